This is an optimization exercise on Yosys and OpenROAD, whose aim is small area, a short achievable clock period and few clock cycles, not a production implementation.
Where RTL was checked, it was by simulation tests only, not by an equivalence proof against the original.
Order is by start time. A run may have started before the one above it ended, and the first run may already hold edits.
Not every run is shown, and edits may drop behaviour that the tests do not exercise.
For runs 9, 10, 13 to 17, 21 and 26, only the layout was checked, not whether the RTL still works.
Power figures rest on the tool's default switching activity, not on a simulated workload.

===== flow/config.mk =====
export PLATFORM = sky130hd
export DESIGN_NAME = cordic_core
export DESIGN_NICKNAME = cordic_core
export VERILOG_FILES = /design/flow/design.v
export SDC_FILE = /design/flow/constraint.sdc
export NUM_CORES = 4
export LEC_CHECK = 0
export CAP_MARGIN = 20
export CORE_MARGIN = 2
export CORE_UTILIZATION = 40
export SLEW_MARGIN = 20

===== flow/constraint.sdc =====
create_clock -name core_clock -period 12.0 [get_ports {clk}]
set_input_delay 2.4000 -clock core_clock [delete_from_list [all_inputs] [get_ports {clk}]]
set_output_delay 2.4000 -clock core_clock [all_outputs]
set_load 0.01 [all_outputs]

===== flow/design.v =====
`timescale 1ns / 1ps
module booth#(parameter n = 32, START_STATE = 2'b00, SHIFT_AND_ADD_STATE = 2'b01, DONE_STATE = 2'b10)(input clk, input st, input [(n-1):0] A, input [(n-1):0] B, output[n*2-1:0] product, output Done, input rst
    );
    reg [(n):0] ACC;
    reg [(n):0] RegB;
    integer count;
    wire K;
    wire [n:0] A_in;
    wire [n:0] addout;
    reg load, sh, sh_addinvert, sh_add;
    reg [1:0] state, nextstate;
    assign Done = (state==DONE_STATE)? 1:0;
    assign A_in = (sh_add)? {A[n-1], A}:((sh_addinvert)? ~{A[n-1],A}+1:0);
    assign K = (count == n)? 1:0;
    assign addout = A_in + ACC;
    assign product = {ACC, RegB[n:1]};
    always@(*)
    begin
        nextstate<=0;
        load <=0;
        sh<=0;
        sh_addinvert <=0;
        sh_add <=0;
        case(state)
            START_STATE:
            begin
                if(st)
                begin
                    load <=1;
                    nextstate<=SHIFT_AND_ADD_STATE;
                end
                else
                    nextstate<=START_STATE;
            end
            SHIFT_AND_ADD_STATE:
            begin 
                if(K)
                    nextstate<=DONE_STATE;
                else
                begin
                    nextstate <= SHIFT_AND_ADD_STATE;
                if(RegB[1:0] == 2'b00 || RegB[1:0] == 2'b11)
                    sh<=1;
                else if(RegB[1:0] == 2'b01)
                    sh_add <=1;
                else if (RegB[1:0] == 2'b10)
                    sh_addinvert<=1;
                end
            end
            DONE_STATE:
            begin
                nextstate<=START_STATE;
            end
        endcase
    end
    always@(posedge clk)
    begin
        if(rst)
            state<=START_STATE;
        else
            state<=nextstate;
        if(load)
        begin
            ACC<=0;
            RegB[n:1] <= B;
            RegB[0] <= 0;
            count <=0;
        end
        if(sh_add || sh_addinvert)
        begin
            ACC <= {addout[n], addout[n:1]};
            RegB  <= {addout[0], RegB[n:1]};
            count <= count +1;
        end
        if(sh)
        begin
            ACC <= {ACC[n], ACC[n:1]};
            RegB <= {ACC[0], RegB[n:1]};
            count <= count + 1;
        end
    end
endmodule
`timescale 1ns / 1ps
module arctan_andmagnitude#(n = 16, START_STATE = 3'b000, ADD_STATE = 3'b001, MULT_STATE = 3'b010, DONE_STATE = 3'b011)(input clk, input st, input[15:0] x, input[15:0] y, input [3:0] func, output [31:0] result, input rst, output done_out
    );
    reg signed [15:0] x_reg[16:0];
    reg signed [15:0] y_reg [16:0];
    reg signed [15:0] z_reg[16:0];
    wire signed [15:0] d;
    integer i;
    wire k;
    wire Mdone;
    wire done;
    reg[2:0] state, nextstate;
    reg load, add, mult;
    wire [63:0] mult_temp;
    wire signed [15:0] arctan;
    wire signed [31:0] magnitude;
    wire [15:0] TANROM[15:0];
    assign TANROM[0] = 16'b0011001001000011;
    assign TANROM[1] = 16'b0001110110101100;
    assign TANROM[2] = 16'b0000111110101101;
    assign TANROM[3] = 16'b0000011111110101;
    assign TANROM[4] = 16'b0000001111111110;
    assign TANROM[5] = 16'b0000000111111111;
    assign TANROM[6] = 16'b0000000011111111;
    assign TANROM[7] = 16'b0000000001111111;
    assign TANROM[8] = 16'b0000000000111111;
    assign TANROM[9] = 16'b0000000000011111;
    assign TANROM[10] =16'b0000000000001111;
    assign TANROM[11] =16'b0000000000000111;
    assign TANROM[12] =16'b0000000000000011;
    assign TANROM[13] =16'b0000000000000001;
    assign TANROM[14] =16'b0000000000000000;
    assign TANROM[15] =16'b0000000000000000;
    always@(*)
    begin
        nextstate<=0;
        load<=0;
        add<=0;
        mult<=0;
        case(state)
            START_STATE:
            begin
                if(~st)
                    nextstate<=0;
                else if(st)
                begin
                    load<=1;
                    nextstate<=ADD_STATE;
                end
            end
            ADD_STATE:
            begin
                if(~k)
                begin
                    add<=1;
                    nextstate<=ADD_STATE;
                end
                else
                begin
                    mult<=1;
                    nextstate<= MULT_STATE;
                end
            end
            MULT_STATE:
            begin
                if(Mdone)
                    nextstate<=DONE_STATE;
                else
                    nextstate<=MULT_STATE;
            end
            DONE_STATE:
            begin
                if(~st)
                begin
                    nextstate<=DONE_STATE;
                end
                else
                begin
                    load<=1;
                    nextstate<=ADD_STATE;
                end
            end
        endcase
    end
    always@(posedge clk)
    begin
        if(rst)
            state<=START_STATE;
        else
            state<=nextstate;
        if(load)
        begin
            x_reg[0] <= x;
            y_reg[0] <= y;
            z_reg[0] <= 16'd0;
            i<=0;
        end
        if(add)
        begin
            x_reg[i+1] <= x_reg[i] - d*(y_reg[i] >>> i);
            y_reg[i+1] <= y_reg[i] + d*(x_reg[i] >>> i);
            z_reg[i+1] <= z_reg[i] - d*TANROM[i];
            i <= i+1;
        end
    end
    assign done = (state == DONE_STATE)? 1:0;
    assign k = (i == 16)? 1:0;
    assign d = (y_reg[i] < 0)? 1:-1;
    assign arctan = z_reg[16];
    assign magnitude = mult_temp[63:32];
    assign result = (func == 0)? {arctan}:((func == 1)? magnitude:32'd0);
    assign done_out = done;
    booth booth_alg (clk,mult,32'b00000000000000001001111000000000,{x_reg[16], 16'd0}, mult_temp, Mdone, rst); 
endmodule
`timescale 1ns / 1ps
module arcsin_andarccos#(parameter n = 16) (input clk, input st, input signed [15:0] arcsin_in, input [3:0] func, output signed [31:0] result, input rst, output done_out
    );
    wire k;
    integer i;
    reg signed [15:0] reg_x[n:0];
    reg signed [15:0] reg_y[n:0];
    reg signed [15:0] reg_z[n:0];
    reg[1:0] state, nextstate;
    reg load, add;
    wire signed [15:0] arcsin, arccos;
    wire done;
    wire [15:0] TANROM[15:0];
    assign TANROM[0] = 16'b0011001001000011;
    assign TANROM[1] = 16'b0001110110101100;
    assign TANROM[2] = 16'b0000111110101101;
    assign TANROM[3] = 16'b0000011111110101;
    assign TANROM[4] = 16'b0000001111111110;
    assign TANROM[5] = 16'b0000000111111111;
    assign TANROM[6] = 16'b0000000011111111;
    assign TANROM[7] = 16'b0000000001111111;
    assign TANROM[8] = 16'b0000000000111111;
    assign TANROM[9] = 16'b0000000000011111;
    assign TANROM[10] =16'b0000000000001111;
    assign TANROM[11] =16'b0000000000000111;
    assign TANROM[12] =16'b0000000000000011;
    assign TANROM[13] =16'b0000000000000001;
    assign TANROM[14] =16'b0000000000000000;
    assign TANROM[15] =16'b0000000000000000;
    always@(*)
    begin
        nextstate<=0;
        load<=0;
        add<=0;
        case(state)
        0:
        begin
            if(~st)
                nextstate<=0;
            else if(st == 1)
            begin
                load<=1;
                nextstate<=1;
            end
        end
        1:
        begin
            if(k)
            begin
                nextstate<=2;
            end
            else
            begin
                add<=1;
                nextstate<=1;
            end
        end
        2:
            begin
                if(~st)
                begin
                    nextstate<=2;
                end
                else
                begin
                    load<=1;
                    nextstate<=1;
                end
            end
        endcase
    end
    always@(posedge clk)
    begin
        if(rst)
            state<=0;
        else
            state<=nextstate;
        if(load)
        begin
            reg_x[0] <= 16'b0010011011011101;
            reg_y[0] <= 16'd0;
            reg_z[0] <= 16'd0;
            i<=0;
        end
        else if(add)
        begin
            i<= i+1;
            if(reg_y[i] < arcsin_in)
            begin
                reg_x[i+1] <= reg_x[i] -(reg_y[i] >>> i);
                reg_y[i+1] <= reg_y[i] + (reg_x[i]>>>i);
                reg_z[i+1] <= reg_z[i] + TANROM[i];
            end
            else
            begin
                reg_x[i+1] <= reg_x[i] +(reg_y[i] >>> i);
                reg_y[i+1] <= reg_y[i] - (reg_x[i]>>>i);
                reg_z[i+1] <= reg_z[i] - TANROM[i];
            end
        end
    end
    assign result = (func == 2)? arccos :((func == 3)?arcsin:32'd0);
    assign done_out = done;
    assign k = (i == n)? 1:0;
    assign done = (state == 2)? 1:0;
    assign arcsin = reg_z[n];
    assign arccos = ~{reg_z[n] - 16'b0110010010000111}+1;
endmodule
`timescale 1ns / 1ps
module sinh_andcosh #(parameter n = 16)(
    input clk, input st, input [15:0] z_0, input [3:0] func, output signed [15:0] sinh, output signed [15:0] cosh, output signed [31:0] result, input rst, output done_out);
    reg signed [15:0] reg_z [n:1];
    reg signed [15:0] reg_x[n:1];
    reg signed [15:0] reg_y [n:1];
    integer i;
    reg sign;
    reg [1:0] state, nextstate;
    reg load, add;
    wire LED_reset;
    wire k;
    wire [15:0] TANHROM [n-1:1];
    assign LED_reset = (state == 2'b00)? 1:0;
    assign TANHROM[1] = 16'b0010001100100111;
    assign TANHROM[2] = 16'b0001000001011000;
    assign TANHROM[3] = 16'b0000100000001010;
    assign TANHROM[4] = 16'b0000010000000001;
    assign TANHROM[5] = 16'b0000001000000000;
    assign TANHROM[6] = 16'b0000000100000000;
    assign TANHROM[7] = 16'b0000000010000000;
    assign TANHROM[8] = 16'b0000000001000000;
    assign TANHROM[9] = 16'b0000000000100000;
    assign TANHROM[10] =16'b0000000000010000;
    assign TANHROM[11] =16'b0000000000001000;
    assign TANHROM[12] =16'b0000000000000100;
    assign TANHROM[13] =16'b0000000000000010;
    assign TANHROM[14] =16'b0000000000000001;
    assign TANHROM[15] =16'b0000000000000000;
    always@(*)
    begin
        nextstate<=0;
        load<=0;
        add<=0;
        case(state)
            0:
            begin
                if(~st)
                    nextstate<=0;
                else if(st == 1)
                begin
                    load<=1;
                    nextstate<=1;
                end
            end
            1:
            begin
                if(k)
                    begin
                        nextstate<=2;
                    end
                else
                    begin
                        add<=1;
                        nextstate<=1;
                    end
            end
            2:
                begin
                if(~st)
                begin
                    nextstate<=2;
                end
                else
                begin
                    load<=1;
                    nextstate<=1;
                end
            end
        endcase
    end
    always@(posedge clk)
    begin
        if(rst)
            state<=0;
        else
            state<=nextstate;
        if(load)
        begin
            i<= 1;
            reg_x[1] <= 16'b0101000000000000;
            reg_y[1] <= 16'd0;
            reg_z[1] <= z_0;
        end
        if(add)
        begin
            i<= i+1;
            if(reg_z[i] < 0)
            begin
                reg_x[i+1] <= reg_x[i] -(reg_y[i] >>> i);
                reg_y[i+1] <= reg_y[i] - (reg_x[i]>>>i);
                reg_z[i+1] <= reg_z[i] + TANHROM[i];
            end
            else
            begin
                reg_x[i+1] <= reg_x[i] + (reg_y[i] >>> i);
                reg_y[i+1] <= reg_y[i] + (reg_x[i]>>>i);
                reg_z[i+1] <= reg_z[i] - TANHROM[i];
            end
        end
    end
    assign k = (i ==16)? 1:0;
    assign sinh = reg_y[n];
    assign cosh = reg_x[n];
    assign result = (func == 4)? cosh : ((func == 5)? sinh:32'd0);
    assign done_out = (state == 2'b10)? 1:0;
endmodule
`timescale 1ns / 1ps
module arctan_h #(parameter n = 16)(
    input clk, input st, input [15:0] x_1, input[15:0] y_1, input[3:0] func, output [15:0] arctanh,
 output [31:0] result, input rst, output done_out);
    wire k;
    reg signed [15:0] reg_z [n:1];
    reg signed [15:0] reg_x[n:1];
    reg signed [15:0] reg_y [n:1];
    integer i;
    reg sign;
    wire [15:0] TANHROM [n-1:1];
    wire LED_reset;
    reg [1:0] state, nextstate;
    reg load, add;
    assign k = (i ==16)? 1:0;
    assign arctanh = reg_z[16];
    assign result = (func == 7)? arctanh:32'd0;
    assign done_out = (state == 2'b10)? 1:0;
    assign LED_reset = (state == 2'b00)? 1:0;
    assign TANHROM[1] = 16'b0010001100100111;
    assign TANHROM[2] = 16'b0001000001011000;
    assign TANHROM[3] = 16'b0000100000001010;
    assign TANHROM[4] = 16'b0000010000000001;
    assign TANHROM[5] = 16'b0000001000000000;
    assign TANHROM[6] = 16'b0000000100000000;
    assign TANHROM[7] = 16'b0000000010000000;
    assign TANHROM[8] = 16'b0000000001000000;
    assign TANHROM[9] = 16'b0000000000100000;
    assign TANHROM[10] =16'b0000000000010000;
    assign TANHROM[11] =16'b0000000000001000;
    assign TANHROM[12] =16'b0000000000000100;
    assign TANHROM[13] =16'b0000000000000010;
    assign TANHROM[14] =16'b0000000000000001;
    assign TANHROM[15] =16'b0000000000000000;
    always@(*)
    begin
        nextstate<=0;
        load<=0;
        add<=0;
        case(state)
            0:
            begin
                if(~st)
                    nextstate<=0;
                else if(st == 1)
                begin
                    load<=1;
                    nextstate<=1;
                end
            end
            1:
            begin
                if(k)
                    begin
                        nextstate<=2;
                    end
                else
                    begin
                        add<=1;
                        nextstate<=1;
                    end
            end
            2:
                begin
                if(~st)
                begin
                    nextstate<=2;
                end
                else
                begin
                    load<=1;
                    nextstate<=1;
                end
            end
        endcase
    end
    always@(posedge clk)
    begin
        if(rst)
            state<=0;
        else
            state<=nextstate;
        if(load)
        begin
            i<= 1;
            reg_x[1] <= x_1;
            reg_y[1] <= y_1;
            reg_z[1] <= 0;
        end
        if(add)
        begin
            i<= i+1;
            if(reg_y[i] > 0)
            begin
                reg_x[i+1] <= reg_x[i] -(reg_y[i] >>> i);
                reg_y[i+1] <= reg_y[i] - (reg_x[i]>>>i);
                reg_z[i+1] <= reg_z[i] + TANHROM[i];
            end
            else
            begin
                reg_x[i+1] <= reg_x[i] + (reg_y[i] >>> i);
                reg_y[i+1] <= reg_y[i] + (reg_x[i]>>>i);
                reg_z[i+1] <= reg_z[i] - TANHROM[i];
            end
        end
    end
endmodule
`timescale 1ns / 1ps
module ex(input clk, input st, input signed [15:0] x, input[3:0] func, output [31:0] result, input rst, output done_out
    );
    wire signed [16:0] ex;
    wire signed [15:0] sinh;
    wire signed [15:0] cosh;
    wire signed [31:0] result_temp;
    sinh_andcosh s(clk, st, x, func,sinh, cosh, result_temp, rst, done_out);
    assign ex = sinh+cosh;
    assign result = (func == 6)? ex: 32'd0;
endmodule
`timescale 1ns / 1ps
module ln_x(
    input clk, input st, input [15:0] x,input[3:0] func, output signed [31:0] result, input rst, output done_out
    );
    wire [16:0] ln;
    wire [15:0] ln_temp;
    wire [31:0] result_temp;
    wire [15:0] x_1, y_1;
    assign x_1 = x+16'b0100000000000000;
    assign y_1 = x-16'b0100000000000000;
    arctan_h atanh (clk, st,x_1, y_1, func, ln_temp, result_temp, rst, done_out);
    assign ln = ln_temp <<< 1;
    assign result = (func == 8)? ln:32'd0;
endmodule
`timescale 1ns / 1ps
module cordic_core(input clk, input rst, input start, input [3:0] func, input [15:0] op1, input [15:0] op2,
    output busy, output done, output [31:0] result);
    reg [3:0] func_r;
    reg signed [15:0] op1_r, op2_r;
    reg clr, go, busy_r, done_r;
    wire [31:0] r_am, r_as, r_sc, r_ath, r_ex, r_ln;
    wire [15:0] sinh, cosh, atanh;
    wire d_am, d_as, d_sc, d_ath, d_ex, d_ln;
    wire unit_rst = rst | clr;
    reg sel_done;
    arctan_andmagnitude atan_mag(clk, go, op1_r, op2_r, func_r, r_am, unit_rst, d_am);
    arcsin_andarccos asin_andacos(clk, go, op1_r, func_r, r_as, unit_rst, d_as);
    sinh_andcosh sh_andch(clk, go, op1_r, func_r, sinh, cosh, r_sc, unit_rst, d_sc);
    arctan_h ath(clk, go, op1_r, op2_r, func_r, atanh, r_ath, unit_rst, d_ath);
    ex e_x(clk, go, op1_r, func_r, r_ex, unit_rst, d_ex);
    ln_x lnx(clk, go, op1_r, func_r, r_ln, unit_rst, d_ln);
    assign result = r_am | r_as | r_sc | r_ath | r_ex | r_ln;
    assign busy = busy_r;
    assign done = done_r;
    always @(*)
    begin
        case(func_r)
            4'd0, 4'd1: sel_done = d_am;
            4'd2, 4'd3: sel_done = d_as;
            4'd4, 4'd5: sel_done = d_sc;
            4'd6: sel_done = d_ex;
            4'd7: sel_done = d_ath;
            4'd8: sel_done = d_ln;
            default: sel_done = 1'b0;
        endcase
    end
    always @(posedge clk)
    begin
        if(rst)
        begin
            clr <= 0;
            go <= 0;
            busy_r <= 0;
            done_r <= 0;
        end
        else
        begin
            clr <= 0;
            go <= clr;
            if(start && !busy_r)
            begin
                func_r <= func;
                op1_r <= op1;
                op2_r <= op2;
                clr <= 1;
                busy_r <= 1;
                done_r <= 0;
            end
            else if(busy_r && !clr && !go && sel_done)
            begin
                busy_r <= 0;
                done_r <= 1;
            end
        end
    end
endmodule

===== flow/run.sh =====
#!/bin/bash
# synth_recipe.tcl (not shown) runs the flow's synth.tcl, then flattens the netlist and writes it again
# the make line also repeats each setting of config.mk as NAME=value (left out here)
make -C /OpenROAD-flow-scripts/flow DESIGN_CONFIG=/design/flow/config.mk WORK_HOME=/design/flow/orfs CLKGATE_MAP_FILE= SYNTH_SCRIPT=/design/flow/synth_recipe.tcl finish

==> results of run 1 <==
==> through the flow <==
step / cells / hold slack [ns] / utilization, % / setup WS [ns]
final: 22800 / 0.511 / 45.2 / 1.53
after global routing: 22800 / 0.524 / 45.2 / 0.890
after CTS: 22800 / 0.506 / 45.1 / 1.34
after detailed placement: 21800 / 0.499 / 42.2 / 1.38
after global placement: 21800 / 0.480 / 42.2 / 1.38
after floorplan: 14300 / 0.459 / - / 2.69
==> cell type report <==
class,count,area (sq um)
repair buffers,551,4610
clock inverters,272,2680
clock buffers,673,14200
multi-input cells,7826,77300
flip-flops and latches,5074,152000
fillers,50000,319000
inverters,650,2440
well taps,7755,9700
diodes,20,50.0
==> worst max-delay path by stage <==
stage / startpoint / end / slack, ns / depth (start not counted)
after floorplan: flip-flop / atan_mag.y_reg[0][14] / 2.69 / 36
after global placement: flip-flop / atan_mag.y_reg[13][15] / 1.38 / 33
after detailed placement: flip-flop / atan_mag.y_reg[13][15] / 1.38 / 33
after CTS: flip-flop / atan_mag.y_reg[0][15] / 1.34 / 33
after global routing: flip-flop / atan_mag.x_reg[1][14] / 0.89 / 32
final: flip-flop / atan_mag.x_reg[4][14] / 1.53 / 32
==> logic make-up after synthesis <==
| group | share of synthesized area [%] |
|---|---|
| AO/OA/AOI/OAI | 4.92 |
| XOR/XNOR | 2.55 |
| adder cells (fa/ha/maj) | 4.53 |
| buffers and inverters | 2.37 |
| flip-flops | 65.0 |
| multiplexers | 15.2 |
| AND/OR/NAND/NOR | 5.47 |
==> cell usage in the layout, fill, tap and decap left out, types with 54 or more instances in the layout <==
master,netlist,routed
a211oi_1,59,59
a21o_1,66,66
a21oi_1,507,502
a22oi_1,60,60
a31oi_1,75,75
and2_1,74,74
and3_1,61,60
buf_4,25,457
clkbuf_1,447,120
clkbuf_16,0,549
clkdlybuf4s50_1,0,72
clkinv_1,6,102
clkinv_2,0,65
edfxtp_1,4998,4998
fa_1,212,212
ha_1,503,503
inv_1,634,632
mux2_2,84,84
mux2i_1,248,248
mux4_2,1408,1408
nand2_1,989,988
nand2b_1,56,55
nand3_1,161,161
nand4_1,64,64
nor2_1,925,844
nor2_4,0,57
nor2b_1,86,84
nor3_1,193,142
nor3_2,3,54
nor4_1,57,55
o21ai_0,507,488
o21bai_1,77,77
or3_1,56,55
xnor2_1,398,398
xor2_1,280,279
==> report_power, final <==
group / internal, W / switching [W]
Sequential: 0.0201 / 0.000218
Combinational: 0.00666 / 0.00922
Clock: 0.00916 / 0.00702
==> critical path: cells and delay by family, from the launching register on <==
kind / cells / cell delay [ns]
adder cells (fa/ha/maj): 5 / 2.02
XOR/XNOR: 1 / 0.15
flip-flops: 1 / 0.81
AO/OA/AOI/OAI: 18 / 4.58
buffers and inverters: 4 / 1.41
AND/OR/NAND/NOR: 4 / 1.15
==> metal layers <==
metal | vias up | track usage, %
met3 | 891 | 2.85
met4 | 4 | 6.68
met5 | - | 0
met1 | 68900 | 30.0
met2 | 4732 | 33.0
li1 | 56600 | -
==> results.sh, run 1 <==
export IMPL_initial_utilization_pct=40.2
export IMPL_syn_area_sq_um=233000
export IMPL_power_density_nw_per_um2=199
export IMPL_grt_pass1_wl_um=913000
export IMPL_synth_cell_types=104
export IMPL_cts_setup_buffers=0
export IMPL_yosysTopAreaCell="edfxtp_1"
export IMPL_yosysMostFrequentCell="edfxtp_1"
export IMPL_cp_slowest_stage_delay_ns=0.86
export IMPL_wl_met2_um=293000
export IMPL_status="complete, no violations"
export IMPL_grt_total_usage_pct=20.9
export IMPL_wire_per_inst_um=27.5
export IMPL_num_vias=131000
export IMPL_placementRows=280
export IMPL_setup_tns_ns=0
export IMPL_grt_overflow=0
export IMPL_ff2ff_path_depth=32
export IMPL_area_growth_pct=12.5
export IMPL_leakage_nw=87.8
export IMPL_top_layer_used="met5"
export IMPL_yosysTopAreaCellShare_pct=64.3
export IMPL_fin_skew_ns=0.0504
export IMPL_ir_drop_v=0.000482
export IMPL_drtIter0Drc=14200
export IMPL_critPathLaunchType="flip-flop"
export IMPL_synth_seq_cells=5074
export IMPL_cp_common_cell="o21ai_0"
export IMPL_critPathKind="reg -> reg"
export IMPL_dp_hpwl_um=384000
export IMPL_ys_flop_type="edfxtp_1"
export IMPL_gp_congestion=0.934
export IMPL_clk_path_buf_depth=4
export IMPL_yosysSeqAreaShare_pct=65.0
export IMPL_path_clk_slew_ns=0.06
export IMPL_placement_io_buffers=72
export IMPL_met3WireLength_um=43100
export IMPL_report_final_slew_viol_count=0
export IMPL_period_share_pct=87.2
export IMPL_syn_avg_cell_area_sq_um=16.4
export IMPL_synth_nets=15000
export IMPL_rrSetupSlack_ns=1.53
export IMPL_fmax_mhz=95.5
export IMPL_antenna_left=0
export IMPL_final_area_sq_um=263000
export IMPL_ioPinCount=73
export IMPL_critical_path_max_fanout=49
export IMPL_cts_resized=0
export IMPL_core_area_sq_um=581000
export IMPL_dieArea_sq_um=590000
export IMPL_clock_root_buffer="clkbuf_16"
export IMPL_hold_viol=0
export IMPL_grt_pass1_vias=130000
export IMPL_worstPathArrival_ns=11.28
export IMPL_wl_um=628000
export IMPL_drive_gt1_share_pct=19.9
export IMPL_critPathCaptureType="flip-flop"
export IMPL_cpMaxStageDelayCell="a2111oi_0"
export IMPL_r2r_end="atan_mag.x_reg[4][14]"
export IMPL_yosys_warnings=70
export IMPL_insertion_delay_ns=1.10
export IMPL_power_w=0.0524
export IMPL_cts_htree_levels=6
export IMPL_hp_class="reg -> reg"
export IMPL_viasPerCell=5.75
export IMPL_antenna_found_initial=18
export IMPL_cts_tree="done"
export IMPL_wl_met1_um=270000
export IMPL_cap_violations=0
export IMPL_die_w_um=768
export IMPL_synthCells=14300
export IMPL_grt_max_degree=113
export IMPL_die_y_um=768
export IMPL_tightestPinTransition_ns=1.20
export IMPL_numCtsBuffers=537
export IMPL_min_delay_worst_endpoint="done_r"
export IMPL_dpl_instance_area_sq_um=245000
export IMPL_synth_area_top_cells="edfxtp_1 64%, mux4_2 14%, ha_1 2.7%"
export IMPL_final_nets=15400
export IMPL_async_flop_share_pct=0
export IMPL_hold_depth=2
export IMPL_dr_pass1_iters=6
export IMPL_period_needed_ns=10.47
export IMPL_numClockSinks=5074
export IMPL_worstHoldStart="done_r"
export IMPL_hold_buffers=0
export IMPL_drc_errors=0
export IMPL_crit_required_ns=12.82
export IMPL_synth_common_cells="4998 x edfxtp_1, 1408 x mux4_2, 989 x nand2_1"
export IMPL_setup_viol=0
export IMPL_rsz0062_at_grt="false"
export IMPL_synth_edff_count=4998
export IMPL_slew_headroom_pct=20.0
Testbench counts, summed over its fixed seeds: cycles 134,776.
==> run 2: changes to the inputs <==
==> flow/design.v (replaced) <==
`timescale 1ns / 1ps
module cordic_core(input clk, input rst, input start, input [3:0] func, input [15:0] op1, input [15:0] op2,
    output busy, output done, output [31:0] result);
    reg busy_r, done_r;
    reg prep, first, post;
    reg [3:0] f;
    reg [3:0] cnt;
    reg signed [15:0] x, y, t, z;
    reg r16, rhi;
    assign busy = busy_r;
    assign done = done_r;
    assign result = {{15{rhi}}, r16, z};
    wire m_circ = (f[3:1] == 3'd0);
    wire m_asin = (f[3:1] == 3'd1);
    wire m_hrot = (f == 4'd4) | (f == 4'd5) | (f == 4'd6);
    wire m_hvec = (f == 4'd7) | f[3];
    wire m_acos = (f == 4'd2);
    wire circular = m_circ | m_asin;
    reg [15:0] rom;
    always @(*)
    begin
        if(circular)
            case(cnt)
                4'd0: rom = 16'b0011001001000011;
                4'd1: rom = 16'b0001110110101100;
                4'd2: rom = 16'b0000111110101101;
                4'd3: rom = 16'b0000011111110101;
                4'd4: rom = 16'b0000001111111110;
                4'd5: rom = 16'b0000000111111111;
                4'd6: rom = 16'b0000000011111111;
                4'd7: rom = 16'b0000000001111111;
                4'd8: rom = 16'b0000000000111111;
                4'd9: rom = 16'b0000000000011111;
                4'd10: rom = 16'b0000000000001111;
                4'd11: rom = 16'b0000000000000111;
                4'd12: rom = 16'b0000000000000011;
                4'd13: rom = 16'b0000000000000001;
                default: rom = 16'd0;
            endcase
        else
            case(cnt)
                4'd1: rom = 16'b0010001100100111;
                4'd2: rom = 16'b0001000001011000;
                4'd3: rom = 16'b0000100000001010;
                4'd4: rom = 16'b0000010000000001;
                4'd5: rom = 16'b0000001000000000;
                4'd6: rom = 16'b0000000100000000;
                4'd7: rom = 16'b0000000010000000;
                4'd8: rom = 16'b0000000001000000;
                4'd9: rom = 16'b0000000000100000;
                4'd10: rom = 16'b0000000000010000;
                4'd11: rom = 16'b0000000000001000;
                4'd12: rom = 16'b0000000000000100;
                4'd13: rom = 16'b0000000000000010;
                4'd14: rom = 16'b0000000000000001;
                default: rom = 16'd0;
            endcase
    end
    wire d0 = ~t[15] & (t != 16'd0);
    reg d;
    always @(*)
    begin
        if(m_circ)
            d = y[15];
        else if(m_asin)
            d = first ? d0 : (y < t);
        else if(m_hrot)
            d = first ? t[15] : z[15];
        else
            d = ~y[15] & (y != 16'd0);
    end
    wire sub_x = d;
    wire sub_y = circular ? ~d : d;
    wire sub_z = (m_circ | m_acos) ? d : ~d;
    wire signed [15:0] xs = x >>> cnt;
    wire signed [15:0] ys = y >>> cnt;
    wire signed [15:0] zs = first ? (m_hrot ? t : (m_acos ? 16'h6487 : 16'h0000)) : z;
    wire [15:0] xn = sub_x ? x - ys : x + ys;
    wire [15:0] yn = sub_y ? y - xs : y + xs;
    wire [15:0] zn = sub_z ? zs - rom : zs + rom;
    wire last = (f == 4'd0 || m_asin) ? (cnt == 4'd13) :
                (m_hvec ? (cnt == 4'd14) : (cnt == 4'd15));
    wire need_post = (f == 4'd1) | (f == 4'd6);
    wire signed [22:0] mag_full = x * 23'sd79;
    wire [15:0] mag = mag_full[22:7];
    wire [16:0] esum = {x[15], x} + {y[15], y};
    always @(posedge clk)
    begin
        if(rst)
        begin
            busy_r <= 0;
            done_r <= 0;
            prep <= 0;
            first <= 0;
            post <= 0;
        end
        else if(!busy_r)
        begin
            x <= op1;
            y <= op2;
            t <= op1;
            f <= func;
            cnt <= {3'd0, func[3] | func[2]};
            if(start)
            begin
                busy_r <= 1;
                done_r <= 0;
                prep <= func[3];
                first <= 1;
                post <= 0;
            end
        end
        else if(prep)
        begin
            x <= {x[15:14] + 2'b01, x[13:0]};
            y <= {x[15:14] - 2'b01, x[13:0]};
            prep <= 0;
        end
        else if(post)
        begin
            post <= 0;
            busy_r <= 0;
            done_r <= 1;
            if(f == 4'd1)
            begin
                z <= mag;
                r16 <= x[15];
                rhi <= x[15];
            end
            else
            begin
                z <= esum[15:0];
                r16 <= esum[16];
                rhi <= 0;
            end
        end
        else
        begin
            first <= 0;
            cnt <= cnt + 4'd1;
            if(first && m_asin)
            begin
                x <= 16'h26DD;
                y <= d0 ? 16'h26DD : -16'sh26DD;
            end
            else if(first && m_hrot)
            begin
                x <= 16'h5000;
                y <= t[15] ? -16'sh2800 : 16'sh2800;
            end
            else
            begin
                x <= xn;
                y <= yn;
            end
            z <= zn;
            r16 <= 0;
            rhi <= 0;
            if(last)
            begin
                if(need_post)
                    post <= 1;
                else
                begin
                    busy_r <= 0;
                    done_r <= 1;
                end
                if(f == 4'd4)
                    z <= xn;
                else if(f == 4'd5)
                    z <= yn;
                else if(f == 4'd8)
                begin
                    z <= {zn[14:0], 1'b0};
                    r16 <= zn[15];
                end
            end
        end
    end
endmodule
==> run 2 against run 1 <==
Against the previous run: still clean on timing, DRC and antenna; clock skew is 0.033 ns lower; non-clock buffer count is 456 lower; via count decreased by 91%; sequential cell count down 4995; count of clock-buffer cells in the layout shrank 664; fmax is 64% higher; worst hold slack improved by 0.056 ns; setup slack better by 4.1 ns; routed wire length shrank 92%; combinational power shrank 82%; critical path depth fell by 11; power down 93%; critical path type unchanged; critical endpoint is now z[15].
==> results.sh, run 2 <==
export IMPL_clock_root_buffer="clkbuf_16"
export IMPL_tightestPinTransition_ns=0.946
export IMPL_period_share_pct=53.1
export IMPL_rsz0062_at_grt="false"
export IMPL_dr_pass1_iters=6
export IMPL_period_needed_ns=6.37
export IMPL_synth_common_cells="142 x ha_1, 125 x nand2_1, 120 x a21oi_1"
export IMPL_setup_tns_ns=0
export IMPL_worstPathArrival_ns=6.48
export IMPL_synth_nets=1720
export IMPL_r2r_start="f[2]"
export IMPL_diodes=0
export IMPL_numClockSinks=79
export IMPL_holdWs_ns=0.567
export IMPL_antenna_found_initial=0
export IMPL_async_flop_share_pct=0
export IMPL_syn_area_sq_um=12500
export IMPL_slew_headroom_pct=36.9
export IMPL_fin_skew_ns=0.0171
export IMPL_setup_viol=0
export IMPL_gp_congestion=1.01
export IMPL_grt_total_usage_pct=28.6
export IMPL_num_vias=11900
export IMPL_critical_path_max_fanout=16
export IMPL_power_density_nw_per_um2=262
export IMPL_drive_gt1_share_pct=6.51
export IMPL_final_area_sq_um=13800
export IMPL_ioPinCount=73
export IMPL_hold_viol=0
export IMPL_dieArea_sq_um=32600
export IMPL_dp_worst_setup_slack_ns=5.78
export IMPL_critPathKind="reg -> reg"
export IMPL_cts_setup_buffers=0
export IMPL_hp_class="reg -> reg"
export IMPL_power_w=0.00362
export IMPL_cap_violations=0
export IMPL_antenna_left=0
export IMPL_yosys_warnings=1
export IMPL_clk_path_buf_depth=2
export IMPL_layout_common_cells="142 x ha_1, 125 x nand2_1, 120 x a21oi_1, 116 x nor2_1, 112 x o21ai_0"
export IMPL_synth_seq_cells=79
export IMPL_ir_drop_v=0.000345
export IMPL_yosysSeqAreaShare_pct=18.6
export IMPL_numCtsBuffers=9
export IMPL_synth_area_top_cells="edfxtp_1 18%, ha_1 14%, fa_1 7.2%"
export IMPL_initial_utilization_pct=40.7
export IMPL_leakage_nw=5.63
export IMPL_grt_pass1_vias=11600
export IMPL_crit_start="f[2]"
export IMPL_syn_avg_cell_area_sq_um=8.36
export IMPL_die_y_um=181
export IMPL_synth_cell_types=83
export IMPL_crit_required_ns=12.11
export IMPL_drc_errors=0
export IMPL_grt_pass1_wl_um=70700
export IMPL_final_common_cell="ha_1"
export IMPL_grt_overflow=0
export IMPL_cts_htree_levels=3
export IMPL_ys_flop_type="edfxtp_1"
export IMPL_setup_ws_ns=5.63
export IMPL_cts_tree="done"
export IMPL_yosysTopAreaCellShare_pct=17.8
export IMPL_core_area_sq_um=30700
export IMPL_final_nets=1742
export IMPL_synthCells=1494
export IMPL_nFillCells=2984
export IMPL_dpl_instance_area_sq_um=13500
export IMPL_wl_um=47100
export IMPL_path_clk_slew_ns=0.08
export IMPL_yosysTopAreaCell="edfxtp_1"
export IMPL_dp_hpwl_um=37000
export IMPL_worstHoldStart="first"
export IMPL_cts_resized=0
export IMPL_area_growth_pct=10.6
export IMPL_drtIter0Drc=1264
export IMPL_fmax_mhz=157
export IMPL_yosysMostFrequentCell="ha_1"
export IMPL_critPathLaunchType="flip-flop"
export IMPL_placement_io_buffers=72
export IMPL_viasPerCell=6.21
export IMPL_critPathCaptureType="flip-flop"
export IMPL_die_w_um=181
export IMPL_placementRows=64
export IMPL_hold_buffers=0
export IMPL_report_final_slew_viol_count=0
export IMPL_status="complete, no violations"
export IMPL_synth_edff_count=74
export IMPL_insertion_delay_ns=0.37
export IMPL_grt_max_degree=65
export IMPL_wire_per_inst_um=24.6
[run 2: changes by cell type after synthesis, moves of 334 or more]
| cell | change |
|---|---|
| edfxtp_1 | -4924 |
| xnor2_1 | -334 |
| nand2_1 | -864 |
| clkbuf_1 | -401 |
| nor2_1 | -807 |
| ha_1 | -361 |
| o21ai_0 | -395 |
| mux4_2 | -1392 |
| inv_1 | -524 |
| a21oi_1 | -387 |
[run 2: critical path: stages (launching register included)]
cell,delay (ns)
edfxtp_1,0.59
nor2_1,0.16
buf_4,0.23
and3_1,0.58
nand2_1,0.37
inv_1,0.12
a211o_1,0.16
and2_1,0.44
nor2_1,0.10
xor2_1,0.16
ha_1,0.33
o21a_1,0.19
o31a_1,0.13
o41a_1,0.36
a2111oi_0,0.73
a21oi_1,0.23
a31oi_1,0.29
o21ai_0,0.16
xnor2_1,0.34
nor4_1,0.09
a221oi_1,0.25
nand3_1,0.11
[run 2: where the power goes]
part / total [W] / internal [W] / switching (W)
logic: 0.00282 / 0.00117 / 0.00165
registers: 0.000468 / 0.000367 / 0.000101
clock network: 0.000332 / 0.000188 / 0.000144
total: 0.00362 / 0.00173 / 0.00189
[run 2: cells by family (layout without fill, tap and decap cells)]
logic type / Yosys count / in the layout / synth area share, %
mux: 56 / 56 / 6.94
compound gates: 432 / 432 / 22.0
flops: 79 / 79 / 18.6
fa+ha+maj: 187 / 187 / 21.4
buf+inv: 194 / 221 / 6.69
xor+xnor: 106 / 106 / 7.44
simple gates: 440 / 440 / 16.9
[run 2: cell type report]
type / count / area (sq um) / area share, %
inverters: 110 / 413 / 2.99
multi-input cells: 1221 / 9350 / 67.7
well taps: 396 / 495 / 3.59
repair buffers: 95 / 893 / 6.47
clock buffers: 9 / 225 / 1.63
flip-flops and latches: 79 / 2320 / 16.8
clock inverters: 7 / 109 / 0.789
[run 2: routing by layer]
layer	share of wire [%]	track usage (%)	vias to the layer above
met5	0	0	-
met4	4.4	12.5	0
met3	9.2	5.03	102
met2	45	45.7	588
met1	41	37.8	5720
li1	-	-	5499
[run 2: final timing paths]
check,slack (ns),depth (start not counted),endpoint
worst max-delay path,5.63,21,z[15]
worst min-delay path,0.57,2,first
worst max register to register,5.63,21,z[15]
worst min register to register,0.57,2,first
[run 2: through the flow]
stage,utilization (%),std cells
2_1_floorplan,-,1494
3_3_place_gp,43.9,1901
3_5_place_dp,43.9,1901
4_1_cts,45.0,1917
5_1_grt,45.0,1917
6_report,45.0,1917
Testbench counts for the RTL of run 2, summed over its fixed seeds: cycles 76,328.
==> run 3: changes to the inputs <==
--- a/flow/design.v
+++ b/flow/design.v
@@ -3,9 +3,12 @@
     output busy, output done, output [31:0] result);
     reg busy_r, done_r;
-    reg prep, first, post;
+    reg prep, first;
+    reg [1:0] pst;
     reg [3:0] f;
     reg [3:0] cnt;
-    reg signed [15:0] x, y, t, z;
+    reg signed [15:0] x, y, t;
+    reg [15:0] z;
     reg r16, rhi;
+    reg lt;
     assign busy = busy_r;
     assign done = done_r;
@@ -14,6 +17,6 @@
     wire m_asin = (f[3:1] == 3'd1);
     wire m_hrot = (f == 4'd4) | (f == 4'd5) | (f == 4'd6);
-    wire m_hvec = (f == 4'd7) | f[3];
     wire m_acos = (f == 4'd2);
+    wire m_ln = f[3];
     wire circular = m_circ | m_asin;
     reg [15:0] rom;
@@ -36,4 +39,22 @@
                 4'd12: rom = 16'b0000000000000011;
                 4'd13: rom = 16'b0000000000000001;
+                default: rom = 16'd0;
+            endcase
+        else if(m_ln)
+            case(cnt)
+                4'd1: rom = 16'b0100011001001110;
+                4'd2: rom = 16'b0010000010110000;
+                4'd3: rom = 16'b0001000000010100;
+                4'd4: rom = 16'b0000100000000010;
+                4'd5: rom = 16'b0000010000000000;
+                4'd6: rom = 16'b0000001000000000;
+                4'd7: rom = 16'b0000000100000000;
+                4'd8: rom = 16'b0000000010000000;
+                4'd9: rom = 16'b0000000001000000;
+                4'd10: rom = 16'b0000000000100000;
+                4'd11: rom = 16'b0000000000010000;
+                4'd12: rom = 16'b0000000000001000;
+                4'd13: rom = 16'b0000000000000100;
+                4'd14: rom = 16'b0000000000000010;
                 default: rom = 16'd0;
             endcase
@@ -64,5 +85,5 @@
             d = y[15];
         else if(m_asin)
-            d = first ? d0 : (y < t);
+            d = first ? d0 : lt;
         else if(m_hrot)
             d = first ? t[15] : z[15];
@@ -70,19 +91,25 @@
             d = ~y[15] & (y != 16'd0);
     end
-    wire sub_x = d;
+    wire mc = ({x[1:0], 4'd0} < x[5:0]);
+    wire sub_x = pst[1] ? ~pst[0] : d;
+    wire cin_x = pst[1] ? (~pst[0] & ~mc) : d;
     wire sub_y = circular ? ~d : d;
     wire sub_z = (m_circ | m_acos) ? d : ~d;
     wire signed [15:0] xs = x >>> cnt;
     wire signed [15:0] ys = y >>> cnt;
-    wire signed [15:0] zs = first ? (m_hrot ? t : (m_acos ? 16'h6487 : 16'h0000)) : z;
-    wire [15:0] xn = sub_x ? x - ys : x + ys;
-    wire [15:0] yn = sub_y ? y - xs : y + xs;
-    wire [15:0] zn = sub_z ? zs - rom : zs + rom;
+    wire [16:0] zs = first ? {1'b0, (m_hrot ? t : (m_acos ? 16'h6487 : 16'h0000))} : {r16, z};
+    wire [16:0] xn = {x[15], x} + ({ys[15], ys} ^ {17{sub_x}}) + {16'd0, cin_x};
+    wire [15:0] yn = y + (xs ^ {16{sub_y}}) + {15'd0, sub_y};
+    wire [16:0] zn = zs + ({1'b0, rom} ^ {17{sub_z}}) + {16'd0, sub_z};
+    wire [16:0] ca = {y[15], y};
+    wire [16:0] cb = {xs[15], xs} ^ {17{sub_y}};
+    wire [16:0] cc = ~{t[15], t};
+    wire [16:0] cs_s = ca ^ cb ^ cc;
+    wire [16:0] cs_c = (ca & cb) | (ca & cc) | (cb & cc);
+    wire [17:0] cs_v = {cs_s, 1'b1} + {cs_c[15:0], 1'b1, sub_y};
+    wire lt_next = cs_v[17];
+    wire lt_first = d0 ? (t > 16'sh26DD) : (t > -16'sh26DD);
     wire last = (f == 4'd0 || m_asin) ? (cnt == 4'd13) :
-                (m_hvec ? (cnt == 4'd14) : (cnt == 4'd15));
-    wire need_post = (f == 4'd1) | (f == 4'd6);
-    wire signed [22:0] mag_full = x * 23'sd79;
-    wire [15:0] mag = mag_full[22:7];
-    wire [16:0] esum = {x[15], x} + {y[15], y};
+                ((f == 4'd7 || m_ln) ? (cnt == 4'd14) : (cnt == 4'd15));
     always @(posedge clk)
     begin
@@ -93,5 +120,5 @@
             prep <= 0;
             first <= 0;
-            post <= 0;
+            pst <= 0;
         end
         else if(!busy_r)
@@ -108,5 +135,5 @@
                 prep <= func[3];
                 first <= 1;
-                post <= 0;
+                pst <= 0;
             end
         end
@@ -117,19 +144,30 @@
             prep <= 0;
         end
-        else if(post)
-        begin
-            post <= 0;
+        else if(pst == 2'd1)
+        begin
+            y <= x;
+            cnt <= 4'd6;
+            pst <= 2'd2;
+        end
+        else if(pst == 2'd2)
+        begin
+            x <= xn[15:0];
+            cnt <= 4'd2;
+            pst <= 2'd3;
+        end
+        else if(pst == 2'd3)
+        begin
+            pst <= 0;
             busy_r <= 0;
             done_r <= 1;
+            r16 <= xn[16];
             if(f == 4'd1)
             begin
-                z <= mag;
-                r16 <= x[15];
-                rhi <= x[15];
+                z <= xn[16:1];
+                rhi <= xn[16];
             end
             else
             begin
-                z <= esum[15:0];
-                r16 <= esum[16];
+                z <= xn[15:0];
                 rhi <= 0;
             end
@@ -146,19 +184,30 @@
             else if(first && m_hrot)
             begin
-                x <= 16'h5000;
-                y <= t[15] ? -16'sh2800 : 16'sh2800;
+                if(f == 4'd5)
+                begin
+                    x <= t[15] ? -16'sh2800 : 16'sh2800;
+                    y <= 16'h5000;
+                end
+                else
+                begin
+                    x <= 16'h5000;
+                    y <= t[15] ? -16'sh2800 : 16'sh2800;
+                end
             end
             else
             begin
-                x <= xn;
+                x <= xn[15:0];
                 y <= yn;
             end
-            z <= zn;
-            r16 <= 0;
+            lt <= first ? lt_first : lt_next;
+            z <= zn[15:0];
+            r16 <= m_ln & zn[16];
             rhi <= 0;
             if(last)
             begin
-                if(need_post)
-                    post <= 1;
+                if(f == 4'd1)
+                    pst <= 2'd1;
+                else if(f == 4'd6)
+                    pst <= 2'd3;
                 else
                 begin
@@ -166,13 +215,6 @@
                     done_r <= 1;
                 end
-                if(f == 4'd4)
-                    z <= xn;
-                else if(f == 4'd5)
-                    z <= yn;
-                else if(f == 4'd8)
-                begin
-                    z <= {zn[14:0], 1'b0};
-                    r16 <= zn[15];
-                end
+                if(f == 4'd4 || f == 4'd5)
+                    z <= xn[15:0];
             end
         end
--- a/flow/config.mk
+++ b/flow/config.mk
@@ -6,4 +6,5 @@
 export NUM_CORES = 4
 export LEC_CHECK = 0
+export ABC_AREA = 1
 export CAP_MARGIN = 20
 export CORE_MARGIN = 2
==> run 3 against run 2 <==
Against the previous run: non-clock buffer count is 11 lower; critical path depth decreased by 1; core utilization up 0.69 points; clock power shrank 9.9%; synthesized cell count fell by 4.6%; sequential share of layout area is 4.4 points higher; sequential power fell by 4.5%; sequential cell count rose by 2; routed wire length shrank 16%; final cell count is 7.0% lower; critical endpoint is now z[10]; largest power group unchanged.
==> results.sh, run 3 <==
export IMPL_setup_viol=0
export IMPL_insertion_delay_ns=0.37
export IMPL_final_nets=1591
export IMPL_combPwrFrac_pct=66.7
export IMPL_dieArea_sq_um=26300
export IMPL_synth_seq_cells=81
export IMPL_yosys_warnings=1
export IMPL_ir_drop_v=0.0000930
export IMPL_worstHoldStart="done_r"
export IMPL_swShare_pct=53.7
export IMPL_cpMaxStageDelayCell="edfxtp_1"
export IMPL_placement_io_buffers=72
export IMPL_holdWs_ns=0.474
export IMPL_numClockSinks=81
export IMPL_gp_congestion=0.995
export IMPL_viasPerCell=5.76
export IMPL_dr_pass1_iters=7
export IMPL_cts_tree="done"
export IMPL_tightestPinTransition_ns=1.03
export IMPL_cpLargestDelayFamily="simple AND/OR/NAND/NOR gates"
export IMPL_r2r_start="f[3]"
export IMPL_grt_pass1_wl_um=59200
export IMPL_cts_resized=0
export IMPL_yosysTopAreaCell="edfxtp_1"
export IMPL_cp_common_cell="nand2_1"
export IMPL_yosysTopAreaCellShare_pct=22.5
export IMPL_core_area_sq_um=24500
export IMPL_ioPinCount=73
export IMPL_leakage_nw=4.98
export IMPL_setup_tns_ns=0
export IMPL_report_final_slew_viol_count=0
export IMPL_synthCells=1426
export IMPL_path_clk_slew_ns=0.08
export IMPL_power_frac_clock_pct=13.3
export IMPL_syn_avg_cell_area_sq_um=7.02
export IMPL_final_common_cell="nand2_1"
export IMPL_critPathCaptureType="flip-flop"
export IMPL_crit_start="f[3]"
export IMPL_worstPathArrival_ns=5.00
export IMPL_diodes=0
export IMPL_grt_overflow=0
export IMPL_antenna_left=0
export IMPL_area_growth_pct=11.7
export IMPL_syn_area_sq_um=10000
export IMPL_grt_total_usage_pct=30.4
export IMPL_yosysSeqAreaShare_pct=23.7
export IMPL_clk_path_buf_depth=2
export IMPL_dp_hpwl_um=31300
export IMPL_power_switching_w=0.00120
export IMPL_die_w_um=162
export IMPL_numCtsBuffers=9
export IMPL_critPathKind="reg -> reg"
export IMPL_synth_cell_types=62
export IMPL_yosysMostFrequentCell="nand2_1"
export IMPL_die_y_um=162
export IMPL_drc_errors=0
export IMPL_async_flop_share_pct=0
export IMPL_drtIter0Drc=1099
export IMPL_synth_common_cells="322 x nand2_1, 149 x inv_1, 143 x o21ai_0"
export IMPL_nFillCells=2610
export IMPL_drive_gt1_share_pct=6.24
export IMPL_synth_area_top_cells="edfxtp_1 23%, nand2_1 12%, ha_1 9.8%"
export IMPL_critical_path_max_fanout=17
export IMPL_grt_max_degree=53
export IMPL_cap_violations=0
export IMPL_power_density_nw_per_um2=200
export IMPL_wire_per_inst_um=22.3
export IMPL_placementRows=57
export IMPL_grt_pass1_vias=9763
export IMPL_slew_headroom_pct=31.0
export IMPL_num_vias=10300
export IMPL_cts_setup_buffers=0
export IMPL_sequentialPowerShare_pct=20.0
export IMPL_ys_flop_type="edfxtp_1"
export IMPL_cp_num_buf_inv=1
export IMPL_wl_um=39700
export IMPL_layout_common_cells="322 x nand2_1, 149 x inv_1, 143 x o21ai_0, 122 x a21oi_1, 96 x nor2_1"
export IMPL_cts_htree_levels=3
export IMPL_status="complete, no violations"
export IMPL_hold_viol=0
export IMPL_crit_required_ns=12.07
export IMPL_antenna_found_initial=0
export IMPL_fmax_mhz=203
export IMPL_cp_cell_sequence="nor2_2 -> nand2_1 -> nor2_4 -> nand3_1 -> nand2_1 -> inv_2 -> nand3_4 -> o21ai_4 -> xor2_1 -> fa_1 -> fa_1 -> nand3_1 -> nand2_1 -> a21o_1 -> a21o_1 -> a21oi_1 -> xor2_1 -> a21oi_1 -> o21ai_0 -> o21ai_0"
export IMPL_synth_edff_count=75
export IMPL_period_share_pct=41.0
export IMPL_rsz0062_at_grt="false"
export IMPL_initial_utilization_pct=40.9
export IMPL_hold_buffers=0
export IMPL_p_int_w=0.00104
export IMPL_power_w=0.00224
export IMPL_synth_nets=1563
export IMPL_clock_root_buffer="clkbuf_16"
export IMPL_hp_class="reg -> reg"
export IMPL_period_needed_ns=4.92
export IMPL_critPathLaunchType="flip-flop"
export IMPL_cp_slowest_stage_delay_ns=0.61
export IMPL_fin_skew_ns=0.0187
-- run 3: logic make-up (layout without fill, tap and decap cells) --
group	Yosys count	after routing	share of synthesized area (%)
fa+ha+maj	98	98	13.8
simple gates	557	557	23.9
compound gates	385	385	22.4
buf+inv	233	266	9.87
flops	81	81	23.7
mux	3	3	0.300
xor+xnor	69	69	6.04
-- run 3: worst register-to-register path: stages, from the launching register on --
cell	delay, ns
edfxtp_1	0.61
nor2_2	0.50
nand2_1	0.20
nor2_4	0.23
nand3_1	0.16
nand2_1	0.11
inv_2	0.06
nand3_4	0.09
o21ai_4	0.18
xor2_1	0.22
fa_1	0.46
fa_1	0.41
nand3_1	0.09
nand2_1	0.12
a21o_1	0.20
a21o_1	0.16
a21oi_1	0.15
xor2_1	0.39
a21oi_1	0.11
o21ai_0	0.09
o21ai_0	0.10
-- run 3: metal layers --
layer	part of all wire, %	wire length [um]	vias to the layer above	global-route usage, %
met5	0	0	-	0
met4	4.5	1800	0	13.1
met3	11	4220	87	6.31
met2	43	17100	516	46.0
met1	42	16600	4755	42.1
li1	-	-	4904	-
-- run 3: through the flow --
stage	cell area, sq um	util (%)	cells	setup WS [ns]
after floorplan	10000	-	1426	7.57
after global placement	10900	44.4	1767	7.27
after detailed placement	10900	44.4	1767	7.18
after CTS	11200	45.7	1783	7.17
after global routing	11200	45.7	1783	6.71
final	11200	45.7	1783	7.08
-- run 3: final timing paths --
kind / slack, ns / to / cells past startpoint
worst max-delay path: 7.08 / z[10] / 20
worst min-delay path: 0.47 / done_r / 1
worst max register to register: 7.08 / z[10] / 20
worst min register to register: 0.47 / done_r / 1
-- run 3: power by group through the flow --
| stage | registers [W] | clock network [W] | logic (W) |
|---|---|---|---|
| final | 0.000447 | 0.000299 | 0.00149 |
| after global routing | 0.000446 | 0.000312 | 0.00166 |
| after CTS | 0.000442 | 0.000299 | 0.00146 |
| after detailed placement | 0.000448 | 0 | 0.00145 |
| after global placement | 0.000448 | 0 | 0.00146 |
| after floorplan | 0.000411 | 0 | 0.00104 |
-- run 3: final cells by class --
class / instances / area [sq um] / area share [%]
multi-input cells: 1112 / 6660 / 59.6
flip-flops and latches: 81 / 2370 / 21.2
repair buffers: 84 / 811 / 7.25
inverters: 166 / 626 / 5.60
well taps: 324 / 405 / 3.63
clock buffers: 9 / 225 / 2.01
clock inverters: 7 / 81.3 / 0.728
Testbench counts for the RTL of run 3, summed over its fixed seeds: cycles 77,452.
==> run 4: changes to the inputs <==
==> flow/flow/run.sh (new file) <==
#!/bin/bash
# Standard synthesis, then the standard layout with repair_timing aiming for a larger setup margin.
set -euo pipefail
bash standard.sh synth > flow_synth.log 2>&1
bash standard.sh SETUP_SLACK_MARGIN=9 finish > flow_layout.log 2>&1
==> flow/standard.sh (new file) <==
#!/bin/bash
# synth_recipe.tcl (not shown) runs the flow's synth.tcl, then flattens the netlist and writes it again
# the make line also repeats each setting of config.mk as NAME=value (left out here)
make -C /OpenROAD-flow-scripts/flow DESIGN_CONFIG=/design/flow/config.mk WORK_HOME=/design/flow/orfs CLKGATE_MAP_FILE= SYNTH_SCRIPT=/design/flow/synth_recipe.tcl "${@:-finish}"
removed: flow/run.sh
==> run 4 against run 3 <==
Against the previous run: core utilization increased by 17 points; non-clock buffer count increased by 211; clock skew decreased by 0.0050 ns; register-to-register slack improved by 0.80 ns; routed wire length increased by 18%; fmax increased by 19%; sequential cell count unchanged; cell area increased by 37%; sequential share of layout area decreased by 5.7 points; critical path type unchanged; largest power group unchanged; highest routed layer unchanged.
==> results.sh, run 4 <==
export IMPL_critPathLaunchType="flip-flop"
export IMPL_critPathKind="reg -> reg"
export IMPL_setup_tns_ns=0
export IMPL_ioPinCount=73
export IMPL_yosysMostFrequentCell="nand2_1"
export IMPL_nFillCells=2032
export IMPL_yosysSeqAreaShare_pct=23.7
export IMPL_cts_htree_levels=3
export IMPL_async_flop_share_pct=0
export IMPL_period_share_pct=34.4
export IMPL_wl_um=46800
export IMPL_dr_pass1_iters=6
export IMPL_grt_util_met1_pct=44.5
export IMPL_place_inst=1763
export IMPL_grt_overflow=0
export IMPL_antenna_found_initial=0
export IMPL_cp_num_cells=21
export IMPL_fin_skew_ns=0.0137
export IMPL_instances_no_fill=1999
export IMPL_numClockSinks=81
export IMPL_report_final_slew_viol_count=0
export IMPL_dieArea_sq_um=26300
export IMPL_num_vias=11900
export IMPL_cp_slowest_stage_delay_ns=0.53
export IMPL_cap_violations=0
export IMPL_clock_root_buffer="clkbuf_16"
export IMPL_placementRows=57
export IMPL_power_density_nw_per_um2=218
export IMPL_die_w_um=162
export IMPL_cpLargestDelayFamily="compound AO/OA/AOI/OAI gates"
export IMPL_drive_gt1_share_pct=38.1
export IMPL_yosys_warnings=1
export IMPL_grt_max_degree=43
export IMPL_synthCells=1426
export IMPL_rrSetupSlack_ns=7.87
export IMPL_clk_path_buf_depth=2
export IMPL_yosysTopAreaCell="edfxtp_1"
export IMPL_grt_util_met3_pct=6.61
export IMPL_cts_tree="done"
export IMPL_top_usage_layer="met2"
export IMPL_insertion_delay_ns=0.37
export IMPL_hold_depth=1
export IMPL_setup_viol=0
export IMPL_period_needed_ns=4.13
export IMPL_final_common_cell="nand2_1"
export IMPL_cpMaxStageDelayCell="dfxtp_2"
export IMPL_swShare_pct=50.3
export IMPL_slew_headroom_pct=33.2
export IMPL_critPathCaptureType="flip-flop"
export IMPL_gp_congestion=1.04
export IMPL_sequentialPowerShare_pct=13.2
export IMPL_dp_hpwl_um=30600
export IMPL_power_frac_clock_pct=9.3
export IMPL_initial_utilization_pct=40.9
export IMPL_p_int_w=0.00166
export IMPL_synth_area_top_cells="edfxtp_1 23%, nand2_1 12%, ha_1 9.8%"
export IMPL_syn_avg_cell_area_sq_um=7.02
export IMPL_hold_viol=0
export IMPL_hp_class="reg -> reg"
export IMPL_ir_drop_v=0.000125
export IMPL_critical_path_max_fanout=18
export IMPL_synth_edff_count=75
export IMPL_status="complete, no violations"
export IMPL_drc_errors=0
export IMPL_viasPerCell=5.96
export IMPL_grt_pass1_wl_um=67300
export IMPL_core_area_sq_um=24500
export IMPL_tightestPinTransition_ns=1.00
export IMPL_grt_total_usage_pct=33.9
export IMPL_synth_nets=1563
export IMPL_fmax_mhz=242
export IMPL_ff2ff_path_depth=21
export IMPL_combPwrFrac_pct=77.5
export IMPL_cp_num_buf_inv=5
export IMPL_path_clk_slew_ns=0.09
export IMPL_wire_per_inst_um=23.4
export IMPL_crit_required_ns=12.09
export IMPL_synth_seq_cells=81
export IMPL_cp_cell_sequence="inv_2 -> nor2_4 -> nand3_4 -> nand2_2 -> inv_2 -> nand3_4 -> o21ai_4 -> buf_4 -> buf_6 -> buf_4 -> xnor2_2 -> ha_4 -> a21oi_1 -> o21ai_2 -> a21o_4 -> a21o_1 -> a21oi_2 -> xor2_2 -> a21oi_1 -> o21ai_1 -> o21ai_1"
export IMPL_worstPathArrival_ns=4.22
export IMPL_antenna_left=0
export IMPL_placement_io_buffers=72
export IMPL_leakage_nw=6.60
export IMPL_die_y_um=162
export IMPL_syn_area_sq_um=10000
export IMPL_final_nets=1807
export IMPL_synth_common_cells="322 x nand2_1, 149 x inv_1, 143 x o21ai_0"
export IMPL_grt_pass1_vias=11400
export IMPL_grtUsageMet2_pct=53.4
export IMPL_layout_common_cells="274 x nand2_1, 141 x buf_4, 129 x inv_1, 82 x a21oi_1, 77 x buf_6"
export IMPL_diodes=0
export IMPL_power_switching_w=0.00168
export IMPL_numCtsBuffers=9
export IMPL_rsz0062_at_grt="true"
export IMPL_drtIter0Drc=1432
export IMPL_yosysTopAreaCellShare_pct=22.5
export IMPL_area_growth_pct=53.1
export IMPL_synth_cell_types=62
export IMPL_ys_flop_type="edfxtp_1"
==> run 4: cell counts after synthesis <==
No cell type changed its count.
==> run 4: area by class of cell <==
type	count	area, sq um	share of cell area [%]
clock buffer	9	225	1.47
clock inverter	7	81.3	0.531
inverter	166	671	4.38
multi-input combinational	1115	8660	56.5
sequential	81	2380	15.5
tap	324	405	2.65
timing repair buffer	295	2890	18.8
timing repair inverter	2	16.3	0.106
==> run 4: power groups by stage <==
| stage | sequential, W | combinational, W | clock [W] |
|---|---|---|---|
| floorplan | 0.000412 | 0.00108 | 0 |
| global placement | 0.000447 | 0.00147 | 0 |
| detailed placement | 0.000446 | 0.00147 | 0 |
| CTS | 0.000434 | 0.00209 | 0.000308 |
| global route | 0.000441 | 0.00275 | 0.000316 |
| finish | 0.000442 | 0.00259 | 0.000310 |
==> run 4: worst register-to-register path: stages (launching register included) <==
cell and delay, ns:
dfxtp_2 0.53, inv_2 0.29, nor2_4 0.23, nand3_4 0.11, nand2_2 0.09, inv_2 0.07
nand3_4 0.08, o21ai_4 0.08, buf_4 0.16, buf_6 0.14, buf_4 0.16, xnor2_2 0.24
ha_4 0.27, a21oi_1 0.17, o21ai_2 0.11, a21o_4 0.22, a21o_1 0.17, a21oi_2 0.17
xor2_2 0.30, a21oi_1 0.12, o21ai_1 0.10, o21ai_1 0.07
==> run 4: timing repair <==
item                                    in CTS  in global routing
endpoints found under the hold margin        0                  0
hold buffers                                 0                  0
resized for setup                          498                177
buffers inserted                           149                 58
endpoints found under the setup margin     167                134
pin swaps                                   89                104
cloned                                      10                  3
==> run 4: kinds of logic after synthesis <==
logic type,after synthesis,synth area share [%]
xor+xnor,69,6.04
compound gates,385,22.4
fa+ha+maj,98,13.8
flops,81,23.7
mux,3,0.300
buf+inv,233,9.87
simple gates,557,23.9
==> run 4: worst paths after layout <==
path / startpoint / end
worst max-delay path: first / z[10]
worst min-delay path: done_r / done_r
worst max register to register: first / z[10]
worst min register to register: done_r / done_r
==> run 4: layer usage <==
metal,wire (um),vias to the layer above,part of all wire [%]
li1,-,5339,-
met4,3010,0,6.4
met3,4880,216,10
met2,20800,748,44
met1,18100,5613,39
met5,0,-,0
==> run 4: stage by stage <==
| step | area (sq um) | utilization (%) | hold WS (ns) | power [W] | setup WS (ns) |
|---|---|---|---|---|---|
| finish | 15300 | 62.6 | 0.512 | 0.00334 | 7.87 |
| global route | 15300 | 62.6 | 0.540 | 0.00351 | 7.71 |
| global placement | 11000 | 44.9 | 0.504 | 0.00192 | 7.28 |
| detailed placement | 11000 | 44.9 | 0.518 | 0.00192 | 7.33 |
| CTS | 14000 | 57.3 | 0.518 | 0.00283 | 8.08 |
| floorplan | 10300 | - | 0.509 | 0.00149 | 8.28 |
==> run 5: changes to the inputs <==
--- a/flow/design.v
+++ b/flow/design.v
@@ -6,18 +6,16 @@
     reg [1:0] pst;
     reg [3:0] f;
+    reg m_cir, m_asn, m_acs, m_hro, m_hve;
     reg [3:0] cnt;
     reg signed [15:0] x, y, t;
     reg [15:0] z;
     reg r16, rhi;
-    reg lt;
+    reg lt, zsg, ypos;
     assign busy = busy_r;
     assign done = done_r;
     assign result = {{15{rhi}}, r16, z};
-    wire m_circ = (f[3:1] == 3'd0);
-    wire m_asin = (f[3:1] == 3'd1);
+    wire circular = (f[3:1] == 3'd0) | (f[3:1] == 3'd1);
+    wire m_ln = f[3];
     wire m_hrot = (f == 4'd4) | (f == 4'd5) | (f == 4'd6);
-    wire m_acos = (f == 4'd2);
-    wire m_ln = f[3];
-    wire circular = m_circ | m_asin;
     reg [15:0] rom;
     always @(*)
@@ -79,36 +77,30 @@
     end
     wire d0 = ~t[15] & (t != 16'd0);
-    reg d;
-    always @(*)
-    begin
-        if(m_circ)
-            d = y[15];
-        else if(m_asin)
-            d = first ? d0 : lt;
-        else if(m_hrot)
-            d = first ? t[15] : z[15];
-        else
-            d = ~y[15] & (y != 16'd0);
-    end
     wire mc = ({x[1:0], 4'd0} < x[5:0]);
-    wire sub_x = pst[1] ? ~pst[0] : d;
-    wire cin_x = pst[1] ? (~pst[0] & ~mc) : d;
-    wire sub_y = circular ? ~d : d;
-    wire sub_z = (m_circ | m_acos) ? d : ~d;
+    wire pp1 = (pst == 2'd2);
+    wire sub_x = (m_cir & y[15]) | (m_asn & lt) | (m_acs & lt) | (m_hro & zsg) | (m_hve & ypos) | pp1;
+    wire sub_y = (m_cir & ~y[15]) | (m_asn & ~lt) | (m_acs & ~lt) | (m_hro & zsg) | (m_hve & ypos);
+    wire sub_z = (m_cir & y[15]) | (m_asn & ~lt) | (m_acs & lt) | (m_hro & ~zsg) | (m_hve & ~ypos);
+    wire cin_x = pp1 ? ~mc : sub_x;
     wire signed [15:0] xs = x >>> cnt;
     wire signed [15:0] ys = y >>> cnt;
-    wire [16:0] zs = first ? {1'b0, (m_hrot ? t : (m_acos ? 16'h6487 : 16'h0000))} : {r16, z};
+    wire [16:0] zs = first ? {1'b0, (m_hrot ? t : 16'h0000)} : {r16, z};
+    wire [15:0] yb = xs ^ {16{sub_y}};
     wire [16:0] xn = {x[15], x} + ({ys[15], ys} ^ {17{sub_x}}) + {16'd0, cin_x};
-    wire [15:0] yn = y + (xs ^ {16{sub_y}}) + {15'd0, sub_y};
+    wire [15:0] yn = y + yb + {15'd0, sub_y};
     wire [16:0] zn = zs + ({1'b0, rom} ^ {17{sub_z}}) + {16'd0, sub_z};
+    wire [15:0] zk = {y[14:0] | yb[14:0], sub_y};
+    wire yn_zero = &(~(y ^ yb ^ zk));
+    wire ypos_next = ~yn[15] & ~yn_zero;
     wire [16:0] ca = {y[15], y};
-    wire [16:0] cb = {xs[15], xs} ^ {17{sub_y}};
+    wire [16:0] cb = {xs[15], xs} ^ {17{~lt}};
     wire [16:0] cc = ~{t[15], t};
     wire [16:0] cs_s = ca ^ cb ^ cc;
     wire [16:0] cs_c = (ca & cb) | (ca & cc) | (cb & cc);
-    wire [17:0] cs_v = {cs_s, 1'b1} + {cs_c[15:0], 1'b1, sub_y};
+    wire [17:0] cs_v = {cs_s, 1'b1} + {cs_c[15:0], 1'b1, ~lt};
     wire lt_next = cs_v[17];
     wire lt_first = d0 ? (t > 16'sh26DD) : (t > -16'sh26DD);
-    wire last = (f == 4'd0 || m_asin) ? (cnt == 4'd13) :
+    wire [15:0] yprep = {x[15:14] - 2'b01, x[13:0]};
+    wire last = (f == 4'd0 || f[3:1] == 3'd1) ? (cnt == 4'd13) :
                 ((f == 4'd7 || m_ln) ? (cnt == 4'd14) : (cnt == 4'd15));
     always @(posedge clk)
@@ -128,4 +120,11 @@
             t <= op1;
             f <= func;
+            m_cir <= (func[3:1] == 3'd0);
+            m_acs <= (func[3:1] == 3'd1) & ~func[0];
+            m_asn <= (func[3:1] == 3'd1) & func[0];
+            m_hro <= (func[3:1] == 3'd2) | (func[3:0] == 4'd6);
+            m_hve <= (func[3:0] == 4'd7) | func[3];
+            zsg <= op1[15];
+            ypos <= ~op2[15] & (op2 != 16'd0);
             cnt <= {3'd0, func[3] | func[2]};
             if(start)
@@ -141,5 +140,6 @@
         begin
             x <= {x[15:14] + 2'b01, x[13:0]};
-            y <= {x[15:14] - 2'b01, x[13:0]};
+            y <= yprep;
+            ypos <= ~yprep[15] & (yprep != 16'd0);
             prep <= 0;
         end
@@ -177,37 +177,48 @@
             first <= 0;
             cnt <= cnt + 4'd1;
-            if(first && m_asin)
+            lt <= first ? lt_first : lt_next;
+            zsg <= zn[15];
+            ypos <= ypos_next;
+            r16 <= m_ln & zn[16];
+            rhi <= 0;
+            if(first && (m_asn || m_acs))
             begin
                 x <= 16'h26DD;
                 y <= d0 ? 16'h26DD : -16'sh26DD;
-            end
-            else if(first && m_hrot)
-            begin
-                if(f == 4'd5)
-                begin
-                    x <= t[15] ? -16'sh2800 : 16'sh2800;
-                    y <= 16'h5000;
-                end
+                if(m_acs)
+                    z <= d0 ? 16'h6487 - 16'h3243 : 16'h6487 + 16'h3243;
                 else
-                begin
-                    x <= 16'h5000;
-                    y <= t[15] ? -16'sh2800 : 16'sh2800;
-                end
+                    z <= d0 ? 16'h3243 : -16'sh3243;
             end
             else
             begin
-                x <= xn[15:0];
-                y <= yn;
-            end
-            lt <= first ? lt_first : lt_next;
-            z <= zn[15:0];
-            r16 <= m_ln & zn[16];
-            rhi <= 0;
+                if(first && m_hro)
+                begin
+                    if(f == 4'd5)
+                    begin
+                        x <= zsg ? -16'sh2800 : 16'sh2800;
+                        y <= 16'h5000;
+                    end
+                    else
+                    begin
+                        x <= 16'h5000;
+                        y <= zsg ? -16'sh2800 : 16'sh2800;
+                    end
+                end
+                else
+                begin
+                    x <= xn[15:0];
+                    y <= yn;
+                end
+                z <= zn[15:0];
+            end
             if(last)
             begin
-                if(f == 4'd1)
-                    pst <= 2'd1;
-                else if(f == 4'd6)
-                    pst <= 2'd3;
+                if(f == 4'd1 || f == 4'd6)
+                begin
+                    m_cir <= 0;
+                    m_hro <= 0;
+                    pst <= (f == 4'd1) ? 2'd1 : 2'd3;
+                end
                 else
                 begin
==> flow/run.sh (new file) <==
#!/bin/bash
# synth_recipe.tcl (not shown) runs the flow's synth.tcl, then flattens the netlist and writes it again
# the make line also repeats each setting of config.mk as NAME=value (left out here)
make -C /OpenROAD-flow-scripts/flow DESIGN_CONFIG=/design/flow/config.mk WORK_HOME=/design/flow/orfs CLKGATE_MAP_FILE= SYNTH_SCRIPT=/design/flow/synth_recipe.tcl finish
removed: flow/flow/run.sh
removed: flow/standard.sh
==> run 5 against run 4 <==
Against the previous run: highest routed layer unchanged; cell area fell by 21%; synthesized area rose by 9.9%; routed wire length fell by 7.8%; worst hold slack improved by 0.0092 ns; die area rose by 9.7%; sequential cell count rose by 7; power fell by 16%; via count fell by 6.4%; sequential power rose by 12%; clock power fell by 3%; setup slack got worse by 0.79 ns; register-to-register slack got worse by 0.79 ns; critical path type unchanged.
==> results.sh, run 5 <==
export IMPL_path_clk_slew_ns=0.07
export IMPL_diodes=0
export IMPL_synth_cell_types=59
export IMPL_wire_per_inst_um=22.5
export IMPL_fin_skew_ns=0.0119
export IMPL_clk_path_buf_depth=2
export IMPL_core_area_sq_um=27000
export IMPL_r2r_start="cnt[0]"
export IMPL_hold_buffers=0
export IMPL_placementRows=60
export IMPL_synthCells=1552
export IMPL_viasPerCell=5.81
export IMPL_min_delay_worst_endpoint="done_r"
export IMPL_cts_htree_levels=3
export IMPL_ff2ff_path_depth=24
export IMPL_fmax_mhz=204
export IMPL_period_share_pct=40.9
export IMPL_power_density_nw_per_um2=231
export IMPL_final_common_cell="nand2_1"
export IMPL_final_nets=1726
export IMPL_worstPathArrival_ns=5.04
export IMPL_final_area_sq_um=12200
export IMPL_drive_gt1_share_pct=5.64
export IMPL_status="complete, no violations"
export IMPL_synth_nets=1705
export IMPL_ioPinCount=73
export IMPL_report_final_slew_viol_count=0
export IMPL_r2r_end="y[15]"
export IMPL_hold_viol=0
export IMPL_wl_um=43100
export IMPL_cts_resized=0
export IMPL_synth_common_cells="362 x nand2_1, 178 x inv_1, 121 x o21ai_0"
export IMPL_die_w_um=170
export IMPL_ir_drop_v=0.000134
export IMPL_critPathLaunchType="flip-flop"
export IMPL_drc_errors=0
export IMPL_cap_violations=0
export IMPL_numClockSinks=88
export IMPL_grt_pass1_wl_um=64400
export IMPL_crit_required_ns=12.12
export IMPL_syn_area_sq_um=11000
export IMPL_cts_tree="done"
export IMPL_gp_congestion=0.944
export IMPL_slew_headroom_pct=20.7
export IMPL_hold_depth=2
export IMPL_yosysSeqAreaShare_pct=23.5
export IMPL_grt_pass1_vias=10500
export IMPL_numCtsBuffers=9
export IMPL_grt_max_degree=52
export IMPL_layout_common_cells="362 x nand2_1, 178 x inv_1, 121 x o21ai_0, 118 x a21oi_1, 95 x nor2_1"
export IMPL_placement_io_buffers=72
export IMPL_initial_utilization_pct=40.8
export IMPL_setup_viol=0
export IMPL_ys_flop_type="edfxtp_1"
export IMPL_leakage_nw=5.55
export IMPL_antenna_found_initial=0
export IMPL_antenna_left=0
export IMPL_synth_seq_cells=88
export IMPL_die_y_um=170
export IMPL_rsz0062_at_grt="false"
export IMPL_async_flop_share_pct=0
export IMPL_yosys_warnings=1
export IMPL_period_needed_ns=4.91
export IMPL_rrSetupSlack_ns=7.09
export IMPL_critPathKind="reg -> reg"
export IMPL_tightestPinTransition_ns=1.16
export IMPL_num_vias=11200
export IMPL_dp_hpwl_um=35400
export IMPL_grt_overflow=0
export IMPL_power_w=0.00281
export IMPL_yosysTopAreaCell="edfxtp_1"
export IMPL_worstHoldStart="done_r"
export IMPL_insertion_delay_ns=0.36
export IMPL_setup_tns_ns=0
export IMPL_yosysMostFrequentCell="nand2_1"
export IMPL_hp_class="reg -> reg"
export IMPL_syn_avg_cell_area_sq_um=7.09
export IMPL_critPathCaptureType="flip-flop"
export IMPL_critical_path_max_fanout=51
export IMPL_drtIter0Drc=1358
export IMPL_grt_total_usage_pct=29.9
export IMPL_synth_area_top_cells="edfxtp_1 22%, nand2_1 12%, ha_1 11%"
export IMPL_area_growth_pct=10.5
export IMPL_dieArea_sq_um=28800
export IMPL_cts_setup_buffers=0
export IMPL_dpl_instance_area_sq_um=11800
export IMPL_yosysTopAreaCellShare_pct=22.4
export IMPL_clock_root_buffer="clkbuf_16"
export IMPL_synth_edff_count=82
export IMPL_dr_pass1_iters=6
[run 5: worst max-delay path: stages (launching register included)]
cell       delay (ns)
edfxtp_1         0.50
buf_4            0.46
inv_4            0.19
nand2_1          0.12
nand3_1          0.06
o21ai_0          0.15
nand2_1          0.08
o21ai_0          0.15
nand2_1          0.09
nand2_1          0.14
xor2_1           0.26
inv_1            0.07
ha_1             0.39
nand2_1          0.19
nor2_1           0.07
nor2_1           0.17
nor2_1           0.07
a2111oi_0        0.91
nand3_1          0.20
nand3_1          0.14
nand2_1          0.06
nand2_1          0.05
nand2_1          0.04
nand2_1          0.06
nand2_1          0.05
[run 5: worst max-delay path by stage]
stage | startpoint | end | slack (ns) | cells after the start
final | cnt[0] | y[15] | 7.09 | 24
after global routing | cnt[0] | z[14] | 6.78 | 21
after CTS | lt | z[14] | 7.19 | 15
after detailed placement | lt | z[14] | 7.20 | 15
after global placement | cnt[0] | y[15] | 7.33 | 24
after floorplan | rst | prep | 7.98 | 4
[run 5: kinds of logic (layout without fill, tap and decap cells)]
group	after synthesis	count (layout)	synth area share, %
multiplexers	3	3	0.273
AND/OR/NAND/NOR	608	608	23.9
buffers and inverters	268	294	10.2
flip-flops	88	88	23.5
adder cells (fa/ha/maj)	114	114	14.3
AO/OA/AOI/OAI	379	379	20.5
XOR/XNOR	92	92	7.33
[run 5: stage by stage]
step	util [%]	instances	setup WS, ns	hold slack, ns
after detailed placement	43.9	1903	7.20	0.501
final	45.1	1919	7.09	0.522
after global routing	45.1	1919	6.78	0.561
after CTS	45.1	1919	7.19	0.519
after global placement	43.9	1903	7.33	0.505
after floorplan	-	1552	7.98	0.525
[run 5: cell type report]
| cell class | count | area [sq um] |
|---|---|---|
| clock inverter | 7 | 81.3 |
| multi-input combinational | 1196 | 7300 |
| timing repair buffer | 82 | 796 |
| clock buffer | 9 | 225 |
| fill | 2800 | 14800 |
| sequential | 88 | 2580 |
| inverter | 196 | 741 |
| tap | 341 | 427 |
[run 5: power by group]
group          total, W  internal (W)  switching [W]
logic           0.00201      0.000675        0.00133
registers      0.000495      0.000412      0.0000832
clock network  0.000302      0.000164       0.000138
[run 5: routing by layer]
metal	vias to the layer above	routed length, um	part of all wire (%)	track usage (%)
li1	5287	-	-	-
met1	5244	19200	44	42.6
met2	551	18800	44	46.5
met3	73	3760	8.7	4.98
met4	0	1400	3.3	9.25
met5	-	0	0	0
Testbench counts for the RTL of run 5, summed over its fixed seeds: cycles 77,452.
==> run 6: changes to the inputs <==
==> flow/flow/run.sh (new file) <==
#!/bin/bash
# Standard synthesis, then the standard layout with repair_timing aiming for a larger setup margin.
set -euo pipefail
bash standard.sh synth > flow_synth.log 2>&1
bash standard.sh SETUP_SLACK_MARGIN=8.5 TNS_END_PERCENT=0 finish > flow_layout.log 2>&1
==> flow/standard.sh (new file) <==
#!/bin/bash
# synth_recipe.tcl (not shown) runs the flow's synth.tcl, then flattens the netlist and writes it again
# the make line also repeats each setting of config.mk as NAME=value (left out here)
make -C /OpenROAD-flow-scripts/flow DESIGN_CONFIG=/design/flow/config.mk WORK_HOME=/design/flow/orfs CLKGATE_MAP_FILE= SYNTH_SCRIPT=/design/flow/synth_recipe.tcl "${@:-finish}"
removed: flow/run.sh
==> run 6 against run 5 <==
Against the previous run: non-clock buffer count increased by 33; power increased by 5.8%; clock skew decreased by 0.0034 ns; routed wire length increased by 4.7%; critical path depth decreased by 3; synthesized cell count unchanged; die area unchanged; final cell count increased by 1.7%; register-to-register slack improved by 0.91 ns; global-route usage increased by 1.3 points; via count increased by 2.2%.
==> results.sh, run 6 <==
export IMPL_cp_common_cell="nand2_1"
export IMPL_ys_flop_type="edfxtp_1"
export IMPL_dp_hpwl_um=36000
export IMPL_insertion_delay_ns=0.37
export IMPL_layout_common_cells="359 x nand2_1, 176 x inv_1, 112 x a21oi_1, 92 x nor2_1, 91 x o21ai_0"
export IMPL_final_area_sq_um=12900
export IMPL_hold_buffers=0
export IMPL_grt_total_usage_pct=31.3
export IMPL_final_nets=1759
export IMPL_hold_depth=2
export IMPL_synth_nets=1705
export IMPL_synthCells=1552
export IMPL_worstPathArrival_ns=4.25
export IMPL_min_delay_worst_endpoint="done_r"
export IMPL_wl_um=45200
export IMPL_cp_num_cells=21
export IMPL_numCtsBuffers=9
export IMPL_synth_edff_count=82
export IMPL_cp_num_buf_inv=4
export IMPL_placement_io_buffers=72
export IMPL_synth_cell_types=59
export IMPL_dieArea_sq_um=28800
export IMPL_numClockSinks=88
export IMPL_cpLargestDelayFamily="compound AO/OA/AOI/OAI gates"
export IMPL_fin_skew_ns=0.00851
export IMPL_syn_avg_cell_area_sq_um=7.09
export IMPL_fmax_mhz=250
export IMPL_dr_pass1_iters=6
export IMPL_period_share_pct=33.4
export IMPL_wire_per_inst_um=23.1
export IMPL_cts_htree_levels=3
export IMPL_drc_errors=0
export IMPL_critPathKind="reg -> reg"
export IMPL_period_needed_ns=4.01
export IMPL_hold_viol=0
export IMPL_initial_utilization_pct=40.8
export IMPL_num_vias=11400
export IMPL_r2r_end="z[12]"
export IMPL_rsz0062_at_grt="true"
export IMPL_synth_area_top_cells="edfxtp_1 22%, nand2_1 12%, ha_1 11%"
export IMPL_critPathCaptureType="flip-flop"
export IMPL_crit_required_ns=12.24
export IMPL_grt_pass1_wl_um=66200
export IMPL_leakage_nw=5.85
export IMPL_viasPerCell=5.84
export IMPL_cp_cell_sequence="buf_12 -> inv_6 -> nand2_4 -> inv_2 -> a22oi_1 -> inv_1 -> o221ai_1 -> xor2_1 -> fa_1 -> nand3b_1 -> a21oi_1 -> nor2_1 -> o21ai_1 -> nand2_1 -> nand2_1 -> a21oi_2 -> o21ai_0 -> o21ai_0 -> o21ai_0 -> nand2_1 -> nand2_1"
export IMPL_gp_congestion=0.946
export IMPL_diodes=0
export IMPL_critical_path_max_fanout=25
export IMPL_yosysTopAreaCellShare_pct=22.4
export IMPL_setup_tns_ns=0
export IMPL_power_density_nw_per_um2=230
export IMPL_antenna_found_initial=0
export IMPL_grt_pass1_vias=10600
export IMPL_critPathLaunchType="flip-flop"
export IMPL_cp_slowest_stage_delay_ns=0.43
export IMPL_r2r_start="cnt[2]"
export IMPL_nFillCells=2756
export IMPL_setup_viol=0
export IMPL_worstHoldStart="done_r"
export IMPL_yosys_warnings=1
export IMPL_final_common_cell="nand2_1"
export IMPL_area_growth_pct=17.3
export IMPL_clk_path_buf_depth=2
export IMPL_antenna_left=0
export IMPL_tightestPinTransition_ns=0.976
export IMPL_clock_root_buffer="clkbuf_16"
export IMPL_syn_area_sq_um=11000
export IMPL_ff2ff_path_depth=21
export IMPL_synth_seq_cells=88
export IMPL_drive_gt1_share_pct=10.9
export IMPL_path_clk_slew_ns=0.07
export IMPL_hp_class="reg -> reg"
export IMPL_yosysTopAreaCell="edfxtp_1"
export IMPL_die_y_um=170
export IMPL_synth_common_cells="362 x nand2_1, 178 x inv_1, 121 x o21ai_0"
export IMPL_report_final_slew_viol_count=0
export IMPL_status="complete, no violations"
export IMPL_async_flop_share_pct=0
export IMPL_drtIter0Drc=1344
export IMPL_dpl_instance_area_sq_um=11900
export IMPL_yosysMostFrequentCell="nand2_1"
export IMPL_ioPinCount=73
export IMPL_placementRows=60
export IMPL_grt_max_degree=46
export IMPL_yosysSeqAreaShare_pct=23.5
export IMPL_die_w_um=170
export IMPL_cts_tree="done"
export IMPL_ir_drop_v=0.000142
export IMPL_slew_headroom_pct=34.7
export IMPL_rrSetupSlack_ns=7.99
export IMPL_grt_overflow=0
export IMPL_cpMaxStageDelayCell="fa_1"
export IMPL_cap_violations=0
export IMPL_core_area_sq_um=27000
run 6: cell families after synthesis:
logic type	after synthesis	share of synthesized area (%)
and+or+nand+nor	608	23.9
AOI/OAI and AO/OA	379	20.5
buffers and inverters	268	10.2
adders and majority gates	114	14.3
xor gates and xnor gates	92	7.33
DFF	88	23.5
muxes	3	0.273
run 6: how the worst max path moves through the flow:
| stage | startpoint | endpoint |
|---|---|---|
| global placement | rst | z[11] |
| CTS | cnt[0] | z[14] |
| floorplan | cnt[0] | z[14] |
| finish | cnt[2] | z[12] |
| global route | cnt[0] | z[14] |
| detailed placement | lt | z[14] |
run 6: worst register-to-register path, stage by stage, from the launching register on:
cell and delay (ns):
edfxtp_1 0.42, buf_12 0.19, inv_6 0.20, nand2_4 0.16, inv_2 0.25, a22oi_1 0.13
inv_1 0.11, o221ai_1 0.15, xor2_1 0.21, fa_1 0.43, nand3b_1 0.20, a21oi_1 0.16
nor2_1 0.07, o21ai_1 0.16, nand2_1 0.11, nand2_1 0.09, a21oi_2 0.07, o21ai_0 0.24
o21ai_0 0.13, o21ai_0 0.27, nand2_1 0.08, nand2_1 0.06
run 6: through the flow:
stage                     worst slack [ns]  total power, W  util (%)  hold WS, ns  std cells
after floorplan                       8.31         0.00184         -        0.525       1552
after global placement                7.37         0.00246      44.2        0.527       1904
after detailed placement              7.30         0.00246      44.2        0.511       1904
after CTS                             8.08         0.00290      47.4        0.533       1944
after global routing                  7.79         0.00319      47.9        0.595       1952
final                                 7.99         0.00297      47.9        0.545       1952
run 6: final cells by class:
| type | count | area (sq um) | area share [%] |
|---|---|---|---|
| clock buffer | 10 | 229 | 1.77 |
| clock inverter | 6 | 97.6 | 0.756 |
| inverter | 196 | 753 | 5.84 |
| multi-input combinational | 1196 | 7590 | 58.9 |
| sequential | 88 | 2580 | 20.0 |
| tap | 341 | 427 | 3.31 |
| timing repair buffer | 115 | 1220 | 9.44 |
run 6: metal layers:
| layer | GRT usage, % | vias to the layer above | wire (um) |
|---|---|---|---|
| li1 | - | 5361 | - |
| met1 | 44.2 | 5360 | 19600 |
| met2 | 48.0 | 596 | 19800 |
| met3 | 4.42 | 86 | 3940 |
| met4 | 12.9 | 0 | 1790 |
| met5 | 0 | - | 0 |
run 6: timing repair:
action                                  CTS  global route
pin swaps                                15            10
gates resized for setup                  83            17
endpoints found under the setup margin  169           139
buffers inserted                         20             8
cloned                                    4             0
run 6: where the power goes:
part	total [W]	leakage [nW]	internal [W]	switching (W)
Clock	0.000328	0.160	0.000187	0.000141
Sequential	0.000501	0.840	0.000412	0.0000890
Combinational	0.00214	4.85	0.000767	0.00137
Total	0.00297	5.85	0.00137	0.00160
==> run 7: changes to the inputs <==
--- a/flow/design.v
+++ b/flow/design.v
@@ -11,5 +11,5 @@
     reg [15:0] z;
     reg r16, rhi;
-    reg lt, zsg, ypos;
+    reg zsg;
     assign busy = busy_r;
     assign done = done_r;
@@ -77,4 +77,6 @@
     end
     wire d0 = ~t[15] & (t != 16'd0);
+    wire lt = (y < t);
+    wire ypos = ~y[15] & (y != 16'd0);
     wire mc = ({x[1:0], 4'd0} < x[5:0]);
     wire pp1 = (pst == 2'd2);
@@ -90,15 +92,4 @@
     wire [15:0] yn = y + yb + {15'd0, sub_y};
     wire [16:0] zn = zs + ({1'b0, rom} ^ {17{sub_z}}) + {16'd0, sub_z};
-    wire [15:0] zk = {y[14:0] | yb[14:0], sub_y};
-    wire yn_zero = &(~(y ^ yb ^ zk));
-    wire ypos_next = ~yn[15] & ~yn_zero;
-    wire [16:0] ca = {y[15], y};
-    wire [16:0] cb = {xs[15], xs} ^ {17{~lt}};
-    wire [16:0] cc = ~{t[15], t};
-    wire [16:0] cs_s = ca ^ cb ^ cc;
-    wire [16:0] cs_c = (ca & cb) | (ca & cc) | (cb & cc);
-    wire [17:0] cs_v = {cs_s, 1'b1} + {cs_c[15:0], 1'b1, ~lt};
-    wire lt_next = cs_v[17];
-    wire lt_first = d0 ? (t > 16'sh26DD) : (t > -16'sh26DD);
     wire [15:0] yprep = {x[15:14] - 2'b01, x[13:0]};
     wire last = (f == 4'd0 || f[3:1] == 3'd1) ? (cnt == 4'd13) :
@@ -126,5 +117,4 @@
             m_hve <= (func[3:0] == 4'd7) | func[3];
             zsg <= op1[15];
-            ypos <= ~op2[15] & (op2 != 16'd0);
             cnt <= {3'd0, func[3] | func[2]};
             if(start)
@@ -141,5 +131,4 @@
             x <= {x[15:14] + 2'b01, x[13:0]};
             y <= yprep;
-            ypos <= ~yprep[15] & (yprep != 16'd0);
             prep <= 0;
         end
@@ -177,7 +166,5 @@
             first <= 0;
             cnt <= cnt + 4'd1;
-            lt <= first ? lt_first : lt_next;
             zsg <= zn[15];
-            ypos <= ypos_next;
             r16 <= m_ln & zn[16];
             rhi <= 0;
==> flow/run.sh (new file) <==
#!/bin/bash
# synth_recipe.tcl (not shown) runs the flow's synth.tcl, then flattens the netlist and writes it again
# the make line also repeats each setting of config.mk as NAME=value (left out here)
make -C /OpenROAD-flow-scripts/flow DESIGN_CONFIG=/design/flow/config.mk WORK_HOME=/design/flow/orfs CLKGATE_MAP_FILE= SYNTH_SCRIPT=/design/flow/synth_recipe.tcl finish
removed: flow/flow/run.sh
removed: flow/standard.sh
==> run 7 against run 6 <==
Against the previous run: register-to-register slack worse by 1.3 ns; highest routed layer unchanged; critical path depth is 5 higher; clock skew grew 0.0020 ns; critical path type unchanged; combinational power decreased by 35%; largest cell class unchanged; non-clock buffer count decreased by 30; largest power group unchanged.
==> results.sh, run 7 <==
export IMPL_hold_depth=2
export IMPL_ioPinCount=73
export IMPL_tightestPinTransition_ns=1.03
export IMPL_period_needed_ns=5.35
export IMPL_insertion_delay_ns=0.36
export IMPL_cts_resized=0
export IMPL_drive_gt1_share_pct=4.93
export IMPL_final_area_sq_um=10900
export IMPL_initial_utilization_pct=41.1
export IMPL_r2r_start="y[15]"
export IMPL_num_vias=10200
export IMPL_synth_common_cells="354 x nand2_1, 154 x o21ai_0, 145 x inv_1"
export IMPL_cp_common_cell="nand2_1"
export IMPL_setup_viol=0
export IMPL_grt_pass1_vias=9464
export IMPL_rsz0062_at_grt="false"
export IMPL_hp_class="reg -> reg"
export IMPL_placementRows=56
export IMPL_rrSetupSlack_ns=6.65
export IMPL_critical_path_max_fanout=16
export IMPL_antenna_left=0
export IMPL_cts_tree="done"
export IMPL_synth_edff_count=80
export IMPL_fin_skew_ns=0.0105
export IMPL_slew_headroom_pct=31.3
export IMPL_period_share_pct=44.6
export IMPL_nFillCells=2496
export IMPL_wl_met1_um=17200
export IMPL_die_y_um=160
export IMPL_critPathKind="reg -> reg"
export IMPL_numCtsBuffers=9
export IMPL_dp_hpwl_um=30400
export IMPL_grt_total_usage_pct=29.5
export IMPL_drc_errors=0
export IMPL_report_final_slew_viol_count=0
export IMPL_numClockSinks=86
export IMPL_wl_met2_um=17100
export IMPL_dieArea_sq_um=25500
export IMPL_gp_congestion=0.982
export IMPL_ff2ff_path_depth=26
export IMPL_hold_buffers=0
export IMPL_placement_io_buffers=72
export IMPL_layout_common_cells="354 x nand2_1, 154 x o21ai_0, 145 x inv_1, 115 x a21oi_1, 93 x nor2_1"
export IMPL_cts_setup_buffers=0
export IMPL_dpl_instance_area_sq_um=10600
export IMPL_min_delay_worst_endpoint="done_r"
export IMPL_crit_required_ns=12.12
export IMPL_cpMaxStageDelayCell="edfxtp_1"
export IMPL_power_density_nw_per_um2=197
export IMPL_wl_um=38300
export IMPL_status="complete, no violations"
export IMPL_final_nets=1556
export IMPL_synth_seq_cells=86
export IMPL_dr_pass1_iters=8
export IMPL_yosysTopAreaCellShare_pct=24.8
export IMPL_clk_path_buf_depth=2
export IMPL_synth_nets=1523
export IMPL_yosysMostFrequentCell="nand2_1"
export IMPL_ys_flop_type="edfxtp_1"
export IMPL_leakage_nw=4.83
export IMPL_final_common_cell="nand2_1"
export IMPL_setup_tns_ns=0
export IMPL_grt_max_degree=50
export IMPL_r2r_end="z[15]"
export IMPL_critPathLaunchType="flip-flop"
export IMPL_async_flop_share_pct=0
export IMPL_grt_pass1_wl_um=57500
export IMPL_fmax_mhz=187
export IMPL_core_area_sq_um=23600
export IMPL_synth_area_top_cells="edfxtp_1 25%, nand2_1 14%, ha_1 10%"
export IMPL_critPathCaptureType="flip-flop"
export IMPL_yosysSeqAreaShare_pct=26.0
export IMPL_die_w_um=160
export IMPL_ir_drop_v=0.0000832
export IMPL_top_layer_used="met4"
export IMPL_clock_root_buffer="clkbuf_16"
export IMPL_yosysTopAreaCell="edfxtp_1"
export IMPL_cts_htree_levels=3
export IMPL_path_clk_slew_ns=0.08
export IMPL_syn_avg_cell_area_sq_um=6.92
export IMPL_cap_violations=0
export IMPL_viasPerCell=5.79
export IMPL_diodes=0
export IMPL_worstPathArrival_ns=5.47
export IMPL_synth_cell_types=60
export IMPL_worstHoldStart="done_r"
export IMPL_grt_overflow=0
export IMPL_wire_per_inst_um=21.8
export IMPL_area_growth_pct=12.0
export IMPL_cp_slowest_stage_delay_ns=0.57
export IMPL_drtIter0Drc=1087
export IMPL_met3WireLength_um=3020
export IMPL_synthCells=1402
export IMPL_syn_area_sq_um=9700
export IMPL_hold_viol=0
export IMPL_antenna_found_initial=0
export IMPL_yosys_warnings=1
[run 7: changes by cell type in the layout (fill, tap and decap cells not counted), sizes merged, moves of 8 or more]
cell / before / now
o211ai: 24 / 14
o21ai: 137 / 163
fa: 20 / 4
o31ai: 17 / 1
o22ai: 14 / 6
xor2: 62 / 36
buf: 41 / 13
inv: 197 / 155
ha: 94 / 78
nand2: 384 / 364
[run 7: kinds of logic (layout without fill, tap and decap cells)]
family	count (synthesis)	count (layout)	share of synthesized area, %
AO/OA/AOI/OAI	361	361	21.4
adder cells (fa/ha/maj)	82	82	10.9
AND/OR/NAND/NOR	581	581	25.5
flip-flops	86	86	26.0
buffers and inverters	221	259	9.72
XOR/XNOR	67	67	6.05
multiplexers	4	4	0.413
[run 7: power breakdown]
part           total (W)  switching, W  internal (W)
Clock           0.000295      0.000140      0.000155
Combinational    0.00139      0.000913      0.000478
Sequential      0.000453     0.0000611      0.000391
Total            0.00214       0.00111       0.00102
[run 7: critical path, delay by kind of cell (launching register included)]
| kind | cells | cell delay [ns] |
|---|---|---|
| AND/OR/NAND/NOR | 14 | 1.94 |
| flip-flops | 1 | 0.57 |
| XOR/XNOR | 1 | 0.37 |
| AO/OA/AOI/OAI | 6 | 1.19 |
| buffers and inverters | 2 | 0.14 |
| adder cells (fa/ha/maj) | 3 | 0.93 |
[run 7: metrics by stage]
| step | total power [W] | instances | util [%] | setup WS (ns) | hold slack [ns] |
|---|---|---|---|---|---|
| after CTS | 0.00212 | 1759 | 46.0 | 6.76 | 0.482 |
| after global routing | 0.00230 | 1759 | 46.0 | 6.18 | 0.499 |
| after global placement | 0.00183 | 1743 | 44.8 | 6.77 | 0.472 |
| after floorplan | 0.00141 | 1402 | - | 7.76 | 0.476 |
| final | 0.00214 | 1759 | 46.0 | 6.65 | 0.480 |
| after detailed placement | 0.00181 | 1743 | 44.8 | 6.77 | 0.468 |
[run 7: worst max-delay path by stage]
stage,depth (start not counted),slack (ns),endpoint,from
2_1_floorplan,23,7.76,z[14],y[9]
3_3_place_gp,26,6.77,z[15],y[15]
3_5_place_dp,27,6.77,z[15],y[15]
4_1_cts,27,6.76,z[15],y[15]
5_1_grt,27,6.18,z[15],y[15]
6_report,26,6.65,z[15],y[15]
[run 7: routing by layer]
layer	GRT usage, %	vias up
li1	-	4850
met1	42.8	4776
met2	46.4	489
met3	2.70	66
met4	9.09	0
met5	0	-
[run 7: cell type report]
cell class	instances	area [sq um]	area share, %
inverters	158	598	5.50
multi-input cells	1095	6240	57.4
clock buffers	11	254	2.34
clock inverters	5	40.0	0.368
flip-flops and latches	86	2520	23.2
repair buffers	85	818	7.53
well taps	319	399	3.67
Testbench counts for the RTL of run 7, summed over its fixed seeds: cycles 77,452.
==> run 8: changes to the inputs <==
==> flow/flow/run.sh (new file) <==
#!/bin/bash
# Standard synthesis, then the standard layout with repair_timing aiming for a larger setup margin.
set -euo pipefail
bash standard.sh synth > flow_synth.log 2>&1
bash standard.sh SETUP_SLACK_MARGIN=8.5 TNS_END_PERCENT=0 finish > flow_layout.log 2>&1
==> flow/standard.sh (new file) <==
#!/bin/bash
# synth_recipe.tcl (not shown) runs the flow's synth.tcl, then flattens the netlist and writes it again
# the make line also repeats each setting of config.mk as NAME=value (left out here)
make -C /OpenROAD-flow-scripts/flow DESIGN_CONFIG=/design/flow/config.mk WORK_HOME=/design/flow/orfs CLKGATE_MAP_FILE= SYNTH_SCRIPT=/design/flow/synth_recipe.tcl "${@:-finish}"
removed: flow/run.sh
==> run 8 against run 7 <==
Against the previous run: fmax rose by 24%; still clean on timing, DRC and antenna; global-route usage rose by 0.36 points; core utilization rose by 4.8 points.
==> results.sh, run 8 <==
export IMPL_status="complete, no violations"
export IMPL_area_growth_pct=23.6
export IMPL_yosysTopAreaCellShare_pct=24.8
export IMPL_placementRows=56
export IMPL_combPwrFrac_pct=70.1
export IMPL_instances_no_fill=1818
export IMPL_syn_avg_cell_area_sq_um=6.92
export IMPL_antenna_found_initial=0
export IMPL_critPathCaptureType="flip-flop"
export IMPL_fin_skew_ns=0.00882
export IMPL_period_share_pct=36.0
export IMPL_final_area_sq_um=12000
export IMPL_yosysSeqAreaShare_pct=26.0
export IMPL_slew_headroom_pct=48.6
export IMPL_grt_pass1_wl_um=59100
export IMPL_layout_common_cells="342 x nand2_1, 141 x o21ai_0, 140 x inv_1, 104 x a21oi_1, 89 x nor2_1"
export IMPL_power_density_nw_per_um2=207
export IMPL_yosysMostFrequentCell="nand2_1"
export IMPL_sequentialPowerShare_pct=18.0
export IMPL_drc_errors=0
export IMPL_die_w_um=160
export IMPL_dr_pass1_iters=6
export IMPL_core_area_sq_um=23600
export IMPL_p_int_w=0.00122
export IMPL_final_common_cell="nand2_1"
export IMPL_hp_class="reg -> reg"
export IMPL_ioPinCount=73
export IMPL_viasPerCell=5.83
export IMPL_place_inst=1744
export IMPL_placement_io_buffers=72
export IMPL_diodes=0
export IMPL_num_vias=10600
export IMPL_hold_viol=0
export IMPL_grt_max_degree=50
export IMPL_tightestPinTransition_ns=0.770
export IMPL_ys_flop_type="edfxtp_1"
export IMPL_grt_total_usage_pct=29.9
export IMPL_async_flop_share_pct=0
export IMPL_swShare_pct=50.9
export IMPL_wl_um=39100
export IMPL_synthCells=1402
export IMPL_cts_htree_levels=3
export IMPL_dp_hpwl_um=29400
export IMPL_drive_gt1_share_pct=14.5
export IMPL_wire_per_inst_um=21.5
export IMPL_synth_cell_types=60
export IMPL_path_clk_slew_ns=0.07
export IMPL_yosys_warnings=1
export IMPL_synth_simple_area_share_pct=25.5
export IMPL_antenna_left=0
export IMPL_leakage_nw=5.29
export IMPL_ir_drop_v=0.000130
export IMPL_synth_seq_cells=86
export IMPL_synth_compound_area_share_pct=21.4
export IMPL_critPathLaunchType="flip-flop"
export IMPL_crit_required_ns=12.10
export IMPL_die_y_um=160
export IMPL_rsz0062_at_grt="true"
export IMPL_synth_common_cells="354 x nand2_1, 154 x o21ai_0, 145 x inv_1"
export IMPL_grt_pass1_vias=10000
export IMPL_final_nets=1615
export IMPL_drtIter0Drc=1115
export IMPL_power_switching_w=0.00126
export IMPL_critPathKind="reg -> reg"
export IMPL_critical_path_max_fanout=5
export IMPL_setup_tns_ns=0
export IMPL_synth_area_top_cells="edfxtp_1 25%, nand2_1 14%, ha_1 10%"
export IMPL_worstPathArrival_ns=4.42
export IMPL_grt_overflow=0
export IMPL_initial_utilization_pct=41.1
export IMPL_synth_edff_count=80
export IMPL_power_frac_clock_pct=11.9
export IMPL_rrSetupSlack_ns=7.68
export IMPL_dieArea_sq_um=25500
export IMPL_numClockSinks=86
export IMPL_fin_util_pct=50.8
export IMPL_synth_nets=1523
export IMPL_yosys_area_share_adder_pct=10.9
export IMPL_cap_violations=0
export IMPL_synth_xor_area_share_pct=6.05
export IMPL_numCtsBuffers=9
export IMPL_report_final_slew_viol_count=0
export IMPL_insertion_delay_ns=0.36
export IMPL_fmax_mhz=231
export IMPL_period_needed_ns=4.32
export IMPL_clock_root_buffer="clkbuf_16"
export IMPL_yosysTopAreaCell="edfxtp_1"
export IMPL_clk_path_buf_depth=2
export IMPL_setup_viol=0
export IMPL_syn_area_sq_um=9700
export IMPL_synth_top_family_by_area="simple AND/OR/NAND/NOR gates"
export IMPL_cts_tree="done"
export IMPL_gp_congestion=0.975
export IMPL_muxShareOfSynthArea_pct=0.413
export IMPL_dpl_instance_area_sq_um=10600
[run 8: cell counts after synthesis]
Identical to the previous run, type by type.
[run 8: per-layer routing]
| layer | GRT usage, % | vias up | part of all wire [%] |
|---|---|---|---|
| met5 | 0 | - | 0 |
| li1 | - | 4946 | - |
| met2 | 48.3 | 547 | 46 |
| met4 | 9.01 | 0 | 2.9 |
| met1 | 42.3 | 5040 | 43 |
| met3 | 2.65 | 65 | 8.4 |
[run 8: repair_timing]
item / 4_1_cts / 5_1_grt
buffers inserted: 39 / 18
hold buffers: 0 / 0
pin swaps: 22 / 35
resized for setup: 50 / 73
gates cloned: 1 / 0
setup endpoints to repair: 154 / 155
[run 8: path summary, 6_finish.rpt]
check                             from      to  depth (start not counted)
worst max-delay path              y[9]    z[8]                         20
worst min-delay path            done_r  done_r                          2
worst max register to register    y[9]    z[8]                         20
worst min register to register  done_r  done_r                          2
[run 8: cell families (layout without fill, tap and decap cells)]
family          Yosys count  after routing
simple gates            581            582
compound gates          361            361
buf+inv                 221            317
flops                    86             86
fa+ha+maj                82             82
xor+xnor                 67             67
mux                       4              4
[run 8: through the flow]
step	setup WS (ns)	power, W	hold WS (ns)
2_1_floorplan	8.11	0.00142	0.476
3_3_place_gp	7.19	0.00183	0.455
3_5_place_dp	7.20	0.00183	0.466
4_1_cts	7.78	0.00227	0.477
5_1_grt	7.50	0.00264	0.486
6_report	7.68	0.00248	0.469
[run 8: final cells by class]
type                    instances  area [sq um]
multi-input cells            1096          6890
flip-flops and latches         86          2520
well taps                     319           399
inverters                     158           606
clock inverters                 5          41.3
clock buffers                  11           253
fillers                      2340         11600
repair buffers                143          1280
[run 8: power groups by stage]
stage	Combinational (W)	Clock, W	Sequential (W)
floorplan	0.000989	0	0.000429
global placement	0.00138	0	0.000455
detailed placement	0.00137	0	0.000454
CTS	0.00153	0.000297	0.000441
global route	0.00189	0.000305	0.000447
finish	0.00174	0.000295	0.000445
[run 8: critical path, stage by stage, from the launching register on]
cell and delay, ns:
edfxtp_1 0.39, buf_4 0.15, buf_4 0.15, nor4_2 0.31, nand3_1 0.19, nand3_1 0.11
nand2_1 0.12, nor2_4 0.28, nand2_8 0.11, xnor2_4 0.16, fa_2 0.37, fa_2 0.38
a21oi_2 0.15, o21bai_2 0.12, a21o_1 0.19, buf_4 0.13, buf_4 0.13, xor2_2 0.33
o21ai_0 0.14, nand2_1 0.07, o21ai_0 0.08
==> run 9: changes to the inputs <==
--- a/flow/design.v
+++ b/flow/design.v
@@ -11,5 +11,5 @@
     reg [15:0] z;
     reg r16, rhi;
-    reg zsg;
+    reg lt, zsg, ypos;
     assign busy = busy_r;
     assign done = done_r;
@@ -77,6 +77,4 @@
     end
     wire d0 = ~t[15] & (t != 16'd0);
-    wire lt = (y < t);
-    wire ypos = ~y[15] & (y != 16'd0);
     wire mc = ({x[1:0], 4'd0} < x[5:0]);
     wire pp1 = (pst == 2'd2);
@@ -89,7 +87,21 @@
     wire [16:0] zs = first ? {1'b0, (m_hrot ? t : 16'h0000)} : {r16, z};
     wire [15:0] yb = xs ^ {16{sub_y}};
-    wire [16:0] xn = {x[15], x} + ({ys[15], ys} ^ {17{sub_x}}) + {16'd0, cin_x};
-    wire [15:0] yn = y + yb + {15'd0, sub_y};
-    wire [16:0] zn = zs + ({1'b0, rom} ^ {17{sub_z}}) + {16'd0, sub_z};
+    wire [17:0] xn2 = {x[15], x, 1'b1} + {({ys[15], ys} ^ {17{sub_x}}), cin_x};
+    wire [16:0] yn2 = {y, 1'b1} + {yb, sub_y};
+    wire [17:0] zn2 = {zs, 1'b1} + {({1'b0, rom} ^ {17{sub_z}}), sub_z};
+    wire [16:0] xn = xn2[17:1];
+    wire [15:0] yn = yn2[16:1];
+    wire [16:0] zn = zn2[17:1];
+    wire [15:0] zk = {y[14:0] | yb[14:0], sub_y};
+    wire yn_zero = &(~(y ^ yb ^ zk));
+    wire ypos_next = ~yn[15] & ~yn_zero;
+    wire [16:0] ca = {y[15], y};
+    wire [16:0] cb = {xs[15], xs} ^ {17{~lt}};
+    wire [16:0] cc = ~{t[15], t};
+    wire [16:0] cs_s = ca ^ cb ^ cc;
+    wire [16:0] cs_c = (ca & cb) | (ca & cc) | (cb & cc);
+    wire [17:0] cs_v = {cs_s, 1'b1} + {cs_c[15:0], 1'b1, ~lt};
+    wire lt_next = cs_v[17];
+    wire lt_first = d0 ? (t > 16'sh26DD) : (t > -16'sh26DD);
     wire [15:0] yprep = {x[15:14] - 2'b01, x[13:0]};
     wire last = (f == 4'd0 || f[3:1] == 3'd1) ? (cnt == 4'd13) :
@@ -106,4 +118,45 @@
         end
         else if(!busy_r)
+        begin
+            if(start)
+            begin
+                busy_r <= 1;
+                done_r <= 0;
+                prep <= func[3];
+                first <= 1;
+                pst <= 0;
+            end
+        end
+        else if(prep)
+            prep <= 0;
+        else if(pst != 2'd0)
+        begin
+            pst <= pst + 2'd1;
+            if(pst == 2'd3)
+            begin
+                busy_r <= 0;
+                done_r <= 1;
+            end
+        end
+        else
+        begin
+            first <= 0;
+            if(last)
+            begin
+                if(f == 4'd1)
+                    pst <= 2'd1;
+                else if(f == 4'd6)
+                    pst <= 2'd3;
+                else
+                begin
+                    busy_r <= 0;
+                    done_r <= 1;
+                end
+            end
+        end
+    end
+    always @(posedge clk)
+    begin
+        if(!busy_r)
         begin
             x <= op1;
@@ -117,13 +170,6 @@
             m_hve <= (func[3:0] == 4'd7) | func[3];
             zsg <= op1[15];
+            ypos <= ~op2[15] & (op2 != 16'd0);
             cnt <= {3'd0, func[3] | func[2]};
-            if(start)
-            begin
-                busy_r <= 1;
-                done_r <= 0;
-                prep <= func[3];
-                first <= 1;
-                pst <= 0;
-            end
         end
         else if(prep)
@@ -131,5 +177,5 @@
             x <= {x[15:14] + 2'b01, x[13:0]};
             y <= yprep;
-            prep <= 0;
+            ypos <= ~yprep[15] & (yprep != 16'd0);
         end
         else if(pst == 2'd1)
@@ -137,5 +183,4 @@
             y <= x;
             cnt <= 4'd6;
-            pst <= 2'd2;
         end
         else if(pst == 2'd2)
@@ -143,11 +188,7 @@
             x <= xn[15:0];
             cnt <= 4'd2;
-            pst <= 2'd3;
         end
         else if(pst == 2'd3)
         begin
-            pst <= 0;
-            busy_r <= 0;
-            done_r <= 1;
             r16 <= xn[16];
             if(f == 4'd1)
@@ -164,7 +205,8 @@
         else
         begin
-            first <= 0;
             cnt <= cnt + 4'd1;
+            lt <= first ? lt_first : lt_next;
             zsg <= zn[15];
+            ypos <= ypos_next;
             r16 <= m_ln & zn[16];
             rhi <= 0;
@@ -206,10 +248,4 @@
                     m_cir <= 0;
                     m_hro <= 0;
-                    pst <= (f == 4'd1) ? 2'd1 : 2'd3;
-                end
-                else
-                begin
-                    busy_r <= 0;
-                    done_r <= 1;
                 end
                 if(f == 4'd4 || f == 4'd5)
==> run 9 against run 8 <==
Against the previous run: still clean; non-clock buffer count rose by 1; core utilization fell by 1.1 points; global-route usage rose by 1.1 points; die area rose by 14%.
==> results.sh, run 9 <==
export IMPL_status="complete, no violations"
export IMPL_ioPinCount=73
export IMPL_antenna_left=0
export IMPL_insertion_delay_ns=0.37
export IMPL_clock_root_buffer="clkbuf_16"
export IMPL_cpMaxStageDelayCell="edfxtp_1"
export IMPL_yosysSeqAreaShare_pct=23.0
export IMPL_yosysTopAreaCellShare_pct=21.3
export IMPL_report_final_slew_viol_count=0
export IMPL_numClockSinks=88
export IMPL_multi_input_area_sq_um=8220
export IMPL_dp_hpwl_um=34900
export IMPL_grt_pass1_wl_um=67500
export IMPL_syn_avg_cell_area_sq_um=6.94
export IMPL_initial_utilization_pct=40.3
export IMPL_synth_nets=1757
export IMPL_critical_path_max_fanout=6
export IMPL_grt_pass1_vias=11200
export IMPL_syn_area_sq_um=11100
export IMPL_synthCells=1602
export IMPL_period_needed_ns=3.89
export IMPL_rsz0062_at_grt="true"
export IMPL_num_vias=11900
export IMPL_crit_required_ns=12.07
export IMPL_antenna_found_initial=1
export IMPL_yosysMostFrequentCell="nand2_1"
export IMPL_fin_skew_ns=0.0143
export IMPL_synth_cell_types=60
export IMPL_hold_buffers=0
export IMPL_cp_common_cell="o21ai_2"
export IMPL_wl_um=45500
export IMPL_cap_violations=0
export IMPL_critPathLaunchType="flip-flop"
export IMPL_setup_tns_ns=0
export IMPL_path_clk_slew_ns=0.08
export IMPL_cp_cell_sequence="buf_6 -> bufbuf_16 -> nand2_1 -> o21ai_1 -> o21ai_2 -> o21ai_2 -> a32oi_2 -> xor2_2 -> inv_1 -> ha_1 -> inv_1 -> nor3_2 -> nand2_1 -> o21ai_2 -> inv_1 -> o21ai_2 -> xnor2_2 -> buf_4 -> nand2_1 -> o211ai_1 -> o21ai_0"
export IMPL_holdWs_ns=0.510
export IMPL_dieArea_sq_um=29100
export IMPL_fmax_mhz=257
export IMPL_critPathCaptureType="flip-flop"
export IMPL_synth_edff_count=79
export IMPL_core_area_sq_um=27600
export IMPL_placementRows=61
export IMPL_cts_htree_levels=3
export IMPL_yosysTopAreaCell="edfxtp_1"
export IMPL_period_share_pct=32.4
export IMPL_layout_common_cells="362 x nand2_1, 167 x inv_1, 107 x nor2_1, 103 x a21oi_1, 95 x o21ai_0"
export IMPL_die_y_um=171
export IMPL_die_w_um=171
export IMPL_cpLargestDelayFamily="compound AO/OA/AOI/OAI gates"
export IMPL_cts_tree="done"
export IMPL_hold_viol=0
export IMPL_dr_pass1_iters=6
export IMPL_placement_io_buffers=72
export IMPL_async_flop_share_pct=0
export IMPL_synth_seq_cells=88
export IMPL_final_nets=1834
export IMPL_wire_per_inst_um=22.0
export IMPL_grt_max_degree=39
export IMPL_synth_area_top_cells="edfxtp_1 21%, nand2_1 13%, ha_1 11%"
export IMPL_dp_worst_setup_slack_ns=7.11
export IMPL_grt_overflow=0
export IMPL_cp_num_buf_inv=6
export IMPL_nFillCells=2795
export IMPL_setup_viol=0
export IMPL_gp_congestion=0.978
export IMPL_synth_common_cells="385 x nand2_1, 174 x inv_1, 155 x o21ai_0"
export IMPL_hp_class="reg -> reg"
export IMPL_yosys_warnings=1
export IMPL_area_growth_pct=23.3
export IMPL_worstPathArrival_ns=3.97
export IMPL_tightestPinTransition_ns=1.12
export IMPL_ys_flop_type="edfxtp_1"
export IMPL_final_common_cell="nand2_1"
export IMPL_numCtsBuffers=9
export IMPL_seq_area_sq_um=2560
export IMPL_drtIter0Drc=1405
export IMPL_drc_errors=0
export IMPL_drive_gt1_share_pct=16.6
export IMPL_critPathKind="reg -> reg"
export IMPL_viasPerCell=5.78
export IMPL_cp_slowest_stage_delay_ns=0.45
export IMPL_setup_ws_ns=8.11
export IMPL_slew_headroom_pct=24.9
export IMPL_clk_path_buf_depth=2
export IMPL_grt_total_usage_pct=30.9
[run 9: worst reg2reg max path, cell delays in order (launching register included)]
cell       delay [ns]
edfxtp_1         0.45
buf_6            0.17
bufbuf_16        0.27
nand2_1          0.06
o21ai_1          0.11
o21ai_2          0.26
o21ai_2          0.11
a32oi_2          0.21
xor2_2           0.22
inv_1            0.07
ha_1             0.27
inv_1            0.06
nor3_2           0.19
nand2_1          0.10
o21ai_2          0.25
inv_1            0.08
o21ai_2          0.17
xnor2_2          0.15
buf_4            0.16
nand2_1          0.05
o211ai_1         0.08
o21ai_0          0.10
[run 9: cell families after synthesis]
group,after synthesis,synth area share [%]
AND/OR/NAND/NOR,656,25.2
AO/OA/AOI/OAI,383,19.9
buffers and inverters,262,9.98
adder cells (fa/ha/maj),116,14.3
XOR/XNOR,94,7.41
flip-flops,88,23.0
multiplexers,3,0.270
[run 9: final cells by class]
cell class              count  share of cell area [%]
well taps                 378                    3.45
repair buffers            144                    10.3
diodes                      1                  0.0183
flip-flops and latches     88                    18.7
clock buffers               9                    1.64
multi-input cells        1252                    60.0
inverters                 184                    5.35
clock inverters             7                   0.584
[run 9: layer usage]
metal | share of wire [%] | global-route usage (%) | vias to the layer above
li1 | - | - | 5537
met1 | 42 | 42.0 | 5588
met2 | 45 | 49.0 | 655
met3 | 8.0 | 3.65 | 137
met4 | 5.4 | 14.8 | 0
met5 | 0 | 0 | -
[run 9: final timing paths]
check	startpoint	to	slack, ns	cells after the start
min	done_r	done_r	0.51	1
max	cnt[0]	z[9]	8.11	21
max reg2reg	cnt[0]	z[9]	8.11	21
min reg2reg	done_r	done_r	0.51	1
[run 9: metrics by stage]
| stage | std cells | utilization [%] | cell area (sq um) |
|---|---|---|---|
| after floorplan | 1602 | - | 11200 |
| after global placement | 1985 | 43.7 | 12000 |
| after detailed placement | 1985 | 43.7 | 12000 |
| after CTS | 2044 | 48.0 | 13200 |
| after global routing | 2062 | 49.7 | 13700 |
| final | 2063 | 49.7 | 13700 |
[run 9: what timing repair did]
action / in CTS / in global routing
endpoints found under the setup margin: 84 / 103
cloned: 4 / 1
setup buffers: 39 / 17
gates resized for setup: 154 / 83
pin swaps: 52 / 51
Power of run 9 is left out: the tool's default activity adds up to more than one toggle a clock period on the data nets, which glitch-free logic cannot reach.
==> run 10: changes to the inputs <==
==> flow/flow/run.sh (replaced) <==
#!/bin/bash
# Standard synthesis, then the standard layout with repair_timing aiming for a larger setup margin.
set -euo pipefail
bash standard.sh synth > flow_synth.log 2>&1
bash standard.sh SETUP_SLACK_MARGIN=8.5 TNS_END_PERCENT=0 SETUP_MOVE_SEQUENCE=unbuffer,sizeup,swap SKIP_GATE_CLONING=1 finish > flow_layout.log 2>&1
==> run 10 against run 9 <==
Against the previous run: die area is the same; non-clock buffer count shrank 61; via count shrank 3.8%; register-to-register slack lost 0.26 ns; count of clock-buffer cells in the layout is the same; critical path type unchanged.
==> results.sh, run 10 <==
export IMPL_critPathKind="reg -> reg"
export IMPL_seq_area_sq_um=2560
export IMPL_rsz0062_at_grt="true"
export IMPL_path_clk_slew_ns=0.07
export IMPL_grt_util_met1_pct=41.0
export IMPL_placementRows=61
export IMPL_numClockSinks=88
export IMPL_cts_tree="done"
export IMPL_period_needed_ns=4.15
export IMPL_nFillCells=2866
export IMPL_cts_setup_buffers=0
export IMPL_layout_common_cells="377 x nand2_1, 170 x inv_1, 113 x o21ai_0, 111 x nor2_1, 104 x a21oi_1"
export IMPL_wl_um=43300
export IMPL_r2r_end="z[9]"
export IMPL_grt_total_usage_pct=29.9
export IMPL_ff2ff_path_depth=18
export IMPL_synth_seq_cells=88
export IMPL_synthCells=1602
export IMPL_dr_pass1_iters=5
export IMPL_period_share_pct=34.6
export IMPL_slew_headroom_pct=25.9
export IMPL_final_nets=1773
export IMPL_core_area_sq_um=27600
export IMPL_fin_skew_ns=0.0125
export IMPL_report_final_slew_viol_count=0
export IMPL_top_usage_layer="met2"
export IMPL_drive_gt1_share_pct=9.67
export IMPL_dieArea_sq_um=29100
export IMPL_cap_violations=0
export IMPL_ys_flop_type="edfxtp_1"
export IMPL_final_common_cell="nand2_1"
export IMPL_grt_util_met3_pct=3.72
export IMPL_die_w_um=171
export IMPL_antenna_found_initial=1
export IMPL_placement_io_buffers=72
export IMPL_async_flop_share_pct=0
export IMPL_wire_per_inst_um=21.6
export IMPL_hold_viol=0
export IMPL_crit_required_ns=12.07
export IMPL_setup_viol=0
export IMPL_yosysTopAreaCell="edfxtp_1"
export IMPL_syn_area_sq_um=11100
export IMPL_critPathCaptureType="flip-flop"
export IMPL_tightestPinTransition_ns=1.11
export IMPL_r2r_start="cnt[0]"
export IMPL_crit_end="z[9]"
export IMPL_grt_pass1_wl_um=65300
export IMPL_syn_avg_cell_area_sq_um=6.94
export IMPL_area_growth_pct=15.1
export IMPL_synth_edff_count=79
export IMPL_setup_tns_ns=0
export IMPL_yosys_warnings=1
export IMPL_ioPinCount=73
export IMPL_drc_errors=0
export IMPL_fmax_mhz=241
export IMPL_dp_hpwl_um=34900
export IMPL_hp_class="reg -> reg"
export IMPL_synth_area_top_cells="edfxtp_1 21%, nand2_1 13%, ha_1 11%"
export IMPL_num_vias=11500
export IMPL_grt_max_degree=51
export IMPL_multi_input_area_sq_um=7910
export IMPL_yosysSeqAreaShare_pct=23.0
export IMPL_crit_start="cnt[0]"
export IMPL_critPathLaunchType="flip-flop"
export IMPL_numCtsBuffers=9
export IMPL_status="complete, no violations"
export IMPL_yosysMostFrequentCell="nand2_1"
export IMPL_synth_cell_types=60
export IMPL_antenna_left=0
export IMPL_critical_path_max_fanout=50
export IMPL_initial_utilization_pct=40.3
export IMPL_gp_congestion=0.978
export IMPL_synth_nets=1757
export IMPL_yosysTopAreaCellShare_pct=21.3
export IMPL_cts_htree_levels=3
export IMPL_synth_common_cells="385 x nand2_1, 174 x inv_1, 155 x o21ai_0"
export IMPL_clock_root_buffer="clkbuf_16"
export IMPL_rrSetupSlack_ns=7.85
export IMPL_worstPathArrival_ns=4.22
export IMPL_viasPerCell=5.72
export IMPL_grt_overflow=0
export IMPL_die_y_um=171
export IMPL_insertion_delay_ns=0.36
export IMPL_grt_pass1_vias=10900
export IMPL_drtIter0Drc=1331
export IMPL_grtUsageMet2_pct=47.4
export IMPL_clk_path_buf_depth=2
run 10: cell counts after synthesis:
No cell type changed its count.
run 10: repair_timing:
action	in CTS	in global routing
hold buffers	0	0
pin swaps	25	29
gates resized for setup	86	28
setup endpoints to repair	84	105
run 10: worst min path at each step:
stage | start | endpoint | slack, ns | cells past startpoint
global route | done_r | done_r | 0.55 | 1
CTS | done_r | done_r | 0.51 | 1
global placement | done_r | done_r | 0.49 | 1
finish | done_r | done_r | 0.51 | 1
detailed placement | done_r | done_r | 0.49 | 1
floorplan | done_r | done_r | 0.54 | 1
run 10: cells by family (layout without fill, tap and decap cells):
kind of cell	count (synthesis)	after routing	share of synthesized area, %
other cells	0	1	0
compound gates	383	383	19.9
simple gates	656	656	25.2
xor+xnor	94	94	7.41
fa+ha+maj	116	116	14.3
mux	3	3	0.270
flops	88	88	23.0
buf+inv	262	283	9.98
run 10: final cells by class:
type	count	area share (%)
Multi-Input combinational cell	1252	61.9
Sequential cell	88	20.0
Timing Repair Buffer	83	6.41
Inverter	184	5.63
Tap cell	378	3.70
Clock buffer	9	1.76
Clock inverter	7	0.626
Antenna cell	1	0.0196
run 10: worst max-delay path: stages, from the launching register on:
cell and delay [ns]:
edfxtp_1 0.65, buf_12 0.30, nand2_1 0.07, o21ai_1 0.14
mux2i_1 0.17, a221oi_1 0.38, nand2_1 0.14, xnor2_1 0.19
ha_1 0.37, nand2_1 0.09, nor3_1 0.21, nand2_1 0.10
o21ai_2 0.22, inv_1 0.05, o21ai_0 0.20, xnor2_1 0.27
nand2_1 0.10, o211ai_1 0.10, o21ai_0 0.10
run 10: layer usage:
metal  part of all wire (%)  vias up
met4                    4.5        0
met2                     45      597
met5                      0        -
li1                       -     5418
met1                     43     5328
met3                    7.8      117
run 10: stage by stage:
step	setup WS (ns)	cell area, sq um	hold slack [ns]	utilization (%)	cells
floorplan	8.49	11200	0.539	-	1602
global placement	7.03	12000	0.493	43.7	1985
detailed placement	7.11	12000	0.493	43.7	1985
CTS	7.97	12700	0.515	46.1	2001
global route	7.63	12800	0.552	46.4	2001
finish	7.85	12800	0.510	46.4	2002
Power of run 10 is left out for the same reason.
==> run 11: changes to the inputs <==
--- a/flow/design.v
+++ b/flow/design.v
@@ -3,5 +3,5 @@
     output busy, output done, output [31:0] result);
     reg busy_r, done_r;
-    reg prep, first;
+    reg first;
     reg [1:0] pst;
     reg [3:0] f;
@@ -104,5 +104,6 @@
     wire lt_next = cs_v[17];
     wire lt_first = d0 ? (t > 16'sh26DD) : (t > -16'sh26DD);
-    wire [15:0] yprep = {x[15:14] - 2'b01, x[13:0]};
+    wire [15:0] xln = {op1[15:14] + 2'b01, op1[13:0]};
+    wire [15:0] yln = {op1[15:14] - 2'b01, op1[13:0]};
     wire last = (f == 4'd0 || f[3:1] == 3'd1) ? (cnt == 4'd13) :
                 ((f == 4'd7 || m_ln) ? (cnt == 4'd14) : (cnt == 4'd15));
@@ -113,5 +114,4 @@
             busy_r <= 0;
             done_r <= 0;
-            prep <= 0;
             first <= 0;
             pst <= 0;
@@ -123,11 +123,8 @@
                 busy_r <= 1;
                 done_r <= 0;
-                prep <= func[3];
                 first <= 1;
                 pst <= 0;
             end
         end
-        else if(prep)
-            prep <= 0;
         else if(pst != 2'd0)
         begin
@@ -160,6 +157,6 @@
         if(!busy_r)
         begin
-            x <= op1;
-            y <= op2;
+            x <= func[3] ? xln : op1;
+            y <= func[3] ? yln : op2;
             t <= op1;
             f <= func;
@@ -170,12 +167,6 @@
             m_hve <= (func[3:0] == 4'd7) | func[3];
             zsg <= op1[15];
-            ypos <= ~op2[15] & (op2 != 16'd0);
+            ypos <= func[3] ? (~yln[15] & (yln != 16'd0)) : (~op2[15] & (op2 != 16'd0));
             cnt <= {3'd0, func[3] | func[2]};
-        end
-        else if(prep)
-        begin
-            x <= {x[15:14] + 2'b01, x[13:0]};
-            y <= yprep;
-            ypos <= ~yprep[15] & (yprep != 16'd0);
         end
         else if(pst == 2'd1)
==> flow/flow/run.sh (replaced) <==
#!/bin/bash
# Standard synthesis, then the standard layout with repair_timing aiming for a larger setup margin.
set -euo pipefail
bash standard.sh synth > flow_synth.log 2>&1
bash standard.sh SETUP_SLACK_MARGIN=8.5 TNS_END_PERCENT=0 finish > flow_layout.log 2>&1
==> run 11 against run 10 <==
Against the previous run: still clean on timing, DRC and antenna; via count increased by 9.1%; die area increased by 1.2%; final cell count increased by 4.4%; sequential cell count decreased by 1; count of clock-buffer cells in the layout unchanged; cell area increased by 9.8%; worst hold slack got worse by 0.043 ns; non-clock buffer count increased by 57; critical path depth decreased by 11; synthesized area increased by 1.2%; synthesized cell count increased by 1.6%; highest routed layer unchanged.
==> results.sh, run 11 <==
export IMPL_rsz0062_at_grt="true"
export IMPL_die_w_um=172
export IMPL_wl_um=48800
export IMPL_area_growth_pct=24.9
export IMPL_synth_area_top_cells="edfxtp_1 21%, nand2_1 12%, ha_1 11%"
export IMPL_synth_top_family_by_area="simple AND/OR/NAND/NOR gates"
export IMPL_seq_area_sq_um=2540
export IMPL_muxShareOfSynthArea_pct=0.178
export IMPL_grt_pass1_wl_um=69900
export IMPL_synth_seq_cells=87
export IMPL_fmax_mhz=265
export IMPL_hold_viol=0
export IMPL_syn_avg_cell_area_sq_um=6.91
export IMPL_numCtsBuffers=9
export IMPL_setup_viol=0
export IMPL_layout_common_cells="333 x nand2_1, 173 x inv_1, 105 x o21ai_0, 101 x a21oi_1, 89 x nand3_1"
export IMPL_critical_path_max_fanout=30
export IMPL_synth_common_cells="361 x nand2_1, 190 x inv_1, 161 x o21ai_0"
export IMPL_worstPathArrival_ns=4.00
export IMPL_syn_area_sq_um=11200
export IMPL_hp_class="reg -> reg"
export IMPL_numClockSinks=87
export IMPL_antenna_left=0
export IMPL_fin_skew_ns=0.0165
export IMPL_hold_depth=2
export IMPL_path_clk_slew_ns=0.09
export IMPL_period_share_pct=31.4
export IMPL_insertion_delay_ns=0.36
export IMPL_initial_utilization_pct=40.6
export IMPL_dp_hpwl_um=37000
export IMPL_yosysMostFrequentCell="nand2_1"
export IMPL_synth_xor_area_share_pct=7.09
export IMPL_multi_input_area_sq_um=8520
export IMPL_ys_flop_type="edfxtp_1"
export IMPL_grt_overflow=0
export IMPL_critPathKind="in -> reg"
export IMPL_gp_congestion=0.976
export IMPL_hold_buffers=0
export IMPL_final_nets=1861
export IMPL_yosys_area_share_adder_pct=14.1
export IMPL_grt_pass1_vias=11100
export IMPL_synth_cell_types=58
export IMPL_report_final_slew_viol_count=0
export IMPL_critPathCaptureType="flip-flop"
export IMPL_async_flop_share_pct=0
export IMPL_synth_compound_area_share_pct=21.3
export IMPL_yosys_warnings=1
export IMPL_cap_violations=0
export IMPL_tightestPinTransition_ns=1.02
export IMPL_yosysTopAreaCell="edfxtp_1"
export IMPL_synthCells=1628
export IMPL_status="complete, no violations"
export IMPL_clk_path_buf_depth=2
export IMPL_crit_required_ns=12.23
export IMPL_dr_pass1_iters=6
export IMPL_drc_errors=0
export IMPL_final_common_cell="nand2_1"
export IMPL_antenna_found_initial=0
export IMPL_synth_nets=1783
export IMPL_num_vias=12500
export IMPL_yosysSeqAreaShare_pct=22.5
export IMPL_grt_total_usage_pct=32.1
export IMPL_placementRows=61
export IMPL_synth_simple_area_share_pct=24.5
export IMPL_slew_headroom_pct=32.2
export IMPL_critPathLaunchType="primary input"
export IMPL_setup_tns_ns=0
export IMPL_grt_max_degree=54
export IMPL_placement_io_buffers=72
export IMPL_drive_gt1_share_pct=19.3
export IMPL_synth_edff_count=79
export IMPL_yosysTopAreaCellShare_pct=21.1
export IMPL_ff2ff_path_depth=19
export IMPL_cts_htree_levels=3
export IMPL_drtIter0Drc=1650
export IMPL_core_area_sq_um=27700
export IMPL_viasPerCell=5.98
export IMPL_wire_per_inst_um=23.3
export IMPL_cts_tree="done"
export IMPL_nFillCells=2741
export IMPL_clock_root_buffer="clkbuf_16"
export IMPL_ioPinCount=73
export IMPL_die_y_um=172
export IMPL_dieArea_sq_um=29500
export IMPL_period_needed_ns=3.77
[run 11: routing by layer]
layer / GRT usage (%) / vias up / part of all wire [%]
met3: 6.97 / 130 / 12
met4: 11.2 / 0 / 4.2
met5: 0 / - / 0
met2: 47.8 / 797 / 43
li1: - / 5667 / -
met1: 45.7 / 5911 / 41
[run 11: layout make-up]
type | instances | share of cell area, %
timing repair buffer | 140 | 9.63
clock inverter | 7 | 0.597
multi-input combinational | 1261 | 60.7
timing repair inverter | 2 | 0.134
inverter | 205 | 5.86
sequential | 87 | 18.1
antenna | 1 | 0.0178
tap | 378 | 3.37
clock buffer | 9 | 1.60
[run 11: what timing repair did]
action / CTS / global route
hold endpoints to repair: 0 / 0
setup buffers: 19 / 34
pin swaps: 11 / 67
setup endpoints to repair: 88 / 86
cloned: 2 / 4
gates resized for setup: 114 / 227
[run 11: per-stage QoR]
step | utilization, % | worst slack, ns | area, sq um | instances | hold slack, ns
3_3_place_gp | 43.8 | 7.12 | 12100 | 2014 | 0.458
6_report | 50.7 | 8.23 | 14000 | 2090 | 0.467
4_1_cts | 46.3 | 8.26 | 12800 | 2051 | 0.475
5_1_grt | 50.7 | 8.10 | 14000 | 2089 | 0.525
3_5_place_dp | 43.8 | 7.10 | 12100 | 2014 | 0.457
2_1_floorplan | - | 8.45 | 11200 | 1628 | 0.476
[run 11: path summary, 6_finish.rpt]
kind | from | end | slack (ns)
worst max-delay path | func[3] | y[12] | 8.23
worst min-delay path | done_r | done_r | 0.47
worst max register to register | cnt[0] | lt | 8.28
worst min register to register | done_r | done_r | 0.47
[run 11: worst max-delay path: stages]
cell and delay, ns:
clkdlybuf4s50_1 0.43, buf_8 0.18, nor2_1 0.35, inv_1 0.22
a21oi_1 0.24, a21oi_2 0.08, nand2_1 0.09
[run 11: cell families (layout without fill, tap and decap cells)]
| family | Yosys count | in the layout |
|---|---|---|
| and+or+nand+nor | 632 | 632 |
| AOI/OAI and AO/OA | 420 | 420 |
| buffers and inverters | 280 | 363 |
| adders and majority gates | 116 | 116 |
| xor gates and xnor gates | 91 | 91 |
| DFF | 87 | 87 |
| muxes | 2 | 2 |
| other | 0 | 1 |
Testbench counts for the RTL of run 11, summed over its fixed seeds: cycles 76,922.
Power of run 11 is left out for the same reason.
==> run 12: changes to the inputs <==
==> flow/flow/run.sh (replaced) <==
#!/bin/bash
# Standard synthesis, then the standard layout with repair_timing aiming for a larger setup margin.
set -euo pipefail
bash standard.sh synth > flow_synth.log 2>&1
bash standard.sh SETUP_SLACK_MARGIN=8.5 TNS_END_PERCENT=0 RECOVER_POWER=100 finish > flow_layout.log 2>&1
==> run 12 against run 11 <==
Against the previous run: the layout now fails its checks (capacitance limit, slew limit); synthesized area is the same; setup slack lost 1.7 ns; routed wire length shrank 0.21%; cell area shrank 1.5%; synthesized cell count is the same; first-iteration DRC count grew 0.91%; die area is the same; largest cell class unchanged.
==> results.sh, run 12 <==
export IMPL_synth_common_cells="361 x nand2_1, 190 x inv_1, 161 x o21ai_0"
export IMPL_rsz0062_at_grt="true"
export IMPL_report_final_slew_viol_count=54
export IMPL_nFillCells=2770
export IMPL_synth_seq_cells=87
export IMPL_grt_max_degree=54
export IMPL_rrSetupSlack_ns=6.56
export IMPL_crit_required_ns=12.11
export IMPL_initial_utilization_pct=40.6
export IMPL_die_w_um=172
export IMPL_setup_viol=0
export IMPL_fin_skew_ns=0.0182
export IMPL_fmax_mhz=184
export IMPL_grt_total_usage_pct=32.1
export IMPL_async_flop_share_pct=0
export IMPL_drc_errors=0
export IMPL_period_share_pct=45.3
export IMPL_dpl_instance_area_sq_um=12100
export IMPL_numClockSinks=87
export IMPL_core_area_sq_um=27700
export IMPL_ys_flop_type="edfxtp_1"
export IMPL_violations="capacitance limit, slew limit"
export IMPL_final_common_cell="nand2_1"
export IMPL_num_vias=12400
export IMPL_final_nets=1861
export IMPL_diodes=0
export IMPL_yosysMostFrequentCell="nand2_1"
export IMPL_dr_pass1_iters=6
export IMPL_setup_tns_ns=0
export IMPL_clock_root_buffer="clkbuf_16"
export IMPL_grt_pass1_vias=11100
export IMPL_hold_buffers=0
export IMPL_path_clk_slew_ns=0.09
export IMPL_crit_start="cnt[0]"
export IMPL_clk_path_buf_depth=2
export IMPL_synth_cell_types=58
export IMPL_status="finished with violations"
export IMPL_antenna_found_initial=0
export IMPL_hp_class="reg -> reg"
export IMPL_place_inst=2014
export IMPL_cts_tree="done"
export IMPL_gp_congestion=0.976
export IMPL_insertion_delay_ns=0.37
export IMPL_yosysSeqAreaShare_pct=22.5
export IMPL_yosysTopAreaCellShare_pct=21.1
export IMPL_r2r_start="cnt[0]"
export IMPL_area_growth_pct=23.0
export IMPL_placement_io_buffers=72
export IMPL_cts_htree_levels=3
export IMPL_worstPathArrival_ns=5.55
export IMPL_grt_overflow=0
export IMPL_synth_area_top_cells="edfxtp_1 21%, nand2_1 12%, ha_1 11%"
export IMPL_ioPinCount=73
export IMPL_numCtsBuffers=9
export IMPL_period_needed_ns=5.44
export IMPL_grt_pass1_wl_um=69900
export IMPL_multi_input_area_sq_um=8440
export IMPL_seq_area_sq_um=2540
export IMPL_critPathLaunchType="flip-flop"
export IMPL_synth_nets=1783
export IMPL_instances_no_fill=2089
export IMPL_viasPerCell=5.96
export IMPL_drive_gt1_share_pct=17.5
export IMPL_hold_viol=0
export IMPL_wire_per_inst_um=23.3
export IMPL_critPathCaptureType="flip-flop"
export IMPL_yosysTopAreaCell="edfxtp_1"
export IMPL_layout_common_cells="337 x nand2_1, 175 x inv_1, 116 x o21ai_0, 103 x a21oi_1, 89 x nand3_1"
export IMPL_drtIter0Drc=1665
export IMPL_slew_headroom_pct=-115
export IMPL_tightestPinTransition_ns=3.23
export IMPL_dieArea_sq_um=29500
export IMPL_syn_area_sq_um=11200
export IMPL_syn_avg_cell_area_sq_um=6.91
export IMPL_synthCells=1628
export IMPL_wl_um=48600
export IMPL_final_area_sq_um=13800
export IMPL_yosys_warnings=1
export IMPL_die_y_um=172
export IMPL_cap_violations=2
export IMPL_holdWs_ns=0.464
export IMPL_critical_path_max_fanout=8
export IMPL_worstHoldStart="done_r"
export IMPL_synth_edff_count=79
export IMPL_placementRows=61
export IMPL_antenna_left=0
export IMPL_critPathKind="reg -> reg"
export IMPL_dp_hpwl_um=37000
==> run 12: final cells by class <==
| type | instances | area share, % |
|---|---|---|
| clock buffers | 9 | 1.63 |
| clock inverters | 7 | 0.606 |
| inverters | 205 | 5.77 |
| multi-input cells | 1261 | 61.0 |
| flip-flops and latches | 87 | 18.3 |
| well taps | 378 | 3.42 |
| repair buffers | 140 | 9.10 |
| repair inverters | 2 | 0.136 |
==> run 12: routing by layer <==
metal,vias up,GRT usage [%],wire length (um)
met5,-,0,0
met4,0,11.2,2150
met3,136,6.97,5370
met2,793,47.8,20700
met1,5848,45.7,20400
li1,5666,-,-
==> run 12: cells by family after synthesis <==
| family | share of synthesized area [%] |
|---|---|
| flip-flops | 22.5 |
| AND/OR/NAND/NOR | 24.5 |
| adder cells (fa/ha/maj) | 14.1 |
| buffers and inverters | 10.3 |
| AO/OA/AOI/OAI | 21.3 |
| multiplexers | 0.178 |
| XOR/XNOR | 7.09 |
==> run 12: path summary, 6_finish.rpt <==
path / to / cells after the start
hold / removal: done_r / 2
setup reg to reg: y[8] / 22
hold reg to reg: done_r / 2
setup / recovery: y[8] / 22
==> run 12: worst max-delay path: stages, from the launching register on <==
cell	delay [ns]
edfxtp_1	0.39
clkbuf_1	0.37
clkbuf_1	0.64
clkinvlp_2	0.71
nand2_1	0.17
o21ai_0	0.22
a21oi_1	0.23
a32oi_1	0.21
clkbuf_4	0.20
xor2_1	0.17
inv_1	0.07
ha_1	0.35
a21oi_1	0.17
nand2_1	0.13
a21boi_0	0.31
o21ai_0	0.23
nand2_1	0.11
nand2_1	0.09
nor2_1	0.09
nand3b_1	0.12
nand2_1	0.06
nand2_1	0.07
nand2_1	0.06
==> run 12: metrics by stage <==
step / setup slack (ns) / utilization, %
global placement: 7.12 / 43.8
finish: 6.56 / 49.9
floorplan: 8.45 / -
CTS: 8.26 / 46.3
detailed placement: 7.10 / 43.8
global route: 6.20 / 49.9
==> run 12: repair_timing <==
| action | in CTS | in global routing |
|---|---|---|
| endpoints found under the setup margin | 88 | 86 |
| gates resized for setup | 114 | 227 |
| buffers inserted | 19 | 34 |
| pin swaps | 11 | 67 |
| gates cloned | 2 | 4 |
Power of run 12 is left out for the same reason.
==> run 13: changes to the inputs <==
--- a/flow/design.v
+++ b/flow/design.v
@@ -59,5 +59,5 @@
         else
             case(cnt)
-                4'd1: rom = 16'b0010001100100111;
+                4'd1: rom = m_hro ? ((zsg == s2) ? 16'h337F : 16'h12CF) : 16'b0010001100100111;
                 4'd2: rom = 16'b0001000001011000;
                 4'd3: rom = 16'b0000100000001010;
@@ -76,4 +76,8 @@
             endcase
     end
+    wire s2 = zsg ? (t < -16'sh2327) : (t < 16'sh2327);
+    wire [15:0] hx = (zsg ^ s2) ? 16'h4600 : 16'h5A00;
+    wire [15:0] hy0 = (zsg ^ s2) ? 16'h1400 : 16'h3C00;
+    wire [15:0] hy = zsg ? -hy0 : hy0;
     wire d0 = ~t[15] & (t != 16'd0);
     wire mc = ({x[1:0], 4'd0} < x[5:0]);
@@ -215,13 +219,14 @@
                 if(first && m_hro)
                 begin
+                    cnt <= 4'd3;
                     if(f == 4'd5)
                     begin
-                        x <= zsg ? -16'sh2800 : 16'sh2800;
-                        y <= 16'h5000;
+                        x <= hy;
+                        y <= hx;
                     end
                     else
                     begin
-                        x <= 16'h5000;
-                        y <= zsg ? -16'sh2800 : 16'sh2800;
+                        x <= hx;
+                        y <= hy;
                     end
                 end
==> flow/flow/run.sh (replaced) <==
#!/bin/bash
# Standard synthesis, then the standard layout with repair_timing aiming for a larger setup margin.
set -euo pipefail
bash standard.sh synth > flow_synth.log 2>&1
bash standard.sh SETUP_SLACK_MARGIN=8.5 TNS_END_PERCENT=0 finish > flow_layout.log 2>&1
==> run 13 against run 12 <==
Against the previous run: now clean on timing, DRC and antenna; synthesized area rose by 4.5%; final cell count is 9.0% higher; critical endpoint is now y[10]; sequential share of layout area down 1.6 points; non-clock buffer count up 31; largest cell class unchanged; synthesized cell count up 9.0%; critical path type is now in -> reg; highest routed layer unchanged; core utilization up 2.7 points.
==> results.sh, run 13 <==
export IMPL_fmax_mhz=261
export IMPL_synth_area_top_cells="edfxtp_1 20%, nand2_1 15%, ha_1 10%"
export IMPL_synthCells=1774
export IMPL_placement_io_buffers=72
export IMPL_insertion_delay_ns=0.37
export IMPL_placementRows=62
export IMPL_rrSetupSlack_ns=8.20
export IMPL_area_growth_pct=28.8
export IMPL_die_y_um=175
export IMPL_synth_seq_cells=87
export IMPL_grt_pass1_vias=12500
export IMPL_ys_flop_type="edfxtp_1"
export IMPL_yosysTopAreaCellShare_pct=20.2
export IMPL_hp_class="reg -> reg"
export IMPL_cts_tree="done"
export IMPL_cts_htree_levels=3
export IMPL_wl_um=52500
export IMPL_yosys_warnings=1
export IMPL_die_w_um=175
export IMPL_syn_avg_cell_area_sq_um=6.62
export IMPL_diodes=0
export IMPL_worstPathArrival_ns=4.04
export IMPL_critPathCaptureType="flip-flop"
export IMPL_yosysMostFrequentCell="nand2_1"
export IMPL_path_clk_slew_ns=0.08
export IMPL_dieArea_sq_um=30800
export IMPL_slew_headroom_pct=45.1
export IMPL_num_vias=13500
export IMPL_clk_path_buf_depth=2
export IMPL_critPathLaunchType="primary input"
export IMPL_drc_errors=0
export IMPL_report_final_slew_viol_count=0
export IMPL_layout_common_cells="435 x nand2_1, 203 x inv_1, 111 x nor2_1, 100 x nand3_1, 86 x o21ai_0"
export IMPL_status="complete, no violations"
export IMPL_period_needed_ns=3.83
export IMPL_crit_required_ns=12.22
export IMPL_synth_nets=1927
export IMPL_core_area_sq_um=28800
export IMPL_wire_per_inst_um=23.1
export IMPL_clock_root_buffer="clkbuf_16"
export IMPL_dr_pass1_iters=5
export IMPL_antenna_found_initial=0
export IMPL_numClockSinks=87
export IMPL_cap_violations=0
export IMPL_grt_total_usage_pct=33.3
export IMPL_grt_overflow=0
export IMPL_dp_hpwl_um=40300
export IMPL_grt_pass1_wl_um=76900
export IMPL_viasPerCell=5.95
export IMPL_fin_skew_ns=0.00946
export IMPL_critPathKind="in -> reg"
export IMPL_nFillCells=2806
export IMPL_critical_path_max_fanout=30
export IMPL_ioPinCount=73
export IMPL_drive_gt1_share_pct=20.7
export IMPL_setup_viol=0
export IMPL_syn_area_sq_um=11800
export IMPL_yosysTopAreaCell="edfxtp_1"
export IMPL_grt_max_degree=48
export IMPL_drtIter0Drc=1684
export IMPL_yosysSeqAreaShare_pct=21.5
export IMPL_rsz0062_at_grt="true"
export IMPL_async_flop_share_pct=0
export IMPL_tightestPinTransition_ns=0.821
export IMPL_final_nets=2040
export IMPL_numCtsBuffers=9
export IMPL_final_common_cell="nand2_1"
export IMPL_synth_cell_types=65
export IMPL_period_share_pct=31.9
export IMPL_antenna_left=0
export IMPL_synth_edff_count=79
export IMPL_initial_utilization_pct=40.8
export IMPL_hold_viol=0
export IMPL_gp_congestion=1.08
export IMPL_setup_tns_ns=0
export IMPL_synth_common_cells="473 x nand2_1, 214 x inv_1, 153 x o21ai_0"
==> run 13: logic make-up after synthesis <==
group | after synthesis | synth area share, %
compound gates | 379 | 18.8
flops | 87 | 21.5
simple gates | 811 | 29.5
buf+inv | 298 | 10.5
mux | 3 | 0.256
fa+ha+maj | 114 | 13.2
xor+xnor | 82 | 6.11
==> run 13: worst paths after layout <==
check | to | start | depth (start not counted)
worst max-delay path | y[10] | func[3] | 7
worst max register to register | lt | cnt[0] | 21
worst min register to register | done_r | done_r | 2
worst min-delay path | done_r | done_r | 2
==> run 13: per-layer routing <==
| layer | track usage [%] | vias up | routed length, um |
|---|---|---|---|
| met1 | 46.2 | 6389 | 21400 |
| met3 | 10.3 | 141 | 7060 |
| met5 | 0 | - | 0 |
| met4 | 11.3 | 0 | 2120 |
| met2 | 49.1 | 855 | 22000 |
| li1 | - | 6159 | - |
==> run 13: cell type report <==
cell class                 instances  area (sq um)  area share, %
timing repair buffer             171          1680           11.1
multi-input combinational       1389          9230           61.0
tap                              384           480           3.17
inverter                         228           885           5.85
clock buffer                       9           225           1.49
clock inverter                     7          81.3          0.537
sequential                        87          2540           16.8
timing repair inverter             1          7.51         0.0496
==> run 13: repair_timing <==
action / 4_1_cts / 5_1_grt
hold buffers: 0 / 0
hold endpoints to repair: 0 / 0
cloned: 6 / 0
buffers inserted: 53 / 27
endpoints found under the setup margin: 86 / 83
gates resized for setup: 168 / 207
pin swaps: 44 / 84
==> run 13: worst max-delay path, cell delays in order <==
cell and delay [ns]:
clkdlybuf4s50_1 0.41, buf_6 0.18, nor2_1 0.45, inv_1 0.20
a21oi_1 0.17, a21oi_1 0.08, o21ai_0 0.11
==> run 13: through the flow <==
step	setup slack, ns	hold slack (ns)	cell area [sq um]	utilization, %	cells
final	8.17	0.466	15100	52.6	2276
after global routing	8.01	0.508	15100	52.6	2276
after CTS	8.23	0.471	14100	49.0	2249
after detailed placement	7.18	0.457	12700	44.2	2174
after global placement	7.13	0.461	12700	44.2	2174
after floorplan	8.48	0.476	11800	-	1774
Power of run 13 is left out for the same reason.
==> run 14: changes to the inputs <==
--- a/flow/design.v
+++ b/flow/design.v
@@ -8,4 +8,5 @@
     reg m_cir, m_asn, m_acs, m_hro, m_hve;
     reg [3:0] cnt;
+    reg [3:0] sh_lo, sh_hi;
     reg signed [15:0] x, y, t;
     reg [15:0] z;
@@ -59,5 +60,5 @@
         else
             case(cnt)
-                4'd1: rom = m_hro ? ((zsg == s2) ? 16'h337F : 16'h12CF) : 16'b0010001100100111;
+                4'd1: rom = 16'b0010001100100111;
                 4'd2: rom = 16'b0001000001011000;
                 4'd3: rom = 16'b0000100000001010;
@@ -76,8 +77,4 @@
             endcase
     end
-    wire s2 = zsg ? (t < -16'sh2327) : (t < 16'sh2327);
-    wire [15:0] hx = (zsg ^ s2) ? 16'h4600 : 16'h5A00;
-    wire [15:0] hy0 = (zsg ^ s2) ? 16'h1400 : 16'h3C00;
-    wire [15:0] hy = zsg ? -hy0 : hy0;
     wire d0 = ~t[15] & (t != 16'd0);
     wire mc = ({x[1:0], 4'd0} < x[5:0]);
@@ -87,6 +84,7 @@
     wire sub_z = (m_cir & y[15]) | (m_asn & ~lt) | (m_acs & lt) | (m_hro & ~zsg) | (m_hve & ~ypos);
     wire cin_x = pp1 ? ~mc : sub_x;
-    wire signed [15:0] xs = x >>> cnt;
-    wire signed [15:0] ys = y >>> cnt;
+    wire [15:0] xs, ys;
+    shift_r4 shx(x, sh_lo, sh_hi, xs);
+    shift_r4 shy(y, sh_lo, sh_hi, ys);
     wire [16:0] zs = first ? {1'b0, (m_hrot ? t : 16'h0000)} : {r16, z};
     wire [15:0] yb = xs ^ {16{sub_y}};
@@ -110,4 +108,7 @@
     wire [15:0] xln = {op1[15:14] + 2'b01, op1[13:0]};
     wire [15:0] yln = {op1[15:14] - 2'b01, op1[13:0]};
+    wire [3:0] cnt_nx = (pst == 2'd1) ? 4'd6 : (pst == 2'd2) ? 4'd2 : cnt + 4'd1;
+    wire [3:0] sh_lo_nx = 4'd1 << cnt_nx[1:0];
+    wire [3:0] sh_hi_nx = 4'd1 << cnt_nx[3:2];
     wire last = (f == 4'd0 || f[3:1] == 3'd1) ? (cnt == 4'd13) :
                 ((f == 4'd7 || m_ln) ? (cnt == 4'd14) : (cnt == 4'd15));
@@ -173,14 +174,20 @@
             ypos <= func[3] ? (~yln[15] & (yln != 16'd0)) : (~op2[15] & (op2 != 16'd0));
             cnt <= {3'd0, func[3] | func[2]};
+            sh_lo <= (func[3] | func[2]) ? 4'b0010 : 4'b0001;
+            sh_hi <= 4'b0001;
         end
         else if(pst == 2'd1)
         begin
             y <= x;
-            cnt <= 4'd6;
+            cnt <= cnt_nx;
+            sh_lo <= sh_lo_nx;
+            sh_hi <= sh_hi_nx;
         end
         else if(pst == 2'd2)
         begin
             x <= xn[15:0];
-            cnt <= 4'd2;
+            cnt <= cnt_nx;
+            sh_lo <= sh_lo_nx;
+            sh_hi <= sh_hi_nx;
         end
         else if(pst == 2'd3)
@@ -200,5 +207,7 @@
         else
         begin
-            cnt <= cnt + 4'd1;
+            cnt <= cnt_nx;
+            sh_lo <= sh_lo_nx;
+            sh_hi <= sh_hi_nx;
             lt <= first ? lt_first : lt_next;
             zsg <= zn[15];
@@ -219,14 +228,13 @@
                 if(first && m_hro)
                 begin
-                    cnt <= 4'd3;
                     if(f == 4'd5)
                     begin
-                        x <= hy;
-                        y <= hx;
+                        x <= zsg ? -16'sh2800 : 16'sh2800;
+                        y <= 16'h5000;
                     end
                     else
                     begin
-                        x <= hx;
-                        y <= hy;
+                        x <= 16'h5000;
+                        y <= zsg ? -16'sh2800 : 16'sh2800;
                     end
                 end
@@ -251,2 +259,21 @@
     end
 endmodule
+module shift_r4(input [15:0] v, input [3:0] lo, input [3:0] hi, output [15:0] o);
+    wire [18:0] ve = {{3{v[15]}}, v};
+    wire [27:0] s1e;
+    wire [15:0] s1;
+    genvar b;
+    generate
+        for(b = 0; b < 16; b = b + 1)
+        begin : g
+            assign s1[b] = (lo[0] & ve[b]) | (lo[1] & ve[b + 1]) | (lo[2] & ve[b + 2]) | (lo[3] & ve[b + 3]);
+        end
+    endgenerate
+    assign s1e = {{12{s1[15]}}, s1};
+    generate
+        for(b = 0; b < 16; b = b + 1)
+        begin : h
+            assign o[b] = (hi[0] & s1e[b]) | (hi[1] & s1e[b + 4]) | (hi[2] & s1e[b + 8]) | (hi[3] & s1e[b + 12]);
+        end
+    endgenerate
+endmodule
==> flow/flow/run.sh (replaced) <==
#!/bin/bash
# Standard synthesis, then the standard layout with buf_4 port buffers and repair_timing
# aiming for a larger setup margin.
set -euo pipefail
bash standard.sh synth > flow_synth.log 2>&1
bash standard.sh SETUP_SLACK_MARGIN=8.5 TNS_END_PERCENT=0 "BUFFER_PORTS_ARGS=-buffer_cell sky130_fd_sc_hd__buf_4" finish > flow_layout.log 2>&1
==> run 14 against run 13 <==
Against the previous run: still clean; synthesized cell count shrank 6.0%; count of clock-buffer cells in the layout is the same; worst hold slack gained 0.091 ns; via count shrank 5.7%; final cell count shrank 6.1%; sequential cell count grew 8; synthesized area grew 0.38%; setup slack gained 0.081 ns; die area grew 0.37%; clock skew grew 0.0094 ns; sequential share of layout area grew 2.8 points; fmax grew 2.2%; highest routed layer unchanged.
==> results.sh, run 14 <==
export IMPL_num_vias=12800
export IMPL_synth_edff_count=83
export IMPL_final_common_cell="nand2_1"
export IMPL_yosysTopAreaCell="edfxtp_1"
export IMPL_yosysTopAreaCellShare_pct=21.1
export IMPL_clk_path_buf_depth=2
export IMPL_numCtsBuffers=9
export IMPL_cp_slowest_stage_delay_ns=0.55
export IMPL_worstHoldStart="done_r"
export IMPL_dp_worst_setup_slack_ns=7.51
export IMPL_cp_cell_sequence="inv_1 -> o22ai_1 -> a221oi_2 -> buf_4 -> o221ai_4 -> xor2_1 -> fa_1 -> ha_1 -> inv_1 -> nor3_1 -> o31ai_1 -> o311ai_1 -> nand2_1 -> nand3_2 -> xor2_1 -> nand2_1 -> nand2_1"
export IMPL_critPathCaptureType="flip-flop"
export IMPL_area_growth_pct=18.5
export IMPL_antenna_left=0
export IMPL_synth_nets=1820
export IMPL_status="complete, no violations"
export IMPL_r2r_start="x[12]"
export IMPL_ioPinCount=73
export IMPL_fmax_mhz=267
export IMPL_report_final_slew_viol_count=0
export IMPL_cap_violations=0
export IMPL_yosysSeqAreaShare_pct=23.2
export IMPL_setup_ws_ns=8.26
export IMPL_cp_num_buf_inv=3
export IMPL_synth_common_cells="359 x nand2_1, 202 x inv_1, 127 x a21oi_1"
export IMPL_critical_path_max_fanout=4
export IMPL_grt_total_usage_pct=31.0
export IMPL_cts_tree="done"
export IMPL_holdWs_ns=0.557
export IMPL_r2r_end="lt"
export IMPL_grt_max_degree=57
export IMPL_crit_required_ns=12.15
export IMPL_grt_overflow=0
export IMPL_instances_no_fill=2138
export IMPL_worstPathArrival_ns=3.89
export IMPL_path_clk_slew_ns=0.09
export IMPL_initial_utilization_pct=40.9
export IMPL_insertion_delay_ns=0.38
export IMPL_critPathLaunchType="flip-flop"
export IMPL_dr_pass1_iters=7
export IMPL_dieArea_sq_um=30900
export IMPL_layout_common_cells="357 x nand2_1, 186 x inv_1, 134 x buf_4, 103 x a21oi_1, 101 x nor2_1"
export IMPL_core_area_sq_um=28900
export IMPL_wl_um=49400
export IMPL_synthCells=1667
export IMPL_synth_cell_types=64
export IMPL_grt_pass1_vias=11500
export IMPL_viasPerCell=5.98
export IMPL_tightestPinTransition_ns=1.00
export IMPL_synth_area_top_cells="edfxtp_1 21%, nand2_1 11%, ha_1 10%"
export IMPL_ff2ff_path_depth=17
export IMPL_period_share_pct=31.2
export IMPL_async_flop_share_pct=0
export IMPL_numClockSinks=95
export IMPL_yosysMostFrequentCell="nand2_1"
export IMPL_wire_per_inst_um=23.1
export IMPL_setup_viol=0
export IMPL_syn_area_sq_um=11800
export IMPL_cpMaxStageDelayCell="edfxtp_1"
export IMPL_die_y_um=176
export IMPL_hold_buffers=0
export IMPL_hold_viol=0
export IMPL_fin_skew_ns=0.0189
export IMPL_critPathKind="reg -> reg"
export IMPL_crit_start="x[12]"
export IMPL_setup_tns_ns=0
export IMPL_drtIter0Drc=1785
export IMPL_place_inst=2058
export IMPL_placement_io_buffers=72
export IMPL_dp_hpwl_um=38600
export IMPL_diodes=0
export IMPL_die_w_um=176
export IMPL_clock_root_buffer="clkbuf_16"
export IMPL_period_needed_ns=3.74
export IMPL_rsz0062_at_grt="true"
export IMPL_drc_errors=0
export IMPL_slew_headroom_pct=33.2
export IMPL_drive_gt1_share_pct=21.1
export IMPL_yosys_warnings=1
export IMPL_final_nets=1902
export IMPL_ys_flop_type="edfxtp_1"
export IMPL_placementRows=62
export IMPL_hold_depth=2
export IMPL_syn_avg_cell_area_sq_um=7.08
export IMPL_cts_htree_levels=3
export IMPL_grt_pass1_wl_um=71900
export IMPL_gp_congestion=1.00
export IMPL_rrSetupSlack_ns=8.26
export IMPL_cpLargestDelayFamily="compound AO/OA/AOI/OAI gates"
export IMPL_min_delay_worst_endpoint="done_r"
export IMPL_hp_class="reg -> reg"
export IMPL_cp_common_cell="nand2_1"
export IMPL_antenna_found_initial=0
export IMPL_synth_seq_cells=95
==> run 14: cell types whose count changed after synthesis, moves of 12 or more <==
cell | previous run | this run
a221oi_1 | 7 | 20
nand3_1 | 116 | 94
nand2_1 | 473 | 359
inv_1 | 214 | 202
a21oi_1 | 106 | 127
nor2_1 | 127 | 109
o22ai_1 | 12 | 36
o21ai_0 | 153 | 119
o211ai_1 | 31 | 19
==> run 14: worst reg2reg max path, stage by stage (launching register included) <==
cell and delay, ns:
edfxtp_1 0.55, inv_1 0.23, o22ai_1 0.12, a221oi_2 0.35, buf_4 0.21, o221ai_4 0.16
xor2_1 0.21, fa_1 0.44, ha_1 0.32, inv_1 0.07, nor3_1 0.05, o31ai_1 0.22
o311ai_1 0.14, nand2_1 0.10, nand3_2 0.08, xor2_1 0.16, nand2_1 0.06, nand2_1 0.06
==> run 14: how the worst max path moves through the flow <==
stage                     endpoint  slack [ns]  depth (start not counted)
after floorplan                 lt        8.54                         19
after global routing         z[12]        8.10                         21
final                           lt        8.26                         17
after detailed placement      ypos        7.51                         16
after global placement        y[6]        7.50                         18
after CTS                       lt        8.32                         18
==> run 14: logic make-up (layout without fill, tap and decap cells) <==
group | Yosys count | count (layout) | share of synthesized area, %
and+or+nand+nor | 660 | 660 | 25.0
AOI/OAI and AO/OA | 421 | 421 | 21.7
buffers and inverters | 294 | 381 | 10.7
adders and majority gates | 114 | 114 | 13.2
DFF | 95 | 95 | 23.2
xor gates and xnor gates | 83 | 83 | 6.29
==> run 14: final cells by class <==
class,instances,area [sq um]
Fill cell,2989,14900
Multi-Input combinational cell,1278,8450
Sequential cell,95,2740
Timing Repair Buffer,141,1100
Inverter,221,865
Tap cell,384,480
Clock buffer,9,225
Clock inverter,7,86.3
Timing Repair inverter,3,23.8
==> run 14: repair_timing <==
action / 4_1_cts / 5_1_grt
resized for setup: 70 / 111
pin swaps: 15 / 39
gates cloned: 3 / 0
setup endpoints to repair: 65 / 62
buffers inserted: 31 / 30
==> run 14: per-layer routing <==
metal	vias to the layer above	GRT usage (%)	share of wire (%)
met5	-	0	0
met4	0	11.5	4.5
met3	128	3.94	9.0
met2	741	49.0	45
met1	6047	43.2	42
li1	5859	-	-
==> run 14: through the flow <==
stage | instance area [sq um] | util, %
2_1_floorplan | 11800 | -
3_3_place_gp | 12500 | 43.1
3_5_place_dp | 12500 | 43.1
4_1_cts | 13300 | 45.9
5_1_grt | 14000 | 48.4
6_report | 14000 | 48.4
Power of run 14 is left out for the same reason.
==> run 15: changes to the inputs <==
==> flow/flow/run.sh (replaced) <==
#!/bin/bash
# Standard synthesis, then the standard layout with buf_4 port buffers and repair_timing
# aiming for a larger setup margin.
set -euo pipefail
bash standard.sh synth > flow_synth.log 2>&1
bash standard.sh SETUP_SLACK_MARGIN=8.8 TNS_END_PERCENT=0 "BUFFER_PORTS_ARGS=-buffer_cell sky130_fd_sc_hd__buf_4" finish > flow_layout.log 2>&1
==> run 15 against run 14 <==
Against the previous run: non-clock buffer count fell by 1; routed wire length fell by 0.77%; first-iteration DRC count fell by 3.8%; critical path type unchanged; critical endpoint is now z[10].
==> results.sh, run 15 <==
export IMPL_yosysMostFrequentCell="nand2_1"
export IMPL_r2r_start="y[11]"
export IMPL_multi_input_area_sq_um=8280
export IMPL_cts_htree_levels=3
export IMPL_cpMaxStageDelayCell="edfxtp_1"
export IMPL_synth_common_cells="359 x nand2_1, 202 x inv_1, 127 x a21oi_1"
export IMPL_synth_top_family_by_area="simple AND/OR/NAND/NOR gates"
export IMPL_grt_pass1_wl_um=71900
export IMPL_placementRows=62
export IMPL_cpLargestDelayFamily="compound AO/OA/AOI/OAI gates"
export IMPL_num_vias=12800
export IMPL_grt_max_degree=57
export IMPL_synth_area_top_cells="edfxtp_1 21%, nand2_1 11%, ha_1 10%"
export IMPL_yosysSeqAreaShare_pct=23.2
export IMPL_drc_errors=0
export IMPL_setup_tns_ns=0
export IMPL_cp_num_cells=22
export IMPL_final_area_sq_um=13800
export IMPL_drive_gt1_share_pct=19.5
export IMPL_synth_edff_count=83
export IMPL_rrSetupSlack_ns=8.20
export IMPL_place_inst=2058
export IMPL_layout_common_cells="358 x nand2_1, 186 x inv_1, 135 x buf_4, 110 x a21oi_1, 105 x o21ai_0"
export IMPL_numCtsBuffers=9
export IMPL_cp_slowest_stage_delay_ns=0.56
export IMPL_seq_area_sq_um=2740
export IMPL_slew_headroom_pct=32.9
export IMPL_critPathCaptureType="flip-flop"
export IMPL_hp_class="reg -> reg"
export IMPL_ys_flop_type="edfxtp_1"
export IMPL_clk_path_buf_depth=2
export IMPL_area_growth_pct=17.0
export IMPL_nFillCells=2966
export IMPL_cp_common_cell="nand2_1"
export IMPL_numClockSinks=95
export IMPL_path_clk_slew_ns=0.09
export IMPL_fmax_mhz=263
export IMPL_crit_required_ns=12.13
export IMPL_synth_xor_area_share_pct=6.29
export IMPL_fin_skew_ns=0.0169
export IMPL_syn_area_sq_um=11800
export IMPL_status="complete, no violations"
export IMPL_tightestPinTransition_ns=1.01
export IMPL_yosysTopAreaCell="edfxtp_1"
export IMPL_report_final_slew_viol_count=0
export IMPL_grt_total_usage_pct=31.0
export IMPL_synth_simple_area_share_pct=25.0
export IMPL_rsz0062_at_grt="true"
export IMPL_placement_io_buffers=72
export IMPL_dpl_instance_area_sq_um=12500
export IMPL_cp_num_buf_inv=1
export IMPL_wl_um=49000
export IMPL_yosysTopAreaCellShare_pct=21.1
export IMPL_synth_nets=1820
export IMPL_period_share_pct=31.7
export IMPL_dieArea_sq_um=30900
export IMPL_cap_violations=0
export IMPL_wire_per_inst_um=22.9
export IMPL_final_nets=1902
export IMPL_async_flop_share_pct=0
export IMPL_grt_pass1_vias=11700
export IMPL_die_y_um=176
export IMPL_setup_viol=0
export IMPL_synth_seq_cells=95
export IMPL_cts_tree="done"
export IMPL_instances_no_fill=2138
export IMPL_crit_start="y[11]"
export IMPL_grt_overflow=0
export IMPL_fin_util_pct=47.8
export IMPL_critPathLaunchType="flip-flop"
export IMPL_viasPerCell=5.98
export IMPL_yosys_warnings=1
export IMPL_synthCells=1667
export IMPL_worstPathArrival_ns=3.93
export IMPL_dp_hpwl_um=38300
export IMPL_gp_congestion=1.01
export IMPL_critPathKind="reg -> reg"
export IMPL_ff2ff_path_depth=22
export IMPL_final_common_cell="nand2_1"
export IMPL_initial_utilization_pct=40.9
export IMPL_synth_cell_types=64
export IMPL_period_needed_ns=3.80
export IMPL_syn_avg_cell_area_sq_um=7.08
export IMPL_r2r_end="z[10]"
export IMPL_clock_root_buffer="clkbuf_16"
export IMPL_insertion_delay_ns=0.38
export IMPL_dr_pass1_iters=8
export IMPL_hold_viol=0
export IMPL_diodes=0
export IMPL_cp_cell_sequence="inv_1 -> o22ai_1 -> a21oi_1 -> o21ai_1 -> nand2_1 -> o2111ai_1 -> xor2_1 -> ha_1 -> a21oi_1 -> o21ai_2 -> nand2_1 -> nand3_1 -> nand3_1 -> nand2_1 -> nand2_1 -> nand2_1 -> nand2_1 -> nand2_1 -> nand2_1 -> nand2_1 -> o211ai_1 -> nand2_1"
export IMPL_drtIter0Drc=1718
export IMPL_critical_path_max_fanout=4
export IMPL_core_area_sq_um=28900
export IMPL_synth_compound_area_share_pct=21.7
export IMPL_ioPinCount=73
export IMPL_die_w_um=176
export IMPL_muxShareOfSynthArea_pct=0
export IMPL_yosys_area_share_adder_pct=13.2
export IMPL_antenna_left=0
export IMPL_antenna_found_initial=0
export IMPL_crit_end="z[10]"
-- run 15: cell counts after synthesis --
No cell type changed its count.
-- run 15: area by class of cell --
class                      instances  area share, %
multi-input combinational       1278           60.0
sequential                        95           19.8
timing repair buffer             140           7.82
inverter                         221           6.41
tap                              384           3.48
clock buffer                       9           1.63
clock inverter                     7          0.626
timing repair inverter             4          0.199
-- run 15: metal layers --
layer | GRT usage [%] | up-vias | part of all wire (%)
met5 | 0 | - | 0
met4 | 16.4 | 0 | 5.9
met3 | 4.55 | 174 | 9.2
met2 | 47.8 | 739 | 44
met1 | 41.9 | 6009 | 41
li1 | - | 5862 | -
-- run 15: worst min path at each step --
stage	startpoint	cells after the start	slack (ns)	endpoint
2_1_floorplan	sh_hi[3]	2	0.48	sh_hi[3]
3_3_place_gp	done_r	2	0.54	done_r
3_5_place_dp	pst[1]	2	0.55	pst[1]
4_1_cts	pst[1]	2	0.56	pst[1]
5_1_grt	sh_hi[3]	2	0.60	sh_hi[3]
6_report	pst[1]	2	0.56	pst[1]
-- run 15: cell families (layout without fill, tap and decap cells) --
group	count (synthesis)	in the layout
and+or+nand+nor	660	660
xor gates and xnor gates	83	83
adders and majority gates	114	114
AOI/OAI and AO/OA	421	421
buffers and inverters	294	381
DFF	95	95
-- run 15: worst min-delay path: stages, from the launching register on --
cell      delay [ns]
dfxtp_1         0.34
inv_1           0.10
a211oi_1        0.07
-- run 15: metrics by stage --
step           hold slack (ns)  setup slack, ns
6_report                 0.559             8.20
5_1_grt                  0.599             8.01
4_1_cts                  0.564             8.36
3_5_place_dp             0.553             7.43
3_3_place_gp             0.535             7.43
2_1_floorplan            0.484             8.68
-- run 15: what timing repair did --
item                                    CTS  global route
gates resized for setup                  67            60
cloned                                    3             1
hold buffers                              0             0
endpoints found under the setup margin   87           102
setup buffers                            29            31
pin swaps                                10            26
endpoints found under the hold margin     0             0
Power of run 15 is left out for the same reason.
==> run 16: changes to the inputs <==
==> flow/flow/run.sh (replaced) <==
#!/bin/bash
# Standard synthesis, then the standard layout with buf_4 port buffers and repair_timing
# aiming for a larger setup margin.
set -euo pipefail
bash standard.sh synth > flow_synth.log 2>&1
bash standard.sh SETUP_SLACK_MARGIN=8.5 TNS_END_PERCENT=0 "BUFFER_PORTS_ARGS=-buffer_cell sky130_fd_sc_hd__buf_4" finish > flow_layout.log 2>&1
--- a/flow/config.mk
+++ b/flow/config.mk
@@ -9,4 +9,4 @@
 export CAP_MARGIN = 20
 export CORE_MARGIN = 2
-export CORE_UTILIZATION = 40
+export CORE_UTILIZATION = 55
 export SLEW_MARGIN = 20
==> run 16 against run 15 <==
Against the previous run: worst hold slack got worse by 0.027 ns; setup slack got worse by 0.074 ns; critical path depth unchanged; sequential cell count unchanged; count of clock-buffer cells in the layout unchanged; via count is 1.9% higher; cell area is 0.58% higher; final cell count down 4.9%; core utilization up 18 points; clock skew decreased by 0.0025 ns.
==> results.sh, run 16 <==
export IMPL_status="complete, no violations"
export IMPL_critPathLaunchType="flip-flop"
export IMPL_setup_tns_ns=0
export IMPL_numClockSinks=95
export IMPL_grt_overflow=0
export IMPL_setup_ws_ns=8.13
export IMPL_hp_class="reg -> reg"
export IMPL_ff2ff_path_depth=22
export IMPL_multi_input_area_sq_um=8430
export IMPL_hold_buffers=0
export IMPL_cts_tree="done"
export IMPL_viasPerCell=6.41
export IMPL_num_vias=13000
export IMPL_layout_common_cells="355 x nand2_1, 189 x inv_1, 136 x buf_4, 109 x a21oi_1"
export IMPL_synth_cell_types=64
export IMPL_ioPinCount=73
export IMPL_tightestPinTransition_ns=0.961
export IMPL_crit_end="z[10]"
export IMPL_area_growth_pct=17.6
export IMPL_cp_common_cell="nand2_1"
export IMPL_dr_pass1_iters=6
export IMPL_final_common_cell="nand2_1"
export IMPL_synth_area_top_cells="edfxtp_1 21%, nand2_1 11%, ha_1 10%"
export IMPL_report_final_slew_viol_count=0
export IMPL_rsz0062_at_grt="true"
export IMPL_clock_root_buffer="clkbuf_16"
export IMPL_syn_avg_cell_area_sq_um=7.08
export IMPL_final_area_sq_um=13900
export IMPL_path_clk_slew_ns=0.08
export IMPL_wire_per_inst_um=23.7
export IMPL_rrSetupSlack_ns=8.13
export IMPL_cts_htree_levels=3
export IMPL_antenna_left=0
export IMPL_synth_common_cells="359 x nand2_1, 202 x inv_1, 127 x a21oi_1"
export IMPL_r2r_start="sh_lo[0]"
export IMPL_yosysTopAreaCellShare_pct=21.1
export IMPL_worstPathArrival_ns=3.98
export IMPL_drtIter0Drc=1798
export IMPL_fmax_mhz=258
export IMPL_async_flop_share_pct=0
export IMPL_grt_total_usage_pct=41.6
export IMPL_grt_pass1_vias=11700
export IMPL_cp_slowest_stage_delay_ns=0.49
export IMPL_wl_um=48200
export IMPL_initial_utilization_pct=56.1
export IMPL_yosysMostFrequentCell="nand2_1"
export IMPL_yosys_warnings=1
export IMPL_synth_edff_count=83
export IMPL_insertion_delay_ns=0.37
export IMPL_syn_area_sq_um=11800
export IMPL_grt_pass1_wl_um=69700
export IMPL_diodes=0
export IMPL_synth_nets=1820
export IMPL_dp_hpwl_um=37000
export IMPL_gp_congestion=1.07
export IMPL_crit_required_ns=12.11
export IMPL_cpMaxStageDelayCell="edfxtp_1"
export IMPL_cp_cell_sequence="buf_6 -> clkinv_4 -> buf_12 -> o22ai_1 -> a21oi_1 -> o21ai_0 -> a21oi_1 -> o221ai_2 -> xnor2_2 -> fa_2 -> o21ai_2 -> nand2_1 -> nand3_2 -> nand3_1 -> nand2_2 -> nand2_1 -> nand2_1 -> nand2_1 -> nand3_1 -> nand2_1 -> o211ai_1 -> nand2_1"
export IMPL_placement_io_buffers=72
export IMPL_final_nets=1906
export IMPL_nFillCells=1868
export IMPL_yosysTopAreaCell="edfxtp_1"
export IMPL_grt_max_degree=36
export IMPL_core_area_sq_um=21000
export IMPL_fin_skew_ns=0.0144
export IMPL_period_share_pct=32.3
export IMPL_clk_path_buf_depth=2
export IMPL_yosysSeqAreaShare_pct=23.2
export IMPL_cap_violations=0
export IMPL_dp_worst_setup_slack_ns=7.48
export IMPL_r2r_end="z[10]"
export IMPL_hold_viol=0
export IMPL_period_needed_ns=3.87
export IMPL_ys_flop_type="edfxtp_1"
export IMPL_seq_area_sq_um=2740
export IMPL_synthCells=1667
export IMPL_dpl_instance_area_sq_um=12300
export IMPL_placementRows=53
export IMPL_die_w_um=150
export IMPL_critPathCaptureType="flip-flop"
export IMPL_setup_viol=0
export IMPL_critical_path_max_fanout=6
export IMPL_drc_errors=0
export IMPL_numCtsBuffers=9
export IMPL_crit_start="sh_lo[0]"
export IMPL_dieArea_sq_um=22600
export IMPL_drive_gt1_share_pct=20.0
export IMPL_die_y_um=150
export IMPL_critPathKind="reg -> reg"
export IMPL_antenna_found_initial=0
export IMPL_slew_headroom_pct=36.0
export IMPL_synth_seq_cells=95
==> run 16: cell counts after synthesis <==
No cell type changed its count.
==> run 16: worst max-delay path: cells and delay by family (launching register included) <==
family,cells,cell delay [ns]
buf+inv,3,0.35
xor+xnor,1,0.19
fa+ha+maj,1,0.42
flops,1,0.49
compound gates,7,1.20
simple gates,10,0.94
==> run 16: how the worst min path moves through the flow <==
| stage | startpoint | end | slack (ns) | cells past startpoint |
|---|---|---|---|---|
| 2_1_floorplan | sh_hi[3] | sh_hi[3] | 0.48 | 2 |
| 3_3_place_gp | first | first | 0.51 | 2 |
| 3_5_place_dp | first | first | 0.51 | 2 |
| 4_1_cts | first | first | 0.53 | 2 |
| 5_1_grt | first | first | 0.55 | 2 |
| 6_report | first | first | 0.53 | 2 |
==> run 16: logic make-up after synthesis <==
logic type | after synthesis | synth area share, %
and+or+nand+nor | 660 | 25.0
adders and majority gates | 114 | 13.2
buffers and inverters | 294 | 10.7
AOI/OAI and AO/OA | 421 | 21.7
xor gates and xnor gates | 83 | 6.29
DFF | 95 | 23.2
==> run 16: per-layer routing <==
layer	up-vias	global-route usage, %	wire length (um)
li1	5862	-	-
met1	5979	53.9	18100
met2	956	64.3	21200
met3	230	9.55	5700
met4	0	22.3	3240
met5	-	0	0
==> run 16: per-stage QoR <==
stage / hold slack [ns] / std cells / utilization [%]
6_report: 0.533 / 2033 / 66.0
5_1_grt: 0.551 / 2033 / 66.0
4_1_cts: 0.529 / 2006 / 63.4
3_5_place_dp: 0.511 / 1948 / 58.6
3_3_place_gp: 0.511 / 1948 / 58.6
2_1_floorplan: 0.484 / 1667 / -
==> run 16: cell type report <==
class / instances / share of cell area [%]
multi-input combinational: 1278 / 60.7
sequential: 95 / 19.7
timing repair buffer: 145 / 8.62
inverter: 221 / 6.25
tap: 275 / 2.48
clock buffer: 9 / 1.62
clock inverter: 7 / 0.460
timing repair inverter: 3 / 0.135
==> run 16: timing repair <==
action                                  in CTS  in global routing
endpoints found under the setup margin      64                 62
setup buffers                               38                 27
resized for setup                           90                 75
cloned                                       4                  0
pin swaps                                   13                 34
Power of run 16 is left out for the same reason.
==> run 17: changes to the inputs <==
--- a/flow/config.mk
+++ b/flow/config.mk
@@ -9,4 +9,5 @@
 export CAP_MARGIN = 20
 export CORE_MARGIN = 2
-export CORE_UTILIZATION = 55
+export CORE_UTILIZATION = 50
+export PLACE_DENSITY = 0.7
 export SLEW_MARGIN = 20
==> run 17 against run 16 <==
Against the previous run: global-route usage fell by 1.8 points; setup slack improved by 0.091 ns; die area rose by 9.7%; final cell count rose by 2.1%; highest routed layer unchanged.
==> results.sh, run 17 <==
export IMPL_status="complete, no violations"
export IMPL_critPathCaptureType="flip-flop"
export IMPL_hp_class="reg -> reg"
export IMPL_drtIter0Drc=1441
export IMPL_grt_pass1_vias=11900
export IMPL_gp_congestion=1.01
export IMPL_crit_required_ns=12.12
export IMPL_synth_simple_area_share_pct=25.0
export IMPL_dr_pass1_iters=6
export IMPL_yosysTopAreaCellShare_pct=21.1
export IMPL_fin_util_pct=58.8
export IMPL_critical_path_max_fanout=8
export IMPL_period_share_pct=31.5
export IMPL_insertion_delay_ns=0.36
export IMPL_numClockSinks=95
export IMPL_drc_errors=0
export IMPL_dieArea_sq_um=24800
export IMPL_dp_hpwl_um=38900
export IMPL_period_needed_ns=3.78
export IMPL_final_nets=1904
export IMPL_grt_pass1_wl_um=72800
export IMPL_cts_tree="done"
export IMPL_report_final_slew_viol_count=0
export IMPL_clk_path_buf_depth=2
export IMPL_yosysTopAreaCell="edfxtp_1"
export IMPL_grt_max_degree=35
export IMPL_area_growth_pct=16.4
export IMPL_tightestPinTransition_ns=1.11
export IMPL_rsz0062_at_grt="true"
export IMPL_yosys_warnings=1
export IMPL_ioPinCount=73
export IMPL_critPathKind="reg -> reg"
export IMPL_wire_per_inst_um=23.9
export IMPL_antenna_found_initial=1
export IMPL_muxShareOfSynthArea_pct=0
export IMPL_synthCells=1667
export IMPL_viasPerCell=6.15
export IMPL_grt_overflow=0
export IMPL_wl_um=49600
export IMPL_fin_skew_ns=0.00962
export IMPL_fmax_mhz=264
export IMPL_synth_nets=1820
export IMPL_worstPathArrival_ns=3.90
export IMPL_cts_htree_levels=3
export IMPL_setup_tns_ns=0
export IMPL_placement_io_buffers=72
export IMPL_final_common_cell="nand2_1"
export IMPL_synth_top_family_by_area="simple AND/OR/NAND/NOR gates"
export IMPL_num_vias=12800
export IMPL_synth_seq_cells=95
export IMPL_initial_utilization_pct=50.6
export IMPL_yosys_area_share_adder_pct=13.2
export IMPL_path_clk_slew_ns=0.08
export IMPL_setup_viol=0
export IMPL_clock_root_buffer="clkbuf_16"
export IMPL_yosysMostFrequentCell="nand2_1"
export IMPL_synth_xor_area_share_pct=6.29
export IMPL_grt_total_usage_pct=39.7
export IMPL_ys_flop_type="edfxtp_1"
export IMPL_yosysSeqAreaShare_pct=23.2
export IMPL_dp_worst_setup_slack_ns=7.49
export IMPL_setup_ws_ns=8.22
export IMPL_hold_viol=0
export IMPL_nFillCells=2229
export IMPL_syn_area_sq_um=11800
export IMPL_layout_common_cells="356 x nand2_1, 188 x inv_1, 138 x buf_4, 115 x a21oi_1, 106 x o21ai_0"
export IMPL_rrSetupSlack_ns=8.22
export IMPL_die_w_um=158
export IMPL_antenna_left=0
export IMPL_drive_gt1_share_pct=19.0
export IMPL_core_area_sq_um=23300
export IMPL_placementRows=56
export IMPL_numCtsBuffers=9
export IMPL_synth_compound_area_share_pct=21.7
export IMPL_cap_violations=0
export IMPL_critPathLaunchType="flip-flop"
export IMPL_syn_avg_cell_area_sq_um=7.08
export IMPL_synth_edff_count=83
export IMPL_synth_cell_types=64
export IMPL_slew_headroom_pct=25.1
export IMPL_die_y_um=158
export IMPL_async_flop_share_pct=0
export IMPL_synth_common_cells="359 x nand2_1, 202 x inv_1, 127 x a21oi_1"
export IMPL_diodes=0
export IMPL_synth_area_top_cells="edfxtp_1 21%, nand2_1 11%, ha_1 10%"
run 17: cell counts after synthesis:
Identical to the previous run, type by type.
run 17: per-stage QoR:
step                hold slack, ns  cell area, sq um  std cells
CTS                          0.561             13300       2050
detailed placement           0.545             12400       1993
finish                       0.568             13700       2075
global route                 0.608             13700       2075
global placement             0.543             12400       1993
floorplan                    0.484             11800       1667
run 17: repair_timing:
item / 4_1_cts / 5_1_grt
gates resized for setup: 88 / 48
pin swaps: 7 / 17
buffers inserted: 39 / 25
setup endpoints to repair: 65 / 63
cloned: 2 / 0
hold buffers: 0 / 0
run 17: area by class of cell:
type / instances / area, sq um / area share, %
multi-input cells: 1278 / 8300 / 60.4
flip-flops and latches: 95 / 2740 / 19.9
repair buffers: 144 / 1110 / 8.10
inverters: 221 / 888 / 6.47
well taps: 319 / 399 / 2.91
clock buffers: 9 / 225 / 1.64
clock inverters: 7 / 56.3 / 0.410
repair inverters: 2 / 13.8 / 0.100
run 17: metal layers:
metal | up-vias | wire (um) | GRT usage [%]
met4 | 0 | 3010 | 20.7
met3 | 179 | 5090 | 7.91
met1 | 5941 | 19300 | 51.1
met5 | - | 0 | 0
li1 | 5861 | - | -
met2 | 786 | 22200 | 63.4
run 17: cells by family (layout without fill, tap and decap cells):
logic type	Yosys count	count (layout)
flip-flops	95	95
AND/OR/NAND/NOR	660	660
XOR/XNOR	83	83
adder cells (fa/ha/maj)	114	114
AO/OA/AOI/OAI	421	421
buffers and inverters	294	383
run 17: worst max-delay path, stage by stage (launching register included):
cell and delay [ns]:
edfxtp_1 0.44, buf_6 0.17, clkinv_8 0.07, nand2_8 0.06, nor2_4 0.17, a21oi_4 0.09, inv_2 0.07, nor2_2 0.06
a21oi_1 0.24, o211ai_2 0.28, xor2_2 0.25, inv_1 0.07, ha_2 0.42, nand2_1 0.13, nor2_1 0.14, nand4_1 0.11
o21ai_2 0.24, nand2_1 0.10, nand2_1 0.09, a21oi_1 0.07, o21ai_0 0.09, nand2_1 0.07, nand2_1 0.07, nand2_1 0.05
run 17: final timing paths:
kind                               start      to  depth (start not counted)
worst max register to register  sh_lo[2]   y[14]                         23
worst max-delay path            sh_lo[2]   y[14]                         23
worst min-delay path              done_r  done_r                          2
worst min register to register    done_r  done_r                          2
Power of run 17 is left out for the same reason.
==> run 18: changes to the inputs <==
==> flow/design.v: back to that of run 11 <==
--- a/flow/config.mk
+++ b/flow/config.mk
@@ -9,5 +9,4 @@
 export CAP_MARGIN = 20
 export CORE_MARGIN = 2
-export CORE_UTILIZATION = 50
-export PLACE_DENSITY = 0.7
+export CORE_UTILIZATION = 40
 export SLEW_MARGIN = 20
==> run 18 against run 17 <==
Against the previous run: highest routed layer is now met5; critical path depth down 1; critical endpoint is now z[12]; via count down 4.3%; clock skew up 0.0054 ns; count of clock-buffer cells in the layout unchanged; still clean; synthesized cell count down 2.3%; sequential share of layout area down 0.19 points; non-clock buffer count down 31; first-iteration DRC count up 18%; core utilization down 12 points.
==> results.sh, run 18 <==
export IMPL_cpLargestDelayFamily="simple AND/OR/NAND/NOR gates"
export IMPL_initial_utilization_pct=40.6
export IMPL_drc_errors=0
export IMPL_hold_viol=0
export IMPL_drtIter0Drc=1699
export IMPL_report_final_slew_viol_count=0
export IMPL_ioPinCount=73
export IMPL_synth_seq_cells=87
export IMPL_final_common_cell="nand2_1"
export IMPL_dieArea_sq_um=29500
export IMPL_synth_area_top_cells="edfxtp_1 21%, nand2_1 12%, ha_1 11%"
export IMPL_grt_pass1_wl_um=67000
export IMPL_synth_compound_area_share_pct=21.3
export IMPL_syn_avg_cell_area_sq_um=6.91
export IMPL_cts_tree="done"
export IMPL_worstPathArrival_ns=4.16
export IMPL_synth_nets=1783
export IMPL_yosysTopAreaCellShare_pct=21.1
export IMPL_yosysSeqAreaShare_pct=22.5
export IMPL_syn_area_sq_um=11200
export IMPL_numCtsBuffers=9
export IMPL_num_vias=12200
export IMPL_setup_ws_ns=7.97
export IMPL_seq_area_sq_um=2540
export IMPL_setup_viol=0
export IMPL_drive_gt1_share_pct=14.1
export IMPL_synthCells=1628
export IMPL_synth_edff_count=79
export IMPL_cp_common_cell="nand2_1"
export IMPL_grt_overflow=0
export IMPL_grt_total_usage_pct=30.7
export IMPL_dp_worst_setup_slack_ns=7.12
export IMPL_fmax_mhz=248
export IMPL_diodes=0
export IMPL_core_area_sq_um=27700
export IMPL_instances_no_fill=2061
export IMPL_cap_violations=0
export IMPL_yosys_area_share_adder_pct=14.1
export IMPL_synth_xor_area_share_pct=7.09
export IMPL_placementRows=61
export IMPL_status="complete, no violations"
export IMPL_synth_simple_area_share_pct=24.5
export IMPL_area_growth_pct=14.2
export IMPL_synth_top_family_by_area="simple AND/OR/NAND/NOR gates"
export IMPL_crit_required_ns=12.13
export IMPL_clock_root_buffer="clkbuf_16"
export IMPL_dpl_instance_area_sq_um=12000
export IMPL_antenna_left=0
export IMPL_yosys_warnings=1
export IMPL_placement_io_buffers=72
export IMPL_final_area_sq_um=12800
export IMPL_dr_pass1_iters=6
export IMPL_tightestPinTransition_ns=1.03
export IMPL_layout_common_cells="358 x nand2_1, 188 x inv_1, 129 x o21ai_0, 115 x a21oi_1, 106 x buf_4"
export IMPL_period_needed_ns=4.03
export IMPL_muxShareOfSynthArea_pct=0.178
export IMPL_grt_max_degree=55
export IMPL_yosysTopAreaCell="edfxtp_1"
export IMPL_gp_congestion=0.997
export IMPL_cp_num_buf_inv=3
export IMPL_period_share_pct=33.6
export IMPL_dp_hpwl_um=35700
export IMPL_cts_htree_levels=3
export IMPL_cpMaxStageDelayCell="edfxtp_1"
export IMPL_final_nets=1833
export IMPL_wl_um=46500
export IMPL_hp_class="reg -> reg"
export IMPL_synth_cell_types=58
export IMPL_insertion_delay_ns=0.37
export IMPL_critPathLaunchType="flip-flop"
export IMPL_critPathCaptureType="flip-flop"
export IMPL_path_clk_slew_ns=0.08
export IMPL_nFillCells=2844
export IMPL_critPathKind="reg -> reg"
export IMPL_async_flop_share_pct=0
export IMPL_numClockSinks=87
export IMPL_die_y_um=172
export IMPL_cp_cell_sequence="buf_4 -> clkbuf_16 -> o21ai_0 -> inv_1 -> nand2_1 -> o21ai_0 -> a21oi_1 -> nand2_1 -> nand2_1 -> xor2_1 -> ha_1 -> a21oi_2 -> o21ai_0 -> a21oi_2 -> nand2_2 -> nand2_1 -> nand2_1 -> or2_1 -> nand2_2 -> nand2_1 -> nand3_1 -> nand2_1"
export IMPL_fin_skew_ns=0.0151
export IMPL_rsz0062_at_grt="true"
export IMPL_ys_flop_type="edfxtp_1"
export IMPL_slew_headroom_pct=31.2
export IMPL_critical_path_max_fanout=7
export IMPL_clk_path_buf_depth=2
export IMPL_viasPerCell=5.93
export IMPL_yosysMostFrequentCell="nand2_1"
export IMPL_synth_common_cells="361 x nand2_1, 190 x inv_1, 161 x o21ai_0"
export IMPL_cp_slowest_stage_delay_ns=0.57
export IMPL_place_inst=2013
export IMPL_die_w_um=172
export IMPL_grt_pass1_vias=10900
export IMPL_antenna_found_initial=2
export IMPL_wire_per_inst_um=22.5
export IMPL_setup_tns_ns=0
export IMPL_multi_input_area_sq_um=7810
[run 18: cell types whose count changed after synthesis, sizes merged, moves of 8 or more]
| cell | previous run | this run |
|---|---|---|
| nor2 | 121 | 90 |
| xnor2 | 15 | 27 |
| inv | 213 | 201 |
| o221ai | 20 | 9 |
| o31ai | 4 | 17 |
| o22ai | 36 | 14 |
| clkbuf | 29 | 39 |
| or2 | 5 | 15 |
| nand2 | 385 | 377 |
| buf | 44 | 36 |
| o21ai | 139 | 179 |
| a221oi | 20 | 3 |
[run 18: area by class of cell]
type	count	area share, %
Clock buffer	9	1.75
Clock inverter	7	0.672
Inverter	205	6.10
Multi-Input combinational cell	1261	60.8
Sequential cell	87	19.8
Tap cell	378	3.68
Timing Repair Buffer	113	7.17
Timing Repair inverter	1	0.0585
[run 18: routing by layer]
metal / up-vias / part of all wire [%] / wire length (um) / track usage, %
met5: - / 0.028 / 13 / 0
met4: 2 / 5.0 / 2320 / 13.0
met3: 141 / 11 / 5180 / 5.80
met2: 805 / 42 / 19700 / 45.5
met1: 5640 / 41 / 19200 / 43.5
li1: 5630 / - / - / -
[run 18: path summary, 6_finish.rpt]
check	slack (ns)	start	cells after the start	endpoint
max	7.97	cnt[0]	22	z[12]
min	0.47	done_r	2	done_r
max reg2reg	7.97	cnt[0]	22	z[12]
min reg2reg	0.47	done_r	2	done_r
[run 18: stage by stage]
| stage | hold WS [ns] | utilization, % |
|---|---|---|
| final | 0.469 | 46.3 |
| after global routing | 0.492 | 46.3 |
| after CTS | 0.471 | 44.8 |
| after detailed placement | 0.457 | 43.1 |
| after global placement | 0.456 | 43.1 |
| after floorplan | 0.476 | - |
[run 18: cells by family after synthesis]
group | after synthesis
multiplexers | 2
AND/OR/NAND/NOR | 632
AO/OA/AOI/OAI | 420
flip-flops | 87
buffers and inverters | 280
adder cells (fa/ha/maj) | 116
XOR/XNOR | 91
[run 18: worst reg2reg max path: stages (launching register included)]
cell	delay [ns]
edfxtp_1	0.57
buf_4	0.23
clkbuf_16	0.16
o21ai_0	0.21
inv_1	0.10
nand2_1	0.06
o21ai_0	0.13
a21oi_1	0.23
nand2_1	0.10
nand2_1	0.10
xor2_1	0.22
ha_1	0.31
a21oi_2	0.19
o21ai_0	0.15
a21oi_2	0.19
nand2_2	0.09
nand2_1	0.07
nand2_1	0.08
or2_1	0.26
nand2_2	0.12
nand2_1	0.07
nand3_1	0.10
nand2_1	0.07
[run 18: repair_timing]
action	4_1_cts	5_1_grt
resized for setup	35	62
pin swaps	2	17
setup endpoints to repair	69	65
hold buffers	0	0
buffers inserted	8	18
gates cloned	1	5
Testbench counts for the RTL of run 18, summed over its fixed seeds: cycles 76,922.
Power of run 18 is left out for the same reason.
==> run 19: changes to the inputs <==
==> flow/design.v: back to that of run 7 <==
==> run 19 against run 18 <==
Against the previous run: worst hold slack improved by 0.013 ns; non-clock buffer count rose by 44; fmax fell by 6.9%; cell area fell by 6.0%; first-iteration DRC count fell by 31%; clock skew fell by 0.0047 ns; routed wire length fell by 14%; critical endpoint is now z[10]; still clean; count of clock-buffer cells in the layout rose by 1; register-to-register slack got worse by 0.30 ns; largest cell class unchanged; sequential share of layout area rose by 1.1 points; final cell count fell by 11%; synthesized cell count fell by 14%.
==> results.sh, run 19 <==
export IMPL_cts_tree="done"
export IMPL_yosysTopAreaCell="edfxtp_1"
export IMPL_yosysTopAreaCellShare_pct=24.8
export IMPL_numClockSinks=86
export IMPL_grt_total_usage_pct=29.4
export IMPL_clk_path_buf_depth=2
export IMPL_synth_common_cells="354 x nand2_1, 154 x o21ai_0, 145 x inv_1"
export IMPL_fin_skew_ns=0.0103
export IMPL_critPathCaptureType="flip-flop"
export IMPL_yosys_warnings=1
export IMPL_clock_root_buffer="clkbuf_16"
export IMPL_rrSetupSlack_ns=7.67
export IMPL_critPathLaunchType="flip-flop"
export IMPL_synth_edff_count=80
export IMPL_final_nets=1630
export IMPL_placement_io_buffers=72
export IMPL_critical_path_max_fanout=7
export IMPL_power_density_nw_per_um2=202
export IMPL_wl_um=39800
export IMPL_slew_headroom_pct=42.4
export IMPL_grt_pass1_vias=9803
export IMPL_report_final_slew_viol_count=0
export IMPL_grt_overflow=0
export IMPL_setup_tns_ns=0
export IMPL_fmax_mhz=231
export IMPL_dieArea_sq_um=25500
export IMPL_p_int_w=0.00118
export IMPL_path_clk_slew_ns=0.07
export IMPL_async_flop_share_pct=0
export IMPL_power_switching_w=0.00125
export IMPL_power_w=0.00244
export IMPL_combPwrFrac_pct=70.1
export IMPL_diodes=0
export IMPL_die_y_um=160
export IMPL_grt_max_degree=50
export IMPL_insertion_delay_ns=0.36
export IMPL_critPathKind="reg -> reg"
export IMPL_place_inst=1742
export IMPL_synthCells=1402
export IMPL_tightestPinTransition_ns=0.863
export IMPL_dr_pass1_iters=8
export IMPL_nFillCells=2346
export IMPL_antenna_left=0
export IMPL_wire_per_inst_um=21.7
export IMPL_hp_class="reg -> reg"
export IMPL_cpMaxStageDelayCell="edfxtp_1"
export IMPL_instances_no_fill=1833
export IMPL_cts_htree_levels=3
export IMPL_drtIter0Drc=1173
export IMPL_power_frac_clock_pct=11.5
export IMPL_yosysSeqAreaShare_pct=26.0
export IMPL_synth_seq_cells=86
export IMPL_numCtsBuffers=9
export IMPL_viasPerCell=5.77
export IMPL_sequentialPowerShare_pct=18.3
export IMPL_layout_common_cells="337 x nand2_1, 148 x buf_4, 138 x inv_1, 129 x o21ai_0, 99 x a21oi_1"
export IMPL_ys_flop_type="edfxtp_1"
export IMPL_worstPathArrival_ns=4.43
export IMPL_ir_drop_v=0.000128
export IMPL_cp_common_cell="nand2_1"
export IMPL_rsz0062_at_grt="true"
export IMPL_crit_required_ns=12.10
export IMPL_drive_gt1_share_pct=21.9
export IMPL_placementRows=56
export IMPL_cp_slowest_stage_delay_ns=0.53
export IMPL_leakage_nw=5.46
export IMPL_swShare_pct=51.4
export IMPL_holdWs_ns=0.482
export IMPL_multi_input_area_sq_um=6990
export IMPL_initial_utilization_pct=41.1
export IMPL_cp_cell_sequence="ha_4 -> nand2_1 -> inv_1 -> o21ai_0 -> nand2_1 -> nor2_4 -> nand2_4 -> nand2_4 -> nand2_4 -> nand2_8 -> nand2_8 -> xnor2_2 -> fa_2 -> fa_2 -> a21oi_4 -> o21bai_4 -> a21o_1 -> nand2_1 -> nand2_1 -> a21oi_2 -> xor2_2 -> inv_2 -> a21oi_2 -> o22ai_1"
export IMPL_yosysMostFrequentCell="nand2_1"
export IMPL_seq_area_sq_um=2520
export IMPL_period_share_pct=36.1
export IMPL_die_w_um=160
export IMPL_cap_violations=0
export IMPL_synth_nets=1523
export IMPL_final_common_cell="nand2_1"
export IMPL_syn_avg_cell_area_sq_um=6.92
export IMPL_grt_pass1_wl_um=57500
export IMPL_area_growth_pct=24.4
export IMPL_drc_errors=0
export IMPL_status="complete, no violations"
export IMPL_antenna_found_initial=0
export IMPL_period_needed_ns=4.33
export IMPL_gp_congestion=0.980
export IMPL_setup_viol=0
export IMPL_synth_area_top_cells="edfxtp_1 25%, nand2_1 14%, ha_1 10%"
export IMPL_num_vias=10600
export IMPL_syn_area_sq_um=9700
export IMPL_dp_hpwl_um=29600
export IMPL_synth_cell_types=60
export IMPL_core_area_sq_um=23600
export IMPL_hold_viol=0
export IMPL_ioPinCount=73
run 19: cell types whose count changed after synthesis, moves of 14 or more:
cell and change:
ha_1 -20, nand3_1 -14, xor2_1 -28, fa_1 -14, inv_1 -45, o31ai_1 -16
run 19: layout make-up:
cell class              instances  area share [%]
flip-flops and latches         86            20.9
clock buffers                  10            1.90
clock inverters                 6           0.384
well taps                     319            3.31
inverters                     158            5.11
repair buffers                157            10.5
multi-input cells            1097            57.9
run 19: through the flow:
stage	setup slack (ns)	util [%]	instance area [sq um]
global placement	7.24	44.1	10400
CTS	7.70	47.0	11100
floorplan	8.11	-	9730
global route	7.59	51.1	12100
detailed placement	7.22	44.1	10400
finish	7.67	51.1	12100
run 19: worst paths after layout:
| check | to | cells past startpoint | startpoint |
|---|---|---|---|
| hold / removal | done_r | 2 | done_r |
| setup reg to reg | z[10] | 24 | y[13] |
| setup / recovery | z[10] | 24 | y[13] |
| hold reg to reg | done_r | 2 | done_r |
run 19: worst max-delay path: cells and delay by family (launching register included):
kind / cells / cell delay [ns]
adders and majority gates: 3 / 1.02
AOI/OAI and AO/OA: 7 / 1.00
and+or+nand+nor: 10 / 0.96
DFF: 1 / 0.53
xor gates and xnor gates: 2 / 0.43
buffers and inverters: 2 / 0.11
run 19: kinds of logic (layout without fill, tap and decap cells):
family | after synthesis | after routing | share of synthesized area (%)
DFF | 86 | 86 | 26.0
buffers and inverters | 221 | 331 | 9.72
and+or+nand+nor | 581 | 583 | 25.5
adders and majority gates | 82 | 82 | 10.9
muxes | 4 | 4 | 0.413
xor gates and xnor gates | 67 | 67 | 6.05
AOI/OAI and AO/OA | 361 | 361 | 21.4
run 19: repair_timing:
action,CTS,global route
resized for setup,44,131
buffers inserted,25,46
endpoints found under the setup margin,64,65
hold buffers,0,0
cloned,2,2
pin swaps,17,57
run 19: routing by layer:
metal,wire (um),up-vias,track usage [%]
met1,16800,4955,40.4
met4,1270,0,9.21
li1,-,4983,-
met3,3490,79,4.10
met5,0,-,0
met2,18200,566,47.8
run 19: power groups by stage:
stage	clock (W)	sequential [W]	combinational, W
after floorplan	0	0.000429	0.000989
after global placement	0	0.000459	0.00136
after detailed placement	0	0.000459	0.00135
after CTS	0.000282	0.000447	0.00146
after global routing	0.000291	0.000449	0.00186
final	0.000281	0.000447	0.00171
Testbench counts for the RTL of run 19, summed over its fixed seeds: cycles 77,452.
==> run 20: changes to the inputs <==
==> flow/design.v: back to that of run 11 <==
==> flow/flow/run.sh (replaced) <==
#!/bin/bash
# Standard synthesis and floorplan, then the standard layout with buf_4 port buffers and
# repair_timing (after CTS and global routing) aiming for a larger setup margin.
set -euo pipefail
bash standard.sh synth > flow_synth.log 2>&1
bash standard.sh floorplan > flow_floorplan.log 2>&1
bash standard.sh SETUP_SLACK_MARGIN=8.5 TNS_END_PERCENT=0 "BUFFER_PORTS_ARGS=-buffer_cell sky130_fd_sc_hd__buf_4" finish > flow_layout.log 2>&1
==> run 20 against run 19 <==
Against the previous run: count of clock-buffer cells in the layout decreased by 1; core utilization down 2.6 points; highest routed layer is now met5; sequential cell count up 1; routed wire length grew 23%; largest cell class unchanged; still clean on timing, DRC and antenna; critical path type unchanged; fmax is 14% higher; synthesized cell count increased by 16%; critical path depth shrank 5; synthesized area increased by 16%; cell area grew 11%; clock skew rose by 0.0089 ns; final cell count is 14% higher.
==> results.sh, run 20 <==
export IMPL_status="complete, no violations"
export IMPL_placement_io_buffers=72
export IMPL_layout_common_cells="341 x nand2_1, 183 x inv_1, 122 x buf_4, 115 x o21ai_0, 109 x a21oi_1"
export IMPL_worstPathArrival_ns=3.89
export IMPL_rsz0062_at_grt="true"
export IMPL_ys_flop_type="edfxtp_1"
export IMPL_synth_seq_cells=87
export IMPL_path_clk_slew_ns=0.09
export IMPL_wire_per_inst_um=23.4
export IMPL_period_share_pct=31.7
export IMPL_synth_top_family_by_area="simple AND/OR/NAND/NOR gates"
export IMPL_yosysTopAreaCell="edfxtp_1"
export IMPL_rrSetupSlack_ns=8.19
export IMPL_syn_area_sq_um=11200
export IMPL_viasPerCell=5.86
export IMPL_synth_area_top_cells="edfxtp_1 21%, nand2_1 12%, ha_1 11%"
export IMPL_critPathKind="reg -> reg"
export IMPL_cts_tree="done"
export IMPL_grt_overflow=0
export IMPL_crit_end="z[11]"
export IMPL_clk_path_buf_depth=2
export IMPL_crit_required_ns=12.09
export IMPL_async_flop_share_pct=0
export IMPL_setup_ws_ns=8.19
export IMPL_fin_util_pct=48.5
export IMPL_numCtsBuffers=9
export IMPL_hp_class="reg -> reg"
export IMPL_critPathLaunchType="flip-flop"
export IMPL_drive_gt1_share_pct=19.2
export IMPL_yosys_warnings=1
export IMPL_synth_simple_area_share_pct=24.5
export IMPL_synth_edff_count=79
export IMPL_die_w_um=172
export IMPL_yosys_area_share_adder_pct=14.1
export IMPL_grt_max_degree=54
export IMPL_crit_start="cnt[0]"
export IMPL_dp_hpwl_um=37700
export IMPL_synth_nets=1783
export IMPL_drtIter0Drc=1595
export IMPL_cp_slowest_stage_delay_ns=0.38
export IMPL_yosysMostFrequentCell="nand2_1"
export IMPL_critPathCaptureType="flip-flop"
export IMPL_muxShareOfSynthArea_pct=0.178
export IMPL_die_y_um=172
export IMPL_dieArea_sq_um=29500
export IMPL_final_nets=1856
export IMPL_insertion_delay_ns=0.37
export IMPL_synth_common_cells="361 x nand2_1, 190 x inv_1, 161 x o21ai_0"
export IMPL_critical_path_max_fanout=7
export IMPL_initial_utilization_pct=40.6
export IMPL_gp_congestion=0.995
export IMPL_synth_compound_area_share_pct=21.3
export IMPL_numClockSinks=87
export IMPL_cp_common_cell="o21ai_0"
export IMPL_cts_htree_levels=3
export IMPL_grt_pass1_vias=11200
export IMPL_dp_worst_setup_slack_ns=7.51
export IMPL_core_area_sq_um=27700
export IMPL_cap_violations=0
export IMPL_antenna_found_initial=1
export IMPL_report_final_slew_viol_count=0
export IMPL_yosysSeqAreaShare_pct=22.5
export IMPL_placementRows=61
export IMPL_ff2ff_path_depth=19
export IMPL_r2r_end="z[11]"
export IMPL_tightestPinTransition_ns=1.08
export IMPL_slew_headroom_pct=28.1
export IMPL_clock_root_buffer="clkbuf_16"
export IMPL_cp_cell_sequence="buf_6 -> buf_12 -> o21ai_0 -> inv_1 -> nand2_1 -> o21ai_0 -> o21ai_1 -> o21ai_1 -> xnor2_1 -> ha_1 -> a21oi_1 -> o21ai_0 -> a21oi_1 -> nand2_1 -> or2_2 -> nand2_1 -> inv_1 -> o21ai_0 -> o22ai_1"
export IMPL_r2r_start="cnt[0]"
export IMPL_diodes=0
export IMPL_area_growth_pct=19.6
export IMPL_yosysTopAreaCellShare_pct=21.1
export IMPL_wl_um=48800
export IMPL_grt_total_usage_pct=32.4
export IMPL_num_vias=12200
export IMPL_grt_pass1_wl_um=70200
export IMPL_synth_xor_area_share_pct=7.09
export IMPL_synthCells=1628
export IMPL_syn_avg_cell_area_sq_um=6.91
export IMPL_fin_skew_ns=0.0193
export IMPL_final_common_cell="nand2_1"
export IMPL_dr_pass1_iters=6
export IMPL_antenna_left=0
export IMPL_period_needed_ns=3.81
export IMPL_hold_viol=0
export IMPL_synth_cell_types=58
export IMPL_setup_tns_ns=0
export IMPL_ioPinCount=73
export IMPL_worstHoldStart="done_r"
export IMPL_setup_viol=0
export IMPL_cpMaxStageDelayCell="edfxtp_1"
export IMPL_drc_errors=0
export IMPL_fmax_mhz=263
run 20: metal layers:
layer / up-vias / part of all wire, % / global-route usage, %
met5: - / 0.027 / 0
met4: 2 / 4.1 / 11.7
met3: 104 / 11 / 6.97
met2: 704 / 43 / 48.1
met1: 5740 / 42 / 46.1
li1: 5652 / - / -
run 20: how the worst min path moves through the flow:
| stage | cells past startpoint | endpoint |
|---|---|---|
| after detailed placement | 2 | done_r |
| after global routing | 2 | done_r |
| after global placement | 2 | done_r |
| after floorplan | 2 | done_r |
| final | 2 | done_r |
| after CTS | 2 | done_r |
run 20: layout make-up:
type / count / area [sq um]
Clock buffer: 9 / 225
Timing Repair inverter: 3 / 23.8
Timing Repair Buffer: 134 / 1160
Tap cell: 378 / 473
Inverter: 205 / 813
Clock inverter: 7 / 86.3
Sequential cell: 87 / 2530
Fill cell: 2887 / 14300
Multi-Input combinational cell: 1261 / 8130
run 20: logic make-up after synthesis:
logic type,Yosys count
adders and majority gates,116
muxes,2
DFF,87
AOI/OAI and AO/OA,420
xor gates and xnor gates,91
and+or+nand+nor,632
buffers and inverters,280
run 20: repair_timing:
action,in CTS,in global routing
setup buffers,24,21
pin swaps,16,41
cloned,3,5
gates resized for setup,94,109
hold buffers,0,0
endpoints found under the setup margin,66,65
run 20: metrics by stage:
stage,area [sq um],instances,hold WS (ns)
2_1_floorplan,11200,1628,0.476
3_3_place_gp,12000,2015,0.450
3_5_place_dp,12000,2015,0.457
4_1_cts,12800,2058,0.476
5_1_grt,13400,2084,0.519
6_report,13400,2084,0.472
run 20: worst max-delay path: cells and delay by family, from the launching register on:
family / cells / cell delay [ns]
AO/OA/AOI/OAI: 9 / 1.52
buffers and inverters: 4 / 0.53
flip-flops: 1 / 0.38
adder cells (fa/ha/maj): 1 / 0.35
AND/OR/NAND/NOR: 4 / 0.61
XOR/XNOR: 1 / 0.15
Testbench counts for the RTL of run 20, summed over its fixed seeds: cycles 76,922.
Power of run 20 is left out: the tool's default activity adds up to more than one toggle a clock period on the data nets, which glitch-free logic cannot reach.
==> run 21: changes to the inputs <==
==> flow/design.v: back to that of run 14 <==
==> run 21 against run 20 <==
Against the previous run: largest cell class unchanged; clock skew is essentially flat; sequential share of layout area up 0.76 points; fmax is 1.6% higher; via count increased by 4.7%.
==> results.sh, run 21 <==
export IMPL_gp_congestion=1.00
export IMPL_critPathCaptureType="flip-flop"
export IMPL_grt_pass1_vias=11500
export IMPL_antenna_left=0
export IMPL_syn_area_sq_um=11800
export IMPL_dpl_instance_area_sq_um=12500
export IMPL_r2r_start="x[12]"
export IMPL_slew_headroom_pct=33.2
export IMPL_synth_nets=1820
export IMPL_wire_per_inst_um=23.1
export IMPL_critPathKind="reg -> reg"
export IMPL_final_common_cell="nand2_1"
export IMPL_holdWs_ns=0.557
export IMPL_ys_flop_type="edfxtp_1"
export IMPL_drive_gt1_share_pct=21.1
export IMPL_async_flop_share_pct=0
export IMPL_dieArea_sq_um=30900
export IMPL_yosysTopAreaCell="edfxtp_1"
export IMPL_hold_depth=2
export IMPL_worstHoldStart="done_r"
export IMPL_ioPinCount=73
export IMPL_die_y_um=176
export IMPL_numCtsBuffers=9
export IMPL_yosysMostFrequentCell="nand2_1"
export IMPL_r2r_end="lt"
export IMPL_status="complete, no violations"
export IMPL_rrSetupSlack_ns=8.26
export IMPL_synth_edff_count=83
export IMPL_layout_common_cells="357 x nand2_1, 186 x inv_1, 134 x buf_4, 103 x a21oi_1, 101 x nor2_1"
export IMPL_cts_htree_levels=3
export IMPL_cpMaxStageDelayCell="edfxtp_1"
export IMPL_hold_viol=0
export IMPL_cp_num_buf_inv=3
export IMPL_tightestPinTransition_ns=1.00
export IMPL_dr_pass1_iters=7
export IMPL_min_delay_worst_endpoint="done_r"
export IMPL_report_final_slew_viol_count=0
export IMPL_cap_violations=0
export IMPL_path_clk_slew_ns=0.09
export IMPL_final_nets=1902
export IMPL_yosys_warnings=1
export IMPL_insertion_delay_ns=0.38
export IMPL_clk_path_buf_depth=2
export IMPL_cp_slowest_stage_delay_ns=0.55
export IMPL_synthCells=1667
export IMPL_syn_avg_cell_area_sq_um=7.08
export IMPL_fmax_mhz=267
export IMPL_critical_path_max_fanout=4
export IMPL_hp_class="reg -> reg"
export IMPL_period_needed_ns=3.74
export IMPL_antenna_found_initial=0
export IMPL_cp_common_cell="nand2_1"
export IMPL_placementRows=62
export IMPL_worstPathArrival_ns=3.89
export IMPL_synth_cell_types=64
export IMPL_wl_um=49400
export IMPL_drtIter0Drc=1785
export IMPL_grt_pass1_wl_um=71900
export IMPL_yosysSeqAreaShare_pct=23.2
export IMPL_clock_root_buffer="clkbuf_16"
export IMPL_ff2ff_path_depth=17
export IMPL_cts_tree="done"
export IMPL_critPathLaunchType="flip-flop"
export IMPL_yosysTopAreaCellShare_pct=21.1
export IMPL_core_area_sq_um=28900
export IMPL_num_vias=12800
export IMPL_dp_hpwl_um=38600
export IMPL_crit_required_ns=12.15
export IMPL_grt_total_usage_pct=31.0
export IMPL_synth_seq_cells=95
export IMPL_setup_tns_ns=0
export IMPL_diodes=0
export IMPL_grt_max_degree=57
export IMPL_viasPerCell=5.98
export IMPL_synth_area_top_cells="edfxtp_1 21%, nand2_1 11%, ha_1 10%"
export IMPL_area_growth_pct=18.5
export IMPL_grt_overflow=0
export IMPL_synth_common_cells="359 x nand2_1, 202 x inv_1, 127 x a21oi_1"
export IMPL_die_w_um=176
export IMPL_rsz0062_at_grt="true"
export IMPL_fin_skew_ns=0.0189
export IMPL_final_area_sq_um=14000
export IMPL_setup_viol=0
export IMPL_placement_io_buffers=72
export IMPL_drc_errors=0
export IMPL_cpLargestDelayFamily="compound AO/OA/AOI/OAI gates"
export IMPL_cp_cell_sequence="inv_1 -> o22ai_1 -> a221oi_2 -> buf_4 -> o221ai_4 -> xor2_1 -> fa_1 -> ha_1 -> inv_1 -> nor3_1 -> o31ai_1 -> o311ai_1 -> nand2_1 -> nand3_2 -> xor2_1 -> nand2_1 -> nand2_1"
export IMPL_initial_utilization_pct=40.9
export IMPL_numClockSinks=95
export IMPL_period_share_pct=31.2
[run 21: cell types whose count changed after synthesis, moves of 8 or more]
cell	change
nor2_1	+20
a221oi_1	+17
inv_1	+12
o221ai_1	+11
o22ai_1	+22
xnor2_1	-13
o31ai_1	-13
o21ai_0	-42
nand2_2	+8
clkbuf_1	-11
or2_2	-8
[run 21: cells by family (layout without fill, tap and decap cells)]
group	after synthesis	in the layout	share of synthesized area [%]
adder cells (fa/ha/maj)	114	114	13.2
buffers and inverters	294	381	10.7
XOR/XNOR	83	83	6.29
AND/OR/NAND/NOR	660	660	25.0
flip-flops	95	95	23.2
AO/OA/AOI/OAI	421	421	21.7
[run 21: repair_timing]
action                                  4_1_cts  5_1_grt
pin swaps                                    15       39
buffers inserted                             31       30
gates cloned                                  3        0
gates resized for setup                      70      111
hold buffers                                  0        0
endpoints found under the setup margin       65       62
[run 21: cell type report]
class | count | area [sq um]
sequential | 95 | 2740
timing repair inverter | 3 | 23.8
tap | 384 | 480
inverter | 221 | 865
fill | 2989 | 14900
multi-input combinational | 1278 | 8450
clock inverter | 7 | 86.3
clock buffer | 9 | 225
timing repair buffer | 141 | 1100
[run 21: worst max-delay path by stage]
stage / from / to / slack (ns) / cells past startpoint
floorplan: sh_lo[1] / lt / 8.54 / 19
global placement: sh_lo[2] / y[6] / 7.50 / 18
detailed placement: sh_lo[3] / ypos / 7.51 / 16
CTS: sh_lo[1] / lt / 8.32 / 18
global route: sh_lo[3] / z[12] / 8.10 / 21
finish: x[12] / lt / 8.26 / 17
[run 21: worst reg2reg max path, stage by stage, from the launching register on]
cell and delay [ns]:
edfxtp_1 0.55, inv_1 0.23, o22ai_1 0.12, a221oi_2 0.35, buf_4 0.21, o221ai_4 0.16
xor2_1 0.21, fa_1 0.44, ha_1 0.32, inv_1 0.07, nor3_1 0.05, o31ai_1 0.22
o311ai_1 0.14, nand2_1 0.10, nand3_2 0.08, xor2_1 0.16, nand2_1 0.06, nand2_1 0.06
[run 21: layer usage]
metal,GRT usage (%),share of wire [%]
met5,0,0
met4,11.5,4.5
met3,3.94,9.0
met2,49.0,45
met1,43.2,42
[run 21: stage by stage]
step | utilization, % | instances | setup WS [ns]
6_report | 48.4 | 2138 | 8.26
3_3_place_gp | 43.1 | 2058 | 7.50
4_1_cts | 45.9 | 2108 | 8.32
3_5_place_dp | 43.1 | 2058 | 7.51
2_1_floorplan | - | 1667 | 8.54
5_1_grt | 48.4 | 2138 | 8.10
Power of run 21 is left out for the same reason.
==> run 22: changes to the inputs <==
==> flow/design.v: back to that of run 11 <==
==> flow/flow/run.sh (replaced) <==
#!/bin/bash
# Standard synthesis and floorplan, then the standard layout with buf_4 port buffers and
# repair_timing (after CTS and global routing) aiming for a larger setup margin.
set -euo pipefail
bash standard.sh synth > flow_synth.log 2>&1
bash standard.sh floorplan > flow_floorplan.log 2>&1
bash standard.sh SETUP_SLACK_MARGIN=7.6 TNS_END_PERCENT=0 "BUFFER_PORTS_ARGS=-buffer_cell sky130_fd_sc_hd__buf_4" finish > flow_layout.log 2>&1
==> run 22 against run 21 <==
Against the previous run: still clean; cell area is 11% lower; non-clock buffer count decreased by 46; count of clock-buffer cells in the layout did not move; fmax down 12%; worst hold slack worse by 0.085 ns; setup slack got worse by 0.53 ns; core utilization decreased by 3.6 points; via count is 7.0% lower; synthesized cell count fell by 2.3%; largest cell class unchanged.
==> results.sh, run 22 <==
export IMPL_status="complete, no violations"
export IMPL_critPathKind="reg -> reg"
export IMPL_cts_htree_levels=3
export IMPL_r2r_end="y[10]"
export IMPL_rrSetupSlack_ns=7.72
export IMPL_cap_violations=0
export IMPL_final_nets=1815
export IMPL_initial_utilization_pct=40.6
export IMPL_synth_edff_count=79
export IMPL_final_common_cell="nand2_1"
export IMPL_syn_avg_cell_area_sq_um=6.91
export IMPL_worstPathArrival_ns=4.33
export IMPL_wl_um=47100
export IMPL_hp_class="reg -> reg"
export IMPL_grt_max_degree=54
export IMPL_grt_pass1_wl_um=68300
export IMPL_nFillCells=2989
export IMPL_critPathCaptureType="flip-flop"
export IMPL_path_clk_slew_ns=0.09
export IMPL_drive_gt1_share_pct=10.3
export IMPL_area_growth_pct=10.4
export IMPL_critPathLaunchType="flip-flop"
export IMPL_wire_per_inst_um=23.0
export IMPL_yosysSeqAreaShare_pct=22.5
export IMPL_hold_depth=2
export IMPL_viasPerCell=5.82
export IMPL_fmax_mhz=234
export IMPL_core_area_sq_um=27700
export IMPL_min_delay_worst_endpoint="done_r"
export IMPL_instances_no_fill=2043
export IMPL_diodes=0
export IMPL_ys_flop_type="edfxtp_1"
export IMPL_gp_congestion=0.995
export IMPL_dp_hpwl_um=37700
export IMPL_hold_viol=0
export IMPL_seq_area_sq_um=2530
export IMPL_yosys_warnings=1
export IMPL_clock_root_buffer="clkbuf_16"
export IMPL_syn_area_sq_um=11200
export IMPL_yosysTopAreaCell="edfxtp_1"
export IMPL_yosysTopAreaCellShare_pct=21.1
export IMPL_async_flop_share_pct=0
export IMPL_numCtsBuffers=9
export IMPL_drc_errors=0
export IMPL_report_final_slew_viol_count=0
export IMPL_setup_viol=0
export IMPL_synth_nets=1783
export IMPL_numClockSinks=87
export IMPL_synth_area_top_cells="edfxtp_1 21%, nand2_1 12%, ha_1 11%"
export IMPL_ioPinCount=73
export IMPL_setup_tns_ns=0
export IMPL_cp_common_cell="a21oi_1"
export IMPL_placement_io_buffers=72
export IMPL_die_y_um=172
export IMPL_num_vias=11900
export IMPL_cts_tree="done"
export IMPL_cp_slowest_stage_delay_ns=0.46
export IMPL_yosysMostFrequentCell="nand2_1"
export IMPL_dr_pass1_iters=9
export IMPL_place_inst=2015
export IMPL_cpMaxStageDelayCell="edfxtp_1"
export IMPL_synthCells=1628
export IMPL_slew_headroom_pct=30.6
export IMPL_placementRows=61
export IMPL_period_share_pct=35.6
export IMPL_drtIter0Drc=1564
export IMPL_clk_path_buf_depth=2
export IMPL_multi_input_area_sq_um=7590
export IMPL_grt_total_usage_pct=31.8
export IMPL_crit_required_ns=12.05
export IMPL_antenna_found_initial=2
export IMPL_r2r_start="cnt[0]"
export IMPL_ff2ff_path_depth=17
export IMPL_layout_common_cells="361 x nand2_1, 188 x inv_1, 158 x o21ai_0, 124 x a21oi_1, 98 x ha_1"
export IMPL_cp_cell_sequence="clkbuf_8 -> nand2_1 -> o21ai_0 -> o21ai_0 -> a21oi_1 -> o221ai_1 -> xor2_1 -> inv_1 -> ha_1 -> a21oi_1 -> o21ai_0 -> a21oi_1 -> nand2_1 -> o21ai_0 -> a21oi_1 -> a21oi_1 -> o22ai_1"
export IMPL_grt_pass1_vias=10900
export IMPL_synth_common_cells="361 x nand2_1, 190 x inv_1, 161 x o21ai_0"
export IMPL_grt_overflow=0
export IMPL_period_needed_ns=4.28
export IMPL_synth_seq_cells=87
export IMPL_synth_cell_types=58
export IMPL_dieArea_sq_um=29500
export IMPL_rsz0062_at_grt="true"
export IMPL_fin_skew_ns=0.0197
export IMPL_tightestPinTransition_ns=1.04
export IMPL_worstHoldStart="done_r"
export IMPL_die_w_um=172
export IMPL_antenna_left=0
export IMPL_insertion_delay_ns=0.37
export IMPL_critical_path_max_fanout=48
[run 22: cells by family (layout without fill, tap and decap cells)]
logic type               after synthesis  in the layout  synth area share [%]
AND/OR/NAND/NOR                      632            632                  24.5
flip-flops                            87             87                  22.5
AO/OA/AOI/OAI                        420            420                  21.3
buffers and inverters                280            317                  10.3
multiplexers                           2              2                 0.178
adder cells (fa/ha/maj)              116            116                  14.1
XOR/XNOR                              91             91                  7.09
[run 22: through the flow]
| step | hold slack (ns) | util [%] | setup WS, ns | instance area (sq um) |
|---|---|---|---|---|
| 2_1_floorplan | 0.476 | - | 8.44 | 11200 |
| 4_1_cts | 0.476 | 44.3 | 7.56 | 12300 |
| 6_report | 0.472 | 44.8 | 7.72 | 12400 |
| 3_3_place_gp | 0.450 | 43.2 | 7.57 | 12000 |
| 5_1_grt | 0.519 | 44.8 | 7.59 | 12400 |
| 3_5_place_dp | 0.457 | 43.2 | 7.51 | 12000 |
[run 22: how the worst max path moves through the flow]
stage                      start    end  slack (ns)  depth (start not counted)
final                     cnt[0]  y[10]        7.72                         17
after global placement    cnt[0]     lt        7.57                         17
after detailed placement    f[3]  z[10]        7.51                         18
after floorplan           cnt[0]     lt        8.44                         20
after CTS                 cnt[0]     lt        7.56                         17
after global routing      cnt[0]  z[14]        7.59                         22
[run 22: cell type report]
cell class / instances / share of cell area, %
multi-input cells: 1261 / 61.1
flip-flops and latches: 87 / 20.4
inverters: 205 / 6.32
repair buffers: 95 / 5.82
well taps: 378 / 3.81
clock buffers: 9 / 1.81
clock inverters: 7 / 0.695
repair inverters: 1 / 0.0403
[run 22: per-layer routing]
metal	vias to the layer above	part of all wire, %	track usage (%)
li1	5565	-	-
met1	5568	42	44.3
met2	651	42	46.5
met3	96	12	8.21
met4	4	4.4	12.7
met5	-	0.057	0
[run 22: critical path, delay by kind of cell (launching register included)]
family / cells / cell delay, ns
flops: 1 / 0.46
xor+xnor: 1 / 0.30
compound gates: 11 / 2.22
fa+ha+maj: 1 / 0.37
buf+inv: 2 / 0.37
simple gates: 2 / 0.26
[run 22: repair_timing]
item                                    4_1_cts  5_1_grt
endpoints found under the hold margin         0        0
endpoints found under the setup margin        4       33
gates resized for setup                       1       14
buffers inserted                              0       11
hold buffers                                  0        0
gates cloned                                  0        1
Testbench counts for the RTL of run 22, summed over its fixed seeds: cycles 76,922.
Power of run 22 is left out for the same reason.
==> run 23: changes to the inputs <==
==> flow/flow/run.sh (replaced) <==
#!/bin/bash
# Standard synthesis and floorplan, then the standard layout with buf_4 port buffers and
# repair_timing (after CTS and global routing) aiming for a larger setup margin.
set -euo pipefail
bash standard.sh synth > flow_synth.log 2>&1
bash standard.sh floorplan > flow_floorplan.log 2>&1
bash standard.sh SETUP_SLACK_MARGIN=7.8 TNS_END_PERCENT=0 "BUFFER_PORTS_ARGS=-buffer_cell sky130_fd_sc_hd__buf_4" finish > flow_layout.log 2>&1
==> run 23 against run 22 <==
Against the previous run: register-to-register slack improved by 0.20 ns; fmax increased by 4.9%; core utilization increased by 0.18 points; non-clock buffer count decreased by 2; global-route usage about the same; routed wire length increased by 0.45%; synthesized area unchanged; cell area increased by 0.39%; final cell count about the same; clock skew about the same; worst hold slack about the same; largest cell class unchanged.
==> results.sh, run 23 <==
export IMPL_area_growth_pct=10.9
export IMPL_final_nets=1813
export IMPL_period_needed_ns=4.08
export IMPL_grt_total_usage_pct=31.8
export IMPL_yosysSeqAreaShare_pct=22.5
export IMPL_gp_congestion=0.995
export IMPL_clock_root_buffer="clkbuf_16"
export IMPL_insertion_delay_ns=0.37
export IMPL_period_share_pct=34.0
export IMPL_slew_headroom_pct=29.4
export IMPL_setup_ws_ns=7.92
export IMPL_synth_area_top_cells="edfxtp_1 21%, nand2_1 12%, ha_1 11%"
export IMPL_grt_overflow=0
export IMPL_syn_area_sq_um=11200
export IMPL_setup_viol=0
export IMPL_synth_common_cells="361 x nand2_1, 190 x inv_1, 161 x o21ai_0"
export IMPL_path_clk_slew_ns=0.09
export IMPL_critPathCaptureType="flip-flop"
export IMPL_diodes=0
export IMPL_yosysTopAreaCell="edfxtp_1"
export IMPL_status="complete, no violations"
export IMPL_num_vias=11900
export IMPL_ys_flop_type="edfxtp_1"
export IMPL_crit_required_ns=12.06
export IMPL_hp_class="reg -> reg"
export IMPL_drtIter0Drc=1516
export IMPL_dpl_instance_area_sq_um=12000
export IMPL_synthCells=1628
export IMPL_grt_max_degree=54
export IMPL_syn_avg_cell_area_sq_um=6.91
export IMPL_grt_pass1_vias=10900
export IMPL_drc_errors=0
export IMPL_setup_tns_ns=0
export IMPL_hold_buffers=0
export IMPL_fmax_mhz=245
export IMPL_die_y_um=172
export IMPL_numClockSinks=87
export IMPL_initial_utilization_pct=40.6
export IMPL_grt_pass1_wl_um=68500
export IMPL_dp_hpwl_um=37700
export IMPL_antenna_left=0
export IMPL_core_area_sq_um=27700
export IMPL_wl_um=47300
export IMPL_yosysMostFrequentCell="nand2_1"
export IMPL_ioPinCount=73
export IMPL_wire_per_inst_um=23.2
export IMPL_cts_tree="done"
export IMPL_critPathLaunchType="flip-flop"
export IMPL_fin_util_pct=45.0
export IMPL_nFillCells=2979
export IMPL_yosys_warnings=1
export IMPL_placement_io_buffers=72
export IMPL_die_w_um=172
export IMPL_seq_area_sq_um=2530
export IMPL_numCtsBuffers=9
export IMPL_final_common_cell="nand2_1"
export IMPL_dp_worst_setup_slack_ns=7.51
export IMPL_dieArea_sq_um=29500
export IMPL_antenna_found_initial=2
export IMPL_synth_edff_count=79
export IMPL_async_flop_share_pct=0
export IMPL_final_area_sq_um=12500
export IMPL_report_final_slew_viol_count=0
export IMPL_multi_input_area_sq_um=7640
export IMPL_rsz0062_at_grt="true"
export IMPL_dr_pass1_iters=6
export IMPL_critPathKind="reg -> reg"
export IMPL_synth_nets=1783
export IMPL_synth_cell_types=58
export IMPL_yosysTopAreaCellShare_pct=21.1
export IMPL_clk_path_buf_depth=2
export IMPL_drive_gt1_share_pct=10.8
export IMPL_layout_common_cells="360 x nand2_1, 188 x inv_1, 154 x o21ai_0, 124 x a21oi_1, 98 x ha_1"
export IMPL_cts_htree_levels=3
export IMPL_fin_skew_ns=0.0194
export IMPL_hold_viol=0
export IMPL_viasPerCell=5.83
export IMPL_synth_seq_cells=87
export IMPL_worstPathArrival_ns=4.13
export IMPL_tightestPinTransition_ns=1.06
export IMPL_cap_violations=0
export IMPL_critical_path_max_fanout=48
export IMPL_placementRows=61
## run 23: cell counts after synthesis
Identical to the previous run, type by type.
## run 23: per-stage QoR
stage | cells | hold WS [ns]
finish | 2041 | 0.472
global route | 2041 | 0.519
CTS | 2033 | 0.476
detailed placement | 2015 | 0.457
global placement | 2015 | 0.450
floorplan | 1628 | 0.476
## run 23: layer usage
layer	routed length, um	share of wire [%]	vias up	track usage (%)
li1	-	-	5568	-
met1	20100	42	5574	44.7
met2	19900	42	656	46.4
met3	5260	11	96	7.94
met4	1970	4.2	4	12.6
met5	27	0.057	-	0
## run 23: layout make-up
type / instances / area share, %
inverters: 205 / 6.29
repair buffers: 93 / 5.75
clock inverters: 7 / 0.692
well taps: 378 / 3.79
flip-flops and latches: 87 / 20.3
clock buffers: 9 / 1.81
repair inverters: 1 / 0.0602
multi-input cells: 1261 / 61.3
## run 23: cell families (layout without fill, tap and decap cells)
| kind of cell | Yosys count | in the layout | share of synthesized area (%) |
|---|---|---|---|
| compound gates | 420 | 420 | 21.3 |
| xor+xnor | 91 | 91 | 7.09 |
| fa+ha+maj | 116 | 116 | 14.1 |
| buf+inv | 280 | 315 | 10.3 |
| flops | 87 | 87 | 22.5 |
| mux | 2 | 2 | 0.178 |
| simple gates | 632 | 632 | 24.5 |
## run 23: worst paths after layout
| path | startpoint | endpoint | slack [ns] | cells after the start |
|---|---|---|---|---|
| worst min register to register | done_r | done_r | 0.47 | 2 |
| worst max-delay path | cnt[0] | y[10] | 7.92 | 17 |
| worst min-delay path | done_r | done_r | 0.47 | 2 |
| worst max register to register | cnt[0] | y[10] | 7.92 | 17 |
## run 23: critical path: stages (launching register included)
cell	delay (ns)
edfxtp_1	0.48
buf_8	0.24
nand2_1	0.09
o21ai_1	0.09
o21ai_0	0.31
a21oi_1	0.16
o221ai_2	0.25
xor2_1	0.29
inv_1	0.08
ha_1	0.37
a21oi_1	0.22
o21ai_0	0.12
a21oi_1	0.13
nand2_1	0.14
o21ai_0	0.33
a21oi_1	0.19
a21oi_1	0.17
o22ai_1	0.12
## run 23: timing repair
item / 4_1_cts / 5_1_grt
setup endpoints to repair: 20 / 40
pin swaps: 0 / 0
setup buffers: 2 / 7
gates resized for setup: 5 / 29
gates cloned: 0 / 1
Power of run 23 is left out for the same reason.
==> run 24: changes to the inputs <==
==> flow/flow/run.sh (replaced) <==
#!/bin/bash
# Standard synthesis and floorplan, then the standard layout with buf_4 port buffers and
# repair_timing (after CTS and global routing) aiming for a larger setup margin.
set -euo pipefail
bash standard.sh synth > flow_synth.log 2>&1
bash standard.sh floorplan > flow_floorplan.log 2>&1
bash standard.sh SETUP_SLACK_MARGIN=8.0 TNS_END_PERCENT=0 "BUFFER_PORTS_ARGS=-buffer_cell sky130_fd_sc_hd__buf_4" finish > flow_layout.log 2>&1
==> run 24 against run 23 <==
Against the previous run: still clean; via count increased by 0.82%; final cell count is 0.78% higher; die area stayed put; register-to-register slack better by 0.15 ns; global-route usage up 0.22 points; critical path depth is 4 higher; sequential cell count did not move; cell area rose by 3.0%; highest routed layer unchanged.
==> results.sh, run 24 <==
export IMPL_worstHoldStart="done_r"
export IMPL_layout_common_cells="358 x nand2_1, 186 x inv_1, 131 x o21ai_0, 118 x a21oi_1, 102 x buf_4"
export IMPL_clock_root_buffer="clkbuf_16"
export IMPL_synth_edff_count=79
export IMPL_cts_tree="done"
export IMPL_tightestPinTransition_ns=1.08
export IMPL_min_delay_worst_endpoint="done_r"
export IMPL_final_nets=1829
export IMPL_numClockSinks=87
export IMPL_setup_tns_ns=0
export IMPL_antenna_left=0
export IMPL_synth_common_cells="361 x nand2_1, 190 x inv_1, 161 x o21ai_0"
export IMPL_grt_max_degree=54
export IMPL_critical_path_max_fanout=24
export IMPL_r2r_start="cnt[0]"
export IMPL_grt_pass1_wl_um=68900
export IMPL_synth_area_top_cells="edfxtp_1 21%, nand2_1 12%, ha_1 11%"
export IMPL_synthCells=1628
export IMPL_dp_hpwl_um=37700
export IMPL_period_share_pct=32.8
export IMPL_seq_area_sq_um=2530
export IMPL_initial_utilization_pct=40.6
export IMPL_ff2ff_path_depth=21
export IMPL_rrSetupSlack_ns=8.07
export IMPL_drive_gt1_share_pct=13.8
export IMPL_num_vias=12000
export IMPL_synth_cell_types=58
export IMPL_area_growth_pct=14.2
export IMPL_period_needed_ns=3.93
export IMPL_yosys_warnings=1
export IMPL_cap_violations=0
export IMPL_critPathCaptureType="flip-flop"
export IMPL_multi_input_area_sq_um=7830
export IMPL_hold_viol=0
export IMPL_antenna_found_initial=2
export IMPL_r2r_end="rhi"
export IMPL_slew_headroom_pct=27.7
export IMPL_viasPerCell=5.83
export IMPL_critPathKind="reg -> reg"
export IMPL_ioPinCount=73
export IMPL_status="complete, no violations"
export IMPL_core_area_sq_um=27700
export IMPL_fin_util_pct=46.4
export IMPL_placement_io_buffers=72
export IMPL_grt_pass1_vias=11000
export IMPL_clk_path_buf_depth=2
export IMPL_synth_nets=1783
export IMPL_report_final_slew_viol_count=0
export IMPL_yosysSeqAreaShare_pct=22.5
export IMPL_drc_errors=0
export IMPL_final_common_cell="nand2_1"
export IMPL_dr_pass1_iters=6
export IMPL_critPathLaunchType="flip-flop"
export IMPL_die_w_um=172
export IMPL_grt_total_usage_pct=32.0
export IMPL_yosysTopAreaCellShare_pct=21.1
export IMPL_drtIter0Drc=1576
export IMPL_fmax_mhz=254
export IMPL_fin_skew_ns=0.0205
export IMPL_placementRows=61
export IMPL_worstPathArrival_ns=4.04
export IMPL_insertion_delay_ns=0.37
export IMPL_hold_depth=2
export IMPL_synth_seq_cells=87
export IMPL_yosysMostFrequentCell="nand2_1"
export IMPL_die_y_um=172
export IMPL_crit_required_ns=12.11
export IMPL_numCtsBuffers=9
export IMPL_async_flop_share_pct=0
export IMPL_syn_avg_cell_area_sq_um=6.91
export IMPL_gp_congestion=0.995
export IMPL_syn_area_sq_um=11200
export IMPL_ys_flop_type="edfxtp_1"
export IMPL_yosysTopAreaCell="edfxtp_1"
export IMPL_setup_viol=0
export IMPL_hold_buffers=0
export IMPL_nFillCells=2945
export IMPL_wire_per_inst_um=23.3
export IMPL_grt_overflow=0
export IMPL_hp_class="reg -> reg"
export IMPL_cts_htree_levels=3
export IMPL_crit_start="cnt[0]"
export IMPL_path_clk_slew_ns=0.09
export IMPL_dieArea_sq_um=29500
export IMPL_diodes=0
export IMPL_rsz0062_at_grt="true"
export IMPL_wl_um=47900
## run 24: cell types whose count changed in the layout (fill, tap and decap cells not counted), moves of 6 or more
cell,previous run,this run
o21ai_0,154,131
o21ai_1,23,39
buf_4,90,102
xor2_1,63,56
xor2_2,1,8
a21oi_1,124,118
a21oi_2,2,8
o21ai_2,2,8
## run 24: through the flow
step	instances	area [sq um]	setup slack, ns	hold slack (ns)
6_report	2057	12800	8.07	0.472
5_1_grt	2057	12800	7.87	0.519
4_1_cts	2038	12400	7.98	0.476
3_5_place_dp	2015	12000	7.51	0.457
3_3_place_gp	2015	12000	7.57	0.450
2_1_floorplan	1628	11200	8.44	0.476
## run 24: area by class of cell
cell class,count,share of cell area (%)
Timing Repair Buffer,109,6.93
Multi-Input combinational cell,1261,61.0
Clock buffer,9,1.75
Sequential cell,87,19.7
Clock inverter,7,0.672
Inverter,205,6.22
Timing Repair inverter,1,0.0584
Tap cell,378,3.68
## run 24: worst max-delay path: stages, from the launching register on
cell	delay, ns
edfxtp_1	0.39
buf_4	0.19
clkbuf_16	0.20
o21ai_0	0.27
inv_1	0.13
o21ai_1	0.18
nor2_1	0.08
a221oi_1	0.26
xnor2_1	0.16
inv_1	0.06
ha_1	0.35
a21oi_1	0.22
o21ai_0	0.12
a21oi_2	0.17
nand2_2	0.08
nand2_1	0.06
nand2_1	0.11
nand2_1	0.09
nand3_1	0.12
xor2_2	0.20
or2_1	0.18
nor2_1	0.05
## run 24: cells by family (layout without fill, tap and decap cells)
kind of cell | count (synthesis) | in the layout | share of synthesized area [%]
AOI/OAI and AO/OA | 420 | 420 | 21.3
adders and majority gates | 116 | 116 | 14.1
xor gates and xnor gates | 91 | 91 | 7.09
DFF | 87 | 87 | 22.5
buffers and inverters | 280 | 331 | 10.3
muxes | 2 | 2 | 0.178
and+or+nand+nor | 632 | 632 | 24.5
## run 24: what timing repair did
action / CTS / global route
pin swaps: 0 / 14
cloned: 1 / 2
gates resized for setup: 12 / 92
buffers inserted: 6 / 17
setup endpoints to repair: 37 / 40
## run 24: worst max path at each step
stage / to / slack (ns) / depth (start not counted)
final: rhi / 8.07 / 21
after global routing: z[14] / 7.87 / 21
after CTS: ypos / 7.98 / 17
after detailed placement: z[10] / 7.51 / 18
after global placement: lt / 7.57 / 17
after floorplan: lt / 8.44 / 20
## run 24: metal layers
layer	wire length (um)	GRT usage [%]	up-vias	share of wire, %
li1	-	-	5600	-
met1	20500	44.9	5634	43
met2	19900	46.2	653	42
met3	5180	8.28	105	11
met4	2240	13.7	4	4.7
met5	27	0	-	0.056
Power of run 24 is left out for the same reason.
==> run 25: changes to the inputs <==
==> flow/flow/run.sh (replaced) <==
#!/bin/bash
# Standard synthesis and floorplan, then the standard layout with buf_4 port buffers and
# repair_timing (after CTS and global routing) aiming for a larger setup margin.
set -euo pipefail
bash standard.sh synth > flow_synth.log 2>&1
bash standard.sh floorplan > flow_floorplan.log 2>&1
bash standard.sh SETUP_SLACK_MARGIN=8.2 TNS_END_PERCENT=0 "BUFFER_PORTS_ARGS=-buffer_cell sky130_fd_sc_hd__buf_4" finish > flow_layout.log 2>&1
==> run 25 against run 24 <==
Against the previous run: still clean on timing, DRC and antenna; register-to-register slack better by 0.12 ns; via count is 1.9% higher; clock skew is 0.0016 ns lower; non-clock buffer count is 21 higher; final cell count is 1.1% higher; critical path depth is 15 lower; global-route usage hardly changed; sequential share of layout area is 0.84 points lower; worst hold slack hardly changed; routed wire length is 1.6% higher; synthesized area stayed put; first-iteration DRC count is 5.5% higher; critical path type is now in -> reg; critical endpoint is now ypos.
==> results.sh, run 25 <==
export IMPL_cts_htree_levels=3
export IMPL_muxShareOfSynthArea_pct=0.178
export IMPL_hp_class="reg -> reg"
export IMPL_die_y_um=172
export IMPL_grt_overflow=0
export IMPL_grt_max_degree=54
export IMPL_yosysTopAreaCellShare_pct=21.1
export IMPL_numClockSinks=87
export IMPL_rsz0062_at_grt="true"
export IMPL_syn_avg_cell_area_sq_um=6.91
export IMPL_gp_congestion=0.995
export IMPL_core_area_sq_um=27700
export IMPL_synth_edff_count=79
export IMPL_async_flop_share_pct=0
export IMPL_final_nets=1851
export IMPL_cts_tree="done"
export IMPL_wl_um=48700
export IMPL_insertion_delay_ns=0.37
export IMPL_area_growth_pct=19.4
export IMPL_drc_errors=0
export IMPL_synth_common_cells="361 x nand2_1, 190 x inv_1, 161 x o21ai_0"
export IMPL_numCtsBuffers=9
export IMPL_fmax_mhz=260
export IMPL_layout_common_cells="344 x nand2_1, 180 x inv_1, 115 x o21ai_0, 114 x buf_4, 112 x a21oi_1"
export IMPL_cap_violations=0
export IMPL_grt_pass1_vias=11100
export IMPL_grt_total_usage_pct=32.0
export IMPL_synth_area_top_cells="edfxtp_1 21%, nand2_1 12%, ha_1 11%"
export IMPL_placement_io_buffers=72
export IMPL_report_final_slew_viol_count=0
export IMPL_synth_compound_area_share_pct=21.3
export IMPL_cpLargestDelayFamily="simple AND/OR/NAND/NOR gates"
export IMPL_yosys_warnings=1
export IMPL_path_clk_slew_ns=0.09
export IMPL_hold_viol=0
export IMPL_clk_path_buf_depth=2
export IMPL_yosysMostFrequentCell="nand2_1"
export IMPL_critPathCaptureType="flip-flop"
export IMPL_drive_gt1_share_pct=18.7
export IMPL_synth_cell_types=58
export IMPL_slew_headroom_pct=29.1
export IMPL_yosysSeqAreaShare_pct=22.5
export IMPL_fin_skew_ns=0.0190
export IMPL_diodes=0
export IMPL_synth_simple_area_share_pct=24.5
export IMPL_cp_slowest_stage_delay_ns=0.61
export IMPL_die_w_um=172
export IMPL_placementRows=61
export IMPL_synth_top_family_by_area="simple AND/OR/NAND/NOR gates"
export IMPL_initial_utilization_pct=40.6
export IMPL_period_needed_ns=3.85
export IMPL_synth_seq_cells=87
export IMPL_synthCells=1628
export IMPL_antenna_found_initial=2
export IMPL_crit_required_ns=12.09
export IMPL_synth_xor_area_share_pct=7.09
export IMPL_cp_num_buf_inv=1
export IMPL_setup_tns_ns=0
export IMPL_period_share_pct=32.1
export IMPL_grt_pass1_wl_um=69000
export IMPL_yosysTopAreaCell="edfxtp_1"
export IMPL_dr_pass1_iters=6
export IMPL_synth_nets=1783
export IMPL_tightestPinTransition_ns=1.06
export IMPL_num_vias=12200
export IMPL_syn_area_sq_um=11200
export IMPL_wire_per_inst_um=23.4
export IMPL_cp_cell_sequence="buf_4 -> nor4_1 -> nand4_1 -> a22o_1 -> nand2_1 -> o21ai_2"
export IMPL_viasPerCell=5.88
export IMPL_critical_path_max_fanout=2
export IMPL_dp_hpwl_um=37700
export IMPL_critPathKind="in -> reg"
export IMPL_ioPinCount=73
export IMPL_clock_root_buffer="clkbuf_16"
export IMPL_drtIter0Drc=1662
export IMPL_status="complete, no violations"
export IMPL_cpMaxStageDelayCell="nor4_1"
export IMPL_final_common_cell="nand2_1"
export IMPL_yosys_area_share_adder_pct=14.1
export IMPL_antenna_left=0
export IMPL_worstPathArrival_ns=3.95
export IMPL_ys_flop_type="edfxtp_1"
export IMPL_critPathLaunchType="primary input"
export IMPL_setup_viol=0
export IMPL_dieArea_sq_um=29500
[run 25: logic make-up after synthesis]
family                     after synthesis
muxes                                    2
adders and majority gates              116
xor gates and xnor gates                91
and+or+nand+nor                        632
AOI/OAI and AO/OA                      420
DFF                                     87
buffers and inverters                  280
[run 25: tightest hold or removal path, cell delays in order, from the launching register on]
cell,delay (ns)
dfxtp_1,0.33
inv_1,0.05
a211oi_1,0.06
[run 25: worst paths after layout]
path / start / endpoint / slack [ns] / cells after the start
worst min-delay path: done_r / done_r / 0.47 / 2
worst max register to register: cnt[0] / r16 / 8.19 / 17
worst max-delay path: op2[13] / ypos / 8.15 / 6
worst min register to register: done_r / done_r / 0.47 / 2
[run 25: through the flow]
step,hold WS [ns],util (%),worst slack [ns],instances,area (sq um)
after floorplan,0.476,-,8.44,1628,11200
after global placement,0.450,43.2,7.57,2015,12000
after detailed placement,0.457,43.2,7.51,2015,12000
after CTS,0.476,44.9,8.06,2041,12400
after global routing,0.519,48.5,8.01,2079,13400
final,0.472,48.5,8.15,2079,13400
[run 25: final cells by class]
class | instances | area [sq um]
Fill cell | 2877 | 14300
Multi-Input combinational cell | 1261 | 8120
Sequential cell | 87 | 2540
Timing Repair Buffer | 130 | 1150
Inverter | 205 | 822
Tap cell | 378 | 473
Clock buffer | 9 | 225
Clock inverter | 7 | 86.3
Timing Repair inverter | 2 | 18.8
[run 25: repair_timing]
action / 4_1_cts / 5_1_grt
endpoints found under the setup margin: 47 / 44
cloned: 1 / 8
gates resized for setup: 24 / 179
hold buffers: 0 / 0
pin swaps: 0 / 47
setup buffers: 9 / 30
[run 25: routing by layer]
metal / GRT usage (%) / share of wire (%) / vias to the layer above
li1: - / - / 5644
met1: 45.0 / 42 / 5745
met2: 46.8 / 42 / 702
met3: 8.01 / 12 / 130
met4: 12.7 / 4.7 / 4
met5: 0 / 0.055 / -
Power of run 25 is left out for the same reason.
==> run 26: changes to the inputs <==
==> flow/design.v: back to that of run 14 <==
==> flow/flow/run.sh (replaced) <==
#!/bin/bash
# Standard synthesis and floorplan, then the standard layout with buf_4 port buffers and
# repair_timing (after CTS and global routing) aiming for a larger setup margin.
set -euo pipefail
bash standard.sh synth > flow_synth.log 2>&1
bash standard.sh floorplan > flow_floorplan.log 2>&1
bash standard.sh SETUP_SLACK_MARGIN=8.0 TNS_END_PERCENT=0 "BUFFER_PORTS_ARGS=-buffer_cell sky130_fd_sc_hd__buf_4" finish > flow_layout.log 2>&1
==> run 26 against run 25 <==
Against the previous run: sequential share of layout area increased by 2.1 points; sequential cell count increased by 8; critical path type is now reg -> reg; cell area decreased by 2.8%; highest routed layer is now met4; die area increased by 4.8%; first-iteration DRC count increased by 17%; non-clock buffer count decreased by 35; critical path depth increased by 11.
==> results.sh, run 26 <==
export IMPL_dieArea_sq_um=30900
export IMPL_setup_tns_ns=0
export IMPL_numCtsBuffers=9
export IMPL_ioPinCount=73
export IMPL_yosysTopAreaCell="edfxtp_1"
export IMPL_grt_pass1_wl_um=70800
export IMPL_dr_pass1_iters=5
export IMPL_synthCells=1667
export IMPL_num_vias=12500
export IMPL_syn_area_sq_um=11800
export IMPL_tightestPinTransition_ns=1.00
export IMPL_final_common_cell="nand2_1"
export IMPL_cp_cell_sequence="inv_1 -> o22ai_1 -> a221oi_2 -> o221ai_1 -> xnor2_1 -> inv_1 -> ha_1 -> a21oi_1 -> o21ai_0 -> a21oi_1 -> o21ai_2 -> nand2_1 -> nand2_1 -> xnor2_2 -> inv_1 -> o21ai_0 -> o21ai_1"
export IMPL_antenna_found_initial=0
export IMPL_drc_errors=0
export IMPL_synth_seq_cells=95
export IMPL_wl_um=47800
export IMPL_ff2ff_path_depth=17
export IMPL_yosysSeqAreaShare_pct=23.2
export IMPL_crit_start="y[13]"
export IMPL_synth_area_top_cells="edfxtp_1 21%, nand2_1 11%, ha_1 10%"
export IMPL_grt_util_met3_pct=3.53
export IMPL_critical_path_max_fanout=5
export IMPL_placement_io_buffers=72
export IMPL_worstPathArrival_ns=3.96
export IMPL_cpMaxStageDelayCell="edfxtp_1"
export IMPL_initial_utilization_pct=40.9
export IMPL_worstHoldStart="done_r"
export IMPL_drive_gt1_share_pct=13.7
export IMPL_status="complete, no violations"
export IMPL_grt_util_met1_pct=43.3
export IMPL_hold_viol=0
export IMPL_grt_overflow=0
export IMPL_clock_root_buffer="clkbuf_16"
export IMPL_critPathLaunchType="flip-flop"
export IMPL_syn_avg_cell_area_sq_um=7.08
export IMPL_wire_per_inst_um=22.9
export IMPL_synth_edff_count=83
export IMPL_yosysTopAreaCellShare_pct=21.1
export IMPL_path_clk_slew_ns=0.09
export IMPL_hp_class="reg -> reg"
export IMPL_diodes=0
export IMPL_drtIter0Drc=1946
export IMPL_cap_violations=0
export IMPL_placementRows=62
export IMPL_async_flop_share_pct=0
export IMPL_clk_path_buf_depth=2
export IMPL_fin_skew_ns=0.0204
export IMPL_top_usage_layer="met2"
export IMPL_slew_headroom_pct=33.2
export IMPL_viasPerCell=5.96
export IMPL_final_nets=1855
export IMPL_cp_slowest_stage_delay_ns=0.59
export IMPL_ys_flop_type="edfxtp_1"
export IMPL_report_final_slew_viol_count=0
export IMPL_cp_common_cell="inv_1"
export IMPL_synth_cell_types=64
export IMPL_fmax_mhz=258
export IMPL_antenna_left=0
export IMPL_numClockSinks=95
export IMPL_die_w_um=176
export IMPL_core_area_sq_um=28900
export IMPL_period_needed_ns=3.88
export IMPL_critPathKind="reg -> reg"
export IMPL_crit_required_ns=12.08
export IMPL_gp_congestion=1.00
export IMPL_cts_htree_levels=3
export IMPL_r2r_end="z[12]"
export IMPL_layout_common_cells="359 x nand2_1, 194 x inv_1, 122 x a21oi_1, 113 x o21ai_0, 108 x nor2_1"
export IMPL_area_growth_pct=10.7
export IMPL_grt_pass1_vias=11300
export IMPL_setup_viol=0
export IMPL_yosys_warnings=1
export IMPL_grt_total_usage_pct=30.6
export IMPL_grtUsageMet2_pct=48.3
export IMPL_crit_end="z[12]"
export IMPL_cts_tree="done"
export IMPL_rrSetupSlack_ns=8.12
export IMPL_die_y_um=176
export IMPL_synth_nets=1820
export IMPL_synth_common_cells="359 x nand2_1, 202 x inv_1, 127 x a21oi_1"
export IMPL_r2r_start="y[13]"
export IMPL_dp_hpwl_um=38600
export IMPL_hold_buffers=0
export IMPL_critPathCaptureType="flip-flop"
export IMPL_grt_max_degree=57
export IMPL_insertion_delay_ns=0.38
export IMPL_period_share_pct=32.3
export IMPL_rsz0062_at_grt="true"
export IMPL_yosysMostFrequentCell="nand2_1"
[run 26: cell count changes after synthesis, sizes merged, moves of 8 or more]
cell    change
o221ai     +11
nand2       +8
a221oi     +17
buf         +8
o22ai      +22
o21ai      -40
clkbuf     -10
xnor2      -12
or2        -10
o31ai      -13
inv        +12
nor2       +31
[run 26: layout make-up]
type                            count  area, sq um
Timing Repair Buffer               95          713
Sequential cell                    95         2740
Clock buffer                        9          225
Clock inverter                      7         86.3
Multi-Input combinational cell   1278         7940
Inverter                          221          863
Tap cell                          384          480
Fill cell                        3068        15800
Timing Repair inverter              2         15.0
[run 26: routing by layer]
metal  vias to the layer above  wire (um)
met5                         -          0
met4                         0       1820
met3                       111       4170
met2                       670      21500
met1                      5925      20400
li1                       5761          -
[run 26: how the worst min path moves through the flow]
stage | slack, ns | end | cells after the start
2_1_floorplan | 0.48 | sh_hi[3] | 2
3_3_place_gp | 0.54 | done_r | 2
3_5_place_dp | 0.54 | done_r | 2
4_1_cts | 0.56 | done_r | 2
5_1_grt | 0.58 | done_r | 2
6_report | 0.56 | done_r | 2
[run 26: repair_timing]
action	4_1_cts	5_1_grt
pin swaps	1	4
gates resized for setup	6	45
setup buffers	7	8
endpoints found under the setup margin	35	36
cloned	1	1
[run 26: critical path, delay by kind of cell, from the launching register on]
family,cells,cell delay (ns)
DFF,1,0.59
adders and majority gates,1,0.20
buffers and inverters,3,0.44
AOI/OAI and AO/OA,9,1.60
xor gates and xnor gates,2,0.56
and+or+nand+nor,2,0.18
[run 26: kinds of logic after synthesis]
family	Yosys count	synth area share [%]
XOR/XNOR	83	6.29
buffers and inverters	294	10.7
flip-flops	95	23.2
AO/OA/AOI/OAI	421	21.7
AND/OR/NAND/NOR	660	25.0
adder cells (fa/ha/maj)	114	13.2
[run 26: stage by stage]
step / utilization, % / hold slack (ns) / instance area, sq um / cells / setup WS (ns)
floorplan: - / 0.484 / 11800 / 1667 / 8.54
global placement: 43.1 / 0.537 / 12500 / 2058 / 7.50
detailed placement: 43.1 / 0.543 / 12500 / 2058 / 7.51
CTS: 44.5 / 0.562 / 12800 / 2082 / 7.98
global route: 45.3 / 0.577 / 13100 / 2091 / 7.93
finish: 45.3 / 0.559 / 13100 / 2091 / 8.12
Power of run 26 is left out for the same reason.
==> run 27: changes to the inputs <==
==> flow/design.v: back to that of run 7 <==
==> run 27 against run 26 <==
Against the previous run: still clean on timing, DRC and antenna; synthesized area decreased by 18%; synthesized cell count decreased by 16%; cell area decreased by 11%; setup slack got worse by 0.37 ns; core utilization increased by 4.2 points; final cell count decreased by 14%; sequential share of layout area increased by 0.65 points; largest cell class unchanged; highest routed layer unchanged.
==> results.sh, run 27 <==
export IMPL_status="complete, no violations"
export IMPL_tightestPinTransition_ns=1.06
export IMPL_grt_pass1_wl_um=58000
export IMPL_hold_buffers=0
export IMPL_cpLargestDelayFamily="adder cells"
export IMPL_clock_root_buffer="clkbuf_16"
export IMPL_ys_flop_type="edfxtp_1"
export IMPL_die_y_um=160
export IMPL_fin_skew_ns=0.0126
export IMPL_cp_num_buf_inv=3
export IMPL_numCtsBuffers=9
export IMPL_cp_slowest_stage_delay_ns=0.49
export IMPL_path_clk_slew_ns=0.07
export IMPL_wl_um=38900
export IMPL_clk_path_buf_depth=2
export IMPL_grt_util_met1_pct=41.8
export IMPL_syn_avg_cell_area_sq_um=6.92
export IMPL_antenna_left=0
export IMPL_grt_max_degree=50
export IMPL_yosysTopAreaCellShare_pct=24.8
export IMPL_synth_nets=1523
export IMPL_yosysSeqAreaShare_pct=26.0
export IMPL_dp_worst_setup_slack_ns=6.78
export IMPL_sequentialPowerShare_pct=19.0
export IMPL_r2r_end="z[10]"
export IMPL_layout_common_cells="340 x nand2_1, 141 x inv_1, 139 x o21ai_0, 120 x buf_4, 103 x a21oi_1"
export IMPL_critical_path_max_fanout=4
export IMPL_num_vias=10400
export IMPL_grtUsageMet2_pct=47.5
export IMPL_placement_io_buffers=72
export IMPL_hold_depth=2
export IMPL_worstHoldStart="done_r"
export IMPL_synth_seq_cells=86
export IMPL_yosysTopAreaCell="edfxtp_1"
export IMPL_dp_hpwl_um=29700
export IMPL_ir_drop_v=0.000146
export IMPL_combPwrFrac_pct=68.9
export IMPL_ff2ff_path_depth=25
export IMPL_hold_viol=0
export IMPL_drtIter0Drc=1274
export IMPL_grt_pass1_vias=9667
export IMPL_gp_congestion=0.968
export IMPL_synth_cell_types=60
export IMPL_worstPathArrival_ns=4.35
export IMPL_core_area_sq_um=23600
export IMPL_power_w=0.00235
export IMPL_dieArea_sq_um=25500
export IMPL_rrSetupSlack_ns=7.75
export IMPL_initial_utilization_pct=41.1
export IMPL_p_int_w=0.00114
export IMPL_die_w_um=160
export IMPL_power_density_nw_per_um2=202
export IMPL_antenna_found_initial=0
export IMPL_synth_common_cells="354 x nand2_1, 154 x o21ai_0, 145 x inv_1"
export IMPL_setup_viol=0
export IMPL_area_growth_pct=20.4
export IMPL_synth_edff_count=80
export IMPL_nFillCells=2377
export IMPL_period_share_pct=35.4
export IMPL_placementRows=56
export IMPL_async_flop_share_pct=0
export IMPL_critPathLaunchType="flip-flop"
export IMPL_crit_start="t[14]"
export IMPL_drive_gt1_share_pct=18.5
export IMPL_fmax_mhz=235
export IMPL_min_delay_worst_endpoint="done_r"
export IMPL_critPathKind="reg -> reg"
export IMPL_setup_ws_ns=7.75
export IMPL_r2r_start="t[14]"
export IMPL_numClockSinks=86
export IMPL_synthCells=1402
export IMPL_cap_violations=0
export IMPL_report_final_slew_viol_count=0
export IMPL_period_needed_ns=4.25
export IMPL_grt_overflow=0
export IMPL_viasPerCell=5.80
export IMPL_insertion_delay_ns=0.37
export IMPL_swShare_pct=51.6
export IMPL_dr_pass1_iters=8
export IMPL_yosysMostFrequentCell="nand2_1"
export IMPL_final_common_cell="nand2_1"
export IMPL_cpMaxStageDelayCell="edfxtp_1"
export IMPL_power_frac_clock_pct=12.1
export IMPL_grt_total_usage_pct=29.6
export IMPL_cts_htree_levels=3
export IMPL_top_usage_layer="met2"
export IMPL_grt_util_met3_pct=3.09
export IMPL_hp_class="reg -> reg"
export IMPL_power_switching_w=0.00121
export IMPL_ioPinCount=73
export IMPL_setup_tns_ns=0
export IMPL_leakage_nw=5.27
export IMPL_diodes=0
export IMPL_yosys_warnings=1
export IMPL_slew_headroom_pct=28.8
export IMPL_rsz0062_at_grt="true"
export IMPL_wire_per_inst_um=21.6
export IMPL_final_nets=1597
export IMPL_critPathCaptureType="flip-flop"
export IMPL_cts_tree="done"
export IMPL_syn_area_sq_um=9700
export IMPL_crit_required_ns=12.10
export IMPL_drc_errors=0
export IMPL_synth_area_top_cells="edfxtp_1 25%, nand2_1 14%, ha_1 10%"
run 27: changes by cell type after synthesis, moves of 13 or more:
cell and change:
a221oi_1 -17, fa_1 -13, ha_1 -19, inv_1 -57, nand3_1 -13, nor2_1 -15
o21ai_0 +35, o22ai_1 -30, xnor2_1 +17, xor2_1 -31
run 27: how the worst max path moves through the flow:
stage | end | slack, ns | cells after the start
3_3_place_gp | z[15] | 6.86 | 27
3_5_place_dp | z[15] | 6.78 | 26
4_1_cts | z[10] | 7.74 | 24
2_1_floorplan | z[14] | 7.76 | 23
5_1_grt | y[14] | 7.51 | 31
6_report | z[10] | 7.75 | 25
run 27: kinds of logic after synthesis:
family | share of synthesized area, %
and+or+nand+nor | 25.5
xor gates and xnor gates | 6.05
buffers and inverters | 9.72
AOI/OAI and AO/OA | 21.4
muxes | 0.413
DFF | 26.0
adders and majority gates | 10.9
run 27: tightest hold or removal path, stage by stage, from the launching register on:
cell,delay [ns]
dfxtp_1,0.33
inv_1,0.06
a211oi_1,0.06
run 27: power groups by stage:
stage,Combinational (W),Clock (W),Sequential (W)
2_1_floorplan,0.000983,0,0.000429
3_3_place_gp,0.00136,0,0.000454
3_5_place_dp,0.00135,0,0.000454
4_1_cts,0.00144,0.000285,0.000444
5_1_grt,0.00177,0.000293,0.000450
6_report,0.00162,0.000285,0.000447
run 27: per-layer routing:
layer	share of wire (%)	vias to the layer above
met3	8.5	86
met1	43	4845
met2	45	598
met5	0	-
met4	2.9	0
li1	-	4907
run 27: cell type report:
cell class | count | area (sq um) | area share [%]
inverter | 158 | 616 | 5.27
sequential | 86 | 2520 | 21.6
clock buffer | 10 | 229 | 1.96
clock inverter | 6 | 47.5 | 0.407
multi-input combinational | 1097 | 6880 | 58.9
tap | 319 | 399 | 3.42
timing repair buffer | 124 | 986 | 8.44
run 27: per-stage QoR:
stage                     util (%)  cell area (sq um)  hold slack (ns)  cells
after floorplan                  -               9700            0.476   1402
after global placement        44.0              10400            0.469   1743
after detailed placement      44.0              10400            0.481   1743
after CTS                     46.8              11000            0.492   1780
after global routing          49.5              11700            0.521   1800
final                         49.5              11700            0.497   1800
run 27: timing repair:
item / CTS / global route
resized for setup: 48 / 91
pin swaps: 9 / 37
gates cloned: 1 / 2
buffers inserted: 20 / 18
endpoints found under the setup margin: 45 / 39
Testbench counts for the RTL of run 27, summed over its fixed seeds: cycles 77,452.

[static timing again, ports no longer ideal]
No port has a modelled driver above. Below, the same layouts with a new extraction and two added sets of constraints. Step 1, drivers: a clkbuf_16 drives clk and a buf_2 each remaining input, both assumed. Step 2, shift: input delay + t, output delay - t, t = (earliest + latest rising clock arrival at the registers) / 2. This alone moves slack from input paths to output paths. a / b / c = ideal / step 1 / step 2; a / b = the first two.
run	t, ns	slack for setup (ns)	latest minus earliest clock arrival (ns)	slew at the worst register clock pin (ns)	worst slew at a driven data input, ns
run 1	1.189	1.534 / 1.534 / 1.534	0.054 / 0.054	0.07 / 0.07	0.09
run 2	0.413	5.629 / 5.629 / 5.629	0.017 / 0.017	0.08 / 0.08	0.05
run 3	0.405	7.076 / 7.076 / 7.076	0.019 / 0.018	0.09 / 0.09	0.07
run 4	0.416	7.872 / 7.872 / 7.872	0.013 / 0.014	0.09 / 0.09	0.06
run 5	0.402	7.087 / 7.087 / 7.087	0.012 / 0.012	0.08 / 0.08	0.04
run 6	0.411	7.994 / 7.994 / 7.894	0.008 / 0.009	0.07 / 0.07	0.05
run 7	0.401	6.648 / 6.648 / 6.648	0.010 / 0.011	0.08 / 0.08	0.06
run 8	0.406	7.676 / 7.676 / 7.676	0.008 / 0.009	0.07 / 0.07	0.04
run 9	0.407	8.107 / 8.107 / 8.107	0.014 / 0.014	0.08 / 0.08	0.04
run 10	0.407	7.850 / 7.850 / 7.850	0.013 / 0.012	0.08 / 0.08	0.04
run 11	0.404	8.226 / 8.214 / 7.849	0.017 / 0.016	0.09 / 0.09	0.05
run 12	0.407	6.560 / 6.560 / 6.560	0.018 / 0.018	0.09 / 0.09	0.05
run 13	0.415	8.174 / 8.169 / 7.780	0.010 / 0.009	0.08 / 0.08	0.04
run 14	0.421	8.255 / 8.255 / 7.990	0.019 / 0.019	0.09 / 0.09	0.05
run 15	0.425	8.201 / 8.201 / 7.986	0.017 / 0.016	0.09 / 0.09	0.05
run 16	0.408	8.127 / 8.127 / 7.954	0.014 / 0.014	0.08 / 0.08	0.04
run 17	0.408	8.218 / 8.218 / 7.971	0.010 / 0.010	0.08 / 0.08	0.04
run 18	0.408	7.966 / 7.966 / 7.878	0.015 / 0.015	0.08 / 0.08	0.04
run 19	0.401	7.667 / 7.667 / 7.667	0.011 / 0.010	0.08 / 0.08	0.05
run 20	0.407	8.195 / 8.195 / 7.956	0.019 / 0.019	0.09 / 0.09	0.05
run 21	0.421	8.255 / 8.255 / 7.990	0.019 / 0.019	0.09 / 0.09	0.05
run 22	0.407	7.723 / 7.723 / 7.723	0.020 / 0.019	0.09 / 0.09	0.05
run 23	0.409	7.921 / 7.921 / 7.724	0.019 / 0.020	0.09 / 0.09	0.05
run 24	0.405	8.069 / 8.069 / 7.782	0.021 / 0.021	0.09 / 0.09	0.05
run 25	0.400	8.148 / 8.163 / 7.763	0.019 / 0.019	0.09 / 0.09	0.05
run 26	0.420	8.119 / 8.119 / 7.787	0.021 / 0.020	0.09 / 0.09	0.05
run 27	0.407	7.752 / 7.752 / 7.752	0.012 / 0.013	0.08 / 0.08	0.06
For run 13, which loses most, drivers alone change the setup slack by -0.005 ns; drivers and shift together by -0.394 ns.
